Source: an optimization exercise on an open RTL-to-GDS flow (aim: a short achievable clock period and few clock cycles). Production flows keep margins and buffers that such runs may drop.
Where RTL was checked, it was by simulation tests only, not by an equivalence proof against the original.
Order is by start time. A run may have started before the one above it ended, and the first run may already hold edits.
Some runs may be left out. An edit can pass the tests and still lose a function that they never use.
Function not checked in run 2: the RTL went through the layout flow alone.
Power and IR drop assume default switching activity.

$ cat config.mk
export PLATFORM = sky130hd
export DESIGN_NAME = MIPS_MultiCycle
export DESIGN_NICKNAME = MIPS_MultiCycle
export VERILOG_FILES = /design/flow/design.v
export SDC_FILE = /design/flow/constraint.sdc
export NUM_CORES = 4
export LEC_CHECK = 0
export CAP_MARGIN = 20
export CORE_MARGIN = 2
export CORE_UTILIZATION = 30
export SLEW_MARGIN = 20
$ cat constraint.sdc
create_clock -name core_clock -period 10.0 [get_ports {clk}]
set_input_delay 2.0000 -clock core_clock [delete_from_list [all_inputs] [get_ports {clk}]]
set_output_delay 2.0000 -clock core_clock [all_outputs]
set_load 0.01 [all_outputs]
$ cat design.v
module ALU(a, b, ALU_Operation, ALU_Result, Zero);
  input [31:0] a, b;
  input [2:0] ALU_Operation;
  output reg[31:0] ALU_Result;
  output wire Zero;
  always@(a, b , ALU_Operation)
  begin
    case(ALU_Operation)
      3'b000:ALU_Result = a & b;
      3'b001:ALU_Result = a | b;
      3'b010:ALU_Result = a + b;
      3'b011:ALU_Result = a - b;
      3'b111:begin if(a < b)
                      ALU_Result = 32'b00000000000000000000000000000001;
                  else
                    ALU_Result = 32'b0;
                  end
      default:ALU_Result = 32'b0;
    endcase
  end
  assign Zero = (ALU_Result == 32'b0) ?
                1'b1 : 1'b0;
endmodule
module AluController(aluOp, func, aluOperation);
  input [1:0] aluOp;
  input [5:0] func;
  output reg [2:0] aluOperation;
  always@ (aluOp or func)
  begin
    aluOperation = 3'b000;
    if(aluOp == 2'b00)
    	aluOperation = 3'b010;
   	else if(aluOp == 2'b01)
    	aluOperation = 3'b011;
    else if(aluOp == 2'b11)
    	aluOperation = 3'b000;
    else if(aluOp == 2'b10)
    begin
    	if(func == 6'b100100)
    		aluOperation = 3'b000;
    	if(func == 6'b100101)
    		aluOperation = 3'b001;
    	if(func == 6'b100000)
    		aluOperation = 3'b010;
    	if(func == 6'b100010)
    		aluOperation = 3'b011;
    	if(func == 6'b101010)
    		aluOperation = 3'b111;
    end
  end
endmodule
module Controller(clk, rst, opcode, PCWrite, PCWriteCond, PCBne, MemWrite, MemRead, IRWrite, 
					IorD, MemToReg, RegWrite, Sel1, Sel2, Sel3, RegDst, ALUSrcB, ALUSrcA, PCSrc, ALUOp);
input [5:0] opcode;
input clk, rst;
output reg PCWrite, PCWriteCond, PCBne, MemWrite, MemRead, IRWrite, IorD, MemToReg, RegWrite, 
			Sel1, Sel2, Sel3, RegDst, ALUSrcA;
output reg [1:0] ALUSrcB, PCSrc, ALUOp;
reg [3:0] ps, ns;
localparam IF = 4'b0000;
localparam ID = 4'b0001;
localparam j = 4'b0010;
localparam beq = 4'b0011;
localparam rt = 4'b0100;
localparam rtFinish = 4'b0101;
localparam memRef = 4'b0110;
localparam lw = 4'b0111;
localparam lwFinish = 4'b1000;
localparam sw = 4'b1001;
localparam bne = 4'b1010;
localparam andi = 4'b1011;
localparam addi = 4'b1100;
localparam immFinish = 4'b1101;
localparam jr = 4'b1110;
localparam jal = 4'b1111;
always @(posedge clk or posedge rst)begin
	if(rst)
		ps <= IF;
	else
		ps <= ns;
end
always @(opcode or ps)begin
	case(ps)
		IF: ns = ID;
		ID: begin
			if(opcode == 6'b0) ns = rt;
			else if(opcode == 6'b001000) ns = addi;
			else if(opcode == 6'b001100) ns = andi;
			else if(opcode == 6'b000100) ns = beq;
			else if(opcode == 6'b000101) ns = bne;
			else if(opcode == 6'b000001) ns = jr;
			else if(opcode == 6'b000011) ns = jal;
			else if(opcode == 6'b000010) ns = j;
			else ns = memRef;
		end
		j: ns = IF;
		beq: ns = IF;
		rt: ns = rtFinish;
		memRef: begin
			if(opcode == 6'b100011) ns = lw;
			else ns = sw;
		end
		lw: ns = lwFinish;
		sw: ns = IF;
		rtFinish: ns = IF;
		lwFinish: ns = IF;
		jal: ns = IF;
		bne: ns = IF;
		andi: ns = immFinish;
		addi: ns = immFinish;
		immFinish: ns = IF;
		jr: ns = IF;
	endcase
end
always @(ps)begin
	{PCWrite, PCWriteCond, PCBne, MemWrite, MemRead, IRWrite, IorD, MemToReg, RegWrite, 
		Sel1, Sel2, Sel3, RegDst, ALUSrcA} = 14'b0;
	ALUSrcB = 2'b00;
	PCSrc = 2'b00;
	ALUOp = 2'b00;
	case(ps)
		IF: begin
			{MemRead, IRWrite, PCWrite} = 3'b111;
			ALUSrcB = 2'b01;
		end
		ID: ALUSrcB = 2'b11;
		j: begin
			PCWrite = 1'b1;
			PCSrc = 2'b01;
		end
		beq: begin
			{ALUSrcA, PCWriteCond} = 2'b11;
			ALUOp = 2'b01;
			PCSrc = 2'b10; 
		end
		rt: begin
			ALUOp = 2'b10;
			ALUSrcA = 1'b1;
		end
		rtFinish: {RegDst, RegWrite} = 2'b11;
		memRef: begin
			ALUSrcA = 1'b1;
			ALUSrcB = 2'b10;
		end
		lw: {IorD, MemRead} = 2'b11;
		lwFinish: {MemToReg, RegWrite} = 2'b11;
		sw: {IorD, MemWrite} = 2'b11;
		jal: {Sel1, Sel2, RegWrite, PCSrc, PCWrite} = 5'b11111;
		bne: begin
			{ALUSrcA, PCBne} = 2'b11;
			ALUOp = 2'b01;
			PCSrc = 2'b10; 
		end
		andi: begin
			ALUSrcA = 1'b1;
			ALUSrcB = 2'b10;
			ALUOp = 2'b11;
		end
		addi: begin
			ALUSrcA = 1'b1;
			ALUSrcB = 2'b10;
			ALUOp = 2'b00;
		end
		immFinish: RegWrite = 1'b1;
		jr: begin
			{ALUSrcA, Sel3, PCWrite} = 3'b111;
			ALUSrcB = 2'b01;
		end
	endcase
end
endmodule
module Mux32bits(a, b, sel, y);
  input [31:0] a, b;
  input sel;
  output wire [31:0] y;
  assign y = sel ? a : b;
endmodule
module Mux5bits(a, b, sel, y);
  input [4:0] a, b;
  input sel;
  output wire [4:0] y;
  assign y = sel ? a : b;
endmodule
module Mux3(a, b, c, sel, y);
  input [31:0] a, b, c;
  input [1:0] sel;
  output wire [31:0] y;
  assign y = (sel == 2'b00) ? a:
             (sel == 2'b01) ? b:
             (sel == 2'b10) ? c : a;
endmodule
module Mux4(a, b, c, d, sel, y);
  input [31:0] a, b, c, d;
  input [1:0] sel;
  output wire [31:0] y;
  assign y = (sel == 2'b00) ? a:
             (sel == 2'b01) ? b:
             (sel == 2'b10) ? c:
             (sel == 2'b11) ? d: a;
endmodule
module Register(a, clk, reset, w);
  input [31:0] a;
  input clk, reset;
  output reg [31:0] w;
  always @(posedge clk, posedge reset)
  begin
    if(reset == 1'b1)
      w <= 32'b0;
    else
      w <= a;
    end
  endmodule
module Register_with_control(a, clk, reset, control_signal, w);
  input [31:0] a;
  input clk, reset, control_signal;
  output reg [31:0] w;
  always @(posedge clk, posedge reset)
  begin
    if(reset == 1'b1)
      w <= 32'b0;
    else if(control_signal == 1'b1)
      w <= a;
    end
endmodule
module RegisterFile(Read_Register1, Read_Register2, Write_Register, Write_Data,
RegWrite, clk, reset, Read_Data1, Read_Data2);
input [4:0] Read_Register1, Read_Register2, Write_Register;
input [31:0] Write_Data;
input clk, reset, RegWrite;
output wire [31:0] Read_Data1, Read_Data2;
reg [31:0] reg_File [0:31];
integer i;
always @(posedge clk, posedge reset)
  begin
    if(reset == 1'b1)
      for(i = 0; i < 32; i = i + 1)begin
        reg_File[i] <= 32'b0;
      end
    else if(RegWrite == 1'b1)
            reg_File[Write_Register] <= Write_Data;
    end
assign Read_Data1 = reg_File[Read_Register1];
assign Read_Data2 = reg_File[Read_Register2];
endmodule
module Shifter26bits(a, y);
  input [25:0] a;
  output wire [27:0] y;
  assign y = {a[25:0], 2'b00};
endmodule
module Shifter32bits(a, y);
  input [31:0] a;
  output wire [31:0] y;
  assign y = {a[29:0], 2'b00};
endmodule
module SignExtender(a, y);
  input [15:0] a;
  output wire [31:0] y;
  assign y = a[15] ? {16'b1111111111111111, a[15:0]} : 
                     {16'b0000000000000000, a[15:0]};
endmodule
module DataPath(clk, reset, x, IorD, MemWrite, MemRead, IRWrite, RegDst, MemToReg, RegWrite,
 ALUSrcA, ALUSrcB, ALUOperation, PCSrc, Sel1, Sel2, Sel3, zero, func, opcode,
 mem_addr, mem_we, mem_wdata, mem_rdata);
  output wire [31:0] mem_addr;
  output wire mem_we;
  output wire [31:0] mem_wdata;
  input [31:0] mem_rdata;
  input clk, reset, IorD, MemWrite, MemRead, IRWrite, RegDst, MemToReg, RegWrite, ALUSrcA, x, Sel1, Sel2, Sel3;
  input [2:0] ALUOperation;
  input [1:0] PCSrc, ALUSrcB;
  output wire [5:0] func, opcode;
  output wire zero;
  wire [31:0] nextPc, pc, ALUOUTReg, address, ReadData, BRegOut, ARegOut, ir, mdr, z, WriteData, a,
  l, Read_Data1, Read_Data2, A, B, c, ALUResult, four, zero_num;
  wire [4:0] y, WriteReg,thirthyOne;
  wire ALUZero;
  wire [27:0]b;
  assign thirthyOne = 5'b11111;
  assign four = 32'b00000000000000000000000000000100;
  assign zero_num = 32'b0;
  assign func = ir[5:0];
  assign opcode = ir[31:26];
  assign zero = ALUZero;
  Register_with_control PC (nextPc, clk, reset, x, pc);
  Mux32bits MuxMemory (ALUOUTReg, pc, IorD, address);
  assign mem_addr = address;
  assign mem_we = MemWrite;
  assign mem_wdata = BRegOut;
  assign ReadData = MemRead ? mem_rdata : 32'b0;
  Register_with_control IR (ReadData, clk, reset, IRWrite, ir);
  Register MDR (ReadData, clk, reset, mdr);
  Mux5bits MaxWriteReg1 (ir[15:11], ir[20:16], RegDst, y);
  Mux5bits MaxWriteReg2 (thirthyOne, y, Sel1, WriteReg);
  Mux32bits MuxWriteData1 (mdr, ALUOUTReg, MemToReg, z);
  Mux32bits MuxWriteData2 (pc, z, Sel2, WriteData);
  SignExtender Extender (ir[15:0], l);
  RegisterFile RegFile (ir[25:21], ir[20:16], WriteReg, WriteData, RegWrite, clk, reset, Read_Data1, Read_Data2);
  Register RegA (Read_Data1, clk, reset, ARegOut);
  Register RegB (Read_Data2, clk, reset, BRegOut);
  Shifter32bits Shifter32 (l, a);
  Mux32bits MuxAReg (ARegOut, pc, ALUSrcA, A);
  Mux32bits MuxConstantValue (zero_num, four, Sel3, c);
  Mux4 Mux4 (BRegOut, c, l, a, ALUSrcB, B);
  ALU ALU (A, B, ALUOperation, ALUResult, ALUZero);
  Register ALUOut (ALUResult, clk, reset, ALUOUTReg);
  Shifter26bits Shifter26 (ir[25:0], b);
  Mux3 Mux3 (ALUResult,{pc[31:28],b}, ALUOUTReg, PCSrc, nextPc);
endmodule
module MIPS_MultiCycle(clk, reset, mem_addr, mem_we, mem_wdata, mem_rdata);
  input clk, reset;
  output wire [31:0] mem_addr;
  output wire mem_we;
  output wire [31:0] mem_wdata;
  input [31:0] mem_rdata;
  wire x, IorD, MemWrite, MemRead, IRWrite, RegDst, MemToReg, RegWrite, ALUSrcA, Sel1, Sel2, Sel3, zero,
  PCWrite, PCWriteCond, PCBne;
  wire [1:0] ALUSrcB, PCSrc, ALUOp;
  wire [2:0] ALUOperation;
  wire [5:0] func, opcode;
  wire e,f;
  DataPath DataPath (clk, reset, x, IorD, MemWrite, MemRead, IRWrite, RegDst, MemToReg, RegWrite,
  ALUSrcA, ALUSrcB, ALUOperation, PCSrc, Sel1, Sel2, Sel3, zero, func, opcode,
  mem_addr, mem_we, mem_wdata, mem_rdata);
  Controller Controller (clk, reset, opcode, PCWrite, PCWriteCond, PCBne, MemWrite, MemRead, IRWrite, 
	IorD, MemToReg, RegWrite, Sel1, Sel2, Sel3, RegDst, ALUSrcB, ALUSrcA, PCSrc, ALUOp);
	AluController AluController (ALUOp, func, ALUOperation);	
  assign e = PCWriteCond & zero;
  assign f = PCBne & ~zero;
  assign x = PCWrite | e | f;
endmodule
$ cat run.sh
#!/bin/bash
# synth_recipe.tcl (not shown) runs the flow's synth.tcl, then flattens the netlist and writes it again
# the make line also repeats each setting of config.mk as NAME=value (left out here)
make -C /OpenROAD-flow-scripts/flow DESIGN_CONFIG=/design/flow/config.mk WORK_HOME=/design/flow/orfs CLKGATE_MAP_FILE= SYNTH_SCRIPT=/design/flow/synth_recipe.tcl finish
==> summary.md, run 1 <==
| Metric | Value |
|---|---|
| Status | `finished clean` |
| Max-cap violations | `0` |
| Ports | `99` |
| Die area | `210,000 um^2` |
| Worst Path Arrival | `9.07 ns` |
| Register area | `30,500 um^2` |
| Area leader, netlist | `dfrtp_1` |
| Largest net degree at the start of global routing | `186` |
| VDD IR max | `0.208 mV` |
| Post-DP HPWL | `178,000 um` |
| 1st-iter DRT viols | `10,100` |
| Min-delay src | `DataPath.RegFile.reg_File[22][6]` |
| FF-to-FF Start | `Controller.ps[3]` |
| Seq cells post-synth | `1,220` |
| Total iterations of the first detailed-routing run | `10` |
| Most common cell in the netlist | `dfrtp_1` |
| Layout cell share with drive strength beyond 1 | `9.56%` |
| Worst R2R Path Depth | `19` |
| Tcrit/Tclk final | `84.2%` |
| Initial antenna violation count | `18` |
| Slew margin rel. | `15.4%` |
| Pins Over Slew Limit | `0` |
| Final Hold Fails | `0` |
| Tot GR Track Use | `29.5%` |
| Period minus WS final | `8.42 ns` |
| Final Non-Filler Cells | `9,210` |
| Number of buffers created by CTS | `135` |
| Antenna Nets Post-Route | `0` |
| Post-synth EDFFs | `0` |
| Fill count | `20,700` |
| Layout Skew | `0.0418 ns` |
| Seq/Total Area, Yosys | `49.3%` |
| Hold Path Sink | `DataPath.RegFile.reg_File[22][6]` |
| P_leak | `0.0301 uW` |
| RSZ-0062 raised after global routing | `false` |
| Initial Util | `30.2%` |
| RR Endpoint | `DataPath.PC.w[21]` |
| Drc violations | `0` |
| Worst min path class | `reg -> reg` |
| Setup TNS | `0 ns` |
| Multi-input logic area | `29,700 um^2` |
| CP Class | `reg -> reg` |
| Reg power frac | `32.2%` |
| H-tree Lvls | `4` |
| Cells after synthesis | `6,613` |
| Placed Cells | `8,945` |
| Yosys warns | `7` |
| # port buffers | `98` |
| Setup crit start kind | `register` |
| Logic gate share of total power | `45.8%` |
| CTS tree | `done` |
| Chip height | `458 um` |
| Distinct cells, synth | `95` |
| Vias in the first global route | `56,000` |
| Synth area leaders | `dfrtp_1, o21ai_0, nand2_1, a22o_1, a221oi_1` |
| Root Buffer | `clkbuf_16` |
| Crit end category | `register` |
| First-pass GRT wire length | `442,000 um` |
| Wire per inst | `34.8 um` |
| Routed vias | `60,600` |
| Switching share of power | `47.7%` |
| CTS resizes | `0` |
| Worst-path clk slew | `0.06 ns` |
| Wirelength, routed | `321,000 um` |
| Psw | `11,400 uW` |
| PD cells | `338 nW/um^2` |
| Die Wd | `458 um` |
| Worst-case clock buffer depth | `3` |
| Worst setup startpoint | `Controller.ps[3]` |
| Clock group share of total power | `22.0%` |
| Core Rows | `166` |
| Setup Buffers After CTS | `0` |
| Worst-Margin Slew | `1.27 ns` |
| Ys flop type | `dfrtp_1` |
| Layout area overhead | `14.3%` |
| Syn_nets | `6,766` |
| Asr flop ratio synth | `100%` |
| Worst Path Max Fanout | `28` |
| Cell area after synthesis | `62,000 um^2` |
| Overflow after GRT | `0` |
| Via density | `6.58` |
| Clock sink total | `1,220` |
| Final setup violation count | `0` |
| Syn Area/Cell | `9.37 um^2` |
| Hold path cells | `2` |
| Clock latency on the worst-skew pair | `0.81 ns` |
| Fin nets | `6,548` |
| Most frequent cells after synthesis | `dfrtp_1, nand2_1, o21ai_0` |
| Pint | `12,500 uW` |
| Register-to-register setup slack | `1.58 ns` |
| Overall power | `23,900 uW` |
| Global placement routability congestion | `0.949` |
| CTS Hold Bufs | `0` |
| Post-synth top area share | `49.3%` |
| Critical path required time | `10.65 ns` |
| Max Fclk | `0.119 GHz` |
| Core region area | `205,000 um^2` |
==> per-stage QoR <==
stage	hold slack, ns	utilization (%)	instance area [um^2]	setup WS (ns)
floorplan	0.471	-	62000	-8.86
global placement	0.486	32.2	66100	1.33
detailed placement	0.495	32.3	66200	1.66
CTS	0.509	34.5	70700	1.63
global route	0.527	34.5	70800	1.07
finish	0.508	34.5	70800	1.58
==> flip-flops by register name (all words and copies together), names as in the netlist <==
register,cells
DataPath.PC.w,32
DataPath.RegFile.reg_File,1024
DataPath.ALUOut.w,32
DataPath.RegB.w,32
Controller.ps,4
DataPath.MDR.w,32
DataPath.IR.w,32
DataPath.RegA.w,32
==> logic make-up (layout without fill, tap and decap cells) <==
family / count (synthesis) / count (layout) / synth area share, %
AO/OA/AOI/OAI: 2568 / 2568 / 27.8
XOR/XNOR: 27 / 27 / 0.382
adder cells (fa/ha/maj): 119 / 119 / 2.43
buffers and inverters: 710 / 600 / 4.47
flip-flops: 1220 / 1220 / 49.3
multiplexers: 184 / 184 / 3.26
other: 0 / 19 / 0
AND/OR/NAND/NOR: 1785 / 1785 / 12.4
==> cell type report <==
class	count	area share [%]
sequential	1220	43.1
multi-input combinational	4683	41.9
clock buffer	197	5.59
tap	2688	4.75
timing repair buffer	243	3.08
clock inverter	48	0.894
inverter	112	0.599
antenna	19	0.0671
==> cell usage in the layout (no fill, tap or decap), types with 16 or more instances in the layout <==
cell	netlist	routed
and2_1	44	44
nand4_1	137	137
a221oi_1	328	328
xnor2_1	16	16
nand2b_1	19	19
nor2_1	149	84
o32a_1	64	64
nor3_1	29	27
mux2i_1	92	92
o21ai_2	2	21
ha_1	117	117
clkinv_2	0	24
inv_1	112	111
clkdlybuf4s50_1	0	98
a21o_1	30	30
mux2_4	17	17
clkbuf_1	550	32
nand2_1	1218	1186
mux2_2	74	74
o31ai_1	16	16
diode_2	0	19
nand3_1	93	92
clkbuf_8	0	26
a21oi_1	159	156
a22o_1	329	329
nor2_4	0	64
o21ai_0	1145	1113
clkbuf_16	0	139
buf_4	3	135
dfrtp_1	1220	1220
a22oi_1	338	338
nand2_4	0	31
==> how the worst max path moves through the flow <==
stage                              endpoint
after global placement    DataPath.PC.w[21]
after floorplan            Controller.ps[0]
after detailed placement  DataPath.PC.w[21]
after global routing      DataPath.PC.w[26]
after CTS                 DataPath.PC.w[21]
final                     DataPath.PC.w[21]
==> power groups by stage <==
stage | Clock (uW) | Sequential, uW | Combinational, uW
2_1_floorplan | 0 | 7070 | 6440
3_3_place_gp | 0 | 7670 | 10300
3_5_place_dp | 0 | 7700 | 10400
4_1_cts | 5250 | 7630 | 10400
5_1_grt | 5450 | 7820 | 11400
6_report | 5260 | 7700 | 11000
==> worst max-delay path, cell delays in order, from the launching register on <==
cell,delay (ns)
dfrtp_1,0.98
nand2b_1,0.28
and2_1,0.23
mux2i_1,0.46
and2_1,0.19
buf_4,0.30
a21oi_1,0.07
o21ai_0,0.36
ha_1,0.44
nor4_2,0.76
o2111ai_2,0.48
and3_1,0.31
nor3_1,0.20
o21ai_0,0.37
nor4_1,0.66
nand4b_1,0.18
nor4_2,0.37
mux2i_1,0.23
and3_2,0.94
mux2_2,0.43
==> per-layer routing <==
metal / part of all wire, % / vias up / global-route usage, %
met5: 0.20 / - / 1.86
met4: 7.3 / 28 / 16.6
met1: 38 / 29400 / 37.9
li1: - / 24000 / -
met3: 16 / 1656 / 13.8
met2: 39 / 5518 / 40.0
Testbench counts, summed over its fixed seeds: cycles 848,682.
==> run 2: changes to the inputs <==
==> design.v (replaced) <==
module MIPS_MultiCycle(clk, reset, mem_addr, mem_we, mem_wdata, mem_rdata);
  input clk, reset;
  output wire [31:0] mem_addr;
  output wire mem_we;
  output wire [31:0] mem_wdata;
  input [31:0] mem_rdata;
  localparam BI = 5;               
  localparam NB = 1 << BI;
  localparam TW = 16 - 2 - BI;     
  reg [31:0] aq;         
  reg        mcyc;       
  reg        mwe;        
  reg        mlw;        
  reg [4:0]  mrd;        
  reg [31:0] wq;         
  reg [31:0] fpc;        
  reg        dv;
  reg [31:0] ir;
  reg [31:0] pc_d;
  reg        pt_d;       
  reg [31:0] ptgt_d;     
  reg        hit_d;      
  reg [1:0]  ctr_d;
  reg        ev;
  reg [31:0] pc_e;
  reg [31:0] a_e, b_e;
  reg        fa_e, fb_e;     
  reg [4:0]  sa_e, sb_e;     
  reg [31:0] imm_e;
  reg        useimm_e;
  reg        op_and_e, op_or_e, op_add_e, op_sub_e, op_slt_e;
  reg        wr_e;
  reg [4:0]  rd_e;
  reg        lw_e, sw_e, br_e, bne_e, jal_e, jr_e, j_e;
  reg        pt_e;
  reg [31:0] ptgt_e;
  reg [31:0] fall_e;         
  reg [31:0] btgt_e;         
  reg [31:0] chk_e;          
  reg        hit_e;
  reg [1:0]  ctr_e;
  reg [31:0] W;
  reg [4:0]  wtag;
  reg        wpend;
  reg [31:0] rf [0:31];
  reg          bv   [0:NB-1];
  reg [TW-1:0] btag [0:NB-1];
  reg [1:0]    btyp [0:NB-1];    
  reg [13:0]   btgt [0:NB-1];
  reg [1:0]    bctr [0:NB-1];
  reg [31:0]   ras;
  assign mem_addr = aq;
  assign mem_we = mwe;
  assign mem_wdata = wq;
  wire [BI-1:0] fidx = aq[BI+1:2];
  wire f_hit = bv[fidx] && (btag[fidx] == aq[15:BI+2]);
  wire [1:0] f_typ = btyp[fidx];
  wire [1:0] f_ctr = bctr[fidx];
  wire f_pt = f_hit && (f_typ != 2'd0 || f_ctr[1]);
  wire [31:0] f_ptgt = (f_typ == 2'd2) ? ras : {aq[31:16], btgt[fidx], 2'b00};
  wire [31:0] f_seq = aq + 32'd4;
  wire [31:0] f_next = f_pt ? f_ptgt : f_seq;
  wire [5:0] op = ir[31:26];
  wire [5:0] fn = ir[5:0];
  wire [4:0] rs = ir[25:21];
  wire [4:0] rt = ir[20:16];
  wire [4:0] rdf = ir[15:11];
  wire [31:0] sext = {{16{ir[15]}}, ir[15:0]};
  wire d_r    = op == 6'b000000;
  wire d_addi = op == 6'b001000;
  wire d_andi = op == 6'b001100;
  wire d_beq  = op == 6'b000100;
  wire d_bne  = op == 6'b000101;
  wire d_jr   = op == 6'b000001;
  wire d_jal  = op == 6'b000011;
  wire d_j    = op == 6'b000010;
  wire d_lw   = op == 6'b100011;
  wire d_sw   = !(d_r | d_addi | d_andi | d_beq | d_bne | d_jr | d_jal | d_j | d_lw);
  wire d_br   = d_beq | d_bne;
  wire [31:0] d_fall = pc_d + 32'd4;
  wire [31:0] d_btgt = d_fall + {sext[29:0], 2'b00};
  wire [31:0] d_jtgt = {d_fall[31:28], ir[25:0], 2'b00};
  reg        d_pt;
  reg [31:0] d_ptgt;
  always @* begin
    d_pt = 1'b0;
    d_ptgt = d_fall;
    if (d_j) begin
      d_pt = 1'b1; d_ptgt = d_jtgt;
    end else if (d_br) begin
      if (pt_d || (!hit_d && ir[15])) begin
        d_pt = 1'b1; d_ptgt = d_btgt;
      end
    end else if (d_jal) begin
      d_pt = pt_d; d_ptgt = ptgt_d;
    end else if (d_jr) begin
      d_pt = 1'b1; d_ptgt = pt_d ? ptgt_d : ras;
    end
  end
  wire d_redirect = dv && ((d_pt != pt_d) || (d_pt && (d_ptgt != ptgt_d)));
  wire [31:0] d_next = d_pt ? d_ptgt : d_fall;
  wire f_add = fn == 6'b100000;
  wire f_sub = fn == 6'b100010;
  wire f_or  = fn == 6'b100101;
  wire f_slt = fn == 6'b101010;
  wire [4:0] d_sa = d_jal ? rt : rs;
  wire [4:0] d_sb = rt;
  wire [31:0] d_a = (wpend && wtag == d_sa) ? W : rf[d_sa];
  wire [31:0] d_b = (wpend && wtag == d_sb) ? W : rf[d_sb];
  wire [31:0] a_x = fa_e ? W : a_e;
  wire [31:0] b_x = fb_e ? W : b_e;
  wire [31:0] opb = useimm_e ? imm_e : b_x;
  wire [31:0] e_add = a_x + opb;
  wire [31:0] e_sub = a_x - b_x;
  wire e_lt = a_x < b_x;
  wire [31:0] e_res = ({32{op_add_e}} & e_add) | ({32{op_sub_e}} & e_sub) |
                      ({32{op_and_e}} & (a_x & opb)) | ({32{op_or_e}} & (a_x | opb)) |
                      {31'd0, op_slt_e & e_lt} | ({32{jal_e}} & fall_e);
  wire e_eq = a_x == b_x;
  wire e_chk = a_x == chk_e;
  wire e_taken = bne_e ? !e_eq : e_eq;
  wire run = !mcyc;                   
  wire ex = run && ev;
  wire e_misp = ex && ((br_e && (e_taken != pt_e)) || ((jal_e || jr_e) && !(pt_e && e_chk)));
  wire e_mem = ex && (lw_e || sw_e);
  wire [31:0] e_tgt = jal_e ? e_add : jr_e ? a_x : (e_taken ? btgt_e : fall_e);
  wire wr_now = mcyc ? mlw : (ex && wr_e);
  wire [4:0] wtag_now = mcyc ? mrd : rd_e;
  wire [31:0] wval_now = mcyc ? mem_rdata : e_res;
  wire [15:0] dse = aq[15:0] - pc_e[15:0];
  wire [15:0] dsd = aq[15:0] - pc_d[15:0];
  wire ov_e = ev && (dse < 16'd4 || dse > 16'hfffc);
  wire ov_d = dv && (dsd < 16'd4 || dsd > 16'hfffc);
  wire flush = mcyc && mwe && (ov_e || ov_d);
  wire [31:0] refetch = ev ? pc_e : pc_d;
  wire e_ctl = br_e || j_e || jal_e || jr_e;
  wire [1:0] e_ctr_new = !hit_e ? (e_taken ? 2'd2 : 2'd1) :
                         e_taken ? (ctr_e == 2'd3 ? 2'd3 : ctr_e + 2'd1) :
                                   (ctr_e == 2'd0 ? 2'd0 : ctr_e - 2'd1);
  wire [BI-1:0] eidx = pc_e[BI+1:2];
  wire [31:0] nf = d_redirect ? d_next : f_next;
  integer i;
  always @(posedge clk or posedge reset) begin
    if (reset) begin
      aq <= 32'd0; mcyc <= 1'b0; mwe <= 1'b0; mlw <= 1'b0; mrd <= 5'd0; wq <= 32'd0;
      fpc <= 32'd0;
      dv <= 1'b0; ir <= 32'd0; pc_d <= 32'd0; pt_d <= 1'b0; ptgt_d <= 32'd0; hit_d <= 1'b0;
      ctr_d <= 2'd0;
      ev <= 1'b0; pc_e <= 32'd0; a_e <= 32'd0; b_e <= 32'd0; fa_e <= 1'b0; fb_e <= 1'b0;
      sa_e <= 5'd0; sb_e <= 5'd0; imm_e <= 32'd0; useimm_e <= 1'b0;
      op_and_e <= 1'b0; op_or_e <= 1'b0; op_add_e <= 1'b0; op_sub_e <= 1'b0; op_slt_e <= 1'b0;
      wr_e <= 1'b0; rd_e <= 5'd0; lw_e <= 1'b0; sw_e <= 1'b0; br_e <= 1'b0; bne_e <= 1'b0;
      jal_e <= 1'b0; jr_e <= 1'b0; j_e <= 1'b0; pt_e <= 1'b0; ptgt_e <= 32'd0;
      fall_e <= 32'd0; btgt_e <= 32'd0; chk_e <= 32'd0; hit_e <= 1'b0; ctr_e <= 2'd0;
      W <= 32'd0; wtag <= 5'd0; wpend <= 1'b0;
      ras <= 32'd0;
      for (i = 0; i < 32; i = i + 1) rf[i] <= 32'd0;
      for (i = 0; i < NB; i = i + 1) begin
        bv[i] <= 1'b0; btag[i] <= {TW{1'b0}}; btyp[i] <= 2'd0; btgt[i] <= 14'd0; bctr[i] <= 2'd0;
      end
    end else begin
      if (wpend) rf[wtag] <= W;
      wpend <= wr_now;
      if (wr_now) begin
        W <= wval_now;
        wtag <= wtag_now;
      end
      if (dv && d_jal) ras <= d_fall;
      if (run) begin
        ev <= dv && !e_misp;
        pc_e <= pc_d;
        a_e <= d_a; b_e <= d_b;
        fa_e <= wr_now && (wtag_now == d_sa);
        fb_e <= wr_now && (wtag_now == d_sb);
        sa_e <= d_sa; sb_e <= d_sb;
        imm_e <= d_jal ? d_fall : sext;
        useimm_e <= !d_r && !d_br;
        op_add_e <= (d_r && f_add) || d_addi || d_lw || d_sw;
        op_sub_e <= d_r && f_sub;
        op_or_e  <= d_r && f_or;
        op_slt_e <= d_r && f_slt;
        op_and_e <= (d_r && !f_add && !f_sub && !f_or && !f_slt) || d_andi;
        wr_e <= d_r || d_addi || d_andi || d_lw || d_jal;
        rd_e <= d_r ? rdf : rt;
        lw_e <= d_lw; sw_e <= d_sw; br_e <= d_br; bne_e <= d_bne;
        jal_e <= d_jal; jr_e <= d_jr; j_e <= d_j;
        pt_e <= d_pt; ptgt_e <= d_ptgt;
        fall_e <= d_fall; btgt_e <= d_btgt;
        chk_e <= d_jal ? (d_ptgt - d_fall) : d_ptgt;
        hit_e <= hit_d; ctr_e <= ctr_d;
        dv <= !e_misp && !d_redirect;
        ir <= mem_rdata;
        pc_d <= aq;
        pt_d <= f_pt; ptgt_d <= f_ptgt; hit_d <= f_hit; ctr_d <= f_ctr;
        fpc <= nf;
        if (e_misp) aq <= e_tgt;
        else if (e_mem) aq <= e_add;
        else aq <= nf;
        mcyc <= e_mem;
        mwe <= e_mem && sw_e;
        mlw <= e_mem && lw_e;
        mrd <= rd_e;
        wq <= b_x;
        if (ex && e_ctl && (hit_e || e_taken || !br_e)) begin
          bv[eidx] <= 1'b1;
          btag[eidx] <= pc_e[15:BI+2];
          btyp[eidx] <= jr_e ? 2'd2 : br_e ? 2'd0 : 2'd1;
          if (!br_e || e_taken) btgt[eidx] <= j_e ? ptgt_e[15:2] : e_tgt[15:2];
          bctr[eidx] <= e_ctr_new;
        end else if (ex && !e_ctl && hit_e) begin
          bv[eidx] <= 1'b0;
        end
      end else begin
        a_e <= a_x; b_e <= b_x;
        fa_e <= wr_now && (wtag_now == sa_e);
        fb_e <= wr_now && (wtag_now == sb_e);
        if (dv) begin
          pt_d <= d_pt; ptgt_d <= d_ptgt;
        end
        mcyc <= 1'b0;
        mwe <= 1'b0;
        mlw <= 1'b0;
        if (flush) begin
          ev <= 1'b0;
          dv <= 1'b0;
          aq <= refetch;
        end else if (d_redirect) aq <= d_next;
        else aq <= fpc;
      end
    end
  end
endmodule
==> summary.md, run 2 <==
| Metric | Value |
|---|---|
| Status | `finished clean` |
| Tot GR Track Use | `26.9% (-2.6 points)` |
| Final setup violation count | `0 (unchanged)` |
| Die Wd | `654 um (+43%)` |
| Worst-Margin Slew | `1.33 ns (+0.0563 ns)` |
| Adder-cell share of the synthesized area | `2.06% (-0.37 points)` |
| Number of buffers created by CTS | `281 (+110%)` |
| Cells after synthesis | `12,400 (+88%)` |
| Worst setup startpoint | `pc_d[2]` |
| Clock sink total | `2,465 (+100%)` |
| Max Fclk | `0.131 GHz (+10%)` |
| Hold path cells | `2 (unchanged)` |
| Multi-input logic area | `61,100 um^2 (+110%)` |
| Setup Buffers After CTS | `0 (unchanged)` |
| Compound-cell area share of the yosys netlist | `19.5% (-8.3 points)` |
| Area leader, netlist | `dfrtp_1` |
| CP Class | `reg -> reg` |
| Worst-path clk slew | `0.07 ns (about the same)` |
| Worst min path class | `reg -> reg` |
| Most used cell, CP | `a21oi_1` |
| Syn_nets | `12,700 (+87%)` |
| Worst-case clock buffer depth | `4 (+1)` |
| Main combinational cell family by area after synthesis | `compound AO/OA/AOI/OAI gates` |
| Period minus WS final | `7.63 ns (-0.788 ns)` |
| FF-to-FF Start | `pc_d[2]` |
| Post-synth top area share | `48.6% (-0.63 points)` |
| CP max stage cell | `dfrtp_1` |
| RSZ-0062 raised after global routing | `false` |
| Hold slack | `0.475 ns (-0.0334 ns)` |
| Tcrit/Tclk final | `76.3% (-7.9 points)` |
| CTS tree | `done` |
| Die area | `428,000 um^2 (+100%)` |
| Distinct cells, synth | `101 (+6.3%)` |
| Antenna Nets Post-Route | `0 (unchanged)` |
| Initial Util | `30.2% (-0.064 points)` |
| Fill count | `42,600 (+110%)` |
| Syn Area/Cell | `10.2 um^2 (+8.9%)` |
| CP peak stage delay | `0.61 ns (-0.37 ns)` |
| Core Rows | `238 (+43%)` |
| VDD IR max | `0.269 mV (+29%)` |
| # port buffers | `98 (unchanged)` |
| Crit end category | `register` |
| Layout cell share with drive strength beyond 1 | `19.8% (+10 points)` |
| Critical path required time | `10.75 ns (+0.10 ns)` |
| Layout area overhead | `14.6%` |
| Worst Path Arrival | `8.38 ns (-0.69 ns)` |
| 1st-iter DRT viols | `17,400 (+73%)` |
| Final Hold Fails | `0 (unchanged)` |
| P_leak | `0.0647 uW (+110%)` |
| Most common cell in the netlist | `dfrtp_1` |
| Seq cells post-synth | `2,465 (+100%)` |
| Initial antenna violation count | `40 (+22)` |
| Wirelength, routed | `594,000 um (+85%)` |
| Most frequent cells in the layout | `dfrtp_1, nand2_1, mux2_2, o21ai_0, a22oi_1` |
| Hold Path Sink | `btgt_e[17]` |
| Worst Path Max Fanout | `12 (-57%)` |
| Routed vias | `112,000 (+84%)` |
| Ports | `99 (unchanged)` |
| Min-delay src | `btgt_e[17]` |
| First-pass GRT wire length | `832,000 um (+88%)` |
| Reg with most FFs | `rf` |
| Synth area leaders | `dfrtp_1, mux2_2, nand2_1, o21ai_0, a22oi_1` |
| Setup TNS | `0 ns (unchanged)` |
| CTS Hold Bufs | `0 (unchanged)` |
| Most frequent cells after synthesis | `dfrtp_1, nand2_1, mux2_2` |
| Overflow after GRT | `0 (unchanged)` |
| Seq/Total Area, Yosys | `48.6% (-0.63 points)` |
| Post-synth EDFFs | `0 (unchanged)` |
| Root Buffer | `clkbuf_16` |
| Total iterations of the first detailed-routing run | `9 (-1)` |
| Commonest non-fill, non-tap cell in the layout | `dfrtp_1` |
| Xor and xnor fraction of the mapped netlist area | `1.77% (+1.4 points)` |
| Via density | `6.17 (-6.2%)` |
| Fin nets | `12,400 (+90%)` |
| Asr flop ratio synth | `100% (unchanged)` |
| Register-to-register setup slack | `2.37 ns (+0.79 ns)` |
| H-tree Lvls | `5 (+1)` |
| Global placement routability congestion | `1.00 (+5.3%)` |
| CTS resizes | `0 (unchanged)` |
| Chip height | `654 um (+43%)` |
| Slew margin rel. | `11.4% (-4.0 points)` |
| Yosys warns | `7 (unchanged)` |
| Max-cap violations | `0 (unchanged)` |
| Register area | `61,700 um^2 (+100%)` |
| Post-DP HPWL | `371,000 um (+110%)` |
| Ys flop type | `dfrtp_1` |
| Clock latency on the worst-skew pair | `1.02 ns (+0.21 ns)` |
| Cell area after synthesis | `127,000 um^2 (+100%)` |
| PD cells | `324 nW/um^2 (-3.9%)` |
| Vias in the first global route | `106,000 (+90%)` |
| Proportion of synthesized area in mux cells | `13.8% (+11 points)` |
| Core region area | `420,000 um^2 (+110%)` |
| Biggest regs | `rf: 1024 flops, btgt: 448 flops, btag: 288 flops` |
| Layout Skew | `0.135 ns (+0.0932 ns)` |
| Largest net degree at the start of global routing | `182 (-2.2%)` |
| Number of flip-flops under the largest register name | `1,024 (unchanged)` |
| Pins Over Slew Limit | `0 (unchanged)` |
| Wire per inst | `32.8 um (-5.7%)` |
| Post-Synth Simple-Gate Area | `10.3% (-2.1 points)` |
| RR Endpoint | `chk_e[30]` |
| Worst R2R Path Depth | `29 (+10)` |
| Setup crit start kind | `register` |
| Drc violations | `0 (unchanged)` |
[run 2: power breakdown]
group,leakage [uW],total [uW],switching (uW),internal (uW)
clock network,0.00478,11200,4720,6450
registers,0.0334,15100,2660,12500
logic,0.0265,20800,14100,6700
total,0.0647,47100,21500,25600
[run 2: worst max path at each step]
stage                endpoint  slack, ns  cells after the start
floorplan                W[0]     -26.27                      1
global placement       aq[20]       2.77                     21
detailed placement     aq[20]       2.76                     21
CTS                 chk_e[30]       2.66                     29
global route        chk_e[31]       1.96                     25
finish              chk_e[30]       2.37                     29
[run 2: final cells by class]
class,instances,area share (%)
flip-flops and latches,2465,42.5
multi-input cells,8630,42.0
clock buffers,386,5.45
well taps,5640,4.86
repair buffers,539,3.13
clock inverters,122,1.29
inverters,280,0.731
diodes,22,0.0379
[run 2: metal layers]
layer  wire, um  GRT usage, %  vias to the layer above
met1     218000          32.8                    55800
met5        500         0.328                        -
met2     252000          40.0                     7933
met4      50600          18.5                       40
met3      72200          8.82                     2482
li1           -             -                    45300
[run 2: logic make-up after synthesis]
kind of cell	after synthesis
buffers and inverters	1331
AND/OR/NAND/NOR	2948
flip-flops	2465
XOR/XNOR	254
adder cells (fa/ha/maj)	205
AO/OA/AOI/OAI	3646
multiplexers	1577
[run 2: worst max-delay path, delay by kind of cell (launching register included)]
kind | cells | cell delay [ns]
adders and majority gates | 3 | 1.04
buffers and inverters | 2 | 0.29
DFF | 1 | 0.61
and+or+nand+nor | 4 | 0.67
xor gates and xnor gates | 3 | 0.80
AOI/OAI and AO/OA | 17 | 4.00
[run 2: metrics by stage]
stage          power (uW)  setup slack (ns)  cells  util (%)  instance area (um^2)
2_1_floorplan       26500            -26.27  12400         -                127000
3_3_place_gp        35100              2.77  17600      32.2                135000
3_5_place_dp        35200              2.76  17600      32.2                135000
4_1_cts             46300              2.66  18100      34.5                145000
5_1_grt             48800              1.96  18100      34.6                145000
6_report            47100              2.37  18100      34.6                145000
==> run 3: changes to the inputs <==
==> design.v (replaced) <==
module MIPS_MultiCycle(clk, reset, mem_addr, mem_we, mem_wdata, mem_rdata);
  input clk, reset;
  output wire [31:0] mem_addr;
  output wire mem_we;
  output wire [31:0] mem_wdata;
  input [31:0] mem_rdata;
  localparam BI = 5;               
  localparam NB = 1 << BI;
  localparam TW = 16 - 2 - BI;     
  reg [31:0] aq;         
  reg        mcyc;       
  reg        mwe;        
  reg        mlw;        
  reg [31:0] wq;         
  reg        dv;         
  reg        ev;         
  reg        lrv;        
  reg        wpend;      
  reg [31:0] rfv;        
  reg [NB-1:0] bv;       
  reg        buv;        
  reg        seq;        
  reg [31:0] ras;        
  reg [4:0]  mrd;        
  reg [31:0] fpc;        
  reg [31:0] lrt;
  reg [31:0] ir;
  reg [31:0] pc_d;
  reg [31:0] pc4_d;      
  reg [13:0] pm1_d, pp1_d;   
  reg        pt_d;       
  reg [31:0] ptgt_d;     
  reg        hit_d;      
  reg [1:0]  ctr_d;
  reg [31:0] pc_e;
  reg [13:0] pm1_e, pp1_e;
  reg [31:0] a_e;           
  reg [31:0] b_e;           
  reg [31:0] s_e;           
  reg [4:0]  sa_e, sb_e;     
  reg        useimm_e;
  reg        op_and_e, op_or_e, op_add_e, op_sub_e, op_slt_e;
  reg        wr_e;
  reg [4:0]  rd_e;
  reg        lw_e, sw_e, br_e, bne_e, jal_e, jr_e, j_e;
  reg        pt_e;
  reg [31:0] ptgt_e;
  reg [31:0] fall_e;         
  reg [31:0] btgt_e;         
  reg        bok_e;          
  reg [31:0] alt_e;          
  reg [31:0] chk_e;          
  reg        hit_e;
  reg [1:0]  ctr_e;
  reg [31:0] W;
  reg [4:0]  wtag;
  reg [31:0] rf [0:31];
  reg [TW-1:0] btag [0:NB-1];
  reg [1:0]    btyp [0:NB-1];    
  reg [13:0]   btgt [0:NB-1];
  reg [1:0]    bctr [0:NB-1];
  reg          pq_hit;
  reg [1:0]    pq_typ;
  reg [1:0]    pq_ctr;
  reg [13:0]   pq_tgt;
  reg [BI-1:0] bu_idx;
  reg [TW-1:0] bu_tag;
  reg [1:0]    bu_typ;
  reg [13:0]   bu_tgt;
  reg [1:0]    bu_ctr;
  reg          bu_wt;           
  reg          bu_inv;          
  assign mem_addr = aq;
  assign mem_we = mwe;
  assign mem_wdata = wq;
  wire [BI-1:0] lidx = aq[BI+1:2];
  wire l_hit = bv[lidx] && (btag[lidx] == aq[15:BI+2]);
  wire f_hit = pq_hit && seq;
  wire [1:0] f_ctr = pq_ctr;
  wire f_pt = f_hit && (pq_typ != 2'd0 || pq_ctr[1]);
  wire [31:0] f_ptgt = (pq_typ == 2'd2) ? ras : {aq[31:16], pq_tgt, 2'b00};
  wire [31:0] f_seq = aq + 32'd4;
  wire [31:0] f_next = f_pt ? f_ptgt : f_seq;
  wire [5:0] op = ir[31:26];
  wire [5:0] fn = ir[5:0];
  wire [4:0] rs = ir[25:21];
  wire [4:0] rt = ir[20:16];
  wire [4:0] rdf = ir[15:11];
  wire [31:0] sext = {{16{ir[15]}}, ir[15:0]};
  wire d_r    = op == 6'b000000;
  wire d_addi = op == 6'b001000;
  wire d_andi = op == 6'b001100;
  wire d_beq  = op == 6'b000100;
  wire d_bne  = op == 6'b000101;
  wire d_jr   = op == 6'b000001;
  wire d_jal  = op == 6'b000011;
  wire d_j    = op == 6'b000010;
  wire d_lw   = op == 6'b100011;
  wire d_sw   = !(d_r | d_addi | d_andi | d_beq | d_bne | d_jr | d_jal | d_j | d_lw);
  wire d_br   = d_beq | d_bne;
  wire [31:0] d_fall = pc4_d;
  wire [31:0] d_btgt = pc4_d + {sext[29:0], 2'b00};
  wire [31:0] d_jtgt = {pc4_d[31:28], ir[25:0], 2'b00};
  reg        d_pt;
  reg [31:0] d_ptgt;
  always @* begin
    d_pt = 1'b0;
    d_ptgt = d_fall;
    if (d_j) begin
      d_pt = 1'b1; d_ptgt = d_jtgt;
    end else if (d_br) begin
      if (pt_d) begin
        d_pt = 1'b1; d_ptgt = ptgt_d;
      end else if (!hit_d && ir[15]) begin
        d_pt = 1'b1; d_ptgt = d_btgt;
      end
    end else if (d_jal) begin
      d_pt = pt_d; d_ptgt = ptgt_d;
    end else if (d_jr) begin
      d_pt = 1'b1; d_ptgt = pt_d ? ptgt_d : ras;
    end
  end
  wire d_redirect = dv && ((d_j && (!pt_d || (d_jtgt != ptgt_d))) ||
                           (d_br && !pt_d && !hit_d && ir[15]) ||
                           (d_jr && !pt_d) ||
                           (!(d_j || d_br || d_jal || d_jr) && pt_d));
  wire [31:0] d_next = d_pt ? d_ptgt : d_fall;
  wire f_add = fn == 6'b100000;
  wire f_sub = fn == 6'b100010;
  wire f_or  = fn == 6'b100101;
  wire f_slt = fn == 6'b101010;
  wire [31:0] rf_rs = rfv[rs] ? rf[rs] : 32'd0;
  wire [31:0] rf_rt = rfv[rt] ? rf[rt] : 32'd0;
  wire [31:0] d_rs = (wpend && wtag == rs) ? W : rf_rs;
  wire [31:0] d_b = (wpend && wtag == rt) ? W : rf_rt;
  wire [31:0] d_a = d_jal ? d_b : d_rs;       
  wire [4:0] d_sa = d_jal ? rt : rs;
  wire [31:0] a_x = a_e;
  wire [31:0] b_x = b_e;
  wire [31:0] e_add = a_x + b_x;
  wire [31:0] e_sub = a_x - b_x;
  wire e_lt = a_x < b_x;
  wire [31:0] e_res = ({32{op_add_e}} & e_add) | ({32{op_sub_e}} & e_sub) |
                      ({32{op_and_e}} & (a_x & b_x)) | ({32{op_or_e}} & (a_x | b_x)) |
                      {31'd0, op_slt_e & e_lt} | ({32{jal_e}} & fall_e);
  wire e_eq = a_x == b_x;
  wire e_chk = a_x == chk_e;
  wire e_taken = bne_e ? !e_eq : e_eq;
  wire run = !mcyc;                   
  wire ex = run && ev;
  wire e_brmis = ex && br_e && (pt_e ? (bok_e && !e_taken) : e_taken);
  wire e_brlate = ex && br_e && pt_e && !bok_e;      
  wire e_useadd = ex && (lw_e || sw_e || (jal_e && !pt_e));
  wire e_late = (ex && (jal_e || jr_e) && pt_e && !e_chk) || e_brlate;
  wire e_kill = e_brmis || (ex && jal_e && !pt_e) || e_late;    
  wire e_mem = ex && (lw_e || sw_e);
  wire e_wr = ex && wr_e;
  wire wr_now = mcyc ? mlw : (ex && wr_e);
  wire [4:0] wtag_now = mcyc ? mrd : rd_e;
  wire [31:0] wval_now = mcyc ? mem_rdata : e_res;
  wire [13:0] sw_w = aq[15:2];
  wire ov_e = ev && (sw_w == pc_e[15:2] || sw_w == pm1_e || sw_w == pp1_e);
  wire ov_d = dv && (sw_w == pc_d[15:2] || sw_w == pm1_d || sw_w == pp1_d);
  wire flush = mcyc && mwe && (ov_e || ov_d);
  wire [31:0] refetch = ev ? pc_e : pc_d;
  wire e_ctl = br_e || j_e || jal_e || jr_e;
  wire [1:0] e_ctr_new = !hit_e ? (e_taken ? 2'd2 : 2'd1) :
                         e_taken ? (ctr_e == 2'd3 ? 2'd3 : ctr_e + 2'd1) :
                                   (ctr_e == 2'd0 ? 2'd0 : ctr_e - 2'd1);
  wire [31:0] e_jtgt = jal_e ? e_add : jr_e ? a_x : j_e ? ptgt_e : btgt_e;
  wire [31:0] nf = d_redirect ? d_next : f_next;
  wire [15:0] pc_em4 = pc_e[15:0] - 16'd4;     
  always @(posedge clk or posedge reset) begin
    if (reset) begin
      aq <= 32'd0; mcyc <= 1'b0; mwe <= 1'b0; mlw <= 1'b0; wq <= 32'd0;
      dv <= 1'b0; ev <= 1'b0; lrv <= 1'b0; wpend <= 1'b0; rfv <= 32'd0;
      bv <= {NB{1'b0}}; buv <= 1'b0; ras <= 32'd0; seq <= 1'b0;
    end else begin
      wpend <= wr_now;
      if (wpend) rfv[wtag] <= 1'b1;
      if (dv && d_jal) ras <= d_fall;
      if (buv) begin
        if (bu_inv) bv[bu_idx] <= 1'b0;
        else bv[bu_idx] <= 1'b1;
      end
      buv <= ex && (e_ctl ? (hit_e || e_taken || !br_e) : hit_e);
      if (run) begin
        ev <= dv && !e_kill && !lrv;
        dv <= !e_kill && !d_redirect && !lrv;
        if (e_useadd) aq <= e_add;
        else if (e_brmis) aq <= alt_e;
        else if (lrv) aq <= lrt;
        else aq <= nf;
        seq <= !(e_brmis || (ex && jal_e && !pt_e) || lrv || d_redirect || f_pt);
        lrv <= e_late;
        mcyc <= e_mem;
        mwe <= e_mem && sw_e;
        mlw <= e_mem && lw_e;
        wq <= s_e;
      end else begin
        mcyc <= 1'b0;
        mwe <= 1'b0;
        mlw <= 1'b0;
        if (flush) begin
          ev <= 1'b0;
          dv <= 1'b0;
          aq <= refetch;
          seq <= 1'b0;
        end else if (d_redirect) begin
          aq <= d_next;
          seq <= 1'b0;
        end else aq <= fpc;
      end
    end
  end
  always @(posedge clk) begin
    if (wpend) rf[wtag] <= W;
    if (wr_now) begin
      W <= wval_now;
      wtag <= wtag_now;
    end
    if (buv) begin
      btag[bu_idx] <= bu_tag;
      btyp[bu_idx] <= bu_typ;
      bctr[bu_idx] <= bu_ctr;
      if (bu_wt) btgt[bu_idx] <= bu_tgt;
    end
    bu_idx <= pc_em4[BI+1:2];
    bu_tag <= pc_em4[15:BI+2];
    bu_typ <= jr_e ? 2'd2 : br_e ? 2'd0 : 2'd1;
    bu_tgt <= e_jtgt[15:2];
    bu_ctr <= e_ctr_new;
    bu_wt <= !br_e || e_taken;
    bu_inv <= !e_ctl;
    lrt <= br_e ? (e_taken ? btgt_e : fall_e) : jal_e ? e_add : a_x;
    if (run) begin
      pc_e <= pc_d;
      pm1_e <= pm1_d; pp1_e <= pp1_d;
      a_e <= d_jal ? ((e_wr && rd_e == rt) ? e_res : d_b) : ((e_wr && rd_e == rs) ? e_res : d_rs);
      b_e <= d_jal ? d_fall : (!d_r && !d_br) ? sext : (e_wr && rd_e == rt) ? e_res : d_b;
      s_e <= (e_wr && rd_e == rt) ? e_res : d_b;
      sa_e <= d_sa; sb_e <= rt;
      useimm_e <= !d_r && !d_br;
      op_add_e <= (d_r && f_add) || d_addi || d_lw || d_sw;
      op_sub_e <= d_r && f_sub;
      op_or_e  <= d_r && f_or;
      op_slt_e <= d_r && f_slt;
      op_and_e <= (d_r && !f_add && !f_sub && !f_or && !f_slt) || d_andi;
      wr_e <= d_r || d_addi || d_andi || d_jal;
      rd_e <= d_r ? rdf : rt;
      lw_e <= d_lw; sw_e <= d_sw; br_e <= d_br; bne_e <= d_bne;
      jal_e <= d_jal; jr_e <= d_jr; j_e <= d_j;
      pt_e <= d_pt; ptgt_e <= d_ptgt;
      fall_e <= d_fall; btgt_e <= d_btgt;
      chk_e <= d_jal ? (ptgt_d - pc4_d) : d_ptgt;
      bok_e <= !pt_d || (d_btgt == ptgt_d);
      alt_e <= d_pt ? d_fall : d_btgt;
      hit_e <= hit_d; ctr_e <= ctr_d;
      ir <= mem_rdata;
      pq_hit <= l_hit;
      pq_typ <= btyp[lidx];
      pq_ctr <= bctr[lidx];
      pq_tgt <= btgt[lidx];
      pc_d <= aq;
      pm1_d <= aq[15:2] - 14'd1;
      pp1_d <= aq[15:2] + 14'd1;
      pc4_d <= f_seq;
      pt_d <= f_pt; ptgt_d <= f_ptgt; hit_d <= f_hit; ctr_d <= f_ctr;
      fpc <= nf;
      mrd <= rd_e;
    end else begin
      if (mlw && mrd == sa_e) a_e <= mem_rdata;
      if (mlw && mrd == sb_e && !useimm_e) b_e <= mem_rdata;
      if (mlw && mrd == sb_e) s_e <= mem_rdata;
      if (dv) begin
        pt_d <= d_pt; ptgt_d <= d_ptgt;
      end
    end
  end
endmodule
==> flow/run.sh (new file) <==
#!/bin/bash
set -uo pipefail
bash standard.sh SETUP_SLACK_MARGIN=6.5 finish > standard.log 2>&1
==> standard.sh (new file) <==
#!/bin/bash
# synth_recipe.tcl (not shown) runs the flow's synth.tcl, then flattens the netlist and writes it again
# the make line also repeats each setting of config.mk as NAME=value (left out here)
make -C /OpenROAD-flow-scripts/flow DESIGN_CONFIG=/design/flow/config.mk WORK_HOME=/design/flow/orfs CLKGATE_MAP_FILE= SYNTH_SCRIPT=/design/flow/synth_recipe.tcl "${@:-finish}"
--- a/config.mk
+++ b/config.mk
@@ -7,2 +7,3 @@
 export LEC_CHECK = 0
+export ABC_CLOCK_PERIOD_IN_PS = 3000
 export CAP_MARGIN = 20
removed: run.sh
==> summary.md, run 3 <==
| Metric | Value |
|---|---|
| Layout cell share with drive strength beyond 1 | `35.1% (+15 points)` |
| Root Buffer | `clkbuf_16` |
| Biggest regs | `rf: 1024 flops, btgt: 448 flops, btag: 288 flops` |
| Tot GR Track Use | `21.2% (-5.7 points)` |
| Status | `finished clean` |
| CTS Hold Bufs | `0 (unchanged)` |
| Most common cell in the netlist | `edfxtp_1` |
| Antenna Nets Post-Route | `0 (unchanged)` |
| Layout area overhead | `22.9%` |
| Worst Path Max Fanout | `3 (-9)` |
| Die Wd | `659 um (+0.67%)` |
| CTS tree | `done` |
| Die area | `434,000 um^2 (+1.3%)` |
| # port buffers | `98 (unchanged)` |
| Worst Path Arrival | `4.51 ns (-3.87 ns)` |
| Crit end category | `register` |
| Setup crit start kind | `register` |
| Area leader, netlist | `edfxtp_1` |
| Total iterations of the first detailed-routing run | `7 (-2)` |
| Vias in the first global route | `83,600 (-21%)` |
| Yosys warns | `1 (-6)` |
| PD cells | `357 nW/um^2 (+10%)` |
| Seq/Total Area, Yosys | `61.3% (+13 points)` |
| Post-DP HPWL | `293,000 um (-21%)` |
| First-pass GRT wire length | `656,000 um (-21%)` |
| Synth area leaders | `edfxtp_1, mux4_2, dfrtp_1, nand2_1, xnor2_1` |
| Post-synth top area share | `56.8% (+8.1 points)` |
| Number of flip-flops under the largest register name | `1,024 (unchanged)` |
| Wire per inst | `32.7 um (-0.41%)` |
| Post-Place Cell Area | `137,000 um^2 (+0.93%)` |
| Setup TNS | `0 ns (unchanged)` |
| Initial antenna violation count | `28 (-30%)` |
| Chip height | `659 um (+0.67%)` |
| Post-synth EDFFs | `2,430 (+2,430)` |
| H-tree Lvls | `5 (unchanged)` |
| Routed vias | `86,500 (-22%)` |
| Asr flop ratio synth | `6.31% (-94 points)` |
| P_leak | `0.0527 uW (-19%)` |
| VDD IR max | `0.195 mV (-28%)` |
| Ys flop type | `edfxtp_1` |
| Overflow after GRT | `0 (unchanged)` |
| Core region area | `427,000 um^2 (+1.6%)` |
| Final Util | `37.0% (+2.4 points)` |
| Max Fclk | `0.259 GHz (+98%)` |
| Period minus WS final | `3.86 ns (-3.77 ns)` |
| Via density | `5.83 (-5.5%)` |
| Largest net degree at the start of global routing | `158 (-13%)` |
| 1st-iter DRT viols | `13,000 (-25%)` |
| Syn Area/Cell | `15.6 um^2 (+53%)` |
| Max-cap violations | `0 (unchanged)` |
| Critical path required time | `10.64 ns (-0.11 ns)` |
| Drc violations | `0 (unchanged)` |
| Seq cells post-synth | `2,680 (+8.7%)` |
| Worst-case clock buffer depth | `4 (unchanged)` |
| Fill count | `39,500 (-7.2%)` |
| Number of buffers created by CTS | `292 (+3.9%)` |
| Clock sink total | `2,680 (+8.7%)` |
| Worst-path clk slew | `0.06 ns (about the same)` |
| CP Class | `reg -> reg` |
| Final Hold Fails | `0 (unchanged)` |
| Reg with most FFs | `rf` |
| Core Rows | `240 (+0.84%)` |
| Wirelength, routed | `486,000 um (-18%)` |
| Worst min path class | `reg -> reg` |
| Pins Over Slew Limit | `0 (unchanged)` |
| Layout Skew | `0.0717 ns (-0.0633 ns)` |
| Fin nets | `9,120 (-27%)` |
| Commonest non-fill, non-tap cell in the layout | `edfxtp_1` |
| Syn_nets | `8,475 (-33%)` |
| Clock latency on the worst-skew pair | `0.94 ns (-0.08 ns)` |
| Worst-Margin Slew | `1.15 ns (-0.181 ns)` |
| Distinct cells, synth | `111 (+9.9%)` |
| Design area | `158,000 um^2 (+8.7%)` |
| Global placement routability congestion | `0.984 (-1.5%)` |
| Initial Util | `30.1% (-0.059 points)` |
| Cell area after synthesis | `129,000 um^2 (+1.4%)` |
| Final setup violation count | `0 (unchanged)` |
| Slew margin rel. | `23.6% (+12 points)` |
| Most frequent cells after synthesis | `edfxtp_1, mux4_2, nand2_1` |
| Tcrit/Tclk final | `38.6% (-38 points)` |
| Cells after synthesis | `8,256 (-34%)` |
| Ports | `99 (unchanged)` |
| Most frequent cells in the layout | `edfxtp_1, mux4_2, nand2_1, buf_4, nor2_1` |
| RSZ-0062 raised after global routing | `true` |
[run 3: changes by cell type after synthesis, moves of 325 or more]
cell / before / now
o21ai_0: 1182 / 408
a22o_1: 331 / 6
mux4_2: 0 / 940
clkbuf_1: 886 / 327
edfxtp_1: 0 / 2430
dfrtp_1: 2465 / 169
mux2_2: 1329 / 136
a221oi_1: 399 / 61
a22oi_1: 571 / 24
nand2_1: 1607 / 621
[run 3: worst paths after layout]
path,cells after the start,endpoint,slack (ns),start
worst max-delay path,13,a_e[30],6.14,a_e[0]
worst min-delay path,0,ctr_e[0],0.40,ctr_d[0]
worst max register to register,13,a_e[30],6.14,a_e[0]
worst min register to register,0,ctr_e[0],0.40,ctr_d[0]
max in group asynchronous,4,wq[9],6.86,reset
min in group asynchronous,2,wq[27],1.94,reset
[run 3: layer usage]
layer / vias to the layer above / track usage, % / part of all wire (%)
met5: - / 0 / 0.013
met4: 10 / 11.5 / 6.4
met3: 1202 / 3.36 / 9.9
met2: 5643 / 33.3 / 46
met1: 45200 / 28.2 / 38
li1: 34400 / - / -
[run 3: area by class of cell]
class | instances | area (um^2) | share of cell area [%]
inverter | 210 | 871 | 0.551
timing repair buffer | 905 | 9400 | 5.95
timing repair inverter | 1 | 7.51 | 0.00475
clock buffer | 376 | 8080 | 5.12
clock inverter | 156 | 1750 | 1.11
multi-input combinational | 4811 | 51800 | 32.8
tap | 5687 | 7120 | 4.50
antenna | 20 | 50.0 | 0.0317
sequential | 2680 | 78900 | 50.0
[run 3: cells by family after synthesis]
| kind of cell | count (synthesis) | share of synthesized area, % |
|---|---|---|
| XOR/XNOR | 358 | 2.44 |
| adder cells (fa/ha/maj) | 185 | 1.82 |
| AND/OR/NAND/NOR | 1554 | 5.46 |
| flip-flops | 2680 | 61.3 |
| multiplexers | 1209 | 18.7 |
| AO/OA/AOI/OAI | 1500 | 7.73 |
| buffers and inverters | 770 | 2.53 |
[run 3: timing repair]
item / 4_1_cts / 5_1_grt
setup endpoints to repair: 660 / 264
buffers inserted: 322 / 194
gates cloned: 27 / 20
pin swaps: 138 / 260
gates resized for setup: 1106 / 494
[run 3: power by group]
part	internal, uW	switching (uW)	total [uW]
Sequential	15400	2360	17800
Combinational	11300	16000	27400
Clock	6530	4680	11200
[run 3: stage by stage]
stage / worst slack, ns / total power, uW / hold WS, ns / std cells
after floorplan: 5.85 / 30200 / 0.400 / 8256
after global placement: 4.34 / 38800 / 0.404 / 13700
after detailed placement: 4.44 / 38900 / 0.409 / 13700
after CTS: 6.12 / 53800 / 0.422 / 14600
after global routing: 6.06 / 58000 / 0.432 / 14800
final: 6.14 / 56400 / 0.403 / 14800
[run 3: critical path, stage by stage (launching register included)]
cell	delay, ns
edfxtp_1	0.47
ha_4	0.22
fa_2	0.38
a211oi_4	0.29
nor2_2	0.06
o31ai_2	0.25
or4b_4	0.58
nand4_1	0.16
buf_6	0.17
nand2_8	0.07
mux2i_2	0.16
a221o_1	0.42
o211ai_1	0.22
o211ai_1	0.14
Testbench counts for the RTL of run 3, summed over its fixed seeds: cycles 284,229.
==> run 4: changes to the inputs <==
==> run.sh (new file) <==
#!/bin/bash
# synth_recipe.tcl (not shown) runs the flow's synth.tcl, then flattens the netlist and writes it again
# the make line also repeats each setting of config.mk as NAME=value (left out here)
make -C /OpenROAD-flow-scripts/flow DESIGN_CONFIG=/design/flow/config.mk WORK_HOME=/design/flow/orfs CLKGATE_MAP_FILE= SYNTH_SCRIPT=/design/flow/synth_recipe.tcl finish
--- a/config.mk
+++ b/config.mk
@@ -11,2 +11,3 @@
 export CORE_UTILIZATION = 30
+export SETUP_SLACK_MARGIN = 5
 export SLEW_MARGIN = 20
removed: flow/run.sh
removed: standard.sh
==> summary.md, run 4 <==
| Metric | Value |
|---|---|
| Status | `finished clean` |
| Tot GR Track Use | `20.1% (-1.1 points)` |
| H-tree Lvls | `5 (unchanged)` |
| Biggest regs | `rf: 1024 flops, btgt: 448 flops, btag: 288 flops` |
| Clock sink total | `2,680 (unchanged)` |
| Max Fclk | `0.202 GHz (-22%)` |
| Die Wd | `659 um (unchanged)` |
| Total iterations of the first detailed-routing run | `7 (unchanged)` |
| First-pass GRT wire length | `626,000 um (-4.5%)` |
| Hold slack | `0.428 ns (+0.0253 ns)` |
| Distinct cells, synth | `111 (unchanged)` |
| Commonest non-fill, non-tap cell in the layout | `edfxtp_1` |
| CTS tree | `done` |
| Slew margin rel. | `19.3% (-4.3 points)` |
| Hold path cells | `0 (unchanged)` |
| CTS Hold Bufs | `0 (unchanged)` |
| Layout area overhead | `13.9%` |
| Vias in the first global route | `80,700 (-3.4%)` |
| Worst Path Max Fanout | `35 (+32)` |
| Worst-path clk slew | `0.06 ns (about the same)` |
| Via density | `5.75 (-1.3%)` |
| Layout Skew | `0.0611 ns (-0.0106 ns)` |
| Routed vias | `82,000 (-5.2%)` |
| Fin nets | `8,548 (-6.3%)` |
| Most common cell in the netlist | `edfxtp_1` |
| Pins Over Slew Limit | `0 (unchanged)` |
| Antenna Nets Post-Route | `0 (unchanged)` |
| RR Endpoint | `s_e[19]` |
| CP max stage cell | `dfrtp_2` |
| Synth area leaders | `edfxtp_1, mux4_2, dfrtp_1, nand2_1, xnor2_1` |
| Initial Util | `30.1% (unchanged)` |
| Layout cell share with drive strength beyond 1 | `23.1% (-12 points)` |
| Crit end category | `primary output` |
| Tcrit/Tclk final | `49.5% (+11 points)` |
| PD cells | `341 nW/um^2 (-4.6%)` |
| Reg with most FFs | `rf` |
| Most frequent cells after synthesis | `edfxtp_1, mux4_2, nand2_1` |
| Core Rows | `240 (unchanged)` |
| Area leader, netlist | `edfxtp_1` |
| Overflow after GRT | `0 (unchanged)` |
| Critical path required time | `8.00 ns (-2.64 ns)` |
| Worst Path Arrival | `2.95 ns (-1.56 ns)` |
| Worst min path class | `reg -> reg` |
| Syn_nets | `8,475 (unchanged)` |
| Clock latency on the worst-skew pair | `0.94 ns (about the same)` |
| Final setup violation count | `0 (unchanged)` |
| Yosys warns | `1 (unchanged)` |
| Post-route worst setup slack | `5.05 ns (-1.09 ns)` |
| Worst setup startpoint | `aq[6]` |
| Hold Path Sink | `ctr_d[0]` |
| Drc violations | `0 (unchanged)` |
| Chip height | `659 um (unchanged)` |
| Ys flop type | `edfxtp_1` |
| FF-to-FF Start | `a_e[7]` |
| Setup crit start kind | `register` |
| RSZ-0062 raised after global routing | `true` |
| # port buffers | `98 (unchanged)` |
| Seq/Total Area, Yosys | `61.3% (unchanged)` |
| DP Worst Slack | `4.89 ns (+0.459 ns)` |
| CP peak stage delay | `0.68 ns (+0.10 ns)` |
| Initial antenna violation count | `23 (-18%)` |
| Global placement routability congestion | `0.988 (+0.37%)` |
| Number of buffers created by CTS | `286 (-2.1%)` |
| Largest net degree at the start of global routing | `155 (-1.9%)` |
| Max-cap violations | `0 (unchanged)` |
| Worst R2R Path Depth | `12 (-1)` |
| Root Buffer | `clkbuf_16` |
| Seq cells post-synth | `2,680 (unchanged)` |
| Post-synth EDFFs | `2,430 (unchanged)` |
| Number of flip-flops under the largest register name | `1,024 (unchanged)` |
| Period minus WS final | `4.95 ns (+1.09 ns)` |
| Worst-case clock buffer depth | `4 (unchanged)` |
| 1st-iter DRT viols | `11,000 (-15%)` |
| Post-synth top area share | `56.8% (unchanged)` |
| Min-delay src | `pq_ctr[0]` |
| Core region area | `427,000 um^2 (unchanged)` |
| VDD IR max | `0.236 mV (+21%)` |
| Worst-Margin Slew | `1.20 ns (+0.0525 ns)` |
| CP cell instances | `buf_4, clkdlybuf4s50_1` |
| Most frequent cells in the layout | `edfxtp_1, mux4_2, nand2_1, o21ai_0, nor2_1` |
| Asr flop ratio synth | `6.31% (unchanged)` |
| Die area | `434,000 um^2 (unchanged)` |
| Ports | `99 (unchanged)` |
| Register-to-register setup slack | `5.08 ns (-1.06 ns)` |
| Wirelength, routed | `451,000 um (-7.2%)` |
| CP Class | `reg -> out` |
| Cell area after synthesis | `129,000 um^2 (unchanged)` |
| Final Hold Fails | `0 (unchanged)` |
| Syn Area/Cell | `15.6 um^2 (unchanged)` |
| Wire per inst | `31.6 um (-3.4%)` |
| Post-DP HPWL | `289,000 um (-1.2%)` |
| P_leak | `0.0479 uW (-9.0%)` |
| Setup TNS | `0 ns (unchanged)` |
| Cells after synthesis | `8,256 (unchanged)` |
-- run 4: timing repair --
action / 4_1_cts / 5_1_grt
setup buffers: 2 / 1
resized for setup: 5 / 7
endpoints found under the hold margin: 0 / 0
endpoints found under the setup margin: 11 / 30
pin swaps: 1 / 0
-- run 4: worst max path at each step --
stage | slack [ns] | cells after the start | endpoint
floorplan | 5.69 | 5 | ptgt_d[10]
global placement | 4.84 | 12 | aq[2]
detailed placement | 4.89 | 7 | pq_hit
CTS | 5.01 | 11 | aq[31]
global route | 4.91 | 13 | b_e[28]
finish | 5.05 | 2 | mem_addr[6]
-- run 4: cells by family after synthesis --
family                   Yosys count  share of synthesized area (%)
XOR/XNOR                         358                           2.44
flip-flops                      2680                           61.3
adder cells (fa/ha/maj)          185                           1.82
multiplexers                    1209                           18.7
AO/OA/AOI/OAI                   1500                           7.73
AND/OR/NAND/NOR                 1554                           5.46
buffers and inverters            770                           2.53
-- run 4: cell type report --
class	count	area, um^2
inverter	210	800
antenna	16	40.0
sequential	2680	78900
fill	40600	281000
clock buffer	368	7890
tap	5687	7120
multi-input combinational	4806	47000
clock inverter	152	1510
timing repair buffer	345	3160
-- run 4: where the power goes --
part / switching (uW) / total, uW / internal, uW / leakage [uW]
sequential: 2780 / 18200 / 15400 / 0.0254
combinational: 13000 / 20900 / 7950 / 0.0179
clock: 4640 / 10800 / 6130 / 0.00460
total: 20400 / 49900 / 29500 / 0.0479
-- run 4: through the flow --
stage / area (um^2) / utilization [%] / std cells / total power (uW)
after floorplan: 129000 / - / 8256 / 30200
after global placement: 137000 / 32.0 / 13700 / 38700
after detailed placement: 137000 / 32.0 / 13700 / 38900
after CTS: 146000 / 34.2 / 14200 / 49700
after global routing: 146000 / 34.3 / 14300 / 51600
final: 146000 / 34.3 / 14300 / 49900
-- run 4: routing by layer --
layer,wire length [um],GRT usage (%),up-vias
li1,-,-,33200
met2,209000,31.9,4711
met3,38300,2.90,1007
met4,27400,10.5,8
met5,39,0,-
met1,176000,26.9,43100
-- run 4: worst max-delay path, delay by kind of cell (launching register included) --
| family | cells | cell delay (ns) |
|---|---|---|
| DFF | 1 | 0.68 |
| buffers and inverters | 2 | 1.32 |
==> run 5: changes to the inputs <==
--- a/design.v
+++ b/design.v
@@ -10,2 +10,3 @@
   reg [31:0] aq;         
+  reg [31:0] ao;         
   reg        mcyc;       
@@ -33,3 +34,2 @@
   reg        hit_d;      
-  reg [1:0]  ctr_d;
   reg [31:0] pc_e;
@@ -44,2 +44,3 @@
   reg [4:0]  rd_e;
+  reg        back_e;         
   reg        lw_e, sw_e, br_e, bne_e, jal_e, jr_e, j_e;
@@ -49,3 +50,2 @@
   reg [31:0] btgt_e;         
-  reg        bok_e;          
   reg [31:0] alt_e;          
@@ -53,3 +53,2 @@
   reg        hit_e;
-  reg [1:0]  ctr_e;
   reg [31:0] W;
@@ -61,2 +60,4 @@
   reg [1:0]    bctr [0:NB-1];
+  reg [2:0]    biter [0:NB-1];   
+  reg [2:0]    btrip [0:NB-1];   
   reg          pq_hit;
@@ -65,2 +66,3 @@
   reg [13:0]   pq_tgt;
+  reg          pq_lexit;        
   reg [BI-1:0] bu_idx;
@@ -70,5 +72,6 @@
   reg [1:0]    bu_ctr;
+  reg [2:0]    bu_iter, bu_trip;
   reg          bu_wt;           
   reg          bu_inv;          
-  assign mem_addr = aq;
+  assign mem_addr = ao;
   assign mem_we = mwe;
@@ -76,6 +79,13 @@
   wire [BI-1:0] lidx = aq[BI+1:2];
-  wire l_hit = bv[lidx] && (btag[lidx] == aq[15:BI+2]);
+  wire l_bu = buv && (bu_idx == lidx);
+  wire l_v = l_bu ? !bu_inv : bv[lidx];
+  wire [TW-1:0] l_tag = l_bu ? bu_tag : btag[lidx];
+  wire [1:0] l_typ = l_bu ? bu_typ : btyp[lidx];
+  wire [1:0] l_ctr = l_bu ? bu_ctr : bctr[lidx];
+  wire [13:0] l_tgt = (l_bu && bu_wt) ? bu_tgt : btgt[lidx];
+  wire [2:0] l_iter = l_bu ? bu_iter : biter[lidx];
+  wire [2:0] l_trip = l_bu ? bu_trip : btrip[lidx];
+  wire l_hit = l_v && (l_tag == aq[15:BI+2]);
   wire f_hit = pq_hit && seq;
-  wire [1:0] f_ctr = pq_ctr;
-  wire f_pt = f_hit && (pq_typ != 2'd0 || pq_ctr[1]);
+  wire f_pt = f_hit && (pq_typ != 2'd0 || (pq_ctr[1] && !pq_lexit));
   wire [31:0] f_ptgt = (pq_typ == 2'd2) ? ras : {aq[31:16], pq_tgt, 2'b00};
@@ -150,2 +160,3 @@
   wire ex = run && ev;
+  wire bok_e = ptgt_e == btgt_e;      
   wire e_brmis = ex && br_e && (pt_e ? (bok_e && !e_taken) : e_taken);
@@ -166,11 +177,17 @@
   wire e_ctl = br_e || j_e || jal_e || jr_e;
-  wire [1:0] e_ctr_new = !hit_e ? (e_taken ? 2'd2 : 2'd1) :
-                         e_taken ? (ctr_e == 2'd3 ? 2'd3 : ctr_e + 2'd1) :
-                                   (ctr_e == 2'd0 ? 2'd0 : ctr_e - 2'd1);
+  wire [BI-1:0] eidx = pm1_e[BI-1:0];
+  wire [1:0] r_ctr = bctr[eidx];
+  wire [2:0] r_iter = biter[eidx];
+  wire [2:0] r_trip = btrip[eidx];
+  wire r_hit = bv[eidx] && btag[eidx] == pm1_e[13:BI] && btyp[eidx] == 2'd0;
+  wire [1:0] e_ctr_new = !r_hit ? (e_taken ? 2'd2 : 2'd1) :
+                         e_taken ? (r_ctr == 2'd3 ? 2'd3 : r_ctr + 2'd1) :
+                                   (r_ctr == 2'd0 ? 2'd0 : r_ctr - 2'd1);
+  wire [2:0] e_iter_new = !e_taken ? 3'd0 : !r_hit ? 3'd1 : (r_iter == 3'd7 ? 3'd7 : r_iter + 3'd1);
+  wire [2:0] e_trip_new = !r_hit ? (e_taken ? 3'd7 : 3'd0) : e_taken ? r_trip : r_iter;
   wire [31:0] e_jtgt = jal_e ? e_add : jr_e ? a_x : j_e ? ptgt_e : btgt_e;
   wire [31:0] nf = d_redirect ? d_next : f_next;
-  wire [15:0] pc_em4 = pc_e[15:0] - 16'd4;     
   always @(posedge clk or posedge reset) begin
     if (reset) begin
-      aq <= 32'd0; mcyc <= 1'b0; mwe <= 1'b0; mlw <= 1'b0; wq <= 32'd0;
+      aq <= 32'd0; ao <= 32'd0; mcyc <= 1'b0; mwe <= 1'b0; mlw <= 1'b0; wq <= 32'd0;
       dv <= 1'b0; ev <= 1'b0; lrv <= 1'b0; wpend <= 1'b0; rfv <= 32'd0;
@@ -185,3 +202,3 @@
       end
-      buv <= ex && (e_ctl ? (hit_e || e_taken || !br_e) : hit_e);
+      buv <= ex && (e_ctl ? (r_hit || e_taken || !br_e || back_e) : hit_e);
       if (run) begin
@@ -193,2 +210,6 @@
         else aq <= nf;
+        if (e_brmis) ao <= alt_e;
+        else if (e_useadd) ao <= e_add;
+        else if (lrv) ao <= lrt;
+        else ao <= nf;
         seq <= !(e_brmis || (ex && jal_e && !pt_e) || lrv || d_redirect || f_pt);
@@ -207,2 +228,3 @@
           aq <= refetch;
+          ao <= refetch;
           seq <= 1'b0;
@@ -210,4 +232,8 @@
           aq <= d_next;
+          ao <= d_next;
           seq <= 1'b0;
-        end else aq <= fpc;
+        end else begin
+          aq <= fpc;
+          ao <= fpc;
+        end
       end
@@ -225,6 +251,8 @@
       bctr[bu_idx] <= bu_ctr;
+      biter[bu_idx] <= bu_iter;
+      btrip[bu_idx] <= bu_trip;
       if (bu_wt) btgt[bu_idx] <= bu_tgt;
     end
-    bu_idx <= pc_em4[BI+1:2];
-    bu_tag <= pc_em4[15:BI+2];
+    bu_idx <= eidx;
+    bu_tag <= pm1_e[13:BI];
     bu_typ <= jr_e ? 2'd2 : br_e ? 2'd0 : 2'd1;
@@ -232,2 +260,4 @@
     bu_ctr <= e_ctr_new;
+    bu_iter <= e_iter_new;
+    bu_trip <= e_trip_new;
     bu_wt <= !br_e || e_taken;
@@ -255,10 +285,11 @@
       chk_e <= d_jal ? (ptgt_d - pc4_d) : d_ptgt;
-      bok_e <= !pt_d || (d_btgt == ptgt_d);
       alt_e <= d_pt ? d_fall : d_btgt;
-      hit_e <= hit_d; ctr_e <= ctr_d;
+      hit_e <= hit_d;
+      back_e <= ir[15];
       ir <= mem_rdata;
       pq_hit <= l_hit;
-      pq_typ <= btyp[lidx];
-      pq_ctr <= bctr[lidx];
-      pq_tgt <= btgt[lidx];
+      pq_typ <= l_typ;
+      pq_ctr <= l_ctr;
+      pq_tgt <= l_tgt;
+      pq_lexit <= (l_trip != 3'd7) && (l_iter == l_trip);
       pc_d <= aq;
@@ -267,3 +298,3 @@
       pc4_d <= f_seq;
-      pt_d <= f_pt; ptgt_d <= f_ptgt; hit_d <= f_hit; ctr_d <= f_ctr;
+      pt_d <= f_pt; ptgt_d <= f_ptgt; hit_d <= f_hit;
       fpc <= nf;
==> flow/run.sh (new file) <==
#!/bin/bash
set -uo pipefail
bash standard.sh SETUP_SLACK_MARGIN=6.5 finish > standard.log 2>&1
==> standard.sh (new file) <==
#!/bin/bash
# synth_recipe.tcl (not shown) runs the flow's synth.tcl, then flattens the netlist and writes it again
# the make line also repeats each setting of config.mk as NAME=value (left out here)
make -C /OpenROAD-flow-scripts/flow DESIGN_CONFIG=/design/flow/config.mk WORK_HOME=/design/flow/orfs CLKGATE_MAP_FILE= SYNTH_SCRIPT=/design/flow/synth_recipe.tcl "${@:-finish}"
--- a/config.mk
+++ b/config.mk
@@ -11,3 +11,2 @@
 export CORE_UTILIZATION = 30
-export SETUP_SLACK_MARGIN = 5
 export SLEW_MARGIN = 20
removed: run.sh
==> summary.md, run 5 <==
| Metric | Value |
|---|---|
| CP Class | `reg -> reg` |
| VDD IR max | `0.271 mV (+15%)` |
| Syn Area/Cell | `15.6 um^2 (+0.13%)` |
| Worst Path Max Fanout | `4 (-89%)` |
| Register area | `86,200 um^2 (+9.2%)` |
| Min-delay src | `pc_d[16]` |
| Reg with most FFs | `rf` |
| Post-synth top area share | `55.4% (-1.4 points)` |
| 1st-iter DRT viols | `13,500 (+23%)` |
| Commonest non-fill, non-tap cell in the layout | `edfxtp_1` |
| Synth area leaders | `edfxtp_1, mux4_2, dfrtp_1, nand2_1, ha_1` |
| CTS tree | `done` |
| RR Endpoint | `a_e[0]` |
| Post-Place Cell Area | `152,000 um^2 (+11%)` |
| Most common cell in the netlist | `edfxtp_1` |
| Yosys warns | `1 (unchanged)` |
| Wire per inst | `32.0 um (+1.2%)` |
| Setup TNS | `0 ns (unchanged)` |
| Hold path cells | `0 (unchanged)` |
| Number of flip-flops under the largest register name | `1,024 (unchanged)` |
| Worst setup startpoint | `a_e[0]` |
| RSZ-0062 raised after global routing | `true` |
| Chip height | `694 um (+5.4%)` |
| Seq/Total Area, Yosys | `60.2% (-1.1 points)` |
| Status | `finished clean` |
| Layout Skew | `0.121 ns (+0.0597 ns)` |
| Syn_nets | `9,386 (+11%)` |
| H-tree Lvls | `5 (unchanged)` |
| # port buffers | `98 (unchanged)` |
| Cell area after synthesis | `143,000 um^2 (+11%)` |
| Max Fclk | `0.259 GHz (+28%)` |
| Layout area overhead | `21.2%` |
| Post-DP HPWL | `313,000 um (+8.2%)` |
| Final Hold Fails | `0 (unchanged)` |
| Pins Over Slew Limit | `0 (unchanged)` |
| Design area | `173,000 um^2 (+18%)` |
| FF-to-FF Start | `a_e[0]` |
| Tot GR Track Use | `20.5% (+0.38 points)` |
| Most frequent cells after synthesis | `edfxtp_1, mux4_2, nand2_1` |
| Distinct cells, synth | `100 (-9.9%)` |
| Core Rows | `253 (+5.4%)` |
| Tcrit/Tclk final | `38.7% (-11 points)` |
| Routed vias | `94,300 (+15%)` |
| Ports | `99 (unchanged)` |
| Max-cap violations | `0 (unchanged)` |
| Cells after synthesis | `9,167 (+11%)` |
| Worst-Margin Slew | `1.28 ns (+0.0832 ns)` |
| Worst-case clock buffer depth | `4 (unchanged)` |
| Slew margin rel. | `14.6% (-4.7 points)` |
| Root Buffer | `clkbuf_16` |
| Total iterations of the first detailed-routing run | `7 (unchanged)` |
| Clock latency on the worst-skew pair | `0.96 ns (+0.02 ns)` |
| Worst Path Arrival | `4.48 ns (+1.53 ns)` |
| Global placement routability congestion | `1.00 (+1.5%)` |
| Post-synth EDFFs | `2,636 (+8.5%)` |
| Die area | `482,000 um^2 (+11%)` |
| Antenna Nets Post-Route | `0 (unchanged)` |
| Area leader, netlist | `edfxtp_1` |
| Period minus WS final | `3.87 ns (-1.09 ns)` |
| Die Wd | `694 um (+5.4%)` |
| Vias in the first global route | `89,900 (+11%)` |
| Register-to-register setup slack | `6.13 ns (+1.05 ns)` |
| Worst min path class | `reg -> reg` |
| Largest net degree at the start of global routing | `128 (-17%)` |
| Crit end category | `register` |
| Setup crit start kind | `register` |
| P_leak | `0.0580 uW (+21%)` |
| Layout cell share with drive strength beyond 1 | `33.7% (+11 points)` |
| Ys flop type | `edfxtp_1` |
| Biggest regs | `rf: 1024 flops, btgt: 448 flops, btag: 288 flops` |
| Post-route worst setup slack | `6.13 ns (+1.09 ns)` |
| Critical path required time | `10.62 ns (+2.62 ns)` |
| Overflow after GRT | `0 (unchanged)` |
| Core region area | `475,000 um^2 (+11%)` |
| Worst-path clk slew | `0.06 ns (about the same)` |
| Via density | `5.80 (+0.92%)` |
| PD cells | `361 nW/um^2 (+5.9%)` |
| Final setup violation count | `0 (unchanged)` |
| First-pass GRT wire length | `707,000 um (+13%)` |
| Worst R2R Path Depth | `16 (+4)` |
| Hold slack | `0.444 ns (+0.0156 ns)` |
| Fill count | `43,900 (+8.2%)` |
| DP Worst Slack | `4.59 ns (-0.302 ns)` |
| Asr flop ratio synth | `6.86% (+0.56 points)` |
| Wirelength, routed | `520,000 um (+15%)` |
| Multi-input logic area | `58,400 um^2 (+24%)` |
| Drc violations | `0 (unchanged)` |
| Clock sink total | `2,929 (+9.3%)` |
| Fin nets | `9,943 (+16%)` |
| Initial antenna violation count | `34 (+48%)` |
| Most frequent cells in the layout | `edfxtp_1, mux4_2, nand2_1, buf_4, nor2_1` |
| Initial Util | `30.1% (about the same)` |
| Hold Path Sink | `pc_e[16]` |
| Seq cells post-synth | `2,929 (+9.3%)` |
| Number of buffers created by CTS | `320 (+12%)` |
[run 5: cell types whose count changed in the layout (fill, tap and decap cells not counted), moves of 74 or more]
cell,before,now
buf_4,207,545
mux4_2,940,1164
edfxtp_1,2430,2636
xnor2_1,265,131
buf_6,7,119
xor2_1,90,190
ha_1,181,107
[run 5: what timing repair did]
item | 4_1_cts | 5_1_grt
setup buffers | 268 | 180
cloned | 25 | 21
gates resized for setup | 1040 | 445
pin swaps | 145 | 189
hold buffers | 0 | 0
setup endpoints to repair | 597 | 346
[run 5: power breakdown]
part	leakage [uW]	internal [uW]	switching, uW	total (uW)
sequential	0.0278	17000	2930	19900
combinational	0.0250	12600	17800	30400
clock	0.00518	7010	5180	12200
[run 5: per-layer routing]
metal | up-vias | part of all wire [%] | wire, um | track usage [%]
met3 | 1111 | 11 | 56500 | 4.83
li1 | 38000 | - | - | -
met1 | 49300 | 39 | 200000 | 27.6
met5 | - | 0.017 | 88 | 0
met4 | 14 | 5.6 | 29100 | 9.22
met2 | 5792 | 45 | 234000 | 31.6
[run 5: how the worst max path moves through the flow]
| stage | endpoint | slack, ns | cells after the start |
|---|---|---|---|
| 3_5_place_dp | ao[12] | 4.59 | 13 |
| 4_1_cts | mem_addr[26] | 6.15 | 1 |
| 6_report | a_e[0] | 6.13 | 16 |
| 5_1_grt | a_e[28] | 6.09 | 14 |
| 2_1_floorplan | asynchronous set/reset pin | 5.40 | 1 |
| 3_3_place_gp | ao[12] | 4.67 | 13 |
[run 5: cell type report]
| cell class | instances | area share, % |
|---|---|---|
| sequential | 2929 | 49.7 |
| multi-input combinational | 5390 | 33.7 |
| timing repair buffer | 874 | 5.39 |
| clock buffer | 398 | 4.92 |
| tap | 6247 | 4.51 |
| clock inverter | 191 | 1.23 |
| inverter | 209 | 0.499 |
| antenna | 14 | 0.0202 |
[run 5: logic make-up (layout without fill, tap and decap cells)]
family	count (synthesis)	count (layout)	synth area share (%)
AO/OA/AOI/OAI	1637	1638	7.44
XOR/XNOR	359	359	2.20
adder cells (fa/ha/maj)	185	185	1.64
buffers and inverters	852	1672	2.41
flip-flops	2929	2929	60.2
multiplexers	1479	1479	20.6
other	0	14	0
AND/OR/NAND/NOR	1726	1729	5.48
[run 5: through the flow]
stage,utilization [%],power [uW],cells
6_report,36.5,62500,16300
5_1_grt,36.5,64300,16200
4_1_cts,35.6,59300,16000
3_5_place_dp,32.1,43700,15100
3_3_place_gp,32.0,43700,15100
2_1_floorplan,-,33900,9167
[run 5: worst max-delay path, stage by stage, from the launching register on]
cell	delay (ns)
edfxtp_1	0.42
buf_4	0.17
inv_4	0.08
ha_4	0.14
fa_2	0.23
nor2_4	0.05
o211ai_1	0.16
buf_4	0.16
a2111oi_4	0.06
buf_6	0.16
nor4_4	0.18
o21ai_2	0.15
a21o_1	0.24
buf_6	0.14
a41oi_4	0.43
o21ai_0	0.18
a222oi_1	0.60
Testbench counts for the RTL of run 5, summed over its fixed seeds: cycles 278,507.
==> run 6: changes to the inputs <==
==> flow/run.sh (replaced) <==
#!/bin/bash
set -uo pipefail
bash standard.sh SETUP_SLACK_MARGIN=7.5 finish > standard.log 2>&1
==> summary.md, run 6 <==
| Metric | Value |
|---|---|
| Status | `finished clean` |
| Reg power frac | `29.1% (-2.8 points)` |
| Slew margin rel. | `16.1% (+1.5 points)` |
| H-tree Lvls | `5 (unchanged)` |
| Max-cap violations | `0 (unchanged)` |
| Chip height | `694 um (unchanged)` |
| Max Fclk | `0.249 GHz (-3.9%)` |
| Cell area after synthesis | `143,000 um^2 (unchanged)` |
| CTS tree | `done` |
| Die area | `482,000 um^2 (unchanged)` |
| Synth area leaders | `edfxtp_1, mux4_2, dfrtp_1, nand2_1, ha_1` |
| CP Class | `reg -> reg` |
| DP Worst Slack | `4.63 ns (+0.0408 ns)` |
| Pint | `40,400 uW (+10%)` |
| Post-Place Cell Area | `152,000 um^2 (+0.20%)` |
| Overflow after GRT | `0 (unchanged)` |
| RSZ-0062 raised after global routing | `true` |
| Wire per inst | `33.0 um (+3.2%)` |
| Seq cells post-synth | `2,929 (unchanged)` |
| Most frequent cells after synthesis | `edfxtp_1, mux4_2, nand2_1` |
| Placed Cells | `15,100 (-0.073%)` |
| Met2 wire length | `244,000 um (+4.4%)` |
| Area leader, netlist | `edfxtp_1` |
| Tot GR Track Use | `21.9% (+1.4 points)` |
| Global placement routability congestion | `0.995 (-0.77%)` |
| Via density | `5.88 (+1.4%)` |
| Design area | `184,000 um^2 (+6.2%)` |
| Setup TNS | `0 ns (unchanged)` |
| Initial Util | `30.1% (unchanged)` |
| Worst-case clock buffer depth | `4 (unchanged)` |
| Vias in the first global route | `94,600 (+5.2%)` |
| Layout cell share with drive strength beyond 1 | `41.0% (+7.2 points)` |
| Cell family with most CP delay | `compound AO/OA/AOI/OAI gates` |
| 1st-iter DRT viols | `14,900 (+10%)` |
| Number of buffers created by CTS | `323 (+0.94%)` |
| Total iterations of the first detailed-routing run | `8 (+1)` |
| Cells after synthesis | `9,167 (unchanged)` |
| Core Rows | `253 (unchanged)` |
| Layout area overhead | `28.7%` |
| CP max stage cell | `edfxtp_1` |
| Core region area | `475,000 um^2 (unchanged)` |
| Worst Path Arrival | `4.87 ns (+0.39 ns)` |
| Psw | `28,300 uW (+9.5%)` |
| CP bufs+invs | `1 (-4)` |
| # port buffers | `98 (unchanged)` |
| Final setup violation count | `0 (unchanged)` |
| Fill count | `42,700 (-2.6%)` |
| Syn Area/Cell | `15.6 um^2 (unchanged)` |
| Yosys warns | `1 (unchanged)` |
| Clock group share of total power | `17.9% (-1.6 points)` |
| Worst Path Max Fanout | `9 (+5)` |
| Seq/Total Area, Yosys | `60.2% (unchanged)` |
| Most frequent cells in the layout | `edfxtp_1, mux4_2, buf_4, nand2_1, buf_6` |
| Crit end category | `register` |
| Uppermost layer routed | `met5` |
| Critical path required time | `10.85 ns (+0.23 ns)` |
| Asr flop ratio synth | `6.86% (unchanged)` |
| Distinct cells, synth | `100 (unchanged)` |
| Logic gate share of total power | `53.0% (+4.4 points)` |
| Pins Over Slew Limit | `0 (unchanged)` |
| Largest net degree at the start of global routing | `77 (-40%)` |
| Metal-1 WL | `203,000 um (+1.6%)` |
| Final Hold Fails | `0 (unchanged)` |
| Ys flop type | `edfxtp_1` |
| CP peak stage delay | `0.60 ns (about the same)` |
| Period minus WS final | `4.02 ns (+0.157 ns)` |
| Syn_nets | `9,386 (unchanged)` |
| Layout Skew | `0.103 ns (-0.0174 ns)` |
| Post-synth top area share | `55.4% (unchanged)` |
| Register area | `86,200 um^2 (about the same)` |
| Initial antenna violation count | `29 (-15%)` |
| Worst-Margin Slew | `1.25 ns (-0.0340 ns)` |
| Root Buffer | `clkbuf_16` |
| Post-DP HPWL | `314,000 um (+0.25%)` |
| Final Non-Filler Cells | `16,800 (+3.1%)` |
| PD cells | `374 nW/um^2 (+3.6%)` |
| Worst-path clk slew | `0.06 ns (about the same)` |
| Drc violations | `0 (unchanged)` |
| Multi-input logic area | `61,500 um^2 (+5.4%)` |
| Ports | `99 (unchanged)` |
| Most used cell, CP | `a311oi_2` |
| Overall power | `68,700 uW (+10%)` |
| Most common cell in the netlist | `edfxtp_1` |
| VDD IR max | `0.209 mV (-23%)` |
| Routed vias | `98,500 (+4.5%)` |
| Number of flip-flops under the largest register name | `1,024 (unchanged)` |
| Post-route worst setup slack | `5.98 ns (-0.157 ns)` |
| Fin nets | `10,400 (+5.0%)` |
| Reg with most FFs | `rf` |
| Die Wd | `694 um (unchanged)` |
| Met3 wire length | `61,100 um (+8.2%)` |
| P_leak | `0.0625 uW (+7.7%)` |
| Post-synth EDFFs | `2,636 (unchanged)` |
| Worst min path class | `reg -> reg` |
| Antenna Nets Post-Route | `0 (unchanged)` |
| Tcrit/Tclk final | `40.2% (+1.6 points)` |
| Wirelength, routed | `553,000 um (+6.4%)` |
| Clock latency on the worst-skew pair | `0.98 ns (+0.02 ns)` |
| CP cell instances | `ha_4, and2_4, a311oi_2, nand4_1, buf_6, a21o_4, o21a_4, a2111o_1, a311oi_2, a211oi_2, o32a_1, nand2_1` |
| Biggest regs | `rf: 1024 flops, btgt: 448 flops, btag: 288 flops` |
| Commonest non-fill, non-tap cell in the layout | `edfxtp_1` |
| Setup crit start kind | `register` |
| Switching share of power | `41.2% (-0.19 points)` |
| Clock sink total | `2,929 (unchanged)` |
| First-pass GRT wire length | `753,000 um (+6.6%)` |
[run 6: cell counts after synthesis]
No cell type changed its count.
[run 6: final cells by class]
type,count,area share (%)
Clock inverter,194,1.16
Antenna cell,10,0.0136
Timing Repair inverter,2,0.0136
Inverter,209,0.484
Timing Repair Buffer,1364,9.09
Sequential cell,2929,46.9
Multi-Input combinational cell,5394,33.4
Clock buffer,404,4.68
Tap cell,6247,4.25
[run 6: logic make-up after synthesis]
group / after synthesis / share of synthesized area (%)
adder cells (fa/ha/maj): 185 / 1.64
XOR/XNOR: 359 / 2.20
buffers and inverters: 852 / 2.41
AO/OA/AOI/OAI: 1637 / 7.44
flip-flops: 2929 / 60.2
AND/OR/NAND/NOR: 1726 / 5.48
multiplexers: 1479 / 20.6
[run 6: power by group through the flow]
| stage | Combinational, uW | Clock, uW | Sequential (uW) |
|---|---|---|---|
| global placement | 23100 | 0 | 20800 |
| finish | 36400 | 12300 | 20000 |
| floorplan | 15800 | 0 | 18600 |
| global route | 37500 | 12800 | 20200 |
| detailed placement | 23100 | 0 | 20800 |
| CTS | 32300 | 12400 | 20000 |
[run 6: worst paths after layout]
path                                              end  slack, ns      from  cells after the start
max                                            ao[28]       5.98     ir[5]                     12
min                                          pc_e[22]       0.44  pc_d[22]                      0
max reg2reg                                    ao[28]       5.98     ir[5]                     12
min reg2reg                                  pc_e[22]       0.44  pc_d[22]                      0
max in group asynchronous                      ras[3]       7.64     reset                      4
min in group asynchronous  asynchronous set/reset pin       1.73     reset                      3
[run 6: metrics by stage]
step	hold slack, ns	utilization (%)
after detailed placement	0.424	32.1
after global routing	0.449	38.8
after CTS	0.436	37.6
after global placement	0.421	32.1
after floorplan	0.346	-
final	0.439	38.8
[run 6: metal layers]
| layer | global-route usage (%) | up-vias |
|---|---|---|
| li1 | - | 39100 |
| met1 | 28.4 | 51300 |
| met3 | 5.23 | 1634 |
| met5 | 0.0300 | - |
| met4 | 13.3 | 22 |
| met2 | 33.3 | 6508 |
[run 6: timing repair]
action / CTS / global route
endpoints found under the setup margin: 2498 / 1457
cloned: 92 / 21
hold buffers: 0 / 0
hold endpoints to repair: 0 / 0
pin swaps: 381 / 349
gates resized for setup: 2014 / 599
buffers inserted: 657 / 234
==> run 7: changes to the inputs <==
--- a/design.v
+++ b/design.v
@@ -6,3 +6,3 @@
   input [31:0] mem_rdata;
-  localparam BI = 5;               
+  localparam BI = 6;               
   localparam NB = 1 << BI;
@@ -41,3 +41,4 @@
   reg        useimm_e;
-  reg        op_and_e, op_or_e, op_add_e, op_sub_e, op_slt_e;
+  reg        op_and_e, op_or_e, op_add_e, op_slt_e;
+  reg        inv_e;          
   reg        wr_e;
@@ -92,3 +93,8 @@
   wire [31:0] f_seq = aq + 32'd4;
-  wire [31:0] f_next = f_pt ? f_ptgt : f_seq;
+  wire fr_j = mem_rdata[31:26] == 6'b000010;
+  wire fr_jr = mem_rdata[31:26] == 6'b000001;
+  wire [31:0] fr_jt = {f_seq[31:28], mem_rdata[25:0], 2'b00};
+  wire fx_pt = f_pt || fr_j || fr_jr;
+  wire [31:0] fx_tgt = fr_j ? fr_jt : fr_jr ? ras : f_ptgt;
+  wire [31:0] f_next = fx_pt ? fx_tgt : f_seq;
   wire [5:0] op = ir[31:26];
@@ -149,8 +155,8 @@
   wire [31:0] b_x = b_e;
-  wire [31:0] e_add = a_x + b_x;
-  wire [31:0] e_sub = a_x - b_x;
-  wire e_lt = a_x < b_x;
-  wire [31:0] e_res = ({32{op_add_e}} & e_add) | ({32{op_sub_e}} & e_sub) |
+  wire [32:0] e_sum = {1'b0, a_x} + {1'b0, b_x} + {32'd0, inv_e};
+  wire [31:0] e_add = e_sum[31:0];
+  wire [31:0] e_lres = 
                       ({32{op_and_e}} & (a_x & b_x)) | ({32{op_or_e}} & (a_x | b_x)) |
-                      {31'd0, op_slt_e & e_lt} | ({32{jal_e}} & fall_e);
+                      ({32{jal_e}} & fall_e);
+  wire [31:0] e_res = op_add_e ? e_add : op_slt_e ? {31'd0, !e_sum[32]} : e_lres;
   wire e_eq = a_x == b_x;
@@ -189,2 +195,3 @@
   wire [31:0] nf = d_redirect ? d_next : f_next;
+  wire r_other = e_useadd || e_brmis || lrv || d_redirect;    
   always @(posedge clk or posedge reset) begin
@@ -202,3 +209,3 @@
       end
-      buv <= ex && (e_ctl ? (r_hit || e_taken || !br_e || back_e) : hit_e);
+      buv <= ex && (br_e ? (r_hit || e_taken || back_e) : jal_e || (!e_ctl && hit_e));
       if (run) begin
@@ -206,11 +213,17 @@
         dv <= !e_kill && !d_redirect && !lrv;
-        if (e_useadd) aq <= e_add;
+        if (!r_other && fr_j) aq <= fr_jt;
+        else if (!r_other && fr_jr) aq <= ras;
+        else if (e_useadd) aq <= e_add;
         else if (e_brmis) aq <= alt_e;
         else if (lrv) aq <= lrt;
-        else aq <= nf;
-        if (e_brmis) ao <= alt_e;
+        else if (d_redirect) aq <= d_next;
+        else aq <= f_pt ? f_ptgt : f_seq;
+        if (!r_other && fr_j) ao <= fr_jt;
+        else if (!r_other && fr_jr) ao <= ras;
+        else if (e_brmis) ao <= alt_e;
         else if (e_useadd) ao <= e_add;
         else if (lrv) ao <= lrt;
-        else ao <= nf;
-        seq <= !(e_brmis || (ex && jal_e && !pt_e) || lrv || d_redirect || f_pt);
+        else if (d_redirect) ao <= d_next;
+        else ao <= f_pt ? f_ptgt : f_seq;
+        seq <= !(e_brmis || (ex && jal_e && !pt_e) || lrv || d_redirect || fx_pt);
         lrv <= e_late;
@@ -269,3 +282,6 @@
       a_e <= d_jal ? ((e_wr && rd_e == rt) ? e_res : d_b) : ((e_wr && rd_e == rs) ? e_res : d_rs);
-      b_e <= d_jal ? d_fall : (!d_r && !d_br) ? sext : (e_wr && rd_e == rt) ? e_res : d_b;
+      b_e <= d_jal ? d_fall : (!d_r && !d_br) ? sext :
+             (d_r && (f_sub || f_slt)) ? ~((e_wr && rd_e == rt) ? e_res : d_b) :
+             (e_wr && rd_e == rt) ? e_res : d_b;
+      inv_e <= d_r && (f_sub || f_slt);
       s_e <= (e_wr && rd_e == rt) ? e_res : d_b;
@@ -273,4 +289,3 @@
       useimm_e <= !d_r && !d_br;
-      op_add_e <= (d_r && f_add) || d_addi || d_lw || d_sw;
-      op_sub_e <= d_r && f_sub;
+      op_add_e <= (d_r && (f_add || f_sub)) || d_addi || d_lw || d_sw;
       op_or_e  <= d_r && f_or;
@@ -298,3 +313,3 @@
       pc4_d <= f_seq;
-      pt_d <= f_pt; ptgt_d <= f_ptgt; hit_d <= f_hit;
+      pt_d <= fx_pt; ptgt_d <= fx_tgt; hit_d <= f_hit;
       fpc <= nf;
@@ -303,3 +318,3 @@
       if (mlw && mrd == sa_e) a_e <= mem_rdata;
-      if (mlw && mrd == sb_e && !useimm_e) b_e <= mem_rdata;
+      if (mlw && mrd == sb_e && !useimm_e) b_e <= inv_e ? ~mem_rdata : mem_rdata;
       if (mlw && mrd == sb_e) s_e <= mem_rdata;
==> flow/run.sh (replaced) <==
#!/bin/bash
set -uo pipefail
bash standard.sh SETUP_SLACK_MARGIN=6.5 finish > standard.log 2>&1
==> summary.md, run 7 <==
| Metric | Value |
|---|---|
| Initial Util | `30.1% (about the same)` |
| Global placement routability congestion | `0.976 (-1.9%)` |
| Layout area overhead | `21.3%` |
| Core Rows | `289 (+14%)` |
| Via density | `5.84 (-0.73%)` |
| Ys flop type | `edfxtp_1` |
| Period minus WS final | `4.02 ns (-0.00238 ns)` |
| Worst Path Arrival | `4.75 ns (-0.12 ns)` |
| Worst-case clock buffer depth | `4 (unchanged)` |
| Crit end category | `register` |
| Clock sink total | `3,954 (+35%)` |
| Total iterations of the first detailed-routing run | `10 (+2)` |
| Reg with most FFs | `rf` |
| Setup crit start kind | `register` |
| Fin nets | `12,000 (+15%)` |
| Critical path required time | `10.73 ns (-0.12 ns)` |
| Routed vias | `120,000 (+22%)` |
| Slew margin rel. | `16.5% (+0.40 points)` |
| Chip height | `792 um (+14%)` |
| CTS tree | `done` |
| Worst min path class | `reg -> reg` |
| Cell area after synthesis | `186,000 um^2 (+30%)` |
| Yosys warns | `1 (unchanged)` |
| Worst Path Max Fanout | `4 (-5)` |
| Initial antenna violation count | `49 (+69%)` |
| Final Hold Fails | `0 (unchanged)` |
| Root Buffer | `clkbuf_16` |
| DP Worst Slack | `4.06 ns (-0.569 ns)` |
| Overflow after GRT | `0 (unchanged)` |
| Antenna Nets Post-Route | `0 (unchanged)` |
| Synth area leaders | `edfxtp_1, mux4_2, dfrtp_1, nand2_1, o21ai_0` |
| H-tree Lvls | `5 (unchanged)` |
| Tcrit/Tclk final | `40.2% (about the same)` |
| Distinct cells, synth | `90 (-10%)` |
| Most common cell in the netlist | `edfxtp_1` |
| Syn_nets | `11,200 (+20%)` |
| Commonest non-fill, non-tap cell in the layout | `edfxtp_1` |
| First-pass GRT wire length | `911,000 um (+21%)` |
| Status | `finished clean` |
| CTS Hold Bufs | `0 (unchanged)` |
| Max-cap violations | `0 (unchanged)` |
| Layout cell share with drive strength beyond 1 | `36.1% (-4.9 points)` |
| Vias in the first global route | `114,000 (+20%)` |
| Setup TNS | `0 ns (unchanged)` |
| Number of flip-flops under the largest register name | `1,024 (unchanged)` |
| PD cells | `345 nW/um^2 (-7.8%)` |
| Post-DP HPWL | `389,000 um (+24%)` |
| Core region area | `619,000 um^2 (+30%)` |
| Biggest regs | `rf: 1024 flops, btgt: 896 flops, btag: 512 flops` |
| CP Class | `reg -> reg` |
| # port buffers | `98 (unchanged)` |
| Seq cells post-synth | `3,954 (+35%)` |
| Max Fclk | `0.249 GHz (about the same)` |
| Post-route worst setup slack | `5.98 ns (+0.00238 ns)` |
| Largest net degree at the start of global routing | `152 (+97%)` |
| Cells after synthesis | `11,100 (+21%)` |
| Die Wd | `792 um (+14%)` |
| Most frequent cells in the layout | `edfxtp_1, mux4_2, nand2_1, buf_4, clkbuf_16` |
| Area leader, netlist | `edfxtp_1` |
| Ports | `99 (unchanged)` |
| Pins Over Slew Limit | `0 (unchanged)` |
| Syn Area/Cell | `16.8 um^2 (+8.1%)` |
| P_leak | `0.0736 uW (+18%)` |
| Drc violations | `0 (unchanged)` |
| Clock latency on the worst-skew pair | `1.08 ns (+0.10 ns)` |
| 1st-iter DRT viols | `18,000 (+21%)` |
| RSZ-0062 raised after global routing | `true` |
| Design area | `226,000 um^2 (+23%)` |
| Number of buffers created by CTS | `417 (+29%)` |
| Tot GR Track Use | `20.4% (-1.5 points)` |
| Post-synth top area share | `58.5% (+3.1 points)` |
| Final setup violation count | `0 (unchanged)` |
| Wire per inst | `32.7 um (-1.0%)` |
| Most frequent cells after synthesis | `edfxtp_1, mux4_2, nand2_1` |
| Worst-Margin Slew | `1.25 ns (+0.00161 ns)` |
| Asr flop ratio synth | `5.89% (-0.97 points)` |
| Seq/Total Area, Yosys | `62.6% (+2.5 points)` |
| VDD IR max | `0.218 mV (+4.5%)` |
| Die area | `627,000 um^2 (+30%)` |
| Worst-path clk slew | `0.06 ns (about the same)` |
| Post-Place Cell Area | `199,000 um^2 (+30%)` |
| Post-synth EDFFs | `3,628 (+38%)` |
| Wirelength, routed | `671,000 um (+21%)` |
| Layout Skew | `0.111 ns (+0.00773 ns)` |
## run 7: layout make-up
class	count	area, um^2
tap	8293	10400
clock inverter	248	2470
timing repair inverter	1	8.76
multi-input combinational	6127	70800
clock buffer	518	11100
timing repair buffer	1143	13300
antenna	49	123
sequential	3954	117000
inverter	201	833
fill	56900	393000
## run 7: routing by layer
layer,routed length [um],up-vias,global-route usage (%)
met3,83100,1659,5.71
met5,246,-,0
li1,-,47000,-
met4,38500,26,9.37
met2,294000,8138,30.5
met1,255000,63100,27.6
## run 7: worst max-delay path, cell delays in order (launching register included)
cell	delay, ns
edfxtp_1	0.42
fa_2	0.46
inv_2	0.08
fa_2	0.26
nor2b_2	0.06
o211ai_1	0.30
a21oi_2	0.15
o211a_4	0.31
a211o_4	0.38
nand2_4	0.09
o31ai_2	0.07
a2111o_1	0.55
a31o_4	0.31
mux2i_1	0.16
o221ai_1	0.12
## run 7: repair_timing
action,4_1_cts,5_1_grt
hold endpoints to repair,0,0
gates cloned,78,21
setup buffers,361,180
pin swaps,223,213
endpoints found under the setup margin,578,417
gates resized for setup,1256,385
## run 7: worst paths after layout
check | startpoint | cells after the start | endpoint | slack [ns]
max reg2reg | inv_e | 14 | b_e[0] | 5.98
max in group asynchronous | reset | 5 | wq[2] | 6.76
min reg2reg | pc_d[18] | 0 | pc_e[18] | 0.40
min | pc_d[18] | 0 | pc_e[18] | 0.40
min in group asynchronous | reset | 2 | ao[27] | 1.20
max | inv_e | 14 | b_e[0] | 5.98
## run 7: report_power, final
| part | leakage, uW | switching [uW] | internal (uW) |
|---|---|---|---|
| Clock | 0.00655 | 6820 | 8840 |
| Combinational | 0.0301 | 21500 | 15700 |
| Sequential | 0.0370 | 2750 | 22300 |
| Total | 0.0736 | 31000 | 46800 |
## run 7: cell families after synthesis
kind of cell | Yosys count | share of synthesized area, %
AO/OA/AOI/OAI | 1766 | 6.11
XOR/XNOR | 393 | 1.85
adder cells (fa/ha/maj) | 139 | 0.950
buffers and inverters | 978 | 2.08
flip-flops | 3954 | 62.6
multiplexers | 1962 | 21.9
AND/OR/NAND/NOR | 1858 | 4.45
## run 7: through the flow
stage / power, uW / instances / util, % / hold slack (ns)
6_report: 77800 / 20500 / 36.5 / 0.398
5_1_grt: 79900 / 20500 / 36.5 / 0.415
4_1_cts: 75000 / 20300 / 35.8 / 0.396
3_5_place_dp: 54300 / 19100 / 32.1 / 0.433
3_3_place_gp: 54200 / 19100 / 32.1 / 0.426
2_1_floorplan: 42700 / 11100 / - / 0.346
Testbench counts for the RTL of run 7, summed over its fixed seeds: cycles 271,954.
==> run 8: changes to the inputs <==
--- a/config.mk
+++ b/config.mk
@@ -10,3 +10,3 @@
 export CORE_MARGIN = 2
-export CORE_UTILIZATION = 30
+export CORE_UTILIZATION = 45
 export SLEW_MARGIN = 20
==> summary.md, run 8 <==
| Metric | Value |
|---|---|
| Status | `finished clean` |
| CP Class | `reg -> reg` |
| Final Hold Fails | `0 (unchanged)` |
| FF-to-FF Start | `inv_e` |
| Overflow after GRT | `0 (unchanged)` |
| Final setup violation count | `0 (unchanged)` |
| Pint | `48,400 uW (+3.3%)` |
| # port buffers | `98 (unchanged)` |
| CTS tree | `done` |
| Worst-Margin Slew | `1.28 ns (+0.0355 ns)` |
| Tcrit/Tclk final | `41.7% (+1.5 points)` |
| Global placement routability congestion | `0.977 (about the same)` |
| Most common cell in the netlist | `edfxtp_1` |
| Initial Util | `45.1% (+15 points)` |
| Fill count | `31,800 (-44%)` |
| Period minus WS final | `4.17 ns (+0.149 ns)` |
| Biggest regs | `rf: 1024 flops, btgt: 896 flops, btag: 512 flops` |
| Worst-case clock buffer depth | `4 (unchanged)` |
| Layout cell share with drive strength beyond 1 | `37.5% (+1.4 points)` |
| PD cells | `358 nW/um^2 (+3.9%)` |
| Asr flop ratio synth | `5.89% (unchanged)` |
| Crit end category | `register` |
| Hold slack | `0.450 ns (+0.0519 ns)` |
| Core Rows | `236 (-18%)` |
| Ys flop type | `edfxtp_1` |
| Initial antenna violation count | `27 (-45%)` |
| Critical path required time | `10.72 ns (about the same)` |
| Tot GR Track Use | `32.3% (+12 points)` |
| Antenna Nets Post-Route | `0 (unchanged)` |
| Setup crit start kind | `register` |
| Largest net degree at the start of global routing | `154 (+1.3%)` |
| Syn Area/Cell | `16.8 um^2 (unchanged)` |
| 1st-iter DRT viols | `17,000 (-5.6%)` |
| Yosys warns | `1 (unchanged)` |
| Commonest non-fill, non-tap cell in the layout | `edfxtp_1` |
| Clock sink total | `3,954 (unchanged)` |
| Syn_nets | `11,200 (unchanged)` |
| Cell area after synthesis | `186,000 um^2 (unchanged)` |
| Worst setup startpoint | `inv_e` |
| Seq cells post-synth | `3,954 (unchanged)` |
| Reg power frac | `31.2% (-0.9 points)` |
| Wirelength, routed | `689,000 um (+2.8%)` |
| Worst Path Arrival | `4.89 ns (+0.14 ns)` |
| Number of buffers created by CTS | `415 (-0.48%)` |
| Psw | `32,200 uW (+3.8%)` |
| Seq/Total Area, Yosys | `62.6% (unchanged)` |
| Root Buffer | `clkbuf_16` |
| Max Fclk | `0.240 GHz (-3.6%)` |
| Cells after synthesis | `11,100 (unchanged)` |
| Post-synth top area share | `58.5% (unchanged)` |
| Post-DP HPWL | `394,000 um (+1.3%)` |
| Synth area leaders | `edfxtp_1, mux4_2, dfrtp_1, nand2_1, o21ai_0` |
| Most frequent cells in the layout | `edfxtp_1, mux4_2, nand2_1, buf_4, clkbuf_16` |
| Clock latency on the worst-skew pair | `1.02 ns (-0.06 ns)` |
| RSZ-0062 raised after global routing | `true` |
| Total iterations of the first detailed-routing run | `12 (+2)` |
| Worst R2R Path Depth | `15 (+1)` |
| Slew margin rel. | `14.4% (-2.1 points)` |
| Register-to-register setup slack | `5.83 ns (-0.15 ns)` |
| Setup TNS | `0 ns (unchanged)` |
| Worst-path clk slew | `0.06 ns (about the same)` |
| Core region area | `413,000 um^2 (-33%)` |
| Layout Skew | `0.0710 ns (-0.0402 ns)` |
| Vias in the first global route | `119,000 (+4.1%)` |
| Die Wd | `647 um (-18%)` |
| P_leak | `0.0748 uW (+1.5%)` |
| Worst min path class | `reg -> reg` |
| H-tree Lvls | `5 (unchanged)` |
| Wire per inst | `38.8 um (+19%)` |
| Logic gate share of total power | `49.0% (+1.3 points)` |
| Max-cap violations | `0 (unchanged)` |
| RR Endpoint | `b_e[29]` |
| Overall power | `80,600 uW (+3.5%)` |
| Layout area overhead | `20.9%` |
| Fin nets | `12,100 (+0.59%)` |
| First-pass GRT wire length | `942,000 um (+3.4%)` |
| Reg with most FFs | `rf` |
| Via density | `6.78 (+16%)` |
| Post-synth EDFFs | `3,628 (unchanged)` |
| Drc violations | `0 (unchanged)` |
| Switching share of power | `40.0% (+0.11 points)` |
| Chip height | `647 um (-18%)` |
| Most frequent cells after synthesis | `edfxtp_1, mux4_2, nand2_1` |
| Die area | `419,000 um^2 (-33%)` |
| CP endpoint | `b_e[29]` |
| Worst Path Max Fanout | `3 (-1)` |
| VDD IR max | `0.282 mV (+29%)` |
| Distinct cells, synth | `90 (unchanged)` |
| Number of flip-flops under the largest register name | `1,024 (unchanged)` |
| Ports | `99 (unchanged)` |
| Area leader, netlist | `edfxtp_1` |
| Routed vias | `120,000 (+0.50%)` |
| Pins Over Slew Limit | `0 (unchanged)` |
| Clock group share of total power | `19.8% (-0.3 points)` |
==> run 8: cell counts after synthesis <==
Identical to the previous run, type by type.
==> run 8: stage by stage <==
stage,cell area [um^2],setup slack [ns],cells,utilization [%]
after detailed placement,195000,3.86,16200,47.3
after global placement,195000,3.84,16200,47.3
after floorplan,187000,4.95,11100,-
after CTS,221000,6.05,17500,53.5
final,225000,5.83,17800,54.6
after global routing,225000,5.79,17700,54.6
==> run 8: worst min path at each step <==
stage / startpoint / to / cells past startpoint
6_report: pc_d[22] / pc_e[22] / 0
5_1_grt: pc_d[29] / pc_e[29] / 0
4_1_cts: pc_d[22] / pc_e[22] / 0
3_5_place_dp: pc_d[22] / pc_e[22] / 0
3_3_place_gp: pc_d[27] / pc_e[27] / 0
2_1_floorplan: pm1_e[1] / bu_idx[1] / 0
==> run 8: layer usage <==
metal	up-vias	part of all wire, %	global-route usage (%)
met4	8	8.0	21.1
met2	7939	46	49.9
met1	63400	36	41.8
li1	47100	-	-
met5	-	0.0096	0
met3	2020	10	6.63
==> run 8: critical path, cell delays in order, from the launching register on <==
cell	delay (ns)
edfxtp_1	0.43
buf_12	0.16
fa_2	0.37
buf_6	0.14
a211o_4	0.34
a211oi_4	0.24
buf_4	0.16
o21a_4	0.16
o21ai_4	0.09
nand4b_1	0.35
and2_4	0.29
o211ai_1	0.30
a21oi_2	0.16
a21oi_2	0.25
mux2i_2	0.38
a211oi_1	0.09
==> run 8: final cells by class <==
class                           instances  area (um^2)  share of cell area (%)
Multi-Input combinational cell       6124        71800                    31.9
Clock inverter                        240         2680                    1.19
Tap cell                             5474         6850                    3.04
Clock buffer                          533        11300                    5.00
Antenna cell                           24         60.1                  0.0267
Inverter                              201          841                   0.373
Timing Repair Buffer                 1220        14800                    6.58
Sequential cell                      3954       117000                    51.9
==> run 8: what timing repair did <==
| item | in CTS | in global routing |
|---|---|---|
| pin swaps | 228 | 234 |
| gates resized for setup | 1429 | 463 |
| endpoints found under the setup margin | 644 | 450 |
| hold buffers | 0 | 0 |
| cloned | 94 | 19 |
| setup buffers | 440 | 164 |
==> run 8: power groups by stage <==
stage                     registers (uW)  clock network (uW)  logic (uW)
after floorplan                    24300                   0       18500
after global placement             25900                   0       28700
after detailed placement           26000                   0       29000
after CTS                          25200               16100       36000
after global routing               25200               16700       40600
final                              25100               16000       39500
==> run 8: cells by family after synthesis <==
logic type                 count (synthesis)  synth area share (%)
xor gates and xnor gates                 393                  1.85
muxes                                   1962                  21.9
adders and majority gates                139                 0.950
AOI/OAI and AO/OA                       1766                  6.11
DFF                                     3954                  62.6
and+or+nand+nor                         1858                  4.45
buffers and inverters                    978                  2.08
==> run 9: changes to the inputs <==
--- a/design.v
+++ b/design.v
@@ -41,4 +41,3 @@
   reg        useimm_e;
-  reg        op_and_e, op_or_e, op_add_e, op_slt_e;
-  reg        inv_e;          
+  reg        op_and_e, op_or_e, op_add_e, op_sub_e, op_slt_e;
   reg        wr_e;
@@ -155,4 +154,5 @@
   wire [31:0] b_x = b_e;
-  wire [32:0] e_sum = {1'b0, a_x} + {1'b0, b_x} + {32'd0, inv_e};
-  wire [31:0] e_add = e_sum[31:0];
+  wire [31:0] e_add = a_x + b_x;
+  wire [31:0] e_sub = a_x - b_x;
+  wire e_lt = a_x < b_x;
   wire [31:0] e_lres = 
@@ -160,3 +160,5 @@
                       ({32{jal_e}} & fall_e);
-  wire [31:0] e_res = op_add_e ? e_add : op_slt_e ? {31'd0, !e_sum[32]} : e_lres;
+  wire [31:0] e_res = op_add_e ? e_add : op_sub_e ? e_sub : op_slt_e ? {31'd0, e_lt} : e_lres;
+  wire e_isfast = op_add_e || op_sub_e || op_slt_e;
+  wire [31:0] e_fast = ({32{op_add_e}} & e_add) | ({32{op_sub_e}} & e_sub) | {31'd0, op_slt_e & e_lt};
   wire e_eq = a_x == b_x;
@@ -174,5 +176,7 @@
   wire e_wr = ex && wr_e;
+  wire fw_a = e_wr && (d_jal ? rd_e == rt : rd_e == rs);
+  wire fw_b = e_wr && rd_e == rt && (d_r || d_br);
   wire wr_now = mcyc ? mlw : (ex && wr_e);
   wire [4:0] wtag_now = mcyc ? mrd : rd_e;
-  wire [31:0] wval_now = mcyc ? mem_rdata : e_res;
+  wire [31:0] wval_now = (!mcyc && e_isfast) ? e_fast : mcyc ? mem_rdata : e_lres;
   wire [13:0] sw_w = aq[15:2];
@@ -281,11 +285,10 @@
       pm1_e <= pm1_d; pp1_e <= pp1_d;
-      a_e <= d_jal ? ((e_wr && rd_e == rt) ? e_res : d_b) : ((e_wr && rd_e == rs) ? e_res : d_rs);
-      b_e <= d_jal ? d_fall : (!d_r && !d_br) ? sext :
-             (d_r && (f_sub || f_slt)) ? ~((e_wr && rd_e == rt) ? e_res : d_b) :
-             (e_wr && rd_e == rt) ? e_res : d_b;
-      inv_e <= d_r && (f_sub || f_slt);
-      s_e <= (e_wr && rd_e == rt) ? e_res : d_b;
+      a_e <= (fw_a && e_isfast) ? e_fast : fw_a ? e_lres : d_a;
+      b_e <= (fw_b && e_isfast) ? e_fast : fw_b ? e_lres :
+             d_jal ? d_fall : (!d_r && !d_br) ? sext : d_b;
+      s_e <= (e_wr && rd_e == rt && e_isfast) ? e_fast : (e_wr && rd_e == rt) ? e_lres : d_b;
       sa_e <= d_sa; sb_e <= rt;
       useimm_e <= !d_r && !d_br;
-      op_add_e <= (d_r && (f_add || f_sub)) || d_addi || d_lw || d_sw;
+      op_add_e <= (d_r && f_add) || d_addi || d_lw || d_sw;
+      op_sub_e <= d_r && f_sub;
       op_or_e  <= d_r && f_or;
@@ -318,3 +321,3 @@
       if (mlw && mrd == sa_e) a_e <= mem_rdata;
-      if (mlw && mrd == sb_e && !useimm_e) b_e <= inv_e ? ~mem_rdata : mem_rdata;
+      if (mlw && mrd == sb_e && !useimm_e) b_e <= mem_rdata;
       if (mlw && mrd == sb_e) s_e <= mem_rdata;
--- a/config.mk
+++ b/config.mk
@@ -10,3 +10,3 @@
 export CORE_MARGIN = 2
-export CORE_UTILIZATION = 45
+export CORE_UTILIZATION = 30
 export SLEW_MARGIN = 20
==> summary.md, run 9 <==
| Metric | Value |
|---|---|
| Status | `finished clean` |
| Initial Util | `30.1% (-15 points)` |
| CP cell instances | `inv_2, ha_4, nor4_4, buf_4, nand4_1, nor3_4, xnor2_4, mux2_8, or4_4, nor3_4, buf_6, buf_12, buf_6, buf_12, a221o_1, a21oi_2, o21ai_1` |
| Worst-case clock buffer depth | `4 (unchanged)` |
| Chip height | `794 um (+23%)` |
| Design area | `229,000 um^2 (+1.7%)` |
| Fill count | `57,300 (+80%)` |
| Critical path required time | `10.92 ns (+0.20 ns)` |
| Area leader, netlist | `edfxtp_1` |
| CTS tree | `done` |
| Final Hold Fails | `0 (unchanged)` |
| Most frequent cells in the layout | `edfxtp_1, mux4_2, buf_4, nand2_1, nor2_1` |
| Layout area overhead | `22.4%` |
| Wire per inst | `34.0 um (-12%)` |
| VDD IR max | `0.215 mV (-24%)` |
| Reg power frac | `30.7% (-0.5 points)` |
| First-pass GRT wire length | `962,000 um (+2.1%)` |
| Slew margin rel. | `21.8% (+7.4 points)` |
| Worst Path Arrival | `5.20 ns (+0.31 ns)` |
| Via density | `5.89 (-13%)` |
| Crit end category | `register` |
| Commonest non-fill, non-tap cell in the layout | `edfxtp_1` |
| Final setup violation count | `0 (unchanged)` |
| Max-cap violations | `0 (unchanged)` |
| Asr flop ratio synth | `5.89% (unchanged)` |
| Synth area leaders | `edfxtp_1, mux4_2, dfrtp_1, nand2_1, o21ai_0` |
| Fin nets | `12,300 (+1.8%)` |
| CP Class | `reg -> reg` |
| Initial antenna violation count | `75 (+180%)` |
| Setup crit start kind | `register` |
| Worst R2R Path Depth | `17 (+2)` |
| Most frequent cells after synthesis | `edfxtp_1, mux4_2, nand2_1` |
| Number of flip-flops under the largest register name | `1,024 (unchanged)` |
| Max Fclk | `0.234 GHz (-2.5%)` |
| Layout Skew | `0.126 ns (+0.0550 ns)` |
| Period minus WS final | `4.28 ns (+0.109 ns)` |
| Syn Area/Cell | `16.6 um^2 (-1.3%)` |
| Root Buffer | `clkbuf_16` |
| Global placement routability congestion | `1.00 (+2.6%)` |
| Most common cell in the netlist | `edfxtp_1` |
| Post-route worst setup slack | `5.72 ns (-0.109 ns)` |
| Clock group share of total power | `19.1% (-0.7 points)` |
| Distinct cells, synth | `95 (+5.6%)` |
| Antenna Nets Post-Route | `0 (unchanged)` |
| Worst min path class | `reg -> reg` |
| Cell family with most CP delay | `simple AND/OR/NAND/NOR gates` |
| P_leak | `0.0748 uW (about the same)` |
| Tcrit/Tclk final | `42.8% (+1.1 points)` |
| Clock latency on the worst-skew pair | `1.07 ns (+0.05 ns)` |
| Number of buffers created by CTS | `408 (-1.7%)` |
| Overflow after GRT | `0 (unchanged)` |
| Seq cells post-synth | `3,954 (unchanged)` |
| # port buffers | `98 (unchanged)` |
| Ports | `99 (unchanged)` |
| Post-synth EDFFs | `3,628 (unchanged)` |
| RR Endpoint | `ao[15]` |
| CP peak stage delay | `0.51 ns (+0.08 ns)` |
| Wirelength, routed | `709,000 um (+2.8%)` |
| Vias in the first global route | `117,000 (-1.3%)` |
| Reg with most FFs | `rf` |
| PD cells | `360 nW/um^2 (+0.68%)` |
| Worst Path Max Fanout | `7 (+4)` |
| Register-to-register setup slack | `5.72 ns (-0.11 ns)` |
| Worst-Margin Slew | `1.17 ns (-0.115 ns)` |
| Largest net degree at the start of global routing | `150 (-2.6%)` |
| Setup TNS | `0 ns (unchanged)` |
| Hold path cells | `1 (+1)` |
| RSZ-0062 raised after global routing | `true` |
| Worst-path clk slew | `0.07 ns (about the same)` |
| Post-synth top area share | `58.3% (-0.26 points)` |
| Core region area | `622,000 um^2 (+51%)` |
| Post-DP HPWL | `423,000 um (+7.5%)` |
| Drc violations | `0 (unchanged)` |
| Tot GR Track Use | `21.5% (-11 points)` |
| 1st-iter DRT viols | `19,600 (+16%)` |
| Cells after synthesis | `11,200 (+1.8%)` |
| Die Wd | `794 um (+23%)` |
| CP endpoint | `ao[15]` |
| Core Rows | `290 (+23%)` |
| CP bufs+invs | `6 (+3)` |
| H-tree Lvls | `5 (unchanged)` |
| Pint | `48,300 uW (-0.19%)` |
| Layout cell share with drive strength beyond 1 | `37.3% (-0.23 points)` |
| Post-Place Cell Area | `200,000 um^2 (+2.3%)` |
| Routed vias | `123,000 (+1.8%)` |
| Syn_nets | `11,500 (+2.0%)` |
| Pins Over Slew Limit | `0 (unchanged)` |
| CP max stage cell | `or4_4` |
| Logic gate share of total power | `50.2% (+1.2 points)` |
| DP Worst Slack | `4.39 ns (+0.530 ns)` |
| Yosys warns | `1 (unchanged)` |
| Total iterations of the first detailed-routing run | `9 (-3)` |
| FF-to-FF Start | `a_e[27]` |
| Biggest regs | `rf: 1024 flops, btgt: 896 flops, btag: 512 flops` |
| Switching share of power | `41.5% (+1.5 points)` |
| Die area | `630,000 um^2 (+50%)` |
| Psw | `34,200 uW (+6.2%)` |
| Clock sink total | `3,954 (unchanged)` |
| Crit path depth | `17 (+2)` |
| Ys flop type | `edfxtp_1` |
| Cell area after synthesis | `187,000 um^2 (+0.45%)` |
| Seq/Total Area, Yosys | `62.4% (-0.28 points)` |
| Worst setup startpoint | `a_e[27]` |
## run 9: through the flow
| stage | total power (uW) | hold WS [ns] | util, % | instances |
|---|---|---|---|---|
| finish | 82500 | 0.440 | 36.8 | 20800 |
| global route | 84200 | 0.459 | 36.8 | 20800 |
| CTS | 78800 | 0.449 | 36.1 | 20500 |
| detailed placement | 56800 | 0.435 | 32.1 | 19300 |
| global placement | 56700 | 0.430 | 32.1 | 19300 |
| floorplan | 43200 | 0.346 | - | 11200 |
## run 9: worst register-to-register path, cell delays in order, from the launching register on
cell	delay [ns]
edfxtp_1	0.46
inv_2	0.11
ha_4	0.23
nor4_4	0.27
buf_4	0.21
nand4_1	0.28
nor3_4	0.44
xnor2_4	0.21
mux2_8	0.44
or4_4	0.52
nor3_4	0.23
buf_6	0.16
buf_12	0.11
buf_6	0.10
buf_12	0.14
a221o_1	0.16
a21oi_2	0.05
o21ai_1	0.11
## run 9: repair_timing
action                                  in CTS  in global routing
gates cloned                                82                 18
endpoints found under the setup margin     529                422
setup buffers                              433                187
endpoints found under the hold margin        0                  0
pin swaps                                  242                196
hold buffers                                 0                  0
resized for setup                         1502                439
## run 9: cell type report
cell class                 count  area [um^2]  area share (%)
clock inverter               246         2850            1.25
timing repair buffer        1228        13900            6.09
sequential                  3954       117000            51.0
tap                         8322        10400            4.55
timing repair inverter         1         7.51         0.00328
clock buffer                 507        10800            4.73
multi-input combinational   6296        73000            31.9
inverter                     210          860           0.376
antenna                       51          128          0.0558
## run 9: how the worst min path moves through the flow
stage	to	from	slack, ns
5_1_grt	pc_e[16]	pc_d[16]	0.46
2_1_floorplan	bu_idx[2]	pm1_e[2]	0.35
6_report	wq[18]	s_e[18]	0.44
4_1_cts	pc_e[23]	pc_d[23]	0.45
3_5_place_dp	pc_e[23]	pc_d[23]	0.43
3_3_place_gp	pc_e[23]	pc_d[23]	0.43
## run 9: cells by family after synthesis
| logic type | Yosys count | synth area share, % |
|---|---|---|
| DFF | 3954 | 62.4 |
| buffers and inverters | 1010 | 2.08 |
| xor gates and xnor gates | 362 | 1.70 |
| adders and majority gates | 171 | 1.16 |
| AOI/OAI and AO/OA | 1824 | 6.19 |
| muxes | 1972 | 21.9 |
| and+or+nand+nor | 1953 | 4.59 |
## run 9: routing by layer
layer	part of all wire [%]	vias up	global-route usage (%)
li1	-	47600	-
met1	38	64600	29.4
met3	13	1675	6.36
met5	0.12	-	0.734
met4	5.2	44	8.80
met2	43	8654	31.8
## run 9: power by group through the flow
stage,sequential (uW),combinational (uW),clock (uW)
global placement,26100,30600,0
global route,25400,42300,16500
floorplan,24300,18900,0
finish,25300,41400,15800
detailed placement,26100,30700,0
CTS,25300,37600,15900
Testbench counts for the RTL of run 9, summed over its fixed seeds: cycles 271,954.
==> run 10: changes to the inputs <==
--- a/design.v
+++ b/design.v
@@ -34,2 +34,4 @@
   reg        hit_d;      
+  reg        dth_d;      
+  reg [1:0]  dtc_d;      
   reg [31:0] pc_e;
@@ -45,2 +47,4 @@
   reg        back_e;         
+  reg        dth_e;
+  reg [1:0]  dtc_e;
   reg        lw_e, sw_e, br_e, bne_e, jal_e, jr_e, j_e;
@@ -62,2 +66,11 @@
   reg [2:0]    btrip [0:NB-1];   
+  localparam DI = 6;
+  localparam DW = 16 - 2 - DI;
+  reg [DW-1:0] dtag [0:(1<<DI)-1];
+  reg [1:0]    dctr [0:(1<<DI)-1];
+  reg [(1<<DI)-1:0] dval;
+  reg          du_v;
+  reg [DI-1:0] du_idx;
+  reg [DW-1:0] du_tag;
+  reg [1:0]    du_ctr;
   reg          pq_hit;
@@ -128,3 +141,3 @@
         d_pt = 1'b1; d_ptgt = ptgt_d;
-      end else if (!hit_d && ir[15]) begin
+      end else if (!hit_d && (dth_d ? dtc_d[1] : ir[15])) begin
         d_pt = 1'b1; d_ptgt = d_btgt;
@@ -138,3 +151,3 @@
   wire d_redirect = dv && ((d_j && (!pt_d || (d_jtgt != ptgt_d))) ||
-                           (d_br && !pt_d && !hit_d && ir[15]) ||
+                           (d_br && !pt_d && !hit_d && (dth_d ? dtc_d[1] : ir[15])) ||
                            (d_jr && !pt_d) ||
@@ -199,3 +212,4 @@
   wire [31:0] nf = d_redirect ? d_next : f_next;
-  wire r_other = e_useadd || e_brmis || lrv || d_redirect;    
+  wire [31:0] f_rest = lrv ? lrt : d_redirect ? d_next : fr_j ? fr_jt : fr_jr ? ras :
+                       f_pt ? f_ptgt : f_seq;
   always @(posedge clk or posedge reset) begin
@@ -204,3 +218,3 @@
       dv <= 1'b0; ev <= 1'b0; lrv <= 1'b0; wpend <= 1'b0; rfv <= 32'd0;
-      bv <= {NB{1'b0}}; buv <= 1'b0; ras <= 32'd0; seq <= 1'b0;
+      bv <= {NB{1'b0}}; buv <= 1'b0; dval <= {(1<<DI){1'b0}}; du_v <= 1'b0; ras <= 32'd0; seq <= 1'b0;
     end else begin
@@ -213,2 +227,4 @@
       end
+      du_v <= ex && br_e;
+      if (du_v) dval[du_idx] <= 1'b1;
       buv <= ex && (br_e ? (r_hit || e_taken || back_e) : jal_e || (!e_ctl && hit_e));
@@ -217,16 +233,8 @@
         dv <= !e_kill && !d_redirect && !lrv;
-        if (!r_other && fr_j) aq <= fr_jt;
-        else if (!r_other && fr_jr) aq <= ras;
-        else if (e_useadd) aq <= e_add;
+        if (e_useadd) aq <= e_add;
         else if (e_brmis) aq <= alt_e;
-        else if (lrv) aq <= lrt;
-        else if (d_redirect) aq <= d_next;
-        else aq <= f_pt ? f_ptgt : f_seq;
-        if (!r_other && fr_j) ao <= fr_jt;
-        else if (!r_other && fr_jr) ao <= ras;
-        else if (e_brmis) ao <= alt_e;
+        else aq <= f_rest;
+        if (e_brmis) ao <= alt_e;
         else if (e_useadd) ao <= e_add;
-        else if (lrv) ao <= lrt;
-        else if (d_redirect) ao <= d_next;
-        else ao <= f_pt ? f_ptgt : f_seq;
+        else ao <= f_rest;
         seq <= !(e_brmis || (ex && jal_e && !pt_e) || lrv || d_redirect || fx_pt);
@@ -281,2 +289,11 @@
     bu_inv <= !e_ctl;
+    if (du_v) begin
+      dtag[du_idx] <= du_tag;
+      dctr[du_idx] <= du_ctr;
+    end
+    du_idx <= pc_e[DI+1:2];
+    du_tag <= pc_e[15:DI+2];
+    du_ctr <= !dth_e ? (e_taken ? 2'd2 : 2'd1) :
+              e_taken ? (dtc_e == 2'd3 ? 2'd3 : dtc_e + 2'd1) :
+                        (dtc_e == 2'd0 ? 2'd0 : dtc_e - 2'd1);
     lrt <= br_e ? (e_taken ? btgt_e : fall_e) : jal_e ? e_add : a_x;
@@ -305,2 +322,3 @@
       hit_e <= hit_d;
+      dth_e <= dth_d; dtc_e <= dtc_d;
       back_e <= ir[15];
@@ -317,2 +335,4 @@
       pt_d <= fx_pt; ptgt_d <= fx_tgt; hit_d <= f_hit;
+      dth_d <= dval[aq[DI+1:2]] && dtag[aq[DI+1:2]] == aq[15:DI+2];
+      dtc_d <= dctr[aq[DI+1:2]];
       fpc <= nf;
==> summary.md, run 10 <==
| Metric | Value |
|---|---|
| Clock sink total | `4,681 (+18%)` |
| Total iterations of the first detailed-routing run | `7 (-2)` |
| Post-DP HPWL | `471,000 um (+11%)` |
| Layout area overhead | `21.8%` |
| 1st-iter DRT viols | `21,200 (+7.8%)` |
| Pins Over Slew Limit | `0 (unchanged)` |
| Wire per inst | `33.8 um (-0.87%)` |
| CP max stage cell | `dfrtp_4` |
| Worst Path Arrival | `1.90 ns (-3.30 ns)` |
| Reg with most FFs | `rf` |
| Area leader, netlist | `edfxtp_1` |
| VDD IR max | `0.260 mV (+21%)` |
| Most frequent cells in the layout | `edfxtp_1, mux4_2, nand2_1, buf_4, clkbuf_16` |
| Commonest non-fill, non-tap cell in the layout | `edfxtp_1` |
| Synth area leaders | `edfxtp_1, mux4_2, dfrtp_1, mux2i_1, nand2_1` |
| Ports | `99 (unchanged)` |
| CTS Hold Bufs | `0 (unchanged)` |
| Setup TNS | `0 ns (unchanged)` |
| Vias in the first global route | `134,000 (+14%)` |
| Largest net degree at the start of global routing | `146 (-2.7%)` |
| Switching share of power | `40.8% (-0.71 points)` |
| Die Wd | `853 um (+7.5%)` |
| Antenna Nets Post-Route | `0 (unchanged)` |
| Overall power | `92,500 uW (+12%)` |
| Ys flop type | `edfxtp_1` |
| Overflow after GRT | `0 (unchanged)` |
| Biggest regs | `rf: 1024 flops, btgt: 896 flops` |
| Crit end category | `primary output` |
| Max Fclk | `0.257 GHz (+9.8%)` |
| Asr flop ratio synth | `6.37% (+0.47 points)` |
| Clock latency on the worst-skew pair | `1.13 ns (+0.06 ns)` |
| Cell area after synthesis | `216,000 um^2 (+16%)` |
| Reg power frac | `31.9% (+1.2 points)` |
| Worst-path clk slew | `0.06 ns (about the same)` |
| Routed vias | `139,000 (+14%)` |
| Root Buffer | `clkbuf_16` |
| Die area | `728,000 um^2 (+16%)` |
| First-pass GRT wire length | `1,100,000 um (+14%)` |
| Post-synth EDFFs | `4,274 (+18%)` |
| Fill count | `66,300 (+16%)` |
| Chip height | `853 um (+7.5%)` |
| Via density | `5.83 (-0.98%)` |
| # port buffers | `98 (unchanged)` |
| Clock group share of total power | `20.6% (+1.5 points)` |
| Seq cells post-synth | `4,681 (+18%)` |
| Seq/Total Area, Yosys | `63.8% (+1.4 points)` |
| Global placement routability congestion | `0.990 (-1.2%)` |
| Initial Util | `30.1% (+0.077 points)` |
| P_leak | `0.0863 uW (+15%)` |
| Post-synth top area share | `59.3% (+1.1 points)` |
| CP Class | `reg -> out` |
| CP bufs+invs | `1 (-5)` |
| CP peak stage delay | `0.60 ns (+0.09 ns)` |
| Number of buffers created by CTS | `519 (+27%)` |
| Initial antenna violation count | `86 (+15%)` |
| Psw | `37,700 uW (+10%)` |
| Most frequent cells after synthesis | `edfxtp_1, mux4_2, nand2_1` |
| Critical path required time | `8.00 ns (-2.92 ns)` |
| Max-cap violations | `0 (unchanged)` |
| Core region area | `718,000 um^2 (+15%)` |
| Core Rows | `311 (+7.2%)` |
| Cells after synthesis | `13,000 (+16%)` |
| Number of flip-flops under the largest register name | `1,024 (unchanged)` |
| CTS tree | `done` |
| Final setup violation count | `0 (unchanged)` |
| H-tree Lvls | `6 (+1)` |
| Cell family with most CP delay | `flip-flops` |
| Drc violations | `0 (unchanged)` |
| Tot GR Track Use | `21.2% (-0.28 points)` |
| Status | `finished clean` |
| PD cells | `351 nW/um^2 (-2.6%)` |
| Tcrit/Tclk final | `39.0% (-3.8 points)` |
| Period minus WS final | `3.90 ns (-0.380 ns)` |
| Worst Path Max Fanout | `2 (-5)` |
| Syn_nets | `13,200 (+16%)` |
| Pint | `54,800 uW (+13%)` |
| Wirelength, routed | `806,000 um (+14%)` |
| Distinct cells, synth | `107 (+13%)` |
| Worst min path class | `reg -> reg` |
| Worst-Margin Slew | `1.28 ns (+0.107 ns)` |
| Setup crit start kind | `register` |
| Final Hold Fails | `0 (unchanged)` |
| CP cell instances | `buf_6` |
| RSZ-0062 raised after global routing | `true` |
| Worst-case clock buffer depth | `4 (unchanged)` |
| Fin nets | `14,100 (+15%)` |
| Layout cell share with drive strength beyond 1 | `33.9% (-3.4 points)` |
| Yosys warns | `1 (unchanged)` |
| Slew margin rel. | `14.7% (-7.1 points)` |
| Most common cell in the netlist | `edfxtp_1` |
| Logic gate share of total power | `47.5% (-2.7 points)` |
| Final Util | `36.7% (-0.090 points)` |
| Layout Skew | `0.0668 ns (-0.0592 ns)` |
| Syn Area/Cell | `16.6 um^2 (about the same)` |
[run 10: cell types whose count changed in the layout (fill, tap and decap cells not counted), moves of 63 or more]
cell	change
edfxtp_1	+646
buf_6	-63
o21bai_1	+68
o31ai_1	+64
o221ai_1	+105
mux2i_1	+222
clkbuf_16	+125
dfrtp_1	+67
[run 10: final cells by class]
class | count | area (um^2) | share of cell area, %
flip-flops and latches | 4681 | 138000 | 52.5
repair inverters | 3 | 22.5 | 0.00855
repair buffers | 1244 | 15500 | 5.89
multi-input cells | 7207 | 80000 | 30.4
clock buffers | 680 | 14100 | 5.36
clock inverters | 255 | 2580 | 0.979
inverters | 231 | 973 | 0.370
well taps | 9546 | 11900 | 4.53
diodes | 31 | 77.6 | 0.0295
[run 10: metrics by stage]
step | setup slack, ns | hold WS, ns | std cells | instance area, um^2
6_report | 6.10 | 0.444 | 23900 | 263000
5_1_grt | 6.07 | 0.446 | 23900 | 263000
4_1_cts | 6.04 | 0.440 | 23600 | 259000
3_5_place_dp | 4.33 | 0.425 | 22200 | 230000
3_3_place_gp | 4.44 | 0.401 | 22200 | 230000
2_1_floorplan | 4.04 | 0.343 | 13000 | 217000
[run 10: repair_timing]
item | 4_1_cts | 5_1_grt
setup buffers | 379 | 184
cloned | 119 | 22
pin swaps | 187 | 232
setup endpoints to repair | 751 | 463
resized for setup | 1448 | 493
hold endpoints to repair | 0 | 0
[run 10: logic make-up after synthesis]
family,after synthesis,share of synthesized area [%]
buf+inv,1131,2.25
simple gates,2216,4.61
mux,2195,19.9
flops,4681,63.8
xor+xnor,375,1.53
fa+ha+maj,176,1.03
compound gates,2242,6.89
[run 10: path summary, 6_finish.rpt]
path	from	to	slack, ns	depth (start not counted)
worst min-delay path	dtc_d[0]	dtc_e[0]	0.44	0
worst max-delay path	ao[1]	mem_addr[1]	6.10	1
min in group asynchronous	reset	wq[6]	1.49	3
worst max register to register	a_e[1]	ao[23]	6.14	16
worst min register to register	dtc_d[0]	dtc_e[0]	0.44	0
max in group asynchronous	reset	dval[43]	7.00	5
[run 10: metal layers]
layer | vias up | track usage [%] | part of all wire (%) | routed length [um]
met5 | - | 0 | 0.033 | 264
met4 | 40 | 10.2 | 6.2 | 49900
met3 | 2011 | 5.49 | 12 | 95100
met2 | 9429 | 32.3 | 44 | 357000
met1 | 72800 | 28.3 | 38 | 304000
li1 | 55000 | - | - | -
[run 10: power by group through the flow]
stage	Combinational, uW	Sequential (uW)	Clock, uW
after global routing	45200	29700	20000
final	43900	29500	19100
after CTS	40100	29500	19200
after floorplan	21000	28400	0
after global placement	33100	30300	0
after detailed placement	33300	30300	0
Testbench counts for the RTL of run 10, summed over its fixed seeds: cycles 270,563.
==> run 11: changes to the inputs <==
--- a/design.v
+++ b/design.v
@@ -6,3 +6,3 @@
   input [31:0] mem_rdata;
-  localparam BI = 6;               
+  localparam BI = 5;               
   localparam NB = 1 << BI;
==> summary.md, run 11 <==
| Metric | Value |
|---|---|
| H-tree Lvls | `5 (-1)` |
| Number of buffers created by CTS | `378 (-27%)` |
| Setup TNS | `0 ns (unchanged)` |
| Compound-cell area share of the yosys netlist | `7.09% (+0.20 points)` |
| Max-cap violations | `0 (unchanged)` |
| Hold path cells | `0 (unchanged)` |
| Fill count | `52,900 (-20%)` |
| Worst-path clk slew | `0.06 ns (about the same)` |
| Final Hold Fails | `0 (unchanged)` |
| Biggest regs | `rf: 1024 flops, dtag: 512 flops, btgt: 448 flops` |
| Yosys warns | `1 (unchanged)` |
| Die area | `579,000 um^2 (-20%)` |
| Final Non-Filler Cells | `19,200 (-20%)` |
| Main combinational cell family by area after synthesis | `multiplexers` |
| PD cells | `347 nW/um^2 (-1.2%)` |
| Tot GR Track Use | `20.9% (-0.34 points)` |
| Adder-cell share of the synthesized area | `1.29% (+0.26 points)` |
| Post-DP HPWL | `379,000 um (-19%)` |
| Seq/Total Area, Yosys | `62.5% (-1.3 points)` |
| Largest net degree at the start of global routing | `151 (+3.4%)` |
| RSZ-0062 raised after global routing | `true` |
| Synth area leaders | `edfxtp_1, mux4_2, dfrtp_1, nand2_1, o21ai_0` |
| Layout area overhead | `20.8%` |
| Syn Area/Cell | `16.1 um^2 (-3.0%)` |
| Worst-Margin Slew | `1.31 ns (+0.0368 ns)` |
| FF-to-FF Start | `b_e[0]` |
| Proportion of synthesized area in mux cells | `20.0% (+0.063 points)` |
| Commonest non-fill, non-tap cell in the layout | `edfxtp_1` |
| # port buffers | `98 (unchanged)` |
| Worst-case clock buffer depth | `4 (unchanged)` |
| Wirelength, routed | `632,000 um (-22%)` |
| Layout cell share with drive strength beyond 1 | `33.5% (-0.39 points)` |
| Layout Skew | `0.127 ns (+0.0606 ns)` |
| Placed Cells | `17,900 (-19%)` |
| Core Rows | `277 (-11%)` |
| Hold slack | `0.416 ns (-0.0285 ns)` |
| Worst Path Max Fanout | `3 (+1)` |
| Post-Synth Simple-Gate Area | `5.12% (+0.51 points)` |
| Number of flip-flops under the largest register name | `1,024 (unchanged)` |
| Multi-input logic area | `66,000 um^2 (-17%)` |
| Clock sink total | `3,656 (-22%)` |
| Distinct cells, synth | `95 (-11%)` |
| Min-delay src | `pc_d[28]` |
| Post-synth top area share | `57.4% (-2.0 points)` |
| Overflow after GRT | `0 (unchanged)` |
| Worst R2R Path Depth | `12 (-4)` |
| CTS tree | `done` |
| Via density | `5.83 (about the same)` |
| Most frequent cells in the layout | `edfxtp_1, mux4_2, nand2_1, buf_4, nor2_1` |
| Clock latency on the worst-skew pair | `1.05 ns (-0.08 ns)` |
| P_leak | `0.0682 uW (-21%)` |
| First-pass GRT wire length | `861,000 um (-21%)` |
| Initial antenna violation count | `52 (-40%)` |
| Global placement routability congestion | `1.00 (+1.4%)` |
| Asr flop ratio synth | `7.28% (+0.91 points)` |
| Wire per inst | `32.9 um (-2.5%)` |
| Chip height | `761 um (-11%)` |
| Final setup violation count | `0 (unchanged)` |
| Xor and xnor fraction of the mapped netlist area | `1.86% (+0.34 points)` |
| Crit end category | `register` |
| Hold Path Sink | `pc_e[28]` |
| Register-to-register setup slack | `6.10 ns (-0.04 ns)` |
| Cells after synthesis | `10,700 (-18%)` |
| Pins Over Slew Limit | `0 (unchanged)` |
| Register area | `108,000 um^2 (-22%)` |
| CTS Hold Bufs | `0 (unchanged)` |
| Initial Util | `30.2% (about the same)` |
| Die Wd | `761 um (-11%)` |
| Antenna Nets Post-Route | `0 (unchanged)` |
| Cell area after synthesis | `172,000 um^2 (-21%)` |
| Most common cell in the netlist | `edfxtp_1` |
| Syn_nets | `10,900 (-18%)` |
| Vias in the first global route | `108,000 (-20%)` |
| Slew margin rel. | `11.9% (-2.8 points)` |
| Critical path required time | `10.68 ns (+2.68 ns)` |
| Max Fclk | `0.257 GHz (about the same)` |
| Status | `finished clean` |
| Tcrit/Tclk final | `39.0% (about the same)` |
| Worst Path Arrival | `4.58 ns (+2.68 ns)` |
| Most frequent cells after synthesis | `edfxtp_1, mux4_2, nand2_1` |
| 1st-iter DRT viols | `16,200 (-23%)` |
| Reg with most FFs | `rf` |
| Root Buffer | `clkbuf_16` |
| Worst min path class | `reg -> reg` |
| Core region area | `570,000 um^2 (-21%)` |
| Drc violations | `0 (unchanged)` |
| RR Endpoint | `s_e[28]` |
| Total iterations of the first detailed-routing run | `7 (unchanged)` |
| Seq cells post-synth | `3,656 (-22%)` |
| Area leader, netlist | `edfxtp_1` |
| Setup crit start kind | `register` |
| Post-synth EDFFs | `3,282 (-23%)` |
| Period minus WS final | `3.90 ns (-0.000510 ns)` |
| Routed vias | `112,000 (-20%)` |
| Ports | `99 (unchanged)` |
| Ys flop type | `edfxtp_1` |
| VDD IR max | `0.214 mV (-18%)` |
| CP Class | `reg -> reg` |
| Fin nets | `11,500 (-18%)` |
==> run 11: power by group <==
group | leakage (uW) | switching (uW) | internal (uW)
registers | 0.0345 | 3210 | 20800
clock network | 0.00612 | 6230 | 8330
logic | 0.0276 | 19800 | 13700
total | 0.0682 | 29200 | 42800
==> run 11: logic make-up after synthesis <==
| family | after synthesis |
|---|---|
| muxes | 1669 |
| AOI/OAI and AO/OA | 1858 |
| xor gates and xnor gates | 365 |
| and+or+nand+nor | 1980 |
| adders and majority gates | 175 |
| DFF | 3656 |
| buffers and inverters | 956 |
==> run 11: how the worst max path moves through the flow <==
stage / start / end / slack (ns) / cells past startpoint
floorplan: reset / asynchronous set/reset pin / 4.49 / 1
detailed placement: a_e[21] / ao[31] / 4.28 / 16
global route: b_e[0] / s_e[28] / 6.15 / 12
CTS: ao[20] / mem_addr[20] / 6.18 / 1
global placement: a_e[21] / ao[31] / 4.34 / 16
finish: b_e[0] / s_e[28] / 6.10 / 12
==> run 11: stage by stage <==
step                setup slack (ns)  instance area, um^2  utilization (%)  total power, uW
floorplan                       4.49               173000                -            39800
global placement                4.34               183000             32.2            51200
detailed placement              4.28               183000             32.2            51200
CTS                             6.18               203000             35.7            69500
global route                    6.15               207000             36.4            74000
finish                          6.10               208000             36.4            72000
==> run 11: area by class of cell <==
cell class / count / share of cell area [%]
timing repair buffer: 998 / 5.25
antenna: 39 / 0.0470
sequential: 3656 / 51.8
timing repair inverter: 1 / 0.00422
tap: 7533 / 4.54
clock inverter: 187 / 1.12
multi-input combinational: 6053 / 31.8
clock buffer: 515 / 4.98
inverter: 214 / 0.429
==> run 11: worst max-delay path, stage by stage, from the launching register on <==
cell and delay [ns]:
edfxtp_1 0.43, ha_4 0.20, fa_2 0.39, nor2_4 0.13, o211ai_1 0.24, a211oi_2 0.38
o21bai_2 0.16, a221o_1 0.43, a311oi_2 0.37, xnor2_1 0.13, nor2_2 0.14, o21ai_2 0.09
o211ai_1 0.52
==> run 11: timing repair <==
item / in CTS / in global routing
buffers inserted: 332 / 147
resized for setup: 1097 / 436
pin swaps: 139 / 197
setup endpoints to repair: 539 / 319
gates cloned: 44 / 19
==> run 11: layer usage <==
layer / GRT usage [%] / share of wire [%]
met5: 0 / 0.073
met4: 11.8 / 7.1
met3: 4.76 / 10
met2: 32.1 / 45
met1: 27.2 / 38
Testbench counts for the RTL of run 11, summed over its fixed seeds: cycles 272,074.
==> run 12: changes to the inputs <==
--- a/design.v
+++ b/design.v
@@ -6,3 +6,3 @@
   input [31:0] mem_rdata;
-  localparam BI = 5;               
+  localparam BI = 6;               
   localparam NB = 1 << BI;
@@ -41,2 +41,3 @@
   reg [31:0] s_e;           
+  reg        fs_e;          
   reg [4:0]  sa_e, sb_e;     
@@ -244,3 +245,3 @@
         mlw <= e_mem && lw_e;
-        wq <= s_e;
+        wq <= fs_e ? W : s_e;
       end else begin
@@ -305,3 +306,4 @@
              d_jal ? d_fall : (!d_r && !d_br) ? sext : d_b;
-      s_e <= (e_wr && rd_e == rt && e_isfast) ? e_fast : (e_wr && rd_e == rt) ? e_lres : d_b;
+      s_e <= d_b;
+      fs_e <= e_wr && rd_e == rt;
       sa_e <= d_sa; sb_e <= rt;
==> summary.md, run 12 <==
| Metric | Value |
|---|---|
| Layout area overhead | `22.2%` |
| H-tree Lvls | `6 (+1)` |
| Slew margin rel. | `8.39% (-3.5 points)` |
| Max-cap violations | `0 (unchanged)` |
| Global placement routability congestion | `1.00 (-0.48%)` |
| Asr flop ratio synth | `6.36% (-0.91 points)` |
| Tcrit/Tclk final | `38.2% (-0.73 points)` |
| Die area | `726,000 um^2 (+25%)` |
| Area leader, netlist | `edfxtp_1` |
| Vias in the first global route | `135,000 (+25%)` |
| First-pass GRT wire length | `1,140,000 um (+32%)` |
| P_leak | `0.0865 uW (+27%)` |
| Cell area after synthesis | `216,000 um^2 (+26%)` |
| Worst Path Arrival | `1.82 ns (-2.76 ns)` |
| Yosys warns | `1 (unchanged)` |
| Layout Skew | `0.0732 ns (-0.0543 ns)` |
| Distinct cells, synth | `89 (-6.3%)` |
| Initial Util | `30.1% (-0.067 points)` |
| Number of flip-flops under the largest register name | `1,024 (unchanged)` |
| DP Worst Slack | `4.12 ns (-0.163 ns)` |
| Setup TNS | `0 ns (unchanged)` |
| CP max stage cell | `dfrtp_2` |
| Commonest non-fill, non-tap cell in the layout | `edfxtp_1` |
| Period minus WS final | `3.82 ns (-0.0733 ns)` |
| Fin nets | `14,200 (+23%)` |
| Cell family with most CP delay | `flip-flops` |
| Via density | `5.93 (+1.6%)` |
| Wirelength, routed | `854,000 um (+35%)` |
| CP Class | `reg -> out` |
| Chip height | `852 um (+12%)` |
| Most frequent cells in the layout | `edfxtp_1, mux4_2, buf_4, nand2_1, nor2_1` |
| Cells after synthesis | `13,000 (+22%)` |
| Final Hold Fails | `0 (unchanged)` |
| Worst Path Max Fanout | `1 (-2)` |
| Ys flop type | `edfxtp_1` |
| Final setup violation count | `0 (unchanged)` |
| Setup crit start kind | `register` |
| CP bufs+invs | `1 (+1)` |
| Reg with most FFs | `rf` |
| Die Wd | `852 um (+12%)` |
| # port buffers | `98 (unchanged)` |
| Synth area leaders | `edfxtp_1, mux4_2, dfrtp_1, mux2i_1, nor2_1` |
| Clock sink total | `4,682 (+28%)` |
| PD cells | `360 nW/um^2 (+3.7%)` |
| Routed vias | `142,000 (+27%)` |
| Seq cells post-synth | `4,682 (+28%)` |
| Post-route worst setup slack | `6.18 ns (+0.0733 ns)` |
| Syn_nets | `13,200 (+21%)` |
| CP peak stage delay | `0.60 ns (+0.08 ns)` |
| Post-DP HPWL | `523,000 um (+38%)` |
| CP cell instances | `buf_6` |
| Worst-path clk slew | `0.06 ns (about the same)` |
| Initial antenna violation count | `84 (+62%)` |
| Largest net degree at the start of global routing | `157 (+4.0%)` |
| Syn Area/Cell | `16.6 um^2 (+3.2%)` |
| Post-synth top area share | `59.5% (+2.1 points)` |
| Worst min path class | `reg -> reg` |
| Crit end category | `primary output` |
| 1st-iter DRT viols | `22,500 (+38%)` |
| Pins Over Slew Limit | `0 (unchanged)` |
| Drc violations | `0 (unchanged)` |
| Post-synth EDFFs | `4,275 (+30%)` |
| VDD IR max | `0.228 mV (+6.8%)` |
| CTS Hold Bufs | `0 (unchanged)` |
| Critical path required time | `8.00 ns (-2.68 ns)` |
| Seq/Total Area, Yosys | `64.0% (+1.5 points)` |
| CTS tree | `done` |
| Wire per inst | `35.6 um (+8.2%)` |
| Antenna Nets Post-Route | `0 (unchanged)` |
| Layout cell share with drive strength beyond 1 | `35.2% (+1.7 points)` |
| Worst-case clock buffer depth | `4 (unchanged)` |
| Biggest regs | `rf: 1024 flops, btgt: 896 flops` |
| Root Buffer | `clkbuf_16` |
| Tot GR Track Use | `22.4% (+1.5 points)` |
| Clock latency on the worst-skew pair | `1.08 ns (+0.03 ns)` |
| Number of buffers created by CTS | `524 (+39%)` |
| Core Rows | `311 (+12%)` |
| Most common cell in the netlist | `edfxtp_1` |
| Status | `finished clean` |
| Most frequent cells after synthesis | `edfxtp_1, mux4_2, nor2_1` |
| RSZ-0062 raised after global routing | `true` |
| Core region area | `717,000 um^2 (+26%)` |
| Total iterations of the first detailed-routing run | `7 (unchanged)` |
| Worst-Margin Slew | `1.37 ns (+0.0526 ns)` |
| Overflow after GRT | `0 (unchanged)` |
| Max Fclk | `0.262 GHz (+1.9%)` |
| Ports | `99 (unchanged)` |
| Fill count | `66,300 (+25%)` |
## run 12: changes by cell type after synthesis, moves of 69 or more
cell,change
mux4_2,+305
clkbuf_1,+69
mux2i_1,+196
nor2_1,+197
edfxtp_1,+993
o221ai_1,+69
## run 12: kinds of logic after synthesis
| family | after synthesis | share of synthesized area (%) |
|---|---|---|
| simple gates | 2283 | 4.73 |
| fa+ha+maj | 176 | 1.03 |
| xor+xnor | 365 | 1.48 |
| buf+inv | 1109 | 2.11 |
| flops | 4682 | 64.0 |
| mux | 2174 | 20.0 |
| compound gates | 2184 | 6.73 |
## run 12: worst paths after layout
check,from,to,slack (ns),cells past startpoint
setup / recovery,ao[26],mem_addr[26],6.18,1
hold / removal,dtc_d[0],dtc_e[0],0.43,0
setup reg to reg,a_e[14],a_e[29],6.22,12
hold reg to reg,dtc_d[0],dtc_e[0],0.43,0
max in group asynchronous,reset,asynchronous set/reset pin,6.73,4
min in group asynchronous,reset,rfv[7],1.29,2
## run 12: metal layers
metal	GRT usage [%]	wire (um)	share of wire [%]	up-vias
li1	-	-	-	55100
met1	30.1	322000	38	75100
met2	32.7	364000	43	9947
met3	6.76	112000	13	2066
met4	11.5	55500	6.5	36
met5	0	343	0.040	-
## run 12: area by class of cell
class	count	area, um^2	area share [%]
multi-input cells	7191	80000	30.3
well taps	9546	11900	4.53
diodes	52	130	0.0493
clock buffers	692	14300	5.42
clock inverters	254	2280	0.866
repair inverters	3	26.3	0.00996
flip-flops and latches	4682	138000	52.4
repair buffers	1376	15900	6.02
inverters	208	893	0.339
## run 12: stage by stage
step           hold slack, ns  cell area, um^2  power (uW)  utilization [%]  cells
2_1_floorplan           0.346           216000       49300                -  13000
3_3_place_gp            0.406           230000       65900             32.1  22200
3_5_place_dp            0.415           231000       66000             32.2  22200
4_1_cts                 0.436           258000       90700             36.0  23700
5_1_grt                 0.444           264000       96600             36.8  24000
6_report                0.434           264000       94900             36.8  24000
## run 12: power by group
| group | switching (uW) | leakage (uW) | internal (uW) | total, uW |
|---|---|---|---|---|
| clock network | 8200 | 0.00810 | 10800 | 19000 |
| registers | 3490 | 0.0437 | 26200 | 29700 |
| logic | 28200 | 0.0348 | 18100 | 46300 |
## run 12: timing repair
action / CTS / global route
setup buffers: 399 / 235
pin swaps: 157 / 250
setup endpoints to repair: 560 / 360
gates cloned: 96 / 28
gates resized for setup: 1479 / 528
Testbench counts for the RTL of run 12, summed over its fixed seeds: cycles 270,563.
==> run 13: changes to the inputs <==
--- a/config.mk
+++ b/config.mk
@@ -11,2 +11,4 @@
 export CORE_UTILIZATION = 30
+export CTS_CLUSTER_DIAMETER = 80
+export CTS_CLUSTER_SIZE = 20
 export SLEW_MARGIN = 20
==> summary.md, run 13 <==
| Metric | Value |
|---|---|
| Tot GR Track Use | `22.3% (-0.044 points)` |
| Xor and xnor fraction of the mapped netlist area | `1.48% (unchanged)` |
| Critical path required time | `10.83 ns (+2.83 ns)` |
| Worst-case clock buffer depth | `4 (unchanged)` |
| Distinct cells, synth | `89 (unchanged)` |
| Commonest non-fill, non-tap cell in the layout | `edfxtp_1` |
| Die area | `726,000 um^2 (unchanged)` |
| Multi-input logic area | `80,000 um^2 (about the same)` |
| Die Wd | `852 um (unchanged)` |
| 1st-iter DRT viols | `22,600 (+0.63%)` |
| CP max stage cell | `or4_4` |
| Largest net degree at the start of global routing | `157 (unchanged)` |
| Wirelength, routed | `849,000 um (-0.61%)` |
| Worst Path Arrival | `4.61 ns (+2.79 ns)` |
| Clock sink total | `4,682 (unchanged)` |
| Wire per inst | `36.0 um (+1.1%)` |
| Worst min path class | `reg -> reg` |
| Overflow after GRT | `0 (unchanged)` |
| Root Buffer | `clkbuf_16` |
| Worst-path clk slew | `0.08 ns (+0.02 ns)` |
| CP cell instances | `buf_8, or4_4, buf_12, nor2_4, buf_6, buf_4, nor2_4, a22oi_2, nor2_1, mux2_4, mux2_4, a21oi_4, a22oi_1` |
| Most frequent cells in the layout | `edfxtp_1, mux4_2, buf_4, nand2_1, nor2_1` |
| Post-synth EDFFs | `4,275 (unchanged)` |
| Met1 Use GR | `30.0% (-0.18 points)` |
| Initial Util | `30.1% (unchanged)` |
| Chip height | `852 um (unchanged)` |
| Period minus WS final | `3.78 ns (-0.0465 ns)` |
| Syn Area/Cell | `16.6 um^2 (unchanged)` |
| Ports | `99 (unchanged)` |
| Post-DP HPWL | `523,000 um (unchanged)` |
| Status | `finished clean` |
| Ys flop type | `edfxtp_1` |
| CP peak stage delay | `0.66 ns (+0.06 ns)` |
| First-pass GRT wire length | `1,140,000 um (-0.38%)` |
| P_leak | `0.0833 uW (-3.7%)` |
| Syn_nets | `13,200 (unchanged)` |
| Worst setup startpoint | `mem_rdata[30]` |
| Layout cell share with drive strength beyond 1 | `34.3% (-0.85 points)` |
| Core Rows | `311 (unchanged)` |
| Fin nets | `14,000 (-1.3%)` |
| Register-to-register setup slack | `6.23 ns (about the same)` |
| Seq cells post-synth | `4,682 (unchanged)` |
| Reg with most FFs | `rf` |
| Setup TNS | `0 ns (unchanged)` |
| Clock latency on the worst-skew pair | `1.05 ns (-0.03 ns)` |
| PD cells | `348 nW/um^2 (-3.4%)` |
| Yosys warns | `1 (unchanged)` |
| # port buffers | `98 (unchanged)` |
| Compound-cell area share of the yosys netlist | `6.73% (unchanged)` |
| Final Hold Fails | `0 (unchanged)` |
| Grt met2 use | `32.7% (+0.049 points)` |
| Global placement routability congestion | `1.00 (unchanged)` |
| Post-Synth Simple-Gate Area | `4.73% (unchanged)` |
| Slew margin rel. | `9.60% (+1.2 points)` |
| Number of flip-flops under the largest register name | `1,024 (unchanged)` |
| Worst-Margin Slew | `1.35 ns (-0.0180 ns)` |
| Proportion of synthesized area in mux cells | `20.0% (unchanged)` |
| Crit end category | `register` |
| RR Endpoint | `a_e[29]` |
| CP bufs+invs | `4 (+3)` |
| Synth area leaders | `edfxtp_1, mux4_2, dfrtp_1, mux2i_1, nor2_1` |
| Cell area after synthesis | `216,000 um^2 (unchanged)` |
| Seq/Total Area, Yosys | `64.0% (unchanged)` |
| Number of buffers created by CTS | `307 (-41%)` |
| Layout area overhead | `19.2%` |
| Met3 usage | `7.00% (+0.24 points)` |
| Antenna Nets Post-Route | `0 (unchanged)` |
| Cell family with most CP delay | `simple AND/OR/NAND/NOR gates` |
| VDD IR max | `0.235 mV (+3.0%)` |
| Asr flop ratio synth | `6.36% (unchanged)` |
| H-tree Lvls | `5 (-1)` |
| Initial antenna violation count | `90 (+7.1%)` |
| Max Fclk | `0.265 GHz (+1.2%)` |
| Hold slack | `0.430 ns (-0.00395 ns)` |
| Setup crit start kind | `input port` |
| Most common cell in the netlist | `edfxtp_1` |
| CTS tree | `done` |
| Post-synth top area share | `59.5% (unchanged)` |
| Register area | `138,000 um^2 (about the same)` |
| Fill count | `66,800 (+0.71%)` |
| Area leader, netlist | `edfxtp_1` |
| Worst Path Max Fanout | `7 (+6)` |
| Pins Over Slew Limit | `0 (unchanged)` |
| Cells after synthesis | `13,000 (unchanged)` |
| Via density | `5.97 (+0.81%)` |
| Vias in the first global route | `133,000 (-1.3%)` |
| Main combinational cell family by area after synthesis | `multiplexers` |
| Worst R2R Path Depth | `12 (unchanged)` |
| Hold path cells | `0 (unchanged)` |
| Layout Skew | `0.0788 ns (+0.00563 ns)` |
| GRT Max-Usage Layer | `met2` |
| Total iterations of the first detailed-routing run | `8 (+1)` |
| Hold Path Sink | `dtc_e[0]` |
| Drc violations | `0 (unchanged)` |
| Routed vias | `141,000 (-0.88%)` |
| Core region area | `717,000 um^2 (unchanged)` |
| Adder-cell share of the synthesized area | `1.03% (unchanged)` |
| RSZ-0062 raised after global routing | `true` |
| Min-delay src | `dtc_d[0]` |
| Tcrit/Tclk final | `37.8% (-0.47 points)` |
| Final setup violation count | `0 (unchanged)` |
| Biggest regs | `rf: 1024 flops, btgt: 896 flops` |
| Max-cap violations | `0 (unchanged)` |
| CP Class | `in -> reg` |
| Most frequent cells after synthesis | `edfxtp_1, mux4_2, nor2_1` |
| FF-to-FF Start | `a_e[2]` |
run 13: cell count changes in the layout (fill, tap and decap cells not counted), sizes merged, moves of 5 or more:
| cell | before | now |
|---|---|---|
| buf | 1282 | 1317 |
| bufbuf | 42 | 47 |
| bufinv | 25 | 12 |
| clkbuf | 716 | 410 |
| clkinv | 194 | 55 |
| diode | 52 | 61 |
| inv | 221 | 233 |
run 13: cell families after synthesis:
kind of cell,count (synthesis)
AOI/OAI and AO/OA,2184
buffers and inverters,1109
and+or+nand+nor,2283
muxes,2174
adders and majority gates,176
DFF,4682
xor gates and xnor gates,365
run 13: area by class of cell:
type	count	area share (%)
timing repair buffer	1408	6.34
tap	9546	4.64
timing repair inverter	2	0.00681
clock buffer	393	3.23
antenna	61	0.0593
multi-input combinational	7189	31.1
sequential	4682	53.7
clock inverter	114	0.529
inverter	208	0.347
run 13: worst reg2reg max path, stage by stage (launching register included):
cell	delay, ns
edfxtp_1	0.40
buf_4	0.16
ha_2	0.23
a211oi_2	0.26
o21a_1	0.23
o21a_2	0.19
o211ai_1	0.13
a221o_2	0.51
o311a_4	0.37
nand3b_1	0.21
a221oi_4	0.39
nand2_1	0.13
a22o_4	0.31
run 13: worst max path at each step:
stage	depth (start not counted)	endpoint	slack (ns)
6_report	13	aq[0]	6.22
5_1_grt	12	a_e[29]	6.17
4_1_cts	1	mem_wdata[3]	6.16
3_5_place_dp	10	b_e[2]	4.12
3_3_place_gp	10	b_e[2]	4.05
2_1_floorplan	1	asynchronous set/reset pin	4.04
run 13: what timing repair did:
item | in CTS | in global routing
setup buffers | 442 | 223
pin swaps | 231 | 243
hold buffers | 0 | 0
gates resized for setup | 1580 | 476
hold endpoints to repair | 0 | 0
cloned | 106 | 17
setup endpoints to repair | 581 | 464
run 13: routing by layer:
layer / share of wire (%) / routed length (um)
met1: 38 / 321000
met2: 43 / 364000
met3: 13 / 110000
met4: 6.2 / 52900
met5: 0.084 / 716
run 13: where the power goes:
| group | total, uW | internal [uW] | switching [uW] |
|---|---|---|---|
| Sequential | 29600 | 26100 | 3510 |
| Clock | 13400 | 6330 | 7110 |
| Combinational | 46400 | 18200 | 28200 |
| Total | 89500 | 50600 | 38900 |
run 13: through the flow:
stage                     power (uW)  cells  util, %  setup WS [ns]  instance area (um^2)
after global placement         65900  22200     32.1           4.05                230000
after CTS                      85500  23300     35.2           6.16                252000
after floorplan                49300  13000        -           4.04                216000
after global routing           91100  23600     35.9           6.17                257000
final                          89500  23600     35.9           6.22                257000
after detailed placement       66000  22200     32.2           4.12                231000

[separate check: timing with driven ports]
Ports are ideal in the flow. The routed layouts listed here were re-timed in OpenROAD.
Step 1: set_driving_cell puts a clkbuf_16 on clk and a buf_2 on each other input, an assumption about the parent block.
Step 2 also shifts input and output timing later by t, the mid clock arrival at the registers, as if the neighbouring blocks saw the same clock.
Three values: ideal ports, drivers, drivers and shift; two values: the first two.
run | t (ns) | setup slack, ns | hold WS [ns] | worst setup path at the end | slew at the worst register clock pin (ns)
run 1 | 0.875 | 1.580 / 1.580 / 1.580 | 0.508 / 0.508 / 0.508 | register to register | 0.07 / 0.07
run 2 | 1.071 | 2.368 / 2.368 / 2.368 | 0.475 / 0.475 / 0.475 | register to register | 0.08 / 0.08
run 3 | 0.998 | 6.136 / 6.132 / 5.818 | 0.403 / 0.403 / 0.403 | input to register | 0.07 / 0.07
run 4 | 1.007 | 5.047 / 4.945 / 5.084 | 0.428 / 0.428 / 0.428 | register to register | 0.07 / 0.07
run 5 | 1.006 | 6.134 / 6.079 / 5.657 | 0.444 / 0.444 / 0.444 | input to register | 0.07 / 0.07
run 6 | 1.044 | 5.977 / 5.977 / 5.823 | 0.439 / 0.439 / 0.439 | input to register | 0.07 / 0.07
run 7 | 1.145 | 5.980 / 5.980 / 5.027 | 0.398 / 0.398 / 0.398 | input to register | 0.08 / 0.08
run 8 | 1.085 | 5.831 / 5.831 / 5.245 | 0.450 / 0.450 / 0.450 | input to register | 0.08 / 0.08
run 9 | 1.148 | 5.722 / 5.722 / 5.277 | 0.440 / 0.440 / 0.440 | input to register | 0.08 / 0.08
run 10 | 1.230 | 6.102 / 5.969 / 5.095 | 0.444 / 0.444 / 0.444 | input to register | 0.07 / 0.07
run 11 | 1.107 | 6.103 / 6.103 / 5.195 | 0.416 / 0.416 / 0.416 | input to register | 0.07 / 0.07
run 12 | 1.183 | 6.176 / 6.052 / 5.151 | 0.434 / 0.434 / 0.434 | input to register | 0.07 / 0.07
run 13 | 1.151 | 6.223 / 6.096 / 5.147 | 0.430 / 0.430 / 0.430 | input to register | 0.10 / 0.10
After both steps every run listed still meets setup and hold. The setup slack of run 13, which loses most, moves by -0.127 ns with the drivers and by -1.076 ns with both steps.
